Source: an optimization exercise on an open RTL-to-GDS flow (aim: small area, a short achievable clock period and few clock cycles per item). Production flows keep margins and buffers that such runs may drop. RTL that was checked went through simulation tests only; none was proved equivalent to the original. Order is by start time. A run may have started before the one above it ended, and the first run may already hold edits. Not every run is shown, and edits may drop behaviour that the tests do not exercise. Only the layout flow was run in runs 11, 13, 22 and 24; the RTL was not checked for function there.

==> flow/design.v <==
module calc_core (
	input             clk,
	input             rst,
	input             start,
	input      [9:0]  op,
	input      [19:0] a,
	input      [19:0] b,
	output            busy,
	output reg        done,
	output reg [19:0] result,
	output reg        neg,
	output reg [47:0] hex
	);
	localparam OP_ADD  = 10'b0000000001;
	localparam OP_SUB  = 10'b0000000010;
	localparam OP_MUL  = 10'b0000000100;
	localparam OP_DIV  = 10'b0000001000;
	localparam OP_LOG  = 10'b1000000001;
	localparam OP_POW  = 10'b1000000010;
	localparam OP_FACT = 10'b1000000100;
	localparam OP_D2R  = 10'b1000001000;
	localparam S_IDLE = 2'd0;
	localparam S_CALC = 2'd1;
	localparam S_DISP = 2'd2;
	localparam blank = 8'b11111111;
	localparam zero  = 8'b11000000;
	localparam one   = 8'b11111001;
	localparam two   = 8'b10100100;
	localparam three = 8'b10110000;
	localparam four  = 8'b10011001;
	localparam five  = 8'b10010010;
	localparam six   = 8'b10000010;
	localparam seven = 8'b11111000;
	localparam eight = 8'b10000000;
	localparam nine  = 8'b10010000;
	localparam ifn   = 24'b111110111000111010101011;
	reg [1:0]  state;
	reg [9:0]  bttn_track;
	reg [19:0] operand_one;
	reg [19:0] operand_two;
	reg [19:0] operand_one_hold;
	reg        zero_check;
	reg [31:0] i;
	assign busy = (state != S_IDLE);
	function [7:0] seg;
		input [3:0] d;
		begin
			if (d == 4'd0) seg = zero;
			else if (d == 4'd1) seg = one;
			else if (d == 4'd2) seg = two;
			else if (d == 4'd3) seg = three;
			else if (d == 4'd4) seg = four;
			else if (d == 4'd5) seg = five;
			else if (d == 4'd6) seg = six;
			else if (d == 4'd7) seg = seven;
			else if (d == 4'd8) seg = eight;
			else if (d == 4'd9) seg = nine;
			else seg = blank;
		end
	endfunction
	wire [19:0] hex_hold = result[19] ? ((~result) + 20'd1) : result;
	wire [3:0] hex_decode0 = ((((hex_hold % 100000) % 10000) % 1000) % 100) % 10;
	wire [3:0] hex_decode1 = ((((hex_hold % 100000) % 10000) % 1000) % 100) / 10;
	wire [3:0] hex_decode2 = (((hex_hold % 100000) % 10000) % 1000) / 100;
	wire [3:0] hex_decode3 = ((hex_hold % 100000) % 10000) / 1000;
	wire [3:0] hex_decode4 = (hex_hold % 100000) / 10000;
	wire [3:0] hex_decode5 = (hex_hold / 100000);
	always @(posedge clk)
	begin
		done <= 1'b0;
		if (rst)
		begin
			state <= S_IDLE;
			i <= 32'd0;
		end
		else
		begin
			case (state)
			S_IDLE: begin
				if (start)
				begin
					operand_one <= a;
					operand_two <= b;
					bttn_track  <= op;
					zero_check  <= (b == 20'd0) && (op == OP_DIV);
					i <= 32'd0;
					state <= S_CALC;
				end
			end
			S_CALC: begin
				case (bttn_track)
				OP_ADD: begin
					result <= operand_one + operand_two;
					state <= S_DISP;
				end
				OP_SUB: begin
					result <= operand_one - operand_two;
					state <= S_DISP;
				end
				OP_MUL: begin
					result <= operand_one * operand_two;
					state <= S_DISP;
				end
				OP_DIV: begin
					if (zero_check == 1'b1) result <= 20'b0;
					else result <= operand_one / operand_two;
					state <= S_DISP;
				end
				OP_LOG: begin
					if (i == 0) begin operand_one_hold <= operand_one; i <= i + 1; end
					else if (operand_one_hold >= 2)
					begin
						operand_one_hold <= operand_one_hold / 2;
						i <= i + 1;
					end
					else
					begin
						result <= i - 1;
						state <= S_DISP;
					end
				end
				OP_POW: begin
					if (i == 0) begin operand_one_hold <= operand_one; i <= i + 1; end
					else if (i < operand_two)
					begin
						operand_one_hold <= operand_one_hold * operand_one;
						i <= i + 1;
					end
					else
					begin
						result <= operand_one_hold;
						state <= S_DISP;
					end
				end
				OP_FACT: begin
					if (i == 0) begin operand_one_hold <= 20'd1; i <= 32'd1; end
					else if ((i <= operand_one) && (operand_one_hold != 0))
					begin
						operand_one_hold <= operand_one_hold * i;
						i <= i + 1;
					end
					else
					begin
						result <= operand_one_hold;
						state <= S_DISP;
					end
				end
				OP_D2R: begin
					result <= (3 * operand_one) / 180;
					state <= S_DISP;
				end
				default: begin
					result <= 20'd63;  
					state <= S_DISP;
				end
				endcase
			end
			S_DISP: begin
				neg <= result[19];
				if (zero_check == 1'b1)
					hex <= {ifn[23:16], ifn[15:8], ifn[7:0], blank, blank, blank};
				else
					hex <= {seg(hex_decode5), seg(hex_decode4), seg(hex_decode3),
					        seg(hex_decode2), seg(hex_decode1), seg(hex_decode0)};
				done <= 1'b1;
				state <= S_IDLE;
			end
			default: state <= S_IDLE;
			endcase
		end
	end
endmodule
==> flow/run.sh <==
#!/bin/bash
# synth_recipe.tcl (not shown) runs the flow's synth.tcl, then flattens the netlist and writes it again
# the make line also repeats each setting of config.mk as NAME=value (left out here)
make -C /OpenROAD-flow-scripts/flow DESIGN_CONFIG=/design/flow/config.mk WORK_HOME=/design/flow/orfs CLKGATE_MAP_FILE= SYNTH_SCRIPT=/design/flow/synth_recipe.tcl finish
==> flow/config.mk <==
export PLATFORM = sky130hd
export DESIGN_NAME = calc_core
export DESIGN_NICKNAME = calc_core
export VERILOG_FILES = /design/flow/design.v
export SDC_FILE = /design/flow/constraint.sdc
export NUM_CORES = 4
export LEC_CHECK = 0
export CAP_MARGIN = 20
export CORE_MARGIN = 2
export CORE_UTILIZATION = 40
export SLEW_MARGIN = 20
==> flow/constraint.sdc <==
create_clock -name core_clock -period 55.0 [get_ports {clk}]
set_input_delay 11.0000 -clock core_clock [delete_from_list [all_inputs] [get_ports {clk}]]
set_output_delay 11.0000 -clock core_clock [all_outputs]
set_load 0.01 [all_outputs]
==> results of run 1 <==
[metrics by stage]
step           setup WS (ns)  cell area, sq um
2_1_floorplan           4.46             48100
6_report                4.18             52000
3_3_place_gp            2.67             51000
4_1_cts                 1.41             51600
3_5_place_dp            1.62             51000
5_1_grt               -0.106             52000
[metal layers]
| metal | track usage, % | share of wire (%) | vias up |
|---|---|---|---|
| met5 | 0 | 0.026 | - |
| met4 | 8.51 | 3.6 | 6 |
| met3 | 3.73 | 7.1 | 288 |
| met2 | 41.7 | 45 | 1597 |
| met1 | 35.3 | 45 | 22100 |
| li1 | - | - | 21300 |
[sequential cells by signal, summed over array words and instances (netlist names)]
register and flops:
i 32, neg 1, operand_two 20, done 1, bttn_track 10, operand_one_hold 20, state 2, zero_check 1
result 20, operand_one 20, hex 42
[area by class of cell]
type / count / area, sq um / share of cell area [%]
Inverter: 629 / 2360 / 4.54
Clock buffer: 17 / 425 / 0.818
Clock inverter: 15 / 158 / 0.303
Timing Repair Buffer: 251 / 2230 / 4.30
Tap cell: 1612 / 2020 / 3.88
Sequential cell: 169 / 4720 / 9.08
Multi-Input combinational cell: 5012 / 40100 / 77.1
[synthesized netlist by cell type, types with 41 or more instances]
master,n
or3_1,44
inv_1,624
nor3_1,225
o21bai_1,44
o21a_1,173
clkbuf_1,254
nand2b_1,70
a31oi_1,41
xor2_1,99
fa_1,413
o31ai_1,138
a21o_1,114
nand2_1,760
o21ai_0,229
edfxtp_1,134
a21oi_1,295
nor2_1,405
nor4_1,47
mux2i_1,46
ha_1,524
and2_1,205
nand3_1,113
xnor2_1,266
a211oi_1,42
[path summary, 6_finish.rpt]
| path | cells past startpoint | end | start | slack [ns] |
|---|---|---|---|---|
| hold reg to reg | 2 | i[24] | i[24] | 0.52 |
| setup reg to reg | 278 | result[0] | operand_two[8] | 4.18 |
| hold / removal | 2 | i[24] | i[24] | 0.52 |
| setup / recovery | 278 | result[0] | operand_two[8] | 4.18 |
[repair_timing]
action,CTS,global route
setup endpoints to repair,0,1
resized for setup,0,40
buffers inserted,0,22
[logic make-up after synthesis]
group           synth area share [%]
simple gates                    20.9
other cells                  0.00779
compound gates                  22.3
fa+ha+maj                       31.0
flops                           9.82
mux                             1.96
xor+xnor                        6.78
buf+inv                         7.34
[worst reg2reg max path, delay by kind of cell (launching register included)]
kind	cells	cell delay (ns)
buffers and inverters	11	2.33
flip-flops	1	0.38
multiplexers	3	0.93
AO/OA/AOI/OAI	199	36.00
AND/OR/NAND/NOR	46	5.35
adder cells (fa/ha/maj)	19	5.69
==> out/qor.csv, run 1 <==
stage,metric,value,unit
logic_synthesis,avgSynthCellArea,7.89,sq um
sta,max_freq,0.0197,GHz
job,cap_violations,0,
worst_setup_path,crit_path_frequent_cell,o21a_1,
layout,fin_nets,7070,
global_routing,first_global_vias,43200,
routing,vias,45200,
layout,syn_to_final_growth,8.09,%
worst_setup_path,critPathSlowestCell,nor4_4,
logic_synthesis,synth_ff_type,edfxtp_1,
logic_synthesis,yosysSeqAreaShare,9.82,%
sta,period_share,92.4,%
clock_tree,clk_latency,0.55,ns
logic_synthesis,syn_inst,6096,
clock_tree,clock_sinks,169,
worst_hold_path,hp-class,reg2reg,
logic_synthesis,yosys_warnings,1,
logic_synthesis,synthArstFlopShare,0,%
global_routing,grt_max_degree,53,
sta,fin_skew,0.0344,ns
logic_synthesis,synth_edf_count,134,
clock_tree,htree_levels,4,
routing,drc,0,
clock_tree,cts_root_buf,clkbuf_16,
sta,whs,0.521,ns
layout,stdcell_count,7705,
layout,mostFrequentLayoutCells,"759 x nand2_1, 624 x inv_1, 524 x ha_1",
logic_synthesis,synth_top_area_cell,fa_1,
logic_synthesis,synth.cell_area,48100,sq um
placed_design,dp_hpwl,121000,microns
layout,final_core_utilization,43.5,%
floorplan,core,120000,sq um
worst_setup_path,cp_max_fo,37,
layout,antennaDiodeCount,0,
floorplan,start_util,40.2,%
floorplan,dieWidth,351,microns
placed_design,dp_cells,7647,
logic_synthesis,synthTopCellsByArea,"fa_1 17%, ha_1 14%, edfxtp_1 8.4%",
worst_setup_path,cpLargestDelayFamily,compound AO/OA/AOI/OAI gates,
worst_setup_path,worstSetupStartpointType,flip-flop,
global_routing,antenna_found_initial,4,
sta,min_period,50.82,ns
routing,viasPerCell,5.87,
run_status,outcome,finished clean,
floorplan,die_y,351,microns
sta,finalHoldViolations,0,
clock_tree,cts_tree,yes,
layout,drive_gt1_share,6.19,%
routing,drt_first_pass_iters,6,
worst_setup_path,worst-path-buf-inv,11,
clock_tree,cts_hold_buf,0,
placed_design,place_congestion,0.974,
global_routing,grt_pass1_wl,249000,microns
sta,slew_violations,0,
sta,worstMarginPinSlew,1.27,ns
worst_setup_path,cp.required,55.30,ns
placed_design,portBuffers,117,
clock_tree,clk_pin_slew,0.10,ns
floorplan,row_count,127,
floorplan,ioPinCount,124,
sta,max-slew-margin-rel,15.6,%
routing,drt_iter0_markers,3829,
worst_setup_path,crit_path_end_kind,flip-flop,
layout,final_common_cell,nand2_1,
routing,detail-route-antenna-nets,0,
sta,finalSetupTns,0,ns
logic_synthesis,yosys.area.top_type_share,17.2,%
routing,wl,161000,microns
worst_setup_path,critPathKind,reg2reg,
routing,wl_per_cell,20.8,microns
clock_tree,cts_buffers,17,
floorplan,dieArea,123000,sq um
sta,setup_viol,0,
worst_setup_path,cp_data_arrival_time,51.13,ns
global_routing,gr-total-overflow,0,
worst_setup_path,slowest_delay,0.43,ns
clock_tree,cts.path.max_buffers,2,
global_routing,gr-usage-all-layers,25.8,%
logic_synthesis,synth.distinct_cells,136,
logic_synthesis,ys_seq_elements,169,
layout,fill_cells,12000,
Testbench counts, summed over its fixed seeds: cycles 15,405, items 1,920.
Power of run 1 is left out: the tool's default activity adds up to more than one toggle a clock period on the data nets, which glitch-free logic cannot reach.
==> run 2, diff against run 1 <==
==> flow/design.v (replaced) <==
module calc_core (
	input             clk,
	input             rst,
	input             start,
	input      [9:0]  op,
	input      [19:0] a,
	input      [19:0] b,
	output            busy,
	output reg        done,
	output reg [19:0] result,
	output            neg,
	output     [47:0] hex
	);
	localparam OP_ADD  = 10'b0000000001;
	localparam OP_SUB  = 10'b0000000010;
	localparam OP_MUL  = 10'b0000000100;
	localparam OP_DIV  = 10'b0000001000;
	localparam OP_LOG  = 10'b1000000001;
	localparam OP_POW  = 10'b1000000010;
	localparam OP_FACT = 10'b1000000100;
	localparam OP_D2R  = 10'b1000001000;
	localparam N = 5;  
	reg        busy_r;
	reg        mode_pow;    
	reg        divz;        
	reg        acc1;        
	reg [19:0] ra;          
	reg [19:0] rb;          
	reg [1:0]  cnt;         
	assign busy = busy_r;
	assign neg  = result[19];
	wire accept = start & ~busy_r;
	wire        op_pow = (op == OP_POW);
	wire        pmul   = rb[0] & ~acc1;            
	wire [19:0] mx = busy_r ? (pmul ? result : ra) : a;
	wire [19:0] my = busy_r ? ra : (op_pow ? a : b);
	wire [19:0] prod = mx * my;
	function [19:0] fact_lut;
		input [4:0] x;
		begin
			case (x)
			5'd0: fact_lut = 20'd1;
			5'd1: fact_lut = 20'd1;
			5'd2: fact_lut = 20'd2;
			5'd3: fact_lut = 20'd6;
			5'd4: fact_lut = 20'd24;
			5'd5: fact_lut = 20'd120;
			5'd6: fact_lut = 20'd720;
			5'd7: fact_lut = 20'd5040;
			5'd8: fact_lut = 20'd40320;
			5'd9: fact_lut = 20'd362880;
			5'd10: fact_lut = 20'd483072;
			5'd11: fact_lut = 20'd70912;
			5'd12: fact_lut = 20'd850944;
			5'd13: fact_lut = 20'd576512;
			5'd14: fact_lut = 20'd731136;
			5'd15: fact_lut = 20'd481280;
			5'd16: fact_lut = 20'd360448;
			5'd17: fact_lut = 20'd884736;
			5'd18: fact_lut = 20'd196608;
			5'd19: fact_lut = 20'd589824;
			5'd20: fact_lut = 20'd262144;
			5'd21: fact_lut = 20'd262144;
			5'd22: fact_lut = 20'd524288;
			5'd23: fact_lut = 20'd524288;
			default: fact_lut = 20'd0;
			endcase
		end
	endfunction
	reg [19:0] log_r;
	integer k;
	always @* begin
		log_r = 20'd0;
		for (k = 1; k < 20; k = k + 1)
			if (a[k]) log_r = k;
	end
	wire [19:0] fact_r = (a < 20'd24) ? fact_lut(a[4:0]) : 20'd0;
	wire [19:0] d2r_r  = a / 20'd60;
	reg [19:0] dq, dr;
	reg [20:0] dt;
	reg [21:0] dd;
	integer s;
	always @* begin
		dr = ra;
		dq = result;
		for (s = 0; s < N; s = s + 1) begin
			dt = {dr, dq[19]};
			dq = {dq[18:0], 1'b0};
			dd = {1'b0, dt} - {2'b0, rb};
			if (!dd[21]) begin
				dr = dd[19:0];
				dq[0] = 1'b1;
			end else
				dr = dt[19:0];
		end
	end
	wire ge3 = ({15'd0, a[19:15]} >= b);
	wire ge2 = ({10'd0, a[19:10]} >= b);
	wire ge1 = ({5'd0,  a[19:5]}  >= b);
	wire ge0 = (a >= b);
	always @(posedge clk) begin
		done <= 1'b0;
		if (rst) begin
			busy_r <= 1'b0;
		end else if (!busy_r) begin
			if (start) begin
				divz <= 1'b0;
				case (op)
				OP_ADD:  begin result <= a + b; done <= 1'b1; end
				OP_SUB:  begin result <= a - b; done <= 1'b1; end
				OP_MUL:  begin result <= prod;  done <= 1'b1; end
				OP_LOG:  begin result <= log_r; done <= 1'b1; end
				OP_FACT: begin result <= fact_r; done <= 1'b1; end
				OP_D2R:  begin result <= d2r_r; done <= 1'b1; end
				OP_DIV: begin
					rb <= b;
					mode_pow <= 1'b0;
					if (b == 20'd0) begin
						result <= 20'd0; divz <= 1'b1; done <= 1'b1;
					end else if (ge3) begin
						ra <= 20'd0; result <= a; cnt <= 2'd3; busy_r <= 1'b1;
					end else if (ge2) begin
						ra <= {15'd0, a[19:15]}; result <= {a[14:0], 5'd0}; cnt <= 2'd2; busy_r <= 1'b1;
					end else if (ge1) begin
						ra <= {10'd0, a[19:10]}; result <= {a[9:0], 10'd0}; cnt <= 2'd1; busy_r <= 1'b1;
					end else if (ge0) begin
						ra <= {5'd0, a[19:5]}; result <= {a[4:0], 15'd0}; cnt <= 2'd0; busy_r <= 1'b1;
					end else begin
						result <= 20'd0; done <= 1'b1;
					end
				end
				OP_POW: begin
					mode_pow <= 1'b1;
					if (b == 20'd0) begin
						result <= a; done <= 1'b1;
					end else begin
						result <= b[0] ? a : 20'd1;
						acc1 <= ~b[0];
						ra <= prod;
						rb <= {1'b0, b[19:1]};
						if (b[19:1] == 19'd0) done <= 1'b1;
						else busy_r <= 1'b1;
					end
				end
				default: begin result <= 20'd63; done <= 1'b1; end
				endcase
			end
		end else if (!mode_pow) begin
			ra <= dr;
			result <= dq;
			cnt <= cnt - 2'd1;
			if (cnt == 2'd0) begin
				busy_r <= 1'b0; done <= 1'b1;
			end
		end else begin
			if (rb[0]) begin
				if (acc1) begin
					result <= ra;
					acc1 <= 1'b0;
					ra <= prod;
					rb <= {1'b0, rb[19:1]};
				end else begin
					result <= prod;
					rb[0] <= 1'b0;
				end
				if (rb[19:1] == 19'd0) begin
					busy_r <= 1'b0; done <= 1'b1;
				end
			end else begin
				ra <= prod;
				rb <= {1'b0, rb[19:1]};
			end
		end
	end
	function [7:0] seg;
		input [3:0] d;
		begin
			case (d)
			4'd0: seg = 8'b11000000;
			4'd1: seg = 8'b11111001;
			4'd2: seg = 8'b10100100;
			4'd3: seg = 8'b10110000;
			4'd4: seg = 8'b10011001;
			4'd5: seg = 8'b10010010;
			4'd6: seg = 8'b10000010;
			4'd7: seg = 8'b11111000;
			4'd8: seg = 8'b10000000;
			4'd9: seg = 8'b10010000;
			default: seg = 8'b11111111;
			endcase
		end
	endfunction
	wire [19:0] mag = result[19] ? (~result + 20'd1) : result;
	reg [23:0] bcd;
	integer i;
	always @* begin
		bcd = 24'd0;
		for (i = 19; i >= 0; i = i - 1) begin
			if (bcd[3:0]   >= 4'd5) bcd[3:0]   = bcd[3:0]   + 4'd3;
			if (bcd[7:4]   >= 4'd5) bcd[7:4]   = bcd[7:4]   + 4'd3;
			if (bcd[11:8]  >= 4'd5) bcd[11:8]  = bcd[11:8]  + 4'd3;
			if (bcd[15:12] >= 4'd5) bcd[15:12] = bcd[15:12] + 4'd3;
			if (bcd[19:16] >= 4'd5) bcd[19:16] = bcd[19:16] + 4'd3;
			if (bcd[23:20] >= 4'd5) bcd[23:20] = bcd[23:20] + 4'd3;
			bcd = {bcd[22:0], mag[i]};
		end
	end
	assign hex = divz ? 48'hFB8EAB_FFFFFF :
		{seg(bcd[23:20]), seg(bcd[19:16]), seg(bcd[15:12]),
		 seg(bcd[11:8]), seg(bcd[7:4]), seg(bcd[3:0])};
endmodule
==> run 2 against run 1 <==
Net effect:
- register-to-register slack improved by 26 ns
- die area fell by 37%
- clock-buffer cell count fell by 7
- highest routed layer unchanged
- critical endpoint is now hex[35]
- design area fell by 37%
- critical path type is now reg2out
- global-route usage fell by 1.0 points
- clock skew fell by 0.024 ns
- setup slack improved by 13 ns
==> out/qor.csv, run 2 <==
stage,metric,value,unit,change
logic_synthesis,synth_ff_type,edfxtp_1,,
sta,max-slew-margin-rel,18.0,%,+2.3 points
routing,viasPerCell,5.81,,-1.0%
routing,wl_per_cell,19.1,microns,-8.2%
global_routing,gr-usage-all-layers,24.8,%,-1.0 points
clock_tree,cts_root_buf,clkbuf_16,,
worst_setup_path,cp.required,44.00,ns,-11.30 ns
layout,syn_to_final_growth,8.54,%,
logic_synthesis,synth_top_area_cell,ha_1,,
placed_design,place_congestion,0.977,,+0.29%
routing,vias,29900,,-34%
worst_setup_path,crit_path_frequent_cell,ha_1,,
logic_synthesis,yosysSeqAreaShare,6.57,%,-3.2 points
global_routing,antenna_found_initial,3,,-1
sta,grt_setup_unrepaired,false,,
worst_hold_path,hp-class,reg2reg,,
worst_setup_path,cp_data_arrival_time,26.97,ns,-24.16 ns
routing,detail-route-antenna-nets,0,,unchanged
logic_synthesis,synth.distinct_cells,113,,-17%
logic_synthesis,synth_edf_count,65,,-51%
job,cap_violations,0,,unchanged
clock_tree,clk_latency,0.34,ns,-0.21 ns
logic_synthesis,synthAdderAreaFrac,26.3,%,-4.7 points
clock_tree,post_cts_buffers,0,,unchanged
placed_design,dp_hpwl,79300,microns,-34%
layout,fin_nets,4774,,-32%
clock_tree,clock_sinks,67,,-60%
logic_synthesis,yosys.area.top_type_share,16.6,%,-0.58 points
routing,wl,98600,microns,-39%
clock_tree,cts.path.max_buffers,2,,unchanged
global_routing,grt_pass1_wl,155000,microns,-38%
layout,mostFrequentLayoutCells,"478 x inv_1, 402 x ha_1, 387 x nor2_1, 387 x nand2_1, 332 x a21oi_1",,
routing,drc,0,,unchanged
floorplan,dieWidth,279,microns,-20%
floorplan,start_util,40.6,%,+0.35 points
clock_tree,cts_tree,yes,,
global_routing,grt_max_degree,69,,+30%
sta,slew_violations,0,,unchanged
logic_synthesis,yosys_warnings,1,,unchanged
logic_synthesis,synthSimpleGateAreaFrac,19.5,%,-1.4 points
floorplan,dieArea,78000,sq um,-37%
logic_synthesis,synth_top_family_by_area,compound AO/OA/AOI/OAI gates,,
sta,setup_viol,0,,unchanged
placed_design,portBuffers,117,,unchanged
sta,max_freq,0.0263,GHz,+34%
logic_synthesis,synth_compound_area_share,26.3,%,+4.0 points
worst_setup_path,slowest_delay,0.63,ns,+0.20 ns
sta,fin_skew,0.0105,ns,-0.0240 ns
run_status,outcome,finished clean,,
logic_synthesis,synth_commonest_cells,"478 x inv_1, 402 x ha_1, 388 x nor2_1, 387 x nand2_1, 335 x a21oi_1",,
worst_setup_path,critPathSlowestCell,a211oi_1,,
logic_synthesis,synth.cell_area,30300,sq um,-37%
global_routing,gr-total-overflow,0,,unchanged
layout,final_common_cell,inv_1,,
floorplan,die_y,279,microns,-20%
clock_tree,cts_buffers,9,,-8
floorplan,ioPinCount,124,,unchanged
worst_setup_path,worstSetupStartpointType,flip-flop,,
layout,drive_gt1_share,6.46,%,+0.27 points
clock_tree,cts-resized-gates,0,,unchanged
worst_setup_path,crit_path_end_kind,output port,,
clock_tree,cts_hold_buf,0,,unchanged
sta,period_share,69.0,%,-23 points
floorplan,row_count,100,,-21%
sta,finalSetupTns,0,ns,unchanged
routing,drt_first_pass_iters,6,,unchanged
logic_synthesis,synth_xor_area_share,5.50,%,-1.3 points
logic_synthesis,avgSynthCellArea,7.32,sq um,-7.2%
logic_synthesis,synthArstFlopShare,0,%,unchanged
logic_synthesis,synthTopCellsByArea,"ha_1 17%, fa_1 9.5%, edfxtp_1 6.4%",,
global_routing,first_global_vias,28200,,-35%
routing,drt_iter0_markers,2730,,-29%
layout,reg_top3,"ra: 20 flops, rb: 20 flops, result: 20 flops",,
worst_setup_path,cp_max_fo,10,,-73%
sta,min_period,37.97,ns,-12.86 ns
clock_tree,clk_pin_slew,0.06,ns,-0.04 ns
worst_setup_path,critPathKind,reg2out,,
sta,finalHoldViolations,0,,unchanged
sta,worstMarginPinSlew,1.20,ns,-0.0658 ns
logic_synthesis,ys_seq_elements,67,,-60%
floorplan,core,74700,sq um,-38%
clock_tree,htree_levels,3,,-1
logic_synthesis,yosysMostFrequentCell,inv_1,,
logic_synthesis,syn_inst,4138,,-32%
logic_synthesis,synthMuxAreaShare,7.54,%,+5.6 points
run 2: changes by cell type in the layout (fill, tap and decap cells not counted), sizes merged, moves of 122 or more:
cell and change:
nand2 -372, fa -269, nor3 -179, inv -145
o21a -145, and2 -144, ha -122
run 2: cell families (layout without fill, tap and decap cells):
family                     after synthesis  after routing
muxes                                  210            210
and+or+nand+nor                       1256           1256
DFF                                     67             67
buffers and inverters                  655            692
other                                    1              7
AOI/OAI and AO/OA                     1211           1211
adders and majority gates              551            551
xor gates and xnor gates               187            187
run 2: worst max-delay path, delay by kind of cell (launching register included):
| family | cells | cell delay [ns] |
|---|---|---|
| fa+ha+maj | 20 | 4.74 |
| mux | 4 | 0.98 |
| compound gates | 26 | 7.36 |
| buf+inv | 16 | 2.46 |
| simple gates | 35 | 8.01 |
| flops | 1 | 0.55 |
| xor+xnor | 9 | 2.44 |
run 2: final timing paths:
kind / from / to / slack (ns) / cells past startpoint
max: result[0] / hex[35] / 17.03 / 110
min: cnt[0] / cnt[0] / 0.59 / 1
max reg2reg: rb[1] / result[0] / 29.96 / 126
min reg2reg: cnt[0] / cnt[0] / 0.59 / 1
run 2: area by class of cell:
type / count / area (sq um)
tap: 969 / 1210
multi-input combinational: 3421 / 25900
inverter: 493 / 1850
sequential: 67 / 2000
clock inverter: 6 / 56.3
clock buffer: 10 / 229
fill: 7592 / 41800
antenna: 1 / 2.50
timing repair buffer: 183 / 1670
run 2: layer usage:
metal | share of wire [%] | vias to the layer above | routed length (microns) | GRT usage [%]
li1 | - | 14600 | - | -
met1 | 45 | 14000 | 44300 | 34.3
met2 | 43 | 1096 | 42700 | 39.4
met3 | 7.8 | 191 | 7650 | 2.97
met4 | 4.0 | 4 | 3960 | 8.86
met5 | 0.029 | - | 29 | 0
run 2: through the flow:
stage / worst slack [ns] / util [%] / hold slack, ns / std cells / instance area (sq um)
floorplan: 21.74 / - / 0.550 / 4143 / 30300
global placement: 18.27 / 43.6 / 0.567 / 5133 / 32600
detailed placement: 17.68 / 43.6 / 0.576 / 5133 / 32600
CTS: 17.19 / 44.0 / 0.584 / 5149 / 32900
global route: 14.60 / 44.0 / 0.612 / 5149 / 32900
finish: 17.03 / 44.0 / 0.589 / 5150 / 32900
Testbench counts for the RTL of run 2, summed over its fixed seeds: cycles 3,024, items 1,920.
Power of run 2 is left out for the same reason.
==> run 3, diff against run 2 <==
--- a/flow/config.mk
+++ b/flow/config.mk
@@ -7,2 +7,3 @@
 export LEC_CHECK = 0
+export ABC_AREA = 1
 export CAP_MARGIN = 20
==> run 3 against run 2 <==
Net effect:
- still clean on timing, DRC and antenna
- utilization decreased by 0.087 points
- hold slack got worse by 0.011 ns
- critical path depth increased by 42
- setup slack improved by 8.0 ns
- final cell count increased by 13%
- synthesized cell count increased by 15%
- first-iteration DRC count decreased by 9.6%
- clock-buffer cell count decreased by 1
- wire length increased by 5.2%
- die area decreased by 0.55%
- via count increased by 4.9%
- critical path type unchanged
- largest cell class unchanged
- highest routed layer unchanged
==> out/qor.csv, run 3 <==
stage,metric,value,unit,change
run_status,outcome,finished clean,,
layout,syn_to_final_growth,8.57,%,about the same
placed_design,place_congestion,1.04,,+6.9%
job,cap_violations,0,,unchanged
clock_tree,cts-resized-gates,0,,unchanged
worst_setup_path,crit_path_end_kind,output port,,
logic_synthesis,yosys_warnings,1,,unchanged
logic_synthesis,yosysMostFrequentCell,nand2_1,,
floorplan,start_util,40.5,%,-0.092 points
placed_design,place_ws,25.39,ns,+7.71 ns
global_routing,grt_pass1_wl,163000,microns,+4.6%
logic_synthesis,yosys.area.top_type_share,16.7,%,+0.094 points
sta,max_freq,0.0334,GHz,+27%
routing,drt_first_pass_iters,6,,unchanged
clock_tree,post_cts_buffers,0,,unchanged
clock_tree,cts_buffers,9,,unchanged
routing,vias,31400,,+4.9%
sta,max-slew-margin-rel,11.6,%,-6.4 points
floorplan,die_y,278,microns,-0.28%
sta,period_share,54.5,%,-15 points
worst_setup_path,critPathSlowestCell,clkdlybuf4s50_1,,
logic_synthesis,synth_commonest_cells,"1,085 x nand2_1, 814 x inv_1, 402 x ha_1, 361 x nand3_1, 356 x nor2_1",,
sta,fin_skew,0.0174,ns,+0.00689 ns
sta,slew_violations,0,,unchanged
routing,viasPerCell,5.40,,-7.0%
global_routing,gr-total-overflow,0,,unchanged
worst_setup_path,slowest_delay,0.55,ns,-0.08 ns
routing,wl,104000,microns,+5.2%
floorplan,ioPinCount,124,,unchanged
global_routing,grt_max_degree,54,,-22%
logic_synthesis,synth.distinct_cells,70,,-38%
sta,min_period,29.98,ns,-7.99 ns
clock_tree,cts_hold_buf,0,,unchanged
layout,final_core_utilization,43.9,%,-0.087 points
worst_setup_path,cp_max_fo,8,,-2
worst_setup_path,cpLargestDelayFamily,simple AND/OR/NAND/NOR gates,,
sta,worstMarginPinSlew,1.32,ns,+0.123 ns
global_routing,antenna_found_initial,4,,+1
worst_setup_path,critPathKind,reg2out,,
clock_tree,cts_root_buf,clkbuf_16,,
logic_synthesis,ys_seq_elements,67,,unchanged
layout,mostFrequentLayoutCells,"1,085 x nand2_1, 814 x inv_1, 402 x ha_1",,
logic_synthesis,synth_edf_count,65,,unchanged
worst_setup_path,cp.required,44.00,ns,about the same
sta,finalWorstSetupSlack,25.02,ns,+7.99 ns
layout,reg_top3,"ra: 20 flops, rb: 20 flops, result: 20 flops",,
floorplan,row_count,100,,unchanged
logic_synthesis,syn_inst,4749,,+15%
sta,finalSetupTns,0,ns,unchanged
floorplan,dieArea,77500,sq um,-0.55%
placed_design,portBuffers,117,,unchanged
routing,drt_iter0_markers,2469,,-9.6%
logic_synthesis,yosysSeqAreaShare,6.61,%,+0.037 points
placed_design,dp_hpwl,85500,microns,+7.8%
routing,wl_per_cell,17.9,microns,-6.7%
worst_setup_path,worst-path-buf-inv,41,,+25
worst_setup_path,cp_data_arrival_time,18.98,ns,-7.99 ns
logic_synthesis,synthArstFlopShare,0,%,unchanged
routing,detail-route-antenna-nets,0,,unchanged
logic_synthesis,synthTopCellsByArea,"ha_1 17%, nand2_1 14%, inv_1 10%",,
worst_setup_path,crit_path_frequent_cell,inv_1,,
logic_synthesis,synth_ff_type,edfxtp_1,,
layout,final_common_cell,nand2_1,,
worst_setup_path,worstSetupStartpointType,flip-flop,,
clock_tree,htree_levels,3,,unchanged
layout,drive_gt1_share,9.32,%,+2.9 points
layout,fin_nets,5432,,+14%
clock_tree,cts_tree,yes,,
clock_tree,clk_pin_slew,0.07,ns,about the same
global_routing,gr-usage-all-layers,26.5,%,+1.7 points
layout,stdcell_count,5808,,+13%
placed_design,dp_cells,5791,,+13%
logic_synthesis,synth.cell_area,30100,sq um,-0.56%
logic_synthesis,synth_top_area_cell,ha_1,,
clock_tree,clock_sinks,67,,unchanged
sta,finalHoldViolations,0,,unchanged
floorplan,dieWidth,278,microns,-0.28%
worst_hold_path,hp-class,reg2reg,,
sta,setup_viol,0,,unchanged
clock_tree,cts.path.max_buffers,2,,unchanged
global_routing,first_global_vias,29700,,+5.3%
clock_tree,clk_latency,0.38,ns,+0.04 ns
logic_synthesis,avgSynthCellArea,6.34,sq um,-13%
routing,drc,0,,unchanged
sta,grt_setup_unrepaired,false,,
floorplan,core,74400,sq um,-0.33%
-- run 3: final cells by class --
cell class / count / area, sq um
well taps: 969 / 1210
clock buffers: 9 / 225
repair buffers: 171 / 1580
fillers: 7998 / 41700
multi-input cells: 3705 / 24300
inverters: 879 / 3300
diodes: 1 / 2.50
clock inverters: 7 / 67.6
flip-flops and latches: 67 / 1990
-- run 3: cell families (layout without fill, tap and decap cells) --
group,count (synthesis),count (layout),synth area share [%]
multiplexers,4,4,0.137
adder cells (fa/ha/maj),546,546,26.3
buffers and inverters,982,1066,12.7
AO/OA/AOI/OAI,803,803,16.3
flip-flops,67,67,6.61
XOR/XNOR,153,153,4.50
AND/OR/NAND/NOR,2193,2193,33.4
other,1,7,0.0124
-- run 3: per-layer routing --
layer | global-route usage, % | vias up | part of all wire, %
met5 | 0.625 | - | 0.094
met4 | 12.7 | 6 | 5.8
met3 | 3.83 | 301 | 7.4
met2 | 43.7 | 1180 | 44
met1 | 33.8 | 14300 | 43
li1 | - | 15600 | -
-- run 3: stage by stage --
stage	instance area [sq um]	hold slack (ns)
floorplan	30100	0.533
global placement	32400	0.547
detailed placement	32400	0.550
CTS	32700	0.580
global route	32700	0.604
finish	32700	0.578
-- run 3: tightest hold or removal path: stages (launching register included) --
cell	delay, ns
edfxtp_1	0.35
nand2_1	0.06
o221ai_1	0.06
-- run 3: worst paths after layout --
path | slack [ns] | endpoint | cells after the start | from
hold reg to reg | 0.58 | rb[3] | 2 | rb[4]
setup / recovery | 25.02 | hex[38] | 152 | result[0]
hold / removal | 0.58 | rb[3] | 2 | rb[4]
setup reg to reg | 33.97 | ra[1] | 116 | result[19]
Power of run 3 is left out for the same reason.
==> run 4, diff against run 3 <==
--- a/flow/design.v
+++ b/flow/design.v
@@ -21,3 +21,3 @@
 	localparam OP_D2R  = 10'b1000001000;
-	localparam N = 5;  
+	localparam N = 4;  
 	reg        busy_r;
@@ -28,3 +28,3 @@
 	reg [19:0] rb;          
-	reg [1:0]  cnt;         
+	reg [2:0]  cnt;         
 	assign busy = busy_r;
@@ -96,6 +96,27 @@
 	end
-	wire ge3 = ({15'd0, a[19:15]} >= b);
-	wire ge2 = ({10'd0, a[19:10]} >= b);
-	wire ge1 = ({5'd0,  a[19:5]}  >= b);
-	wire ge0 = (a >= b);
+	reg [4:0] la, lb;
+	integer m;
+	always @* begin
+		la = 5'd0;
+		lb = 5'd0;
+		for (m = 0; m < 20; m = m + 1) begin
+			if (a[m]) la = m + 1;
+			if (b[m]) lb = m + 1;
+		end
+	end
+	wire [4:0] ldiff = la - lb;
+	wire       qzero = (la < lb);
+	reg [2:0]  j0;
+	always @* begin
+		if (ldiff >= 5'd16) j0 = 3'd4;
+		else j0 = {1'b0, ldiff[3:2]};
+	end
+	wire pzero = (a == 20'd0) ||
+		(a[0]   == 1'b0  && b >= 20'd20) ||
+		(a[1:0] == 2'd0  && b >= 20'd10) ||
+		(a[2:0] == 3'd0  && b >= 20'd7)  ||
+		(a[3:0] == 4'd0  && b >= 20'd5)  ||
+		(a[4:0] == 5'd0  && b >= 20'd4)  ||
+		(a[6:0] == 7'd0  && b >= 20'd3)  ||
+		(a[9:0] == 10'd0 && b >= 20'd2);
 	always @(posedge clk) begin
@@ -119,12 +140,14 @@
 						result <= 20'd0; divz <= 1'b1; done <= 1'b1;
-					end else if (ge3) begin
-						ra <= 20'd0; result <= a; cnt <= 2'd3; busy_r <= 1'b1;
-					end else if (ge2) begin
-						ra <= {15'd0, a[19:15]}; result <= {a[14:0], 5'd0}; cnt <= 2'd2; busy_r <= 1'b1;
-					end else if (ge1) begin
-						ra <= {10'd0, a[19:10]}; result <= {a[9:0], 10'd0}; cnt <= 2'd1; busy_r <= 1'b1;
-					end else if (ge0) begin
-						ra <= {5'd0, a[19:5]}; result <= {a[4:0], 15'd0}; cnt <= 2'd0; busy_r <= 1'b1;
+					end else if (qzero) begin
+						result <= 20'd0; done <= 1'b1;
 					end else begin
-						result <= 20'd0; done <= 1'b1;
+						busy_r <= 1'b1;
+						cnt <= j0;
+						case (j0)
+						3'd0: begin ra <= {4'd0,  a[19:4]};  result <= {a[3:0],  16'd0}; end
+						3'd1: begin ra <= {8'd0,  a[19:8]};  result <= {a[7:0],  12'd0}; end
+						3'd2: begin ra <= {12'd0, a[19:12]}; result <= {a[11:0], 8'd0};  end
+						3'd3: begin ra <= {16'd0, a[19:16]}; result <= {a[15:0], 4'd0};  end
+						default: begin ra <= 20'd0; result <= a; end
+						endcase
 					end
@@ -135,2 +158,4 @@
 						result <= a; done <= 1'b1;
+					end else if (pzero) begin
+						result <= 20'd0; done <= 1'b1;
 					end else begin
@@ -150,4 +175,4 @@
 			result <= dq;
-			cnt <= cnt - 2'd1;
-			if (cnt == 2'd0) begin
+			cnt <= cnt - 3'd1;
+			if (cnt == 3'd0) begin
 				busy_r <= 1'b0; done <= 1'b1;
@@ -193,2 +218,11 @@
 	wire [19:0] mag = result[19] ? (~result + 20'd1) : result;
+	function [3:0] add3;
+		input [3:0] d;
+		begin
+			add3[3] = d[3] | (d[2] & d[0]) | (d[2] & d[1]);
+			add3[2] = (d[3] & d[0]) | (d[2] & ~d[1] & ~d[0]);
+			add3[1] = (d[3] & ~d[0]) | (~d[2] & d[1]) | (d[1] & d[0]);
+			add3[0] = (d[3] & ~d[0]) | (~d[3] & ~d[2] & d[0]) | (d[2] & d[1] & ~d[0]);
+		end
+	endfunction
 	reg [23:0] bcd;
@@ -198,8 +232,8 @@
 		for (i = 19; i >= 0; i = i - 1) begin
-			if (bcd[3:0]   >= 4'd5) bcd[3:0]   = bcd[3:0]   + 4'd3;
-			if (bcd[7:4]   >= 4'd5) bcd[7:4]   = bcd[7:4]   + 4'd3;
-			if (bcd[11:8]  >= 4'd5) bcd[11:8]  = bcd[11:8]  + 4'd3;
-			if (bcd[15:12] >= 4'd5) bcd[15:12] = bcd[15:12] + 4'd3;
-			if (bcd[19:16] >= 4'd5) bcd[19:16] = bcd[19:16] + 4'd3;
-			if (bcd[23:20] >= 4'd5) bcd[23:20] = bcd[23:20] + 4'd3;
+			bcd[3:0]   = add3(bcd[3:0]);
+			bcd[7:4]   = add3(bcd[7:4]);
+			bcd[11:8]  = add3(bcd[11:8]);
+			bcd[15:12] = add3(bcd[15:12]);
+			bcd[19:16] = add3(bcd[19:16]);
+			bcd[23:20] = add3(bcd[23:20]);
 			bcd = {bcd[22:0], mag[i]};
==> run 4 against run 3 <==
Net effect:
- clock skew fell by 0.0063 ns
- utilization rose by 0.60 points
- clock-buffer cell count rose by 1
- wire length fell by 7.5%
- setup slack improved by 9.2 ns
- first-iteration DRC count rose by 15%
- design area fell by 18%
- critical path depth fell by 107
- sequential share of layout area rose by 1.4 points
- global-route usage rose by 3.6 points
- maximum frequency rose by 44%
==> out/qor.csv, run 4 <==
stage,metric,value,unit,change
routing,wl_met1,40900,microns,-7.2%
worst_hold_path,min-delay-start,rb[4],,
clock_tree,cts_root_buf,clkbuf_16,,
job,cap_violations,0,,unchanged
floorplan,dieArea,63400,sq um,-18%
sta,setup_viol,0,,unchanged
layout,drive_gt1_share,7.70,%,-1.6 points
clock_tree,cts_tree,yes,,
routing,detail-route-antenna-nets,0,,unchanged
logic_synthesis,yosysSeqAreaShare,8.23,%,+1.6 points
logic_synthesis,synthTopCellsByArea,"nand2_1 15%, fa_1 12%, ha_1 11%",,
routing,wl_per_cell,19.8,microns,+11%
logic_synthesis,synth_edf_count,66,,+1.5%
worst_hold_path,hold_end,rb[3],,
logic_synthesis,synth_ff_type,edfxtp_1,,
worst_setup_path,regToRegSetupSlack,39.02,ns,+5.05 ns
routing,vias,26900,,-14%
clock_tree,htree_levels,3,,unchanged
worst_setup_path,worstSetupStartpointType,input port,,
global_routing,first_global_vias,25300,,-15%
worst_setup_path,crit_path_end_kind,flip-flop,,
clock_tree,cts-resized-gates,0,,unchanged
sta,worstMarginPinSlew,1.17,ns,-0.151 ns
worst_setup_path,cp_data_arrival_time,20.84,ns,+1.86 ns
layout,syn_to_final_growth,9.86,%,
sta,min_period,20.75,ns,-9.23 ns
logic_synthesis,yosys_warnings,1,,unchanged
logic_synthesis,synth.cell_area,24600,sq um,-18%
placed_design,dp_cells,4829,,-17%
floorplan,die_y,252,microns,-9.6%
logic_synthesis,synth_top_area_cell,nand2_1,,
worst_setup_path,r2r_start,result[19],,
sta,slew_violations,0,,unchanged
clock_tree,clk_pin_slew,0.06,ns,about the same
clock_tree,cts_hold_buf,0,,unchanged
worst_hold_path,hold_path_depth,2,,unchanged
routing,drt_first_pass_iters,6,,unchanged
routing,wl,95900,microns,-7.5%
worst_setup_path,cp.required,55.08,ns,+11.08 ns
clock_tree,clock_sinks,68,,+1.5%
layout,fin_nets,4471,,-18%
layout,final_cell_area,27000,sq um,-18%
sta,finalHoldViolations,0,,unchanged
clock_tree,cts.path.max_buffers,2,,unchanged
worst_setup_path,cp_max_fo,50,,+42
sta,period_share,37.7,%,-17 points
floorplan,dieWidth,252,microns,-9.6%
logic_synthesis,yosysMostFrequentCell,nand2_1,,
layout,final_common_cell,nand2_1,,
logic_synthesis,synth_commonest_cells,"1,004 x nand2_1, 626 x inv_1, 330 x nor2_1, 256 x nand3_1, 233 x a21oi_1",,
worst_setup_path,crit_path_frequent_cell,inv_1,,
floorplan,row_count,90,,-10%
routing,drt_iter0_markers,2851,,+15%
placed_design,dp_hpwl,77800,microns,-9.0%
logic_synthesis,avgSynthCellArea,6.18,sq um,-2.7%
sta,finalSetupTns,0,ns,unchanged
floorplan,core,60600,sq um,-19%
worst_setup_path,reg2regPathDepth,93,,-20%
routing,wl_met2,40900,microns,-11%
sta,fin_skew,0.0111,ns,-0.00632 ns
routing,dr_wl_met3,9710,microns,+27%
logic_synthesis,synth.distinct_cells,66,,-5.7%
worst_hold_path,hp-class,reg2reg,,
layout,mostFrequentLayoutCells,"1,004 x nand2_1, 625 x inv_1, 330 x nor2_1",,
logic_synthesis,synthArstFlopShare,0,%,unchanged
sta,grt_setup_unrepaired,false,,
routing,viasPerCell,5.55,,+2.7%
placed_design,place_congestion,1.03,,-1.6%
sta,max_freq,0.0482,GHz,+44%
floorplan,ioPinCount,124,,unchanged
worst_setup_path,slowest_delay,0.83,ns,+0.28 ns
clock_tree,clk_latency,0.34,ns,-0.04 ns
floorplan,start_util,40.5,%,+0.068 points
logic_synthesis,syn_inst,3977,,-16%
clock_tree,cts_buffers,9,,unchanged
logic_synthesis,ys_seq_elements,68,,+1.5%
run_status,outcome,finished clean,,
global_routing,grt_pass1_wl,148000,microns,-8.9%
global_routing,gr-total-overflow,0,,unchanged
layout,reg_top3,"ra: 20 flops, rb: 20 flops, result: 20 flops",,
layout,stdcell_count,4846,,-17%
routing,drc,0,,unchanged
global_routing,gr-usage-all-layers,30.1,%,+3.6 points
routing,top_layer,met4,,
sta,max-slew-margin-rel,21.3,%,+9.7 points
worst_setup_path,r2r-end,ra[19],,
logic_synthesis,yosys.area.top_type_share,15.3,%,-1.3 points
global_routing,antenna_found_initial,2,,-2
global_routing,grt_max_degree,61,,+13%
sta,whs,0.586,ns,+0.00839 ns
worst_setup_path,critPathSlowestCell,nor2_1,,
placed_design,portBuffers,117,,unchanged
clock_tree,post_cts_buffers,0,,unchanged
placed_design,placed_cell_area,26700,sq um,-18%
worst_setup_path,critPathKind,in2reg,,
-- run 4: cell types whose count changed after synthesis, moves of 13 or more --
cell and delta:
inv_1 -188, ha_1 -184, nand3_1 -105, nand2_1 -81, nand2_2 -64, nand3_2 -30
a21oi_1 -27, nor2_1 -26, or2_2 -22, clkbuf_1 +18, a31oi_1 +13, nand2_4 -13
-- run 4: area by class of cell --
type	count	area, sq um
Antenna cell	1	2.50
Clock buffer	10	229
Clock inverter	6	31.3
Fill cell	6567	33600
Inverter	694	2610
Multi-Input combinational cell	3108	19500
Sequential cell	68	2020
Tap cell	782	978
Timing Repair Buffer	177	1620
-- run 4: metal layers --
layer  GRT usage, %  vias up
li1               -    13100
met3           6.15      256
met1           40.4    12400
met4           11.3        0
met5              0        -
met2           47.6     1217
-- run 4: critical path, delay by kind of cell --
kind,cells,cell delay [ns]
xor gates and xnor gates,1,0.33
and+or+nand+nor,9,2.07
adders and majority gates,8,3.05
buffers and inverters,13,1.89
AOI/OAI and AO/OA,14,2.50
-- run 4: worst max path at each step --
stage / startpoint / to
after floorplan: op[5] / result[19]
final: op[5] / result[16]
after global routing: op[5] / result[18]
after CTS: op[5] / result[18]
after global placement: op[5] / result[19]
after detailed placement: op[5] / result[18]
-- run 4: cell families (layout without fill, tap and decap cells) --
| family | count (synthesis) | count (layout) | synth area share (%) |
|---|---|---|---|
| and+or+nand+nor | 1836 | 1836 | 32.5 |
| buffers and inverters | 806 | 887 | 12.5 |
| AOI/OAI and AO/OA | 746 | 746 | 18.3 |
| adders and majority gates | 360 | 360 | 22.7 |
| xor gates and xnor gates | 158 | 158 | 5.67 |
| DFF | 68 | 68 | 8.23 |
| muxes | 2 | 2 | 0.0866 |
| other | 1 | 7 | 0.0153 |
-- run 4: through the flow --
stage | worst slack (ns) | util, %
4_1_cts | 34.47 | 44.5
3_3_place_gp | 34.39 | 44.1
5_1_grt | 33.46 | 44.5
6_report | 34.25 | 44.5
2_1_floorplan | 36.05 | -
3_5_place_dp | 34.16 | 44.1
Testbench counts for the RTL of run 4, summed over its fixed seeds: cycles 2,897, items 1,920.
Power of run 4 is left out for the same reason.
==> run 5, diff against run 4 <==
--- a/flow/design.v
+++ b/flow/design.v
@@ -32,6 +32,5 @@
 	wire accept = start & ~busy_r;
-	wire        op_pow = (op == OP_POW);
 	wire        pmul   = rb[0] & ~acc1;            
 	wire [19:0] mx = busy_r ? (pmul ? result : ra) : a;
-	wire [19:0] my = busy_r ? ra : (op_pow ? a : b);
+	wire [19:0] my = busy_r ? ra : (op[1] ? a : b);
 	wire [19:0] prod = mx * my;
@@ -76,2 +75,3 @@
 	end
+	wire [19:0] addsub = a + (b ^ {20{op[1]}}) + {19'd0, op[1]};
 	wire [19:0] fact_r = (a < 20'd24) ? fact_lut(a[4:0]) : 20'd0;
@@ -129,4 +129,4 @@
 				case (op)
-				OP_ADD:  begin result <= a + b; done <= 1'b1; end
-				OP_SUB:  begin result <= a - b; done <= 1'b1; end
+				OP_ADD:  begin result <= addsub; done <= 1'b1; end
+				OP_SUB:  begin result <= addsub; done <= 1'b1; end
 				OP_MUL:  begin result <= prod;  done <= 1'b1; end
==> run 5 against run 4 <==
Net effect:
- still clean on timing, DRC and antenna
- first-iteration DRC count shrank 4.0%
- design area decreased by 2.0%
- utilization hardly changed
- maximum frequency grew 4.0%
- register-to-register slack lost 0.74 ns
- synthesized cell count down 1.2%
- sequential share of layout area grew 0.15 points
- non-clock buffer count decreased by 12
- critical path type unchanged
- critical endpoint is now result[18]
==> out/qor.csv, run 5 <==
stage,metric,value,unit,change
placed_design,dp_hpwl,74800,microns,-3.8%
floorplan,ioPinCount,124,,unchanged
routing,wl_per_cell,19.3,microns,-2.7%
routing,wl,92000,microns,-4.1%
clock_tree,cts_tree,yes,,
layout,final_common_cell,nand2_1,,
worst_setup_path,critPathSlowestCell,clkdlybuf4s50_1,,
floorplan,row_count,89,,-1.1%
worst_setup_path,cp_max_fo,18,,-64%
worst_hold_path,hp-class,reg2reg,,
sta,setup_viol,0,,unchanged
sta,max-slew-margin-rel,30.7,%,+9.4 points
global_routing,gr-total-overflow,0,,unchanged
global_routing,grt_pass1_wl,142000,microns,-3.8%
worst_setup_path,cp.required,55.07,ns,about the same
sta,worstMarginPinSlew,1.02,ns,-0.149 ns
worst_setup_path,slowest_delay,0.93,ns,+0.10 ns
sta,finalSetupTns,0,ns,unchanged
worst_setup_path,worstSetupStartpointType,input port,,
global_routing,grt_use_met1,39.2,%,-1.2 points
logic_synthesis,yosys_warnings,1,,unchanged
floorplan,dieArea,62200,sq um,-1.8%
worst_setup_path,critPathKind,in2reg,,
logic_synthesis,synth_commonest_cells,"1,069 x nand2_1, 603 x inv_1, 334 x nor2_1, 236 x o21ai_0, 234 x nand3_1",,
routing,vias,26500,,-1.6%
global_routing,grt_most_used_layer,met2,,
logic_synthesis,syn_inst,3929,,-1.2%
layout,antennaDiodeCount,0,,-1
placed_design,place_ws,34.96,ns,+0.805 ns
clock_tree,cts_hold_buf,0,,unchanged
run_status,outcome,finished clean,,
clock_tree,cts-resized-gates,0,,unchanged
job,cap_violations,0,,unchanged
clock_tree,clock_sinks,68,,unchanged
layout,drive_gt1_share,6.63,%,-1.1 points
logic_synthesis,yosysMostFrequentCell,nand2_1,,
logic_synthesis,avgSynthCellArea,6.14,sq um,-0.65%
placed_design,portBuffers,117,,unchanged
layout,syn_to_final_growth,9.69,%,
logic_synthesis,ys_seq_elements,68,,unchanged
sta,period_share,36.3,%,-1.5 points
global_routing,grt_max_degree,51,,-16%
logic_synthesis,synth.cell_area,24100,sq um,-1.8%
worst_setup_path,crit_path_end_kind,flip-flop,,
logic_synthesis,synthTopCellsByArea,"nand2_1 17%, fa_1 12%, ha_1 11%",,
logic_synthesis,synth_top_area_cell,nand2_1,,
routing,detail-route-antenna-nets,0,,unchanged
clock_tree,clk_latency,0.35,ns,about the same
global_routing,antenna_found_initial,3,,+1
layout,fin_nets,4404,,-1.5%
routing,drc,0,,unchanged
layout,stdcell_count,4773,,-1.5%
routing,drt_first_pass_iters,9,,+3
sta,min_period,19.95,ns,-0.807 ns
clock_tree,htree_levels,3,,unchanged
floorplan,start_util,40.6,%,+0.077 points
global_routing,first_global_vias,24700,,-2.6%
global_routing,use_met3,5.34,%,-0.81 points
sta,finalWorstSetupSlack,35.05,ns,+0.807 ns
floorplan,die_y,249,microns,-0.91%
logic_synthesis,synthArstFlopShare,0,%,unchanged
clock_tree,cts_buffers,9,,unchanged
global_routing,grtUsageMet2,45.3,%,-2.3 points
sta,finalHoldViolations,0,,unchanged
clock_tree,post_cts_buffers,0,,unchanged
worst_setup_path,crit_path_frequent_cell,inv_1,,
sta,grt_setup_unrepaired,false,,
logic_synthesis,yosys.area.top_type_share,16.6,%,+1.3 points
floorplan,dieWidth,249,microns,-0.91%
worst_setup_path,cp_data_arrival_time,20.01,ns,-0.83 ns
placed_design,place_congestion,1.05,,+2.4%
placed_design,dp_cells,4758,,-1.5%
layout,mostFrequentLayoutCells,"1,069 x nand2_1, 603 x inv_1, 334 x nor2_1",,
logic_synthesis,synth.distinct_cells,64,,-3.0%
layout,reg_top3,"ra: 20 flops, rb: 20 flops, result: 20 flops",,
sta,fin_skew,0.00830,ns,-0.00275 ns
logic_synthesis,synth_ff_type,edfxtp_1,,
clock_tree,cts_root_buf,clkbuf_16,,
sta,max_freq,0.0501,GHz,+4.0%
clock_tree,cts.path.max_buffers,2,,unchanged
floorplan,core,59400,sq um,-2.0%
logic_synthesis,synth_edf_count,66,,unchanged
routing,drt_iter0_markers,2738,,-4.0%
routing,viasPerCell,5.54,,about the same
sta,slew_violations,0,,unchanged
logic_synthesis,yosysSeqAreaShare,8.39,%,+0.15 points
global_routing,gr-usage-all-layers,29.1,%,-0.95 points
clock_tree,clk_pin_slew,0.06,ns,about the same
[run 5: changes by cell type after synthesis, sizes merged, moves of 8 or more]
cell,change
a31oi,-10
or2,-8
nand3,-33
a221oi,+9
nand2,+54
inv,-29
[run 5: kinds of logic (layout without fill, tap and decap cells)]
| group | Yosys count | after routing | share of synthesized area (%) |
|---|---|---|---|
| AO/OA/AOI/OAI | 725 | 725 | 18.1 |
| adder cells (fa/ha/maj) | 355 | 355 | 22.8 |
| multiplexers | 1 | 1 | 0.0415 |
| other | 1 | 6 | 0.0156 |
| flip-flops | 68 | 68 | 8.39 |
| AND/OR/NAND/NOR | 1843 | 1843 | 32.5 |
| buffers and inverters | 776 | 842 | 12.3 |
| XOR/XNOR | 160 | 160 | 5.88 |
[run 5: per-stage QoR]
step	hold slack [ns]	area [sq um]	util, %
2_1_floorplan	0.552	24100	-
3_3_place_gp	0.650	26100	44.1
3_5_place_dp	0.667	26100	44.1
4_1_cts	0.676	26400	44.5
5_1_grt	0.721	26400	44.5
6_report	0.680	26400	44.5
[run 5: metal layers]
| metal | wire length (microns) | up-vias | part of all wire (%) |
|---|---|---|---|
| li1 | - | 12800 | - |
| met4 | 5110 | 6 | 5.6 |
| met2 | 38900 | 1237 | 42 |
| met3 | 8720 | 265 | 9.5 |
| met5 | 41 | - | 0.045 |
| met1 | 39200 | 12100 | 43 |
[run 5: path summary, 6_finish.rpt]
| kind | from | to | slack, ns | depth (start not counted) |
|---|---|---|---|---|
| worst max-delay path | a[2] | result[18] | 35.05 | 42 |
| worst max register to register | result[19] | ra[17] | 38.28 | 96 |
| worst min register to register | cnt[0] | cnt[0] | 0.68 | 3 |
| worst min-delay path | cnt[0] | cnt[0] | 0.68 | 3 |
[run 5: layout make-up]
class                   instances  area [sq um]
repair buffers                165          1530
multi-input cells            3090         19100
flip-flops and latches         68          2020
clock buffers                   9           225
inverters                     662          2480
clock inverters                 6          66.3
fillers                      6422         32900
well taps                     773           967
[run 5: worst max-delay path: cells and delay by family]
family | cells | cell delay (ns)
compound gates | 18 | 2.72
fa+ha+maj | 8 | 3.00
simple gates | 4 | 0.68
xor+xnor | 1 | 0.33
buf+inv | 11 | 2.26
Testbench counts for the RTL of run 5, summed over its fixed seeds: cycles 2,897, items 1,920.
Power of run 5 is left out for the same reason.
==> run 6, diff against run 5 <==
--- a/flow/config.mk
+++ b/flow/config.mk
@@ -8,5 +8,5 @@
 export ABC_AREA = 1
-export CAP_MARGIN = 20
+export CAP_MARGIN = 50
 export CORE_MARGIN = 2
 export CORE_UTILIZATION = 40
-export SLEW_MARGIN = 20
+export SLEW_MARGIN = 70
==> run 6 against run 5 <==
Net effect:
- die area unchanged
- clock skew increased by 0.0025 ns
- setup slack improved by 0.48 ns
- via count increased by 0.34%
- wire length increased by 0.40%
- hold slack got worse by 0.0068 ns
- flip-flop and latch count unchanged
- critical path depth increased by 9
==> out/qor.csv, run 6 <==
stage,metric,value,unit,change
routing,drt_iter0_markers,2915,,+6.5%
sta,finalHoldViolations,0,,unchanged
logic_synthesis,synth_edf_count,66,,unchanged
sta,period_share,35.4,%,-0.87 points
routing,drc,0,,unchanged
routing,wl_per_cell,19.3,microns,+0.14%
floorplan,ioPinCount,124,,unchanged
clock_tree,cts_hold_buf,0,,unchanged
layout,syn_to_final_growth,11.0,%,
layout,fin_nets,4414,,+0.23%
logic_synthesis,yosysMostFrequentCell,nand2_1,,
logic_synthesis,syn_inst,3929,,unchanged
routing,drt_first_pass_iters,6,,-3
logic_synthesis,synth.cell_area,24100,sq um,unchanged
layout,drive_gt1_share,9.53,%,+2.9 points
worst_setup_path,worstSetupStartpointType,flip-flop,,
clock_tree,cts_buffers,9,,unchanged
clock_tree,cts-resized-gates,0,,unchanged
sta,max_freq,0.0514,GHz,+2.5%
global_routing,antenna_found_initial,1,,-2
logic_synthesis,synth_commonest_cells,"1,069 x nand2_1, 603 x inv_1, 334 x nor2_1, 236 x o21ai_0, 234 x nand3_1",,
sta,finalSetupTns,0,ns,unchanged
sta,slew_violations,0,,unchanged
logic_synthesis,synth_top_area_cell,nand2_1,,
placed_design,dp_hpwl,75000,microns,+0.27%
clock_tree,cts_root_buf,clkbuf_16,,
worst_setup_path,cpLargestDelayFamily,simple AND/OR/NAND/NOR gates,,
layout,mostFrequentLayoutCells,"1,064 x nand2_1, 578 x inv_1, 327 x nor2_1",,
worst_setup_path,cp.required,44.00,ns,-11.07 ns
clock_tree,post_cts_buffers,0,,unchanged
worst_setup_path,cp_data_arrival_time,8.47,ns,-11.54 ns
global_routing,grt_max_degree,51,,unchanged
logic_synthesis,synthArstFlopShare,0,%,unchanged
worst_setup_path,cp_max_fo,8,,-10
worst_setup_path,worst-path-buf-inv,5,,-6
worst_setup_path,crit_path_frequent_cell,nand2_1,,
floorplan,dieArea,62200,sq um,unchanged
global_routing,gr-total-overflow,0,,unchanged
logic_synthesis,synthTopCellsByArea,"nand2_1 17%, fa_1 12%, ha_1 11%",,
clock_tree,clk_latency,0.35,ns,about the same
layout,reg_top3,"ra: 20 flops, rb: 20 flops, result: 20 flops",,
logic_synthesis,synth.distinct_cells,64,,unchanged
worst_setup_path,crit_path_end_kind,output port,,
worst_setup_path,reg2regPathDepth,98,,+2.1%
routing,wl,92300,microns,+0.40%
job,cap_violations,0,,unchanged
placed_design,placed_cell_area,26400,sq um,+0.93%
worst_setup_path,r2r_start,result[19],,
sta,worstMarginPinSlew,0.518,ns,-0.506 ns
clock_tree,clk_pin_slew,0.06,ns,about the same
layout,final_cell_area,26800,sq um,+1.2%
logic_synthesis,yosysSeqAreaShare,8.39,%,unchanged
floorplan,dieWidth,249,microns,unchanged
logic_synthesis,synth_ff_type,edfxtp_1,,
worst_hold_path,hp-class,reg2reg,,
logic_synthesis,ys_seq_elements,68,,unchanged
placed_design,portBuffers,117,,unchanged
sta,min_period,19.47,ns,-0.479 ns
logic_synthesis,yosys_warnings,1,,unchanged
routing,vias,26500,,+0.34%
global_routing,first_global_vias,24700,,-0.093%
layout,final_common_cell,nand2_1,,
floorplan,start_util,40.6,%,unchanged
worst_setup_path,crit_start,result[0],,
worst_setup_path,slowest_delay,0.54,ns,-0.39 ns
floorplan,die_y,249,microns,unchanged
sta,grt_setup_unrepaired,false,,
placed_design,dp_cells,4766,,+0.17%
routing,detail-route-antenna-nets,0,,unchanged
routing,viasPerCell,5.55,,about the same
floorplan,core,59400,sq um,unchanged
run_status,outcome,finished clean,,
clock_tree,cts_tree,yes,,
worst_setup_path,path_depth,51,,+21%
worst_setup_path,critPathKind,reg2out,,
clock_tree,cts.path.max_buffers,2,,unchanged
clock_tree,clock_sinks,68,,unchanged
sta,fin_skew,0.0108,ns,+0.00246 ns
logic_synthesis,avgSynthCellArea,6.14,sq um,unchanged
worst_hold_path,hold_path_depth,3,,unchanged
sta,setup_viol,0,,unchanged
floorplan,row_count,89,,unchanged
worst_hold_path,min-delay-start,cnt[0],,
placed_design,place_congestion,1.05,,unchanged
global_routing,gr-usage-all-layers,29.1,%,-0.053 points
global_routing,grt_pass1_wl,142000,microns,about the same
sta,max-slew-margin-rel,65.5,%,+35 points
layout,stdcell_count,4785,,+0.25%
sta,whs,0.673,ns,-0.00683 ns
clock_tree,htree_levels,3,,unchanged
worst_setup_path,critPathSlowestCell,clkdlybuf4s50_1,,
logic_synthesis,yosys.area.top_type_share,16.6,%,unchanged
run 6: worst paths after layout:
kind	to	slack, ns
hold / removal	cnt[0]	0.67
hold reg to reg	cnt[0]	0.67
setup / recovery	hex[35]	35.53
setup reg to reg	ra[4]	39.77
run 6: layer usage:
| metal | wire [microns] | GRT usage [%] | vias to the layer above |
|---|---|---|---|
| met3 | 8780 | 5.18 | 262 |
| met4 | 5060 | 13.4 | 0 |
| met1 | 39500 | 39.2 | 12100 |
| met2 | 39000 | 45.3 | 1285 |
| met5 | 0 | 0 | - |
| li1 | - | - | 12900 |
run 6: through the flow:
step / util [%] / setup slack, ns
final: 45.1 / 35.53
after global routing: 45.1 / 34.40
after CTS: 44.9 / 35.48
after detailed placement: 44.5 / 35.61
after global placement: 44.1 / 35.15
after floorplan: - / 36.50
run 6: layout make-up:
type | count | area [sq um]
Antenna cell | 2 | 5.00
Clock buffer | 9 | 225
Clock inverter | 6 | 42.5
Fill cell | 6369 | 32600
Inverter | 662 | 2500
Multi-Input combinational cell | 3090 | 19500
Sequential cell | 68 | 2020
Tap cell | 773 | 967
Timing Repair Buffer | 175 | 1480
run 6: kinds of logic after synthesis:
logic type	after synthesis	synth area share, %
adder cells (fa/ha/maj)	355	22.8
XOR/XNOR	160	5.88
buffers and inverters	776	12.3
multiplexers	1	0.0415
flip-flops	68	8.39
AO/OA/AOI/OAI	725	18.1
AND/OR/NAND/NOR	1843	32.5
other	1	0.0156
run 6: worst min-delay path, delay by kind of cell (launching register included):
family | cells | cell delay (ns)
DFF | 1 | 0.32
and+or+nand+nor | 1 | 0.05
buffers and inverters | 1 | 0.07
AOI/OAI and AO/OA | 1 | 0.06
Power of run 6 is left out for the same reason.
==> run 7, diff against run 6 <==
--- a/flow/config.mk
+++ b/flow/config.mk
@@ -8,5 +8,5 @@
 export ABC_AREA = 1
-export CAP_MARGIN = 50
+export CAP_MARGIN = 20
 export CORE_MARGIN = 2
-export CORE_UTILIZATION = 40
-export SLEW_MARGIN = 70
+export CORE_UTILIZATION = 70
+export SLEW_MARGIN = 20
==> run 7 against run 6 <==
Net effect:
- critical endpoint is now result[18]
- still clean
- utilization up 32 points
- clock-buffer cell count rose by 3
- area after synthesis unchanged
- flip-flop and latch count is the same
- via count is 6.9% higher
- maximum frequency shrank 2.4%
- highest routed layer unchanged
==> out/qor.csv, run 7 <==
stage,metric,value,unit,change
clock_tree,htree_levels,3,,unchanged
routing,viasPerCell,6.40,,+15%
floorplan,ioPinCount,124,,unchanged
logic_synthesis,avgSynthCellArea,6.14,sq um,unchanged
logic_synthesis,synth_ff_type,edfxtp_1,,
logic_synthesis,synthArstFlopShare,0,%,unchanged
global_routing,antenna_found_initial,4,,+3
logic_synthesis,yosysMostFrequentCell,nand2_1,,
floorplan,dieWidth,190,microns,-24%
logic_synthesis,synth_edf_count,66,,unchanged
global_routing,first_global_vias,26400,,+7.0%
clock_tree,cts_hold_buf,0,,unchanged
clock_tree,clock_sinks,68,,unchanged
clock_tree,cts_root_buf,clkbuf_16,,
sta,finalHoldViolations,0,,unchanged
layout,mostFrequentLayoutCells,"1,068 x nand2_1, 603 x inv_1, 334 x nor2_1",,
logic_synthesis,synth_commonest_cells,"1,069 x nand2_1, 603 x inv_1, 334 x nor2_1, 236 x o21ai_0, 234 x nand3_1",,
floorplan,die_y,190,microns,-24%
clock_tree,clk_latency,0.34,ns,about the same
clock_tree,cts-resized-gates,0,,unchanged
layout,syn_to_final_growth,7.50,%,
placed_design,dp_hpwl,71400,microns,-4.9%
sta,max_freq,0.0501,GHz,-2.4%
worst_setup_path,crit_path_end_kind,flip-flop,,
clock_tree,cts_tree,yes,,
layout,fin_nets,4388,,-0.59%
routing,wl,89300,microns,-3.2%
logic_synthesis,syn_inst,3929,,unchanged
sta,finalSetupTns,0,ns,unchanged
sta,setup_viol,0,,unchanged
routing,vias,28400,,+6.9%
layout,final_common_cell,nand2_1,,
floorplan,start_util,71.5,%,+31 points
floorplan,row_count,67,,-25%
clock_tree,post_cts_buffers,0,,unchanged
routing,wl_per_cell,20.1,microns,+4.3%
worst_setup_path,critPathKind,in2reg,,
routing,drt_iter0_markers,4301,,+48%
layout,drive_gt1_share,6.22,%,-3.3 points
global_routing,grt_pass1_wl,138000,microns,-3.1%
job,cap_violations,0,,unchanged
run_status,outcome,finished clean,,
floorplan,core,33700,sq um,-43%
sta,period_share,36.3,%,+0.86 points
sta,min_period,19.94,ns,+0.472 ns
worst_setup_path,r2r-end,ra[16],,
layout,fill_cells,2662,,-58%
routing,drc,0,,unchanged
placed_design,portBuffers,117,,unchanged
worst_setup_path,slowest_delay,0.85,ns,+0.31 ns
logic_synthesis,yosys.area.top_type_share,16.6,%,unchanged
logic_synthesis,synth_top_area_cell,nand2_1,,
worst_setup_path,reg2regPathDepth,95,,-3.1%
routing,detail-route-antenna-nets,0,,unchanged
logic_synthesis,synthTopCellsByArea,"nand2_1 17%, fa_1 12%, ha_1 11%",,
logic_synthesis,yosys_warnings,1,,unchanged
sta,fin_skew,0.00479,ns,-0.00597 ns
worst_setup_path,critPathSlowestCell,clkdlybuf4s50_1,,
layout,reg_top3,"ra: 20 flops, rb: 20 flops, result: 20 flops",,
worst_setup_path,worstSetupStartpointType,input port,,
sta,max-slew-margin-rel,14.7,%,-51 points
worst_setup_path,crit_path_frequent_cell,inv_1,,
worst_setup_path,cp.required,55.06,ns,+11.06 ns
logic_synthesis,yosysSeqAreaShare,8.39,%,unchanged
sta,worstMarginPinSlew,1.27,ns,+0.753 ns
worst_setup_path,regToRegSetupSlack,36.14,ns,-3.63 ns
clock_tree,clk_pin_slew,0.06,ns,about the same
logic_synthesis,synth.cell_area,24100,sq um,unchanged
routing,drt_first_pass_iters,13,,+7
placed_design,place_congestion,1.15,,+9.5%
global_routing,gr-usage-all-layers,48.6,%,+20 points
worst_hold_path,hp-class,reg2reg,,
floorplan,dieArea,35900,sq um,-42%
worst_setup_path,r2r_start,result[19],,
global_routing,grt_max_degree,58,,+14%
clock_tree,cts.path.max_buffers,2,,unchanged
clock_tree,cts_buffers,9,,unchanged
sta,slew_violations,0,,unchanged
sta,grt_setup_unrepaired,false,,
worst_setup_path,cp_data_arrival_time,20.00,ns,+11.53 ns
logic_synthesis,synth.distinct_cells,64,,unchanged
worst_setup_path,cp_max_fo,16,,+8
worst_setup_path,cp-endpoint,result[18],,
global_routing,gr-total-overflow,0,,unchanged
worst_setup_path,crit_start,a[3],,
logic_synthesis,ys_seq_elements,68,,unchanged
run 7: final cells by class:
type / instances / area [sq um] / area share, %
multi-input combinational: 3090 / 19200 / 74.0
inverter: 662 / 2480 / 9.59
sequential: 68 / 2020 / 7.80
timing repair buffer: 149 / 1410 / 5.45
tap: 448 / 561 / 2.16
clock buffer: 12 / 236 / 0.913
clock inverter: 4 / 18.8 / 0.0724
antenna: 4 / 10.0 / 0.0386
run 7: cells by family (layout without fill, tap and decap cells):
logic type	count (synthesis)	in the layout	share of synthesized area (%)
buffers and inverters	776	827	12.3
adder cells (fa/ha/maj)	355	355	22.8
other	1	10	0.0156
AO/OA/AOI/OAI	725	725	18.1
flip-flops	68	68	8.39
multiplexers	1	1	0.0415
XOR/XNOR	160	160	5.88
AND/OR/NAND/NOR	1843	1843	32.5
run 7: layer usage:
layer,up-vias,part of all wire [%],global-route usage [%]
met4,0,8.3,30.0
met1,12800,35,57.2
met5,-,0,0.687
met2,2217,42,75.4
li1,12800,-,-
met3,565,15,18.2
run 7: worst min path at each step:
stage | cells after the start | endpoint | start
after floorplan | 3 | done | rb[7]
after global placement | 3 | done | rb[7]
after detailed placement | 3 | cnt[0] | cnt[0]
after CTS | 3 | cnt[0] | cnt[0]
after global routing | 3 | done | rb[7]
final | 3 | cnt[0] | cnt[0]
run 7: through the flow:
stage                     util (%)  hold slack (ns)  instances  cell area [sq um]  worst slack [ns]
after floorplan                  -            0.552       3934              24100             36.50
after global placement        76.0            0.651       4414              25600             34.96
after detailed placement      76.0            0.658       4415              25600             35.04
after CTS                     76.8            0.665       4431              25900             35.33
after global routing          76.9            0.730       4433              25900             34.52
final                         76.9            0.674       4437              25900             35.06
run 7: critical path: cells and delay by family:
family / cells / cell delay [ns]
simple gates: 4 / 0.61
compound gates: 18 / 2.72
fa+ha+maj: 8 / 3.06
xor+xnor: 1 / 0.32
buf+inv: 11 / 2.27
Power of run 7 is left out for the same reason.
==> run 8, diff against run 7 <==
--- a/flow/config.mk
+++ b/flow/config.mk
@@ -8,5 +8,5 @@
 export ABC_AREA = 1
-export CAP_MARGIN = 20
+export CAP_MARGIN = 80
 export CORE_MARGIN = 2
 export CORE_UTILIZATION = 70
-export SLEW_MARGIN = 20
+export SLEW_MARGIN = 90
==> run 8 against run 7 <==
Net effect:
- the flow now stops in detailed placement
- area after synthesis unchanged
- synthesized cell count unchanged
==> out/qor.csv, run 8 <==
stage,metric,value,unit,change
floorplan,row_count,67,,unchanged
floorplan,ioPinCount,124,,unchanged
logic_synthesis,synthMuxAreaShare,0.0415,%,unchanged
logic_synthesis,synth_edf_count,66,,unchanged
logic_synthesis,synth.cell_area,24100,sq um,unchanged
run_status,firstError,"[ERROR DPL-0038] Utilization greater than 100%, impossible to legalize",,
placed_design,place_congestion,1.15,,unchanged
logic_synthesis,synth_commonest_cells,"1,069 x nand2_1, 603 x inv_1, 334 x nor2_1, 236 x o21ai_0, 234 x nand3_1",,
logic_synthesis,synth_top_family_by_area,simple AND/OR/NAND/NOR gates,,
logic_synthesis,synthArstFlopShare,0,%,unchanged
logic_synthesis,ys_seq_elements,68,,unchanged
logic_synthesis,yosysMostFrequentCell,nand2_1,,
floorplan,start_util,71.5,%,unchanged
floorplan,dieWidth,190,microns,unchanged
logic_synthesis,synthTopCellsByArea,"nand2_1 17%, fa_1 12%, ha_1 11%",,
logic_synthesis,synth.distinct_cells,64,,unchanged
placed_design,portBuffers,117,,unchanged
run_status,outcome,aborted with a tool error,,
logic_synthesis,syn_inst,3929,,unchanged
logic_synthesis,synth_ff_type,edfxtp_1,,
logic_synthesis,yosysSeqAreaShare,8.39,%,unchanged
logic_synthesis,yosys_warnings,1,,unchanged
floorplan,die_y,190,microns,unchanged
logic_synthesis,synth_top_area_cell,nand2_1,,
logic_synthesis,synth_xor_area_share,5.88,%,unchanged
logic_synthesis,synthSimpleGateAreaFrac,32.5,%,unchanged
logic_synthesis,yosys.area.top_type_share,16.6,%,unchanged
run_status,haltStage,detailed placement,,
logic_synthesis,synth_compound_area_share,18.1,%,unchanged
logic_synthesis,avgSynthCellArea,6.14,sq um,unchanged
logic_synthesis,synthAdderAreaFrac,22.8,%,unchanged
==> run 8: cell families after synthesis <==
kind of cell,after synthesis
buffers and inverters,776
multiplexers,1
XOR/XNOR,160
other,1
AND/OR/NAND/NOR,1843
flip-flops,68
AO/OA/AOI/OAI,725
adder cells (fa/ha/maj),355
==> run 8: how the worst min path moves through the flow <==
stage / end / depth (start not counted) / startpoint / slack (ns)
after floorplan: done / 3 / rb[7] / 0.55
after global placement: done / 3 / rb[7] / 0.65
==> run 8: stage by stage <==
step | std cells | setup slack, ns | hold slack (ns) | area, sq um
2_1_floorplan | 3934 | 36.50 | 0.552 | 24100
3_3_place_gp | 4414 | 34.96 | 0.651 | 25600
==> run 9, diff against run 8 <==
--- a/flow/config.mk
+++ b/flow/config.mk
@@ -10,3 +10,3 @@
 export CORE_MARGIN = 2
-export CORE_UTILIZATION = 70
+export CORE_UTILIZATION = 40
 export SLEW_MARGIN = 90
==> run 9 against run 8 <==
Net effect:
- the run fails in global routing
- synthesized cell count is the same
- area after synthesis is the same
==> out/qor.csv, run 9 <==
stage,metric,value,unit,change
logic_synthesis,synth.cell_area,24100,sq um,unchanged
logic_synthesis,synth.distinct_cells,64,,unchanged
logic_synthesis,synth_top_area_cell,nand2_1,,
floorplan,row_count,89,,+33%
clock_tree,htree_levels,3,,
clock_tree,post_cts_buffers,0,,
floorplan,start_util,40.6,%,-31 points
clock_tree,cts.path.max_buffers,2,,
run_status,haltStage,global routing,,
clock_tree,cts_hold_buf,0,,
logic_synthesis,ys_seq_elements,68,,unchanged
global_routing,grt_max_degree,19,,
floorplan,ioPinCount,124,,unchanged
floorplan,die_y,249,microns,+32%
run_status,firstError,[ERROR GRT-0116] Global routing finished with congestion. Check the congestion regions in the DRC Viewer.,,
global_routing,gr-total-overflow,3227,,
clock_tree,cts_buffers,9,,
logic_synthesis,yosys.area.top_type_share,16.6,%,unchanged
logic_synthesis,yosys_warnings,1,,unchanged
clock_tree,clock_sinks,68,,
logic_synthesis,synth_ff_type,edfxtp_1,,
logic_synthesis,synth_commonest_cells,"1,069 x nand2_1, 603 x inv_1, 334 x nor2_1, 236 x o21ai_0, 234 x nand3_1",,
logic_synthesis,synthTopCellsByArea,"nand2_1 17%, fa_1 12%, ha_1 11%",,
logic_synthesis,yosysSeqAreaShare,8.39,%,unchanged
global_routing,grt_pass1_wl,436000,microns,
logic_synthesis,synth_edf_count,66,,unchanged
logic_synthesis,syn_inst,3929,,unchanged
global_routing,first_global_vias,54600,,
placed_design,place_congestion,1.05,,-8.7%
global_routing,gr-usage-all-layers,95.2,%,
clock_tree,cts_root_buf,clkbuf_16,,
placed_design,portBuffers,117,,unchanged
logic_synthesis,synthArstFlopShare,0,%,unchanged
logic_synthesis,avgSynthCellArea,6.14,sq um,unchanged
placed_design,dp_hpwl,170000,microns,
clock_tree,cts-resized-gates,0,,
run_status,outcome,aborted with a tool error,,
logic_synthesis,yosysMostFrequentCell,nand2_1,,
placed_design,placed_cell_area,49800,sq um,
floorplan,dieWidth,249,microns,+32%
[run 9: cell counts after synthesis]
Identical to the previous run, type by type.
[run 9: per-stage QoR]
| step | utilization [%] | setup WS [ns] | hold WS (ns) | instances |
|---|---|---|---|---|
| 4_1_cts | 84.4 | 21.54 | 0.633 | 6316 |
| 3_5_place_dp | 83.8 | 21.82 | 0.614 | 6300 |
| 2_1_floorplan | - | 36.50 | 0.552 | 3934 |
| 3_3_place_gp | 44.1 | 35.15 | 0.650 | 4758 |
[run 9: per-layer routing]
layer / global-route usage (%) / GRT overflow
met2: 112 / 2100
met5: 69.1 / 13
met1: 88.7 / 229
met4: 98.8 / 730
met3: 85.1 / 155
[run 9: how the worst max path moves through the flow]
stage | startpoint | end | slack [ns] | cells after the start
2_1_floorplan | op[1] | result[18] | 36.50 | 43
3_3_place_gp | a[2] | result[18] | 35.15 | 42
3_5_place_dp | b[3] | result[6] | 21.82 | 90
4_1_cts | op[7] | result[6] | 21.54 | 80
[run 9: logic make-up after synthesis]
group	synth area share [%]
xor gates and xnor gates	5.88
DFF	8.39
and+or+nand+nor	32.5
buffers and inverters	12.3
adders and majority gates	22.8
AOI/OAI and AO/OA	18.1
other	0.0156
muxes	0.0415
==> run 10, diff against run 9 <==
--- a/flow/design.v
+++ b/flow/design.v
@@ -68,9 +68,2 @@
 	endfunction
-	reg [19:0] log_r;
-	integer k;
-	always @* begin
-		log_r = 20'd0;
-		for (k = 1; k < 20; k = k + 1)
-			if (a[k]) log_r = k;
-	end
 	wire [19:0] addsub = a + (b ^ {20{op[1]}}) + {19'd0, op[1]};
@@ -108,2 +101,3 @@
 	wire       qzero = (la < lb);
+	wire [19:0] log_r = {15'd0, (la[4:1] == 4'd0) ? 5'd0 : la - 5'd1};
 	reg [2:0]  j0;
@@ -160,2 +154,4 @@
 						result <= 20'd0; done <= 1'b1;
+					end else if (b == 20'd2) begin
+						result <= prod; done <= 1'b1;
 					end else begin
@@ -196,2 +192,6 @@
 				rb <= {1'b0, rb[19:1]};
+				if (acc1 && rb[19:1] == 19'd1) begin
+					result <= prod;
+					busy_r <= 1'b0; done <= 1'b1;
+				end
 			end
--- a/flow/config.mk
+++ b/flow/config.mk
@@ -8,5 +8,5 @@
 export ABC_AREA = 1
-export CAP_MARGIN = 80
+export CAP_MARGIN = 50
 export CORE_MARGIN = 2
 export CORE_UTILIZATION = 40
-export SLEW_MARGIN = 90
+export SLEW_MARGIN = 70
==> run 10 against run 9 <==
Net effect:
- synthesized cell count up 2.5%
- the run now finishes clean
- area after synthesis increased by 2.5%
==> out/qor.csv, run 10 <==
stage,metric,value,unit,change
run_status,outcome,finished clean,,
worst_setup_path,r2r_start,result[19],,
worst_setup_path,worstSetupStartpointType,input port,,
placed_design,placed_cell_area,27100,sq um,-46%
clock_tree,cts_tree,yes,,
worst_setup_path,cp.required,55.08,ns,
routing,drc,0,,
floorplan,die_y,252,microns,+1.2%
global_routing,grt_pass1_wl,147000,microns,
layout,fill_cells,6526,,
logic_synthesis,synthTopCellsByArea,"nand2_1 16%, fa_1 12%, ha_1 11%",,
global_routing,gr-total-overflow,0,,
clock_tree,cts_root_buf,clkbuf_16,,
clock_tree,clock_sinks,68,,unchanged
worst_hold_path,min-delay-start,cnt[0],,
floorplan,dieArea,63800,sq um,
worst_setup_path,cp_data_arrival_time,19.60,ns,
logic_synthesis,synth_edf_count,66,,unchanged
sta,worstMarginPinSlew,0.523,ns,
worst_setup_path,crit_path_end_kind,flip-flop,,
logic_synthesis,synth_commonest_cells,"1,054 x nand2_1, 605 x inv_1, 357 x nor2_1, 241 x nand3_1, 230 x a21oi_1",,
floorplan,ioPinCount,124,,unchanged
logic_synthesis,synth_top_area_cell,nand2_1,,
worst_hold_path,hold_path_depth,1,,
logic_synthesis,ys_seq_elements,68,,unchanged
logic_synthesis,yosysMostFrequentCell,nand2_1,,
layout,syn_to_final_growth,11.3,%,
sta,min_period,19.52,ns,
logic_synthesis,yosysSeqAreaShare,8.19,%,-0.20 points
clock_tree,post_cts_buffers,0,,unchanged
worst_hold_path,hp-class,reg2reg,,
layout,final_common_cell,nand2_1,,
routing,viasPerCell,5.62,,
layout,multi_input_area,20100,sq um,
logic_synthesis,synthArstFlopShare,0,%,unchanged
placed_design,portBuffers,117,,unchanged
routing,drt_iter0_markers,2893,,
sta,max_freq,0.0512,GHz,
worst_setup_path,r2r-end,ra[14],,
clock_tree,cts_buffers,9,,unchanged
clock_tree,clk_pin_slew,0.06,ns,
routing,detail-route-antenna-nets,0,,
worst_setup_path,regToRegSetupSlack,39.84,ns,
layout,drive_gt1_share,10.1,%,
worst_setup_path,cp_max_fo,12,,
job,cap_violations,0,,
worst_setup_path,critPathKind,in2reg,,
clock_tree,cts_hold_buf,0,,unchanged
layout,ff_latch_area,2020,sq um,
logic_synthesis,avgSynthCellArea,6.13,sq um,about the same
sta,grt_setup_unrepaired,false,,
sta,finalSetupTns,0,ns,
worst_setup_path,slowest_delay,0.65,ns,
routing,wl_per_cell,19.5,microns,
global_routing,gr-usage-all-layers,29.7,%,
worst_setup_path,reg2regPathDepth,93,,
clock_tree,htree_levels,3,,unchanged
logic_synthesis,syn_inst,4029,,+2.5%
placed_design,place_congestion,1.03,,-1.8%
logic_synthesis,synth.distinct_cells,69,,+7.8%
layout,final_cell_area,27500,sq um,
clock_tree,cts-resized-gates,0,,unchanged
logic_synthesis,synth_ff_type,edfxtp_1,,
placed_design,dp_hpwl,76700,microns,-55%
sta,slew_violations,0,,
logic_synthesis,yosys_warnings,1,,unchanged
worst_hold_path,hold_end,cnt[0],,
sta,period_share,35.5,%,
layout,antennaDiodeCount,0,,
clock_tree,clk_latency,0.35,ns,
layout,fin_nets,4513,,
routing,vias,27500,,
global_routing,antenna_found_initial,0,,
sta,setup_viol,0,,
global_routing,grt_max_degree,58,,
floorplan,core,61400,sq um,
routing,drt_first_pass_iters,8,,
floorplan,dieWidth,252,microns,+1.2%
layout,mostFrequentLayoutCells,"1,050 x nand2_1, 584 x inv_1, 342 x nor2_1",,
clock_tree,cts.path.max_buffers,2,,unchanged
sta,finalHoldViolations,0,,
sta,fin_skew,0.00917,ns,
layout,reg_top3,"ra: 20 flops, rb: 20 flops, result: 20 flops",,
floorplan,start_util,40.2,%,-0.37 points
floorplan,row_count,91,,+2.2%
routing,wl,95300,microns,
global_routing,first_global_vias,25500,,
logic_synthesis,yosys.area.top_type_share,16.0,%,-0.63 points
worst_setup_path,critPathSlowestCell,clkdlybuf4s50_1,,
logic_synthesis,synth.cell_area,24700,sq um,+2.5%
sta,max-slew-margin-rel,65.2,%,
## run 10: logic make-up (layout without fill, tap and decap cells)
kind of cell    after synthesis  after routing  share of synthesized area (%)
compound gates              772            772                           18.8
other cells                   1              6                         0.0152
simple gates               1877           1877                           32.6
mux                           1              1                         0.0456
fa+ha+maj                   356            356                           22.3
flops                        68             68                           8.19
xor+xnor                    155            155                           5.56
buf+inv                     799            873                           12.4
## run 10: worst max-delay path by stage
stage                     startpoint    endpoint  depth (start not counted)
after floorplan                op[1]  result[18]                         37
after global placement          a[5]  result[18]                         39
after detailed placement        a[4]  result[18]                         38
after CTS                       a[4]  result[18]                         38
after global routing       result[0]     hex[27]                         54
final                           a[5]  result[18]                         37
## run 10: cell type report
class	count	area share, %
multi-input cells	3167	72.9
inverters	678	9.33
flip-flops and latches	68	7.35
repair buffers	180	5.65
well taps	790	3.60
clock buffers	10	0.833
clock inverters	5	0.282
## run 10: stage by stage
| stage | hold slack, ns | setup slack, ns | util [%] | std cells |
|---|---|---|---|---|
| after CTS | 0.585 | 35.35 | 44.7 | 4896 |
| after global placement | 0.571 | 35.24 | 43.6 | 4870 |
| after global routing | 0.593 | 34.63 | 44.8 | 4898 |
| after floorplan | 0.549 | 36.70 | - | 4034 |
| after detailed placement | 0.574 | 35.00 | 44.2 | 4881 |
| final | 0.588 | 35.48 | 44.8 | 4898 |
## run 10: critical path, delay by kind of cell
family	cells	cell delay [ns]
AO/OA/AOI/OAI	15	2.28
XOR/XNOR	1	0.33
adder cells (fa/ha/maj)	8	3.49
buffers and inverters	8	1.75
AND/OR/NAND/NOR	5	0.73
## run 10: layer usage
metal	track usage, %	vias to the layer above	part of all wire [%]
li1	-	13300	-
met1	40.4	12700	43
met2	45.7	1316	42
met3	5.28	250	9.9
met4	13.3	0	5.2
met5	0	-	0
Testbench counts for the RTL of run 10, summed over its fixed seeds: cycles 2,871, items 1,920.
Power of run 10 is left out for the same reason.
==> run 11, diff against run 10 <==
--- a/flow/design.v
+++ b/flow/design.v
@@ -217,3 +217,3 @@
 	endfunction
-	wire [19:0] mag = result[19] ? (~result + 20'd1) : result;
+	wire [19:0] mag = result ^ {20{result[19]}};
 	function [3:0] add3;
@@ -241,5 +241,16 @@
 	end
+	reg [23:0] dig;
+	reg        cy;
+	integer    g;
+	always @* begin
+		cy = result[19];
+		for (g = 0; g < 6; g = g + 1) begin
+			dig[4*g +: 4] = !cy ? bcd[4*g +: 4] :
+				(bcd[4*g +: 4] == 4'd9) ? 4'd0 : bcd[4*g +: 4] + 4'd1;
+			cy = cy & (bcd[4*g +: 4] == 4'd9);
+		end
+	end
 	assign hex = divz ? 48'hFB8EAB_FFFFFF :
-		{seg(bcd[23:20]), seg(bcd[19:16]), seg(bcd[15:12]),
-		 seg(bcd[11:8]), seg(bcd[7:4]), seg(bcd[3:0])};
+		{seg(dig[23:20]), seg(dig[19:16]), seg(dig[15:12]),
+		 seg(dig[11:8]), seg(dig[7:4]), seg(dig[3:0])};
 endmodule
==> run 11 against run 10 <==
Net effect:
- utilization down 0.28 points
- clock skew decreased by 0.0023 ns
- final cell count down 1.4%
- design area is 0.62% lower
- hold slack worse by 0.0025 ns
- highest routed layer is now met5
- critical path depth up 18
- flip-flop and latch count stayed put
==> out/qor.csv, run 11 <==
stage,metric,value,unit,change
run_status,outcome,finished clean,,
clock_tree,cts.path.max_buffers,2,,unchanged
placed_design,portBuffers,117,,unchanged
worst_setup_path,cp.required,44.00,ns,-11.08 ns
clock_tree,clk_pin_slew,0.06,ns,about the same
worst_setup_path,crit_start,result[16],,
worst_setup_path,crit_path_end_kind,output port,,
sta,max_freq,0.0520,GHz,+1.6%
sta,max-slew-margin-rel,65.9,%,+0.78 points
placed_design,dp_cells,4811,,-1.4%
global_routing,grt_max_degree,58,,unchanged
worst_hold_path,hp-class,reg2reg,,
floorplan,ioPinCount,124,,unchanged
logic_synthesis,yosysMostFrequentCell,nand2_1,,
clock_tree,cts-resized-gates,0,,unchanged
worst_setup_path,cp-endpoint,hex[35],,
logic_synthesis,yosysSeqAreaShare,8.18,%,about the same
layout,syn_to_final_growth,10.6,%,
logic_synthesis,avgSynthCellArea,6.23,sq um,+1.7%
worst_setup_path,r2r-end,ra[16],,
sta,slew_violations,0,,unchanged
logic_synthesis,synth_ff_type,edfxtp_1,,
layout,mostFrequentLayoutCells,"998 x nand2_1, 570 x inv_1, 322 x nor2_1",,
floorplan,die_y,253,microns,about the same
worst_setup_path,slowest_delay,0.48,ns,-0.17 ns
routing,vias,26900,,-2.3%
layout,ff_latch_area,2020,sq um,about the same
sta,worstMarginPinSlew,0.511,ns,-0.0121 ns
worst_setup_path,critPathSlowestCell,edfxtp_1,,
layout,fin_nets,4450,,-1.4%
floorplan,start_util,40.3,%,about the same
logic_synthesis,syn_inst,3964,,-1.6%
global_routing,gr-usage-all-layers,29.1,%,-0.54 points
worst_setup_path,r2r_start,result[19],,
worst_setup_path,cp_max_fo,9,,-3
sta,grt_setup_unrepaired,false,,
floorplan,dieWidth,253,microns,about the same
layout,multi_input_area,20000,sq um,-0.45%
global_routing,gr-total-overflow,0,,unchanged
routing,detail-route-antenna-nets,0,,unchanged
routing,viasPerCell,5.57,,-0.91%
layout,stdcell_count,4829,,-1.4%
worst_setup_path,cp_data_arrival_time,8.21,ns,-11.39 ns
logic_synthesis,synth.distinct_cells,73,,+5.8%
logic_synthesis,yosys.area.top_type_share,15.2,%,-0.78 points
floorplan,row_count,91,,unchanged
logic_synthesis,synthTopCellsByArea,"nand2_1 15%, fa_1 12%, ha_1 11%",,
global_routing,antenna_found_initial,3,,+3
layout,antennaDiodeCount,0,,unchanged
placed_design,dp_hpwl,75300,microns,-1.8%
clock_tree,cts_buffers,9,,unchanged
logic_synthesis,synth_top_area_cell,nand2_1,,
floorplan,core,61400,sq um,unchanged
layout,reg_top3,"ra: 20 flops, rb: 20 flops, result: 20 flops",,
clock_tree,clk_latency,0.35,ns,about the same
clock_tree,htree_levels,3,,unchanged
routing,drt_first_pass_iters,9,,+1
logic_synthesis,synth_edf_count,66,,unchanged
worst_setup_path,reg2regPathDepth,96,,+3.2%
clock_tree,cts_hold_buf,0,,unchanged
floorplan,dieArea,63800,sq um,about the same
logic_synthesis,yosys_warnings,1,,unchanged
logic_synthesis,ys_seq_elements,68,,unchanged
clock_tree,cts_tree,yes,,
sta,finalSetupTns,0,ns,unchanged
routing,wl,94200,microns,-1.2%
worst_setup_path,worstSetupStartpointType,flip-flop,,
clock_tree,clock_sinks,68,,unchanged
logic_synthesis,synth.cell_area,24700,sq um,about the same
layout,fill_cells,6517,,-0.14%
sta,finalHoldViolations,0,,unchanged
sta,setup_viol,0,,unchanged
sta,min_period,19.21,ns,-0.310 ns
routing,drc,0,,unchanged
routing,wl_per_cell,19.5,microns,+0.25%
sta,fin_skew,0.00685,ns,-0.00232 ns
worst_setup_path,critPathKind,reg2out,,
global_routing,first_global_vias,25200,,-1.3%
worst_setup_path,regToRegSetupSlack,39.53,ns,-0.31 ns
layout,drive_gt1_share,10.3,%,+0.17 points
routing,drt_iter0_markers,2523,,-13%
worst_setup_path,crit_path_frequent_cell,nand2_1,,
clock_tree,cts_root_buf,clkbuf_16,,
placed_design,place_congestion,1.08,,+4.1%
worst_hold_path,hold_path_depth,1,,unchanged
logic_synthesis,synth_commonest_cells,"1,003 x nand2_1, 592 x inv_1, 333 x nor2_1, 245 x nand3_1, 237 x a21oi_1",,
sta,period_share,34.9,%,-0.56 points
global_routing,grt_pass1_wl,145000,microns,-1.8%
layout,final_common_cell,nand2_1,,
logic_synthesis,synthArstFlopShare,0,%,unchanged
job,cap_violations,0,,unchanged
clock_tree,post_cts_buffers,0,,unchanged
-- run 11: cell types whose count changed after synthesis, moves of 13 or more --
cell      before   now
clkbuf_8       0    17
nand2_1     1054  1003
inv_2         54    71
nor2_2        30    14
inv_1        605   592
nand2_2       67    48
nor2_1       357   333
-- run 11: logic make-up (layout without fill, tap and decap cells) --
family,count (synthesis),count (layout),synth area share (%)
buf+inv,805,875,13.2
compound gates,785,785,19.2
other cells,1,6,0.0152
xor+xnor,169,169,6.16
simple gates,1772,1772,30.5
mux,1,1,0.0456
flops,68,68,8.18
fa+ha+maj,363,363,22.7
-- run 11: worst max-delay path: cells and delay by family, from the launching register on --
kind	cells	cell delay, ns
XOR/XNOR	2	0.42
buffers and inverters	9	1.30
AO/OA/AOI/OAI	10	1.70
flip-flops	1	0.48
adder cells (fa/ha/maj)	2	0.47
AND/OR/NAND/NOR	32	3.49
-- run 11: through the flow --
stage / instance area [sq um] / utilization (%) / worst slack [ns] / hold WS [ns]
after global routing: 27300 / 44.5 / 34.63 / 0.622
final: 27300 / 44.5 / 35.79 / 0.585
after global placement: 26500 / 43.2 / 35.12 / 0.574
after detailed placement: 26900 / 43.9 / 35.30 / 0.577
after floorplan: 24700 / - / 36.10 / 0.549
after CTS: 27200 / 44.3 / 35.62 / 0.584
-- run 11: final cells by class --
class	instances	share of cell area (%)
clock buffers	10	0.838
clock inverters	6	0.151
inverters	678	9.38
multi-input cells	3096	73.1
flip-flops and latches	68	7.41
well taps	790	3.62
repair buffers	181	5.54
-- run 11: how the worst min path moves through the flow --
stage            from  endpoint  slack [ns]
4_1_cts        cnt[0]    cnt[0]        0.58
3_5_place_dp   cnt[0]    cnt[0]        0.58
3_3_place_gp   cnt[0]    cnt[0]        0.57
2_1_floorplan  cnt[0]    cnt[0]        0.55
5_1_grt        cnt[0]    cnt[0]        0.62
6_report       cnt[0]    cnt[0]        0.59
-- run 11: routing by layer --
layer	share of wire [%]	track usage [%]	routed length, microns
met5	0.034	0	32
met4	6.3	15.4	5950
met3	9.4	5.52	8810
met2	43	45.3	40200
met1	42	38.2	39200
Power of run 11 is left out for the same reason.
==> run 12, diff against run 11 <==
--- a/flow/design.v
+++ b/flow/design.v
@@ -115,2 +115,5 @@
 		(a[9:0] == 10'd0 && b >= 20'd2);
+	wire take_prod = busy_r ?
+		(mode_pow & ((rb[0] & ~acc1) | (~rb[0] & acc1 & (rb[19:1] == 19'd1)))) :
+		(start & ((op == OP_MUL) | ((op == OP_POW) & (b == 20'd2) & ~pzero)));
 	always @(posedge clk) begin
@@ -125,3 +128,3 @@
 				OP_SUB:  begin result <= addsub; done <= 1'b1; end
-				OP_MUL:  begin result <= prod;  done <= 1'b1; end
+				OP_MUL:  done <= 1'b1;
 				OP_LOG:  begin result <= log_r; done <= 1'b1; end
@@ -155,3 +158,3 @@
 					end else if (b == 20'd2) begin
-						result <= prod; done <= 1'b1;
+						done <= 1'b1;
 					end else begin
@@ -183,3 +186,2 @@
 				end else begin
-					result <= prod;
 					rb[0] <= 1'b0;
@@ -193,3 +195,2 @@
 				if (acc1 && rb[19:1] == 19'd1) begin
-					result <= prod;
 					busy_r <= 1'b0; done <= 1'b1;
@@ -198,2 +199,3 @@
 		end
+		if (!rst && take_prod) result <= prod;
 	end
==> run 12 against run 11 <==
Net effect:
- still clean on timing, DRC and antenna
- final cell count down 3.5%
- critical path depth decreased by 2
- utilization up 0.54 points
- design area fell by 2.8%
- sequential share of layout area up 0.21 points
- wire length is 12% lower
- critical endpoint is now hex[25]
==> out/qor.csv, run 12 <==
stage,metric,value,unit,change
logic_synthesis,synthTopCellsByArea,"nand2_1 15%, fa_1 12%, ha_1 12%",,
logic_synthesis,synthMuxAreaShare,0.137,%,+0.091 points
logic_synthesis,yosysMostFrequentCell,nand2_1,,
logic_synthesis,synthSimpleGateAreaFrac,30.5,%,-0.070 points
logic_synthesis,synth_commonest_cells,"947 x nand2_1, 616 x inv_1, 341 x nor2_1, 233 x nand3_1, 230 x a21oi_1",,
global_routing,gr-total-overflow,0,,unchanged
layout,mostFrequentLayoutCells,"942 x nand2_1, 600 x inv_1, 333 x nor2_1",,
logic_synthesis,synth_compound_area_share,18.6,%,-0.58 points
routing,drc,0,,unchanged
logic_synthesis,ys_seq_elements,68,,unchanged
routing,drt_iter0_markers,2372,,-6.0%
layout,reg_top3,"ra: 20 flops, rb: 20 flops, result: 20 flops",,
worst_setup_path,slowest_delay,0.58,ns,+0.10 ns
global_routing,antenna_found_initial,0,,-3
clock_tree,htree_levels,3,,unchanged
logic_synthesis,synthArstFlopShare,0,%,unchanged
logic_synthesis,synth.distinct_cells,76,,+4.1%
routing,wl_per_cell,17.7,microns,-9.1%
routing,viasPerCell,5.48,,-1.6%
clock_tree,clk_pin_slew,0.06,ns,about the same
worst_hold_path,hp-class,reg2reg,,
placed_design,dp_cells,4637,,-3.6%
sta,finalSetupTns,0,ns,unchanged
global_routing,grt_pass1_wl,129000,microns,-10%
clock_tree,cts_hold_buf,0,,unchanged
global_routing,grt_max_degree,58,,unchanged
global_routing,first_global_vias,23800,,-5.5%
worst_setup_path,worstSetupStartpointType,flip-flop,,
sta,fin_skew,0.00566,ns,-0.00119 ns
sta,period_share,35.0,%,+0.039 points
routing,drt_first_pass_iters,6,,-3
routing,vias,25500,,-5.1%
placed_design,portBuffers,117,,unchanged
sta,setup_viol,0,,unchanged
layout,antennaDiodeCount,0,,unchanged
logic_synthesis,syn_inst,3807,,-4.0%
sta,worstMarginPinSlew,0.498,ns,-0.0128 ns
global_routing,gr-usage-all-layers,26.7,%,-2.4 points
layout,fill_cells,6208,,-4.7%
floorplan,row_count,89,,-2.2%
layout,drive_gt1_share,8.60,%,-1.7 points
worst_setup_path,cp_data_arrival_time,8.23,ns,+0.02 ns
sta,max_freq,0.0520,GHz,-0.11%
job,cap_violations,0,,unchanged
sta,max-slew-margin-rel,66.7,%,+0.73 points
worst_setup_path,cp.required,44.00,ns,about the same
worst_setup_path,cp_max_fo,10,,+1
layout,stdcell_count,4658,,-3.5%
layout,final_common_cell,nand2_1,,
worst_setup_path,crit_path_end_kind,output port,,
logic_synthesis,synthAdderAreaFrac,23.6,%,+0.87 points
worst_setup_path,critPathSlowestCell,edfxtp_1,,
logic_synthesis,synth_top_area_cell,nand2_1,,
routing,wl,82600,microns,-12%
logic_synthesis,synth_ff_type,edfxtp_1,,
floorplan,core,58900,sq um,-4.0%
logic_synthesis,synth_top_family_by_area,simple AND/OR/NAND/NOR gates,,
clock_tree,cts-resized-gates,0,,unchanged
clock_tree,cts_buffers,9,,unchanged
sta,grt_setup_unrepaired,false,,
floorplan,start_util,40.4,%,+0.14 points
clock_tree,cts.path.max_buffers,2,,unchanged
clock_tree,cts_root_buf,clkbuf_16,,
layout,fin_nets,4296,,-3.5%
clock_tree,clk_latency,0.34,ns,about the same
floorplan,ioPinCount,124,,unchanged
logic_synthesis,avgSynthCellArea,6.25,sq um,+0.30%
clock_tree,clock_sinks,68,,unchanged
logic_synthesis,synth_edf_count,66,,unchanged
logic_synthesis,yosys.area.top_type_share,14.9,%,-0.30 points
worst_setup_path,crit_path_frequent_cell,nand2_1,,
worst_setup_path,critPathKind,reg2out,,
clock_tree,post_cts_buffers,0,,unchanged
sta,finalHoldViolations,0,,unchanged
floorplan,dieWidth,248,microns,-1.8%
clock_tree,cts_tree,yes,,
floorplan,die_y,248,microns,-1.8%
placed_design,place_congestion,1.00,,-7.0%
logic_synthesis,yosysSeqAreaShare,8.49,%,+0.31 points
sta,slew_violations,0,,unchanged
logic_synthesis,synth_xor_area_share,6.31,%,+0.16 points
layout,syn_to_final_growth,11.5,%,
logic_synthesis,synth.cell_area,23800,sq um,-3.7%
layout,final_core_utilization,45.1,%,+0.54 points
logic_synthesis,yosys_warnings,1,,unchanged
run_status,outcome,finished clean,,
sta,min_period,19.23,ns,+0.0213 ns
placed_design,dp_hpwl,67300,microns,-11%
floorplan,dieArea,61500,sq um,-3.6%
routing,detail-route-antenna-nets,0,,unchanged
run 12: changes by cell type in the layout (fill, tap and decap cells not counted), sizes merged, moves of 25 or more:
| cell | change |
|---|---|
| o211ai | -32 |
| o21ai | -36 |
| inv | -25 |
| nand2 | -66 |
run 12: cell families after synthesis:
| group | count (synthesis) |
|---|---|
| AOI/OAI and AO/OA | 726 |
| xor gates and xnor gates | 169 |
| adders and majority gates | 363 |
| other | 1 |
| buffers and inverters | 766 |
| muxes | 3 |
| and+or+nand+nor | 1711 |
| DFF | 68 |
run 12: final timing paths:
check / from / endpoint / slack (ns) / depth (start not counted)
hold / removal: cnt[0] / cnt[0] / 0.70 / 3
setup / recovery: result[16] / hex[25] / 35.77 / 53
setup reg to reg: result[19] / ra[11] / 39.48 / 109
hold reg to reg: cnt[0] / cnt[0] / 0.70 / 3
run 12: layout make-up:
| cell class | instances | area [sq um] | area share (%) |
|---|---|---|---|
| sequential | 68 | 2020 | 7.62 |
| clock buffer | 9 | 225 | 0.848 |
| clock inverter | 7 | 115 | 0.434 |
| tap | 773 | 967 | 3.64 |
| timing repair buffer | 169 | 1490 | 5.61 |
| inverter | 654 | 2470 | 9.30 |
| multi-input combinational | 2978 | 19300 | 72.5 |
run 12: stage by stage:
step / instance area [sq um] / hold WS, ns / setup slack (ns)
finish: 26500 / 0.697 / 35.77
CTS: 26400 / 0.692 / 35.63
floorplan: 23800 / 0.626 / 36.62
global route: 26500 / 0.721 / 34.69
detailed placement: 26000 / 0.683 / 35.76
global placement: 25800 / 0.652 / 35.38
run 12: critical path: cells and delay by family, from the launching register on:
family          cells  cell delay, ns
compound gates     12            2.07
simple gates       29            3.02
flops               1            0.58
xor+xnor            1            0.35
buf+inv             9            1.31
fa+ha+maj           2            0.54
run 12: layer usage:
metal	up-vias	GRT usage [%]	share of wire [%]
met5	-	0	0
met4	0	10.8	4.4
met3	198	4.17	8.5
met2	1046	43.4	44
met1	11700	35.3	43
li1	12500	-	-
Testbench counts for the RTL of run 12, summed over its fixed seeds: cycles 2,871, items 1,920.
Power of run 12 is left out for the same reason.
==> run 13, diff against run 12 <==
--- a/flow/design.v
+++ b/flow/design.v
@@ -35,3 +35,358 @@
 	wire [19:0] my = busy_r ? ra : (op[1] ? a : b);
-	wire [19:0] prod = mx * my;
+	wire [19:0] pp [0:19];
+	genvar gi;
+	generate
+		for (gi = 0; gi < 20; gi = gi + 1) begin : g_pp
+			assign pp[gi] = {20{mx[gi]}} & my;
+		end
+	endgenerate
+	wire ms1 = pp[0][19] ^ pp[1][18];
+	wire mc1 = pp[0][19] & pp[1][18];
+	wire ms2 = pp[0][13] ^ pp[1][12];
+	wire mc2 = pp[0][13] & pp[1][12];
+	wire ms3 = pp[0][14] ^ pp[1][13] ^ pp[2][12];
+	wire mc3 = (pp[0][14] & pp[1][13]) | (pp[2][12] & (pp[0][14] ^ pp[1][13]));
+	wire ms4 = pp[3][11] ^ pp[4][10];
+	wire mc4 = pp[3][11] & pp[4][10];
+	wire ms5 = pp[0][15] ^ pp[1][14] ^ pp[2][13];
+	wire mc5 = (pp[0][15] & pp[1][14]) | (pp[2][13] & (pp[0][15] ^ pp[1][14]));
+	wire ms6 = pp[3][12] ^ pp[4][11] ^ pp[5][10];
+	wire mc6 = (pp[3][12] & pp[4][11]) | (pp[5][10] & (pp[3][12] ^ pp[4][11]));
+	wire ms7 = pp[6][9] ^ pp[7][8];
+	wire mc7 = pp[6][9] & pp[7][8];
+	wire ms8 = pp[0][16] ^ pp[1][15] ^ pp[2][14];
+	wire mc8 = (pp[0][16] & pp[1][15]) | (pp[2][14] & (pp[0][16] ^ pp[1][15]));
+	wire ms9 = pp[3][13] ^ pp[4][12] ^ pp[5][11];
+	wire mc9 = (pp[3][13] & pp[4][12]) | (pp[5][11] & (pp[3][13] ^ pp[4][12]));
+	wire ms10 = pp[6][10] ^ pp[7][9] ^ pp[8][8];
+	wire mc10 = (pp[6][10] & pp[7][9]) | (pp[8][8] & (pp[6][10] ^ pp[7][9]));
+	wire ms11 = pp[9][7] ^ pp[10][6];
+	wire mc11 = pp[9][7] & pp[10][6];
+	wire ms12 = pp[0][17] ^ pp[1][16] ^ pp[2][15];
+	wire mc12 = (pp[0][17] & pp[1][16]) | (pp[2][15] & (pp[0][17] ^ pp[1][16]));
+	wire ms13 = pp[3][14] ^ pp[4][13] ^ pp[5][12];
+	wire mc13 = (pp[3][14] & pp[4][13]) | (pp[5][12] & (pp[3][14] ^ pp[4][13]));
+	wire ms14 = pp[6][11] ^ pp[7][10] ^ pp[8][9];
+	wire mc14 = (pp[6][11] & pp[7][10]) | (pp[8][9] & (pp[6][11] ^ pp[7][10]));
+	wire ms15 = pp[9][8] ^ pp[10][7] ^ pp[11][6];
+	wire mc15 = (pp[9][8] & pp[10][7]) | (pp[11][6] & (pp[9][8] ^ pp[10][7]));
+	wire ms16 = pp[12][5] ^ pp[13][4];
+	wire mc16 = pp[12][5] & pp[13][4];
+	wire ms17 = pp[0][18] ^ pp[1][17] ^ pp[2][16];
+	wire mc17 = (pp[0][18] & pp[1][17]) | (pp[2][16] & (pp[0][18] ^ pp[1][17]));
+	wire ms18 = pp[3][15] ^ pp[4][14] ^ pp[5][13];
+	wire mc18 = (pp[3][15] & pp[4][14]) | (pp[5][13] & (pp[3][15] ^ pp[4][14]));
+	wire ms19 = pp[6][12] ^ pp[7][11] ^ pp[8][10];
+	wire mc19 = (pp[6][12] & pp[7][11]) | (pp[8][10] & (pp[6][12] ^ pp[7][11]));
+	wire ms20 = pp[9][9] ^ pp[10][8] ^ pp[11][7];
+	wire mc20 = (pp[9][9] & pp[10][8]) | (pp[11][7] & (pp[9][9] ^ pp[10][8]));
+	wire ms21 = pp[12][6] ^ pp[13][5] ^ pp[14][4];
+	wire mc21 = (pp[12][6] & pp[13][5]) | (pp[14][4] & (pp[12][6] ^ pp[13][5]));
+	wire ms22 = pp[15][3] ^ pp[16][2];
+	wire mc22 = pp[15][3] & pp[16][2];
+	wire ms23 = ms1 ^ pp[2][17] ^ pp[3][16];
+	wire mc23 = (ms1 & pp[2][17]) | (pp[3][16] & (ms1 ^ pp[2][17]));
+	wire ms24 = pp[4][15] ^ pp[5][14] ^ pp[6][13];
+	wire mc24 = (pp[4][15] & pp[5][14]) | (pp[6][13] & (pp[4][15] ^ pp[5][14]));
+	wire ms25 = pp[7][12] ^ pp[8][11] ^ pp[9][10];
+	wire mc25 = (pp[7][12] & pp[8][11]) | (pp[9][10] & (pp[7][12] ^ pp[8][11]));
+	wire ms26 = pp[10][9] ^ pp[11][8] ^ pp[12][7];
+	wire mc26 = (pp[10][9] & pp[11][8]) | (pp[12][7] & (pp[10][9] ^ pp[11][8]));
+	wire ms27 = pp[13][6] ^ pp[14][5] ^ pp[15][4];
+	wire mc27 = (pp[13][6] & pp[14][5]) | (pp[15][4] & (pp[13][6] ^ pp[14][5]));
+	wire ms28 = pp[16][3] ^ pp[17][2] ^ pp[18][1];
+	wire mc28 = (pp[16][3] & pp[17][2]) | (pp[18][1] & (pp[16][3] ^ pp[17][2]));
+	wire ms29 = pp[0][9] ^ pp[1][8];
+	wire mc29 = pp[0][9] & pp[1][8];
+	wire ms30 = pp[0][10] ^ pp[1][9] ^ pp[2][8];
+	wire mc30 = (pp[0][10] & pp[1][9]) | (pp[2][8] & (pp[0][10] ^ pp[1][9]));
+	wire ms31 = pp[3][7] ^ pp[4][6];
+	wire mc31 = pp[3][7] & pp[4][6];
+	wire ms32 = pp[0][11] ^ pp[1][10] ^ pp[2][9];
+	wire mc32 = (pp[0][11] & pp[1][10]) | (pp[2][9] & (pp[0][11] ^ pp[1][10]));
+	wire ms33 = pp[3][8] ^ pp[4][7] ^ pp[5][6];
+	wire mc33 = (pp[3][8] & pp[4][7]) | (pp[5][6] & (pp[3][8] ^ pp[4][7]));
+	wire ms34 = pp[6][5] ^ pp[7][4];
+	wire mc34 = pp[6][5] & pp[7][4];
+	wire ms35 = pp[0][12] ^ pp[1][11] ^ pp[2][10];
+	wire mc35 = (pp[0][12] & pp[1][11]) | (pp[2][10] & (pp[0][12] ^ pp[1][11]));
+	wire ms36 = pp[3][9] ^ pp[4][8] ^ pp[5][7];
+	wire mc36 = (pp[3][9] & pp[4][8]) | (pp[5][7] & (pp[3][9] ^ pp[4][8]));
+	wire ms37 = pp[6][6] ^ pp[7][5] ^ pp[8][4];
+	wire mc37 = (pp[6][6] & pp[7][5]) | (pp[8][4] & (pp[6][6] ^ pp[7][5]));
+	wire ms38 = pp[9][3] ^ pp[10][2];
+	wire mc38 = pp[9][3] & pp[10][2];
+	wire ms39 = ms2 ^ pp[2][11] ^ pp[3][10];
+	wire mc39 = (ms2 & pp[2][11]) | (pp[3][10] & (ms2 ^ pp[2][11]));
+	wire ms40 = pp[4][9] ^ pp[5][8] ^ pp[6][7];
+	wire mc40 = (pp[4][9] & pp[5][8]) | (pp[6][7] & (pp[4][9] ^ pp[5][8]));
+	wire ms41 = pp[7][6] ^ pp[8][5] ^ pp[9][4];
+	wire mc41 = (pp[7][6] & pp[8][5]) | (pp[9][4] & (pp[7][6] ^ pp[8][5]));
+	wire ms42 = pp[10][3] ^ pp[11][2] ^ pp[12][1];
+	wire mc42 = (pp[10][3] & pp[11][2]) | (pp[12][1] & (pp[10][3] ^ pp[11][2]));
+	wire ms43 = ms3 ^ ms4 ^ pp[5][9];
+	wire mc43 = (ms3 & ms4) | (pp[5][9] & (ms3 ^ ms4));
+	wire ms44 = pp[6][8] ^ pp[7][7] ^ pp[8][6];
+	wire mc44 = (pp[6][8] & pp[7][7]) | (pp[8][6] & (pp[6][8] ^ pp[7][7]));
+	wire ms45 = pp[9][5] ^ pp[10][4] ^ pp[11][3];
+	wire mc45 = (pp[9][5] & pp[10][4]) | (pp[11][3] & (pp[9][5] ^ pp[10][4]));
+	wire ms46 = pp[12][2] ^ pp[13][1] ^ pp[14][0];
+	wire mc46 = (pp[12][2] & pp[13][1]) | (pp[14][0] & (pp[12][2] ^ pp[13][1]));
+	wire ms47 = ms5 ^ ms6 ^ ms7;
+	wire mc47 = (ms5 & ms6) | (ms7 & (ms5 ^ ms6));
+	wire ms48 = pp[8][7] ^ pp[9][6] ^ pp[10][5];
+	wire mc48 = (pp[8][7] & pp[9][6]) | (pp[10][5] & (pp[8][7] ^ pp[9][6]));
+	wire ms49 = pp[11][4] ^ pp[12][3] ^ pp[13][2];
+	wire mc49 = (pp[11][4] & pp[12][3]) | (pp[13][2] & (pp[11][4] ^ pp[12][3]));
+	wire ms50 = pp[14][1] ^ pp[15][0] ^ mc3;
+	wire mc50 = (pp[14][1] & pp[15][0]) | (mc3 & (pp[14][1] ^ pp[15][0]));
+	wire ms51 = ms8 ^ ms9 ^ ms10;
+	wire mc51 = (ms8 & ms9) | (ms10 & (ms8 ^ ms9));
+	wire ms52 = ms11 ^ pp[11][5] ^ pp[12][4];
+	wire mc52 = (ms11 & pp[11][5]) | (pp[12][4] & (ms11 ^ pp[11][5]));
+	wire ms53 = pp[13][3] ^ pp[14][2] ^ pp[15][1];
+	wire mc53 = (pp[13][3] & pp[14][2]) | (pp[15][1] & (pp[13][3] ^ pp[14][2]));
+	wire ms54 = pp[16][0] ^ mc5 ^ mc6;
+	wire mc54 = (pp[16][0] & mc5) | (mc6 & (pp[16][0] ^ mc5));
+	wire ms55 = ms12 ^ ms13 ^ ms14;
+	wire mc55 = (ms12 & ms13) | (ms14 & (ms12 ^ ms13));
+	wire ms56 = ms15 ^ ms16 ^ pp[14][3];
+	wire mc56 = (ms15 & ms16) | (pp[14][3] & (ms15 ^ ms16));
+	wire ms57 = pp[15][2] ^ pp[16][1] ^ pp[17][0];
+	wire mc57 = (pp[15][2] & pp[16][1]) | (pp[17][0] & (pp[15][2] ^ pp[16][1]));
+	wire ms58 = mc8 ^ mc9 ^ mc10;
+	wire mc58 = (mc8 & mc9) | (mc10 & (mc8 ^ mc9));
+	wire ms59 = ms17 ^ ms18 ^ ms19;
+	wire mc59 = (ms17 & ms18) | (ms19 & (ms17 ^ ms18));
+	wire ms60 = ms20 ^ ms21 ^ ms22;
+	wire mc60 = (ms20 & ms21) | (ms22 & (ms20 ^ ms21));
+	wire ms61 = pp[17][1] ^ pp[18][0] ^ mc12;
+	wire mc61 = (pp[17][1] & pp[18][0]) | (mc12 & (pp[17][1] ^ pp[18][0]));
+	wire ms62 = mc13 ^ mc14 ^ mc15;
+	wire mc62 = (mc13 & mc14) | (mc15 & (mc13 ^ mc14));
+	wire ms63 = ms23 ^ ms24 ^ ms25;
+	wire mc63 = (ms23 & ms24) | (ms25 & (ms23 ^ ms24));
+	wire ms64 = ms26 ^ ms27 ^ ms28;
+	wire mc64 = (ms26 & ms27) | (ms28 & (ms26 ^ ms27));
+	wire ms65 = pp[19][0] ^ mc17 ^ mc18;
+	wire mc65 = (pp[19][0] & mc17) | (mc18 & (pp[19][0] ^ mc17));
+	wire ms66 = mc19 ^ mc20 ^ mc21;
+	wire mc66 = (mc19 & mc20) | (mc21 & (mc19 ^ mc20));
+	wire ms67 = pp[0][6] ^ pp[1][5];
+	wire mc67 = pp[0][6] & pp[1][5];
+	wire ms68 = pp[0][7] ^ pp[1][6] ^ pp[2][5];
+	wire mc68 = (pp[0][7] & pp[1][6]) | (pp[2][5] & (pp[0][7] ^ pp[1][6]));
+	wire ms69 = pp[3][4] ^ pp[4][3];
+	wire mc69 = pp[3][4] & pp[4][3];
+	wire ms70 = pp[0][8] ^ pp[1][7] ^ pp[2][6];
+	wire mc70 = (pp[0][8] & pp[1][7]) | (pp[2][6] & (pp[0][8] ^ pp[1][7]));
+	wire ms71 = pp[3][5] ^ pp[4][4] ^ pp[5][3];
+	wire mc71 = (pp[3][5] & pp[4][4]) | (pp[5][3] & (pp[3][5] ^ pp[4][4]));
+	wire ms72 = pp[6][2] ^ pp[7][1];
+	wire mc72 = pp[6][2] & pp[7][1];
+	wire ms73 = ms29 ^ pp[2][7] ^ pp[3][6];
+	wire mc73 = (ms29 & pp[2][7]) | (pp[3][6] & (ms29 ^ pp[2][7]));
+	wire ms74 = pp[4][5] ^ pp[5][4] ^ pp[6][3];
+	wire mc74 = (pp[4][5] & pp[5][4]) | (pp[6][3] & (pp[4][5] ^ pp[5][4]));
+	wire ms75 = pp[7][2] ^ pp[8][1] ^ pp[9][0];
+	wire mc75 = (pp[7][2] & pp[8][1]) | (pp[9][0] & (pp[7][2] ^ pp[8][1]));
+	wire ms76 = ms30 ^ ms31 ^ pp[5][5];
+	wire mc76 = (ms30 & ms31) | (pp[5][5] & (ms30 ^ ms31));
+	wire ms77 = pp[6][4] ^ pp[7][3] ^ pp[8][2];
+	wire mc77 = (pp[6][4] & pp[7][3]) | (pp[8][2] & (pp[6][4] ^ pp[7][3]));
+	wire ms78 = pp[9][1] ^ pp[10][0] ^ mc29;
+	wire mc78 = (pp[9][1] & pp[10][0]) | (mc29 & (pp[9][1] ^ pp[10][0]));
+	wire ms79 = ms32 ^ ms33 ^ ms34;
+	wire mc79 = (ms32 & ms33) | (ms34 & (ms32 ^ ms33));
+	wire ms80 = pp[8][3] ^ pp[9][2] ^ pp[10][1];
+	wire mc80 = (pp[8][3] & pp[9][2]) | (pp[10][1] & (pp[8][3] ^ pp[9][2]));
+	wire ms81 = pp[11][0] ^ mc30 ^ mc31;
+	wire mc81 = (pp[11][0] & mc30) | (mc31 & (pp[11][0] ^ mc30));
+	wire ms82 = ms35 ^ ms36 ^ ms37;
+	wire mc82 = (ms35 & ms36) | (ms37 & (ms35 ^ ms36));
+	wire ms83 = ms38 ^ pp[11][1] ^ pp[12][0];
+	wire mc83 = (ms38 & pp[11][1]) | (pp[12][0] & (ms38 ^ pp[11][1]));
+	wire ms84 = mc32 ^ mc33 ^ mc34;
+	wire mc84 = (mc32 & mc33) | (mc34 & (mc32 ^ mc33));
+	wire ms85 = ms39 ^ ms40 ^ ms41;
+	wire mc85 = (ms39 & ms40) | (ms41 & (ms39 ^ ms40));
+	wire ms86 = ms42 ^ pp[13][0] ^ mc35;
+	wire mc86 = (ms42 & pp[13][0]) | (mc35 & (ms42 ^ pp[13][0]));
+	wire ms87 = mc36 ^ mc37 ^ mc38;
+	wire mc87 = (mc36 & mc37) | (mc38 & (mc36 ^ mc37));
+	wire ms88 = ms43 ^ ms44 ^ ms45;
+	wire mc88 = (ms43 & ms44) | (ms45 & (ms43 ^ ms44));
+	wire ms89 = ms46 ^ mc2 ^ mc39;
+	wire mc89 = (ms46 & mc2) | (mc39 & (ms46 ^ mc2));
+	wire ms90 = mc40 ^ mc41 ^ mc42;
+	wire mc90 = (mc40 & mc41) | (mc42 & (mc40 ^ mc41));
+	wire ms91 = ms47 ^ ms48 ^ ms49;
+	wire mc91 = (ms47 & ms48) | (ms49 & (ms47 ^ ms48));
+	wire ms92 = ms50 ^ mc4 ^ mc43;
+	wire mc92 = (ms50 & mc4) | (mc43 & (ms50 ^ mc4));
+	wire ms93 = mc44 ^ mc45 ^ mc46;
+	wire mc93 = (mc44 & mc45) | (mc46 & (mc44 ^ mc45));
+	wire ms94 = ms51 ^ ms52 ^ ms53;
+	wire mc94 = (ms51 & ms52) | (ms53 & (ms51 ^ ms52));
+	wire ms95 = ms54 ^ mc7 ^ mc47;
+	wire mc95 = (ms54 & mc7) | (mc47 & (ms54 ^ mc7));
+	wire ms96 = mc48 ^ mc49 ^ mc50;
+	wire mc96 = (mc48 & mc49) | (mc50 & (mc48 ^ mc49));
+	wire ms97 = ms55 ^ ms56 ^ ms57;
+	wire mc97 = (ms55 & ms56) | (ms57 & (ms55 ^ ms56));
+	wire ms98 = ms58 ^ mc11 ^ mc51;
+	wire mc98 = (ms58 & mc11) | (mc51 & (ms58 ^ mc11));
+	wire ms99 = mc52 ^ mc53 ^ mc54;
+	wire mc99 = (mc52 & mc53) | (mc54 & (mc52 ^ mc53));
+	wire ms100 = ms59 ^ ms60 ^ ms61;
+	wire mc100 = (ms59 & ms60) | (ms61 & (ms59 ^ ms60));
+	wire ms101 = ms62 ^ mc16 ^ mc55;
+	wire mc101 = (ms62 & mc16) | (mc55 & (ms62 ^ mc16));
+	wire ms102 = mc56 ^ mc57 ^ mc58;
+	wire mc102 = (mc56 & mc57) | (mc58 & (mc56 ^ mc57));
+	wire ms103 = ms63 ^ ms64 ^ ms65;
+	wire mc103 = (ms63 & ms64) | (ms65 & (ms63 ^ ms64));
+	wire ms104 = ms66 ^ mc22 ^ mc59;
+	wire mc104 = (ms66 & mc22) | (mc59 & (ms66 ^ mc22));
+	wire ms105 = mc60 ^ mc61 ^ mc62;
+	wire mc105 = (mc60 & mc61) | (mc62 & (mc60 ^ mc61));
+	wire ms106 = pp[0][4] ^ pp[1][3];
+	wire mc106 = pp[0][4] & pp[1][3];
+	wire ms107 = pp[0][5] ^ pp[1][4] ^ pp[2][3];
+	wire mc107 = (pp[0][5] & pp[1][4]) | (pp[2][3] & (pp[0][5] ^ pp[1][4]));
+	wire ms108 = pp[3][2] ^ pp[4][1];
+	wire mc108 = pp[3][2] & pp[4][1];
+	wire ms109 = ms67 ^ pp[2][4] ^ pp[3][3];
+	wire mc109 = (ms67 & pp[2][4]) | (pp[3][3] & (ms67 ^ pp[2][4]));
+	wire ms110 = pp[4][2] ^ pp[5][1] ^ pp[6][0];
+	wire mc110 = (pp[4][2] & pp[5][1]) | (pp[6][0] & (pp[4][2] ^ pp[5][1]));
+	wire ms111 = ms68 ^ ms69 ^ pp[5][2];
+	wire mc111 = (ms68 & ms69) | (pp[5][2] & (ms68 ^ ms69));
+	wire ms112 = pp[6][1] ^ pp[7][0] ^ mc67;
+	wire mc112 = (pp[6][1] & pp[7][0]) | (mc67 & (pp[6][1] ^ pp[7][0]));
+	wire ms113 = ms70 ^ ms71 ^ ms72;
+	wire mc113 = (ms70 & ms71) | (ms72 & (ms70 ^ ms71));
+	wire ms114 = pp[8][0] ^ mc68 ^ mc69;
+	wire mc114 = (pp[8][0] & mc68) | (mc69 & (pp[8][0] ^ mc68));
+	wire ms115 = ms73 ^ ms74 ^ ms75;
+	wire mc115 = (ms73 & ms74) | (ms75 & (ms73 ^ ms74));
+	wire ms116 = mc70 ^ mc71 ^ mc72;
+	wire mc116 = (mc70 & mc71) | (mc72 & (mc70 ^ mc71));
+	wire ms117 = ms76 ^ ms77 ^ ms78;
+	wire mc117 = (ms76 & ms77) | (ms78 & (ms76 ^ ms77));
+	wire ms118 = mc73 ^ mc74 ^ mc75;
+	wire mc118 = (mc73 & mc74) | (mc75 & (mc73 ^ mc74));
+	wire ms119 = ms79 ^ ms80 ^ ms81;
+	wire mc119 = (ms79 & ms80) | (ms81 & (ms79 ^ ms80));
+	wire ms120 = mc76 ^ mc77 ^ mc78;
+	wire mc120 = (mc76 & mc77) | (mc78 & (mc76 ^ mc77));
+	wire ms121 = ms82 ^ ms83 ^ ms84;
+	wire mc121 = (ms82 & ms83) | (ms84 & (ms82 ^ ms83));
+	wire ms122 = mc79 ^ mc80 ^ mc81;
+	wire mc122 = (mc79 & mc80) | (mc81 & (mc79 ^ mc80));
+	wire ms123 = ms85 ^ ms86 ^ ms87;
+	wire mc123 = (ms85 & ms86) | (ms87 & (ms85 ^ ms86));
+	wire ms124 = mc82 ^ mc83 ^ mc84;
+	wire mc124 = (mc82 & mc83) | (mc84 & (mc82 ^ mc83));
+	wire ms125 = ms88 ^ ms89 ^ ms90;
+	wire mc125 = (ms88 & ms89) | (ms90 & (ms88 ^ ms89));
+	wire ms126 = mc85 ^ mc86 ^ mc87;
+	wire mc126 = (mc85 & mc86) | (mc87 & (mc85 ^ mc86));
+	wire ms127 = ms91 ^ ms92 ^ ms93;
+	wire mc127 = (ms91 & ms92) | (ms93 & (ms91 ^ ms92));
+	wire ms128 = mc88 ^ mc89 ^ mc90;
+	wire mc128 = (mc88 & mc89) | (mc90 & (mc88 ^ mc89));
+	wire ms129 = ms94 ^ ms95 ^ ms96;
+	wire mc129 = (ms94 & ms95) | (ms96 & (ms94 ^ ms95));
+	wire ms130 = mc91 ^ mc92 ^ mc93;
+	wire mc130 = (mc91 & mc92) | (mc93 & (mc91 ^ mc92));
+	wire ms131 = ms97 ^ ms98 ^ ms99;
+	wire mc131 = (ms97 & ms98) | (ms99 & (ms97 ^ ms98));
+	wire ms132 = mc94 ^ mc95 ^ mc96;
+	wire mc132 = (mc94 & mc95) | (mc96 & (mc94 ^ mc95));
+	wire ms133 = ms100 ^ ms101 ^ ms102;
+	wire mc133 = (ms100 & ms101) | (ms102 & (ms100 ^ ms101));
+	wire ms134 = mc97 ^ mc98 ^ mc99;
+	wire mc134 = (mc97 & mc98) | (mc99 & (mc97 ^ mc98));
+	wire ms135 = ms103 ^ ms104 ^ ms105;
+	wire mc135 = (ms103 & ms104) | (ms105 & (ms103 ^ ms104));
+	wire ms136 = mc100 ^ mc101 ^ mc102;
+	wire mc136 = (mc100 & mc101) | (mc102 & (mc100 ^ mc101));
+	wire ms137 = pp[0][3] ^ pp[1][2];
+	wire mc137 = pp[0][3] & pp[1][2];
+	wire ms138 = ms106 ^ pp[2][2] ^ pp[3][1];
+	wire mc138 = (ms106 & pp[2][2]) | (pp[3][1] & (ms106 ^ pp[2][2]));
+	wire ms139 = ms107 ^ ms108 ^ pp[5][0];
+	wire mc139 = (ms107 & ms108) | (pp[5][0] & (ms107 ^ ms108));
+	wire ms140 = ms109 ^ ms110 ^ mc107;
+	wire mc140 = (ms109 & ms110) | (mc107 & (ms109 ^ ms110));
+	wire ms141 = ms111 ^ ms112 ^ mc109;
+	wire mc141 = (ms111 & ms112) | (mc109 & (ms111 ^ ms112));
+	wire ms142 = ms113 ^ ms114 ^ mc111;
+	wire mc142 = (ms113 & ms114) | (mc111 & (ms113 ^ ms114));
+	wire ms143 = ms115 ^ ms116 ^ mc113;
+	wire mc143 = (ms115 & ms116) | (mc113 & (ms115 ^ ms116));
+	wire ms144 = ms117 ^ ms118 ^ mc115;
+	wire mc144 = (ms117 & ms118) | (mc115 & (ms117 ^ ms118));
+	wire ms145 = ms119 ^ ms120 ^ mc117;
+	wire mc145 = (ms119 & ms120) | (mc117 & (ms119 ^ ms120));
+	wire ms146 = ms121 ^ ms122 ^ mc119;
+	wire mc146 = (ms121 & ms122) | (mc119 & (ms121 ^ ms122));
+	wire ms147 = ms123 ^ ms124 ^ mc121;
+	wire mc147 = (ms123 & ms124) | (mc121 & (ms123 ^ ms124));
+	wire ms148 = ms125 ^ ms126 ^ mc123;
+	wire mc148 = (ms125 & ms126) | (mc123 & (ms125 ^ ms126));
+	wire ms149 = ms127 ^ ms128 ^ mc125;
+	wire mc149 = (ms127 & ms128) | (mc125 & (ms127 ^ ms128));
+	wire ms150 = ms129 ^ ms130 ^ mc127;
+	wire mc150 = (ms129 & ms130) | (mc127 & (ms129 ^ ms130));
+	wire ms151 = ms131 ^ ms132 ^ mc129;
+	wire mc151 = (ms131 & ms132) | (mc129 & (ms131 ^ ms132));
+	wire ms152 = ms133 ^ ms134 ^ mc131;
+	wire mc152 = (ms133 & ms134) | (mc131 & (ms133 ^ ms134));
+	wire ms153 = ms135 ^ ms136 ^ mc133;
+	wire mc153 = (ms135 & ms136) | (mc133 & (ms135 ^ ms136));
+	wire ms154 = pp[0][2] ^ pp[1][1];
+	wire mc154 = pp[0][2] & pp[1][1];
+	wire ms155 = ms137 ^ pp[2][1] ^ pp[3][0];
+	wire mc155 = (ms137 & pp[2][1]) | (pp[3][0] & (ms137 ^ pp[2][1]));
+	wire ms156 = ms138 ^ pp[4][0] ^ mc137;
+	wire mc156 = (ms138 & pp[4][0]) | (mc137 & (ms138 ^ pp[4][0]));
+	wire ms157 = ms139 ^ mc106 ^ mc138;
+	wire mc157 = (ms139 & mc106) | (mc138 & (ms139 ^ mc106));
+	wire ms158 = ms140 ^ mc108 ^ mc139;
+	wire mc158 = (ms140 & mc108) | (mc139 & (ms140 ^ mc108));
+	wire ms159 = ms141 ^ mc110 ^ mc140;
+	wire mc159 = (ms141 & mc110) | (mc140 & (ms141 ^ mc110));
+	wire ms160 = ms142 ^ mc112 ^ mc141;
+	wire mc160 = (ms142 & mc112) | (mc141 & (ms142 ^ mc112));
+	wire ms161 = ms143 ^ mc114 ^ mc142;
+	wire mc161 = (ms143 & mc114) | (mc142 & (ms143 ^ mc114));
+	wire ms162 = ms144 ^ mc116 ^ mc143;
+	wire mc162 = (ms144 & mc116) | (mc143 & (ms144 ^ mc116));
+	wire ms163 = ms145 ^ mc118 ^ mc144;
+	wire mc163 = (ms145 & mc118) | (mc144 & (ms145 ^ mc118));
+	wire ms164 = ms146 ^ mc120 ^ mc145;
+	wire mc164 = (ms146 & mc120) | (mc145 & (ms146 ^ mc120));
+	wire ms165 = ms147 ^ mc122 ^ mc146;
+	wire mc165 = (ms147 & mc122) | (mc146 & (ms147 ^ mc122));
+	wire ms166 = ms148 ^ mc124 ^ mc147;
+	wire mc166 = (ms148 & mc124) | (mc147 & (ms148 ^ mc124));
+	wire ms167 = ms149 ^ mc126 ^ mc148;
+	wire mc167 = (ms149 & mc126) | (mc148 & (ms149 ^ mc126));
+	wire ms168 = ms150 ^ mc128 ^ mc149;
+	wire mc168 = (ms150 & mc128) | (mc149 & (ms150 ^ mc128));
+	wire ms169 = ms151 ^ mc130 ^ mc150;
+	wire mc169 = (ms151 & mc130) | (mc150 & (ms151 ^ mc130));
+	wire ms170 = ms152 ^ mc132 ^ mc151;
+	wire mc170 = (ms152 & mc132) | (mc151 & (ms152 ^ mc132));
+	wire ms171 = ms153 ^ mc134 ^ mc152;
+	wire mc171 = (ms153 & mc134) | (mc152 & (ms153 ^ mc134));
+	wire [19:0] mt0 = {ms171, ms170, ms169, ms168, ms167, ms166, ms165, ms164, ms163, ms162, ms161, ms160, ms159, ms158, ms157, ms156, ms155, ms154, pp[0][1], pp[0][0]};
+	wire [19:0] mt1 = {mc170, mc169, mc168, mc167, mc166, mc165, mc164, mc163, mc162, mc161, mc160, mc159, mc158, mc157, mc156, mc155, mc154, pp[2][0], pp[1][0], 1'b0};
+	wire        use_tree = busy_r | op[2] | op[9];
+	wire [19:0] sum_x = use_tree ? mt0 : a;
+	wire [19:0] sum_y = use_tree ? mt1 : (b ^ {20{op[1]}});
+	wire [19:0] prod  = sum_x + sum_y + {19'd0, op[1] & ~use_tree};
+	wire [19:0] addsub = prod;
 	function [19:0] fact_lut;
@@ -68,3 +423,2 @@
 	endfunction
-	wire [19:0] addsub = a + (b ^ {20{op[1]}}) + {19'd0, op[1]};
 	wire [19:0] fact_r = (a < 20'd24) ? fact_lut(a[4:0]) : 20'd0;
==> run 13 against run 12 <==
Net effect:
- register-to-register slack lost 0.13 ns
- flip-flop and latch count unchanged
- area after synthesis is 2.1% lower
- clock-buffer cell count stayed put
==> out/qor.csv, run 13 <==
stage,metric,value,unit,change
placed_design,portBuffers,117,,unchanged
logic_synthesis,yosysMostFrequentCell,nand2_1,,
worst_setup_path,critPathSlowestCell,clkdlybuf4s50_1,,
logic_synthesis,yosysSeqAreaShare,8.68,%,+0.18 points
sta,whs,0.676,ns,-0.0209 ns
placed_design,dp_hpwl,70200,microns,+4.4%
logic_synthesis,avgSynthCellArea,6.09,sq um,-2.6%
clock_tree,post_cts_buffers,0,,unchanged
worst_setup_path,r2r_start,result[19],,
floorplan,dieWidth,245,microns,-1.0%
worst_setup_path,crit_path_end_kind,output port,,
logic_synthesis,yosys.area.top_type_share,17.5,%,+2.6 points
floorplan,dieArea,60200,sq um,-2.1%
logic_synthesis,synth_top_area_cell,nand2_1,,
routing,drc,0,,unchanged
floorplan,die_y,245,microns,-1.0%
routing,detail-route-antenna-nets,0,,unchanged
logic_synthesis,synthTopCellsByArea,"nand2_1 18%, fa_1 12%, inv_1 9.8%",,
floorplan,row_count,88,,-1.1%
clock_tree,cts_buffers,9,,unchanged
sta,finalSetupTns,0,ns,unchanged
routing,wl_per_cell,18.7,microns,+5.5%
logic_synthesis,yosys_warnings,1,,unchanged
global_routing,gr-total-overflow,0,,unchanged
sta,fin_skew,0.0166,ns,+0.0110 ns
floorplan,ioPinCount,124,,unchanged
layout,fin_nets,4263,,-0.77%
sta,slew_violations,0,,unchanged
worst_setup_path,worstSetupStartpointType,flip-flop,,
clock_tree,cts_root_buf,clkbuf_16,,
worst_setup_path,worst-path-buf-inv,15,,+6
placed_design,place_ws,35.99,ns,+0.230 ns
run_status,outcome,finished clean,,
layout,antennaDiodeCount,0,,unchanged
placed_design,place_congestion,1.06,,+6.1%
logic_synthesis,synth_edf_count,66,,unchanged
sta,period_share,35.3,%,+0.32 points
sta,grt_setup_unrepaired,false,,
logic_synthesis,syn_inst,3827,,+0.53%
clock_tree,clk_pin_slew,0.07,ns,about the same
sta,min_period,19.41,ns,+0.178 ns
routing,drt_first_pass_iters,6,,unchanged
layout,drive_gt1_share,7.74,%,-0.86 points
clock_tree,cts_hold_buf,0,,unchanged
job,cap_violations,0,,unchanged
global_routing,grt_max_degree,54,,-6.9%
sta,finalHoldViolations,0,,unchanged
logic_synthesis,synth.distinct_cells,70,,-7.9%
layout,syn_to_final_growth,11.6,%,about the same
worst_setup_path,cp_data_arrival_time,8.41,ns,+0.18 ns
sta,max-slew-margin-rel,65.3,%,-1.3 points
worst_hold_path,hp-class,reg2reg,,
global_routing,grt_pass1_wl,137000,microns,+5.5%
layout,final_common_cell,nand2_1,,
clock_tree,cts-resized-gates,0,,unchanged
clock_tree,cts.path.max_buffers,2,,unchanged
worst_setup_path,cpLargestDelayFamily,simple AND/OR/NAND/NOR gates,,
worst_setup_path,critPathKind,reg2out,,
worst_setup_path,crit_start,result[19],,
routing,viasPerCell,5.57,,+1.6%
logic_synthesis,synth_ff_type,edfxtp_1,,
sta,worstMarginPinSlew,0.517,ns,+0.0191 ns
global_routing,antenna_found_initial,1,,+1
routing,drt_iter0_markers,2619,,+10%
global_routing,first_global_vias,24400,,+2.3%
routing,wl,87300,microns,+5.8%
clock_tree,clock_sinks,68,,unchanged
clock_tree,cts_tree,yes,,
global_routing,gr-usage-all-layers,28.8,%,+2.1 points
worst_setup_path,cp_max_fo,28,,+18
sta,finalWorstSetupSlack,35.59,ns,-0.178 ns
clock_tree,htree_levels,3,,unchanged
worst_setup_path,cp.required,44.00,ns,about the same
routing,vias,26000,,+1.9%
worst_setup_path,crit_path_frequent_cell,nand2_1,,
layout,mostFrequentLayoutCells,"1,083 x nand2_1, 593 x inv_1, 298 x nor2_1",,
floorplan,start_util,40.4,%,about the same
floorplan,core,57700,sq um,-2.1%
sta,setup_viol,0,,unchanged
logic_synthesis,ys_seq_elements,68,,unchanged
clock_tree,clk_latency,0.35,ns,about the same
sta,max_freq,0.0515,GHz,-0.92%
logic_synthesis,synthArstFlopShare,0,%,unchanged
layout,reg_top3,"ra: 20 flops, rb: 20 flops, result: 20 flops",,
logic_synthesis,synth_commonest_cells,"1,089 x nand2_1, 606 x inv_1, 306 x nor2_1, 271 x nand3_1, 215 x o21ai_0",,
worst_hold_path,min-delay-start,cnt[0],,
worst_setup_path,slowest_delay,0.53,ns,-0.05 ns
logic_synthesis,synth.cell_area,23300,sq um,-2.1%
## run 13: cell types whose count changed after synthesis, sizes merged, moves of 14 or more
cell	previous run	this run
a221oi	20	38
nand2	990	1116
nand3	244	283
a21oi	241	198
nand4	39	25
xor2	110	91
ha	221	169
nor2	360	328
or2	27	12
## run 13: final timing paths
path                                 to  slack (ns)  cells past startpoint
worst max-delay path            hex[35]       35.59                     62
worst max register to register    ra[5]       39.35                     87
worst min-delay path             cnt[0]        0.68                      3
worst min register to register   cnt[0]        0.68                      3
## run 13: final cells by class
class	instances	area [sq um]
inverter	653	2480
clock inverter	7	81.3
sequential	68	2020
clock buffer	9	225
multi-input combinational	2991	18700
fill	6246	31700
timing repair buffer	176	1510
tap	765	957
## run 13: through the flow
| step | util, % | cells | cell area (sq um) |
|---|---|---|---|
| after CTS | 44.9 | 4667 | 25900 |
| after global routing | 45.1 | 4669 | 26000 |
| after floorplan | - | 3832 | 23300 |
| after global placement | 43.8 | 4634 | 25200 |
| after detailed placement | 44.4 | 4651 | 25600 |
| final | 45.1 | 4669 | 26000 |
## run 13: worst reg2reg max path: cells and delay by family, from the launching register on
kind | cells | cell delay [ns]
muxes | 1 | 0.43
AOI/OAI and AO/OA | 40 | 7.61
adders and majority gates | 4 | 1.26
buffers and inverters | 8 | 2.20
DFF | 1 | 0.34
and+or+nand+nor | 34 | 3.53
## run 13: layer usage
metal / global-route usage [%] / wire (microns) / vias up
li1: - / - / 12600
met1: 37.0 / 35500 / 11800
met2: 45.5 / 37000 / 1292
met3: 6.05 / 8740 / 324
met4: 15.1 / 5970 / 2
met5: 0 / 56 / -
## run 13: cell families after synthesis
logic type | synth area share [%]
XOR/XNOR | 5.88
multiplexers | 0.0483
flip-flops | 8.68
other | 0.0161
AO/OA/AOI/OAI | 18.8
adder cells (fa/ha/maj) | 21.3
buffers and inverters | 12.8
AND/OR/NAND/NOR | 32.6
Power of run 13 is left out for the same reason.
==> run 14, diff against run 13 <==
--- a/flow/design.v
+++ b/flow/design.v
@@ -573,3 +573,10 @@
 	endfunction
-	wire [19:0] mag = result ^ {20{result[19]}};
+	reg [19:0] low_or;
+	integer q;
+	always @* begin
+		low_or[0] = 1'b0;
+		for (q = 1; q < 20; q = q + 1)
+			low_or[q] = low_or[q-1] | result[q-1];
+	end
+	wire [19:0] mag = result ^ ({20{result[19]}} & low_or);
 	function [3:0] add3;
@@ -597,16 +604,5 @@
 	end
-	reg [23:0] dig;
-	reg        cy;
-	integer    g;
-	always @* begin
-		cy = result[19];
-		for (g = 0; g < 6; g = g + 1) begin
-			dig[4*g +: 4] = !cy ? bcd[4*g +: 4] :
-				(bcd[4*g +: 4] == 4'd9) ? 4'd0 : bcd[4*g +: 4] + 4'd1;
-			cy = cy & (bcd[4*g +: 4] == 4'd9);
-		end
-	end
 	assign hex = divz ? 48'hFB8EAB_FFFFFF :
-		{seg(dig[23:20]), seg(dig[19:16]), seg(dig[15:12]),
-		 seg(dig[11:8]), seg(dig[7:4]), seg(dig[3:0])};
+		{seg(bcd[23:20]), seg(bcd[19:16]), seg(bcd[15:12]),
+		 seg(bcd[11:8]), seg(bcd[7:4]), seg(bcd[3:0])};
 endmodule
==> run 14 against run 13 <==
Net effect:
- still clean
- area after synthesis rose by 1.1%
- flip-flop and latch count stayed put
- wire length hardly changed
- synthesized cell count barely moved
- maximum frequency grew 1.1%
- non-clock buffer count increased by 11
- clock-buffer cell count stayed put
- hold slack better by 0.0053 ns
- first-iteration DRC count up 4.0%
- largest cell class unchanged
==> out/qor.csv, run 14 <==
stage,metric,value,unit,change
clock_tree,cts.path.max_buffers,2,,unchanged
placed_design,dp_cells,4656,,+0.11%
placed_design,portBuffers,117,,unchanged
floorplan,start_util,40.7,%,+0.29 points
clock_tree,clock_sinks,68,,unchanged
logic_synthesis,yosys.area.top_type_share,17.6,%,+0.064 points
routing,vias,25900,,-0.30%
worst_setup_path,critPathKind,reg2out,,
floorplan,row_count,88,,unchanged
routing,drc,0,,unchanged
clock_tree,cts_tree,yes,,
logic_synthesis,syn_inst,3825,,-0.052%
sta,grt_setup_unrepaired,false,,
sta,period_share,34.9,%,-0.38 points
logic_synthesis,yosysMostFrequentCell,nand2_1,,
global_routing,antenna_found_initial,1,,unchanged
routing,drt_iter0_markers,2725,,+4.0%
sta,setup_viol,0,,unchanged
logic_synthesis,yosys_warnings,1,,unchanged
layout,syn_to_final_growth,11.3,%,
clock_tree,cts_root_buf,clkbuf_16,,
job,cap_violations,0,,unchanged
floorplan,die_y,247,microns,+0.54%
logic_synthesis,synthTopCellsByArea,"nand2_1 18%, fa_1 12%, inv_1 8.7%",,
clock_tree,clk_latency,0.34,ns,about the same
sta,whs,0.682,ns,+0.00533 ns
logic_synthesis,synth.distinct_cells,72,,+2.9%
layout,reg_top3,"ra: 20 flops, rb: 20 flops, result: 20 flops",,
logic_synthesis,synth_ff_type,edfxtp_1,,
clock_tree,clk_pin_slew,0.06,ns,about the same
sta,max_freq,0.0521,GHz,+1.1%
worst_setup_path,slowest_delay,0.54,ns,about the same
logic_synthesis,synth_edf_count,66,,unchanged
worst_hold_path,hp-class,reg2reg,,
worst_setup_path,worstSetupStartpointType,flip-flop,,
worst_setup_path,cp_max_fo,7,,-75%
layout,final_core_utilization,45.3,%,+0.20 points
logic_synthesis,synth_top_area_cell,nand2_1,,
worst_setup_path,critPathSlowestCell,clkdlybuf4s50_1,,
sta,finalHoldViolations,0,,unchanged
floorplan,ioPinCount,124,,unchanged
routing,wl,87300,microns,about the same
layout,stdcell_count,4676,,+0.15%
placed_design,place_congestion,1.04,,-2.1%
routing,drt_first_pass_iters,6,,unchanged
layout,fin_nets,4262,,-0.023%
clock_tree,cts_buffers,9,,unchanged
clock_tree,cts_hold_buf,0,,unchanged
sta,max-slew-margin-rel,64.4,%,-0.98 points
logic_synthesis,avgSynthCellArea,6.16,sq um,+1.2%
floorplan,dieWidth,247,microns,+0.54%
sta,min_period,19.20,ns,-0.212 ns
clock_tree,cts-resized-gates,0,,unchanged
logic_synthesis,synth_commonest_cells,"1,105 x nand2_1, 547 x inv_1, 287 x nor2_1, 230 x nand3_1, 217 x o21ai_0",,
clock_tree,htree_levels,3,,unchanged
routing,wl_per_cell,18.7,microns,-0.20%
layout,final_common_cell,nand2_1,,
worst_setup_path,cpLargestDelayFamily,simple AND/OR/NAND/NOR gates,,
global_routing,gr-total-overflow,0,,unchanged
layout,fill_cells,6204,,-0.67%
global_routing,grt_pass1_wl,136000,microns,-0.46%
clock_tree,post_cts_buffers,0,,unchanged
layout,antennaDiodeCount,0,,unchanged
routing,detail-route-antenna-nets,0,,unchanged
sta,finalSetupTns,0,ns,unchanged
logic_synthesis,synthArstFlopShare,0,%,unchanged
worst_setup_path,crit_path_frequent_cell,nand2_1,,
worst_setup_path,crit_path_end_kind,output port,,
worst_setup_path,cp.required,44.00,ns,about the same
logic_synthesis,ys_seq_elements,68,,unchanged
layout,mostFrequentLayoutCells,"1,100 x nand2_1, 532 x inv_1, 279 x nor2_1",,
global_routing,first_global_vias,24500,,+0.43%
worst_setup_path,worst-path-buf-inv,9,,-6
sta,fin_skew,0.0108,ns,-0.00580 ns
logic_synthesis,synth.cell_area,23600,sq um,+1.1%
sta,worstMarginPinSlew,0.535,ns,+0.0178 ns
global_routing,grt_max_degree,64,,+19%
worst_setup_path,cp_data_arrival_time,8.20,ns,-0.21 ns
logic_synthesis,yosysSeqAreaShare,8.58,%,-0.094 points
placed_design,dp_hpwl,70200,microns,about the same
layout,drive_gt1_share,10.9,%,+3.2 points
floorplan,core,57900,sq um,+0.38%
routing,viasPerCell,5.54,,-0.45%
sta,slew_violations,0,,unchanged
run_status,outcome,finished clean,,
floorplan,dieArea,60900,sq um,+1.1%
global_routing,gr-usage-all-layers,28.6,%,-0.28 points
[run 14: cell count changes after synthesis, moves of 15 or more]
cell | previous run | this run
nand2_2 | 24 | 87
nor2_1 | 306 | 287
nand3_1 | 271 | 230
nand2_1 | 1089 | 1105
xnor2_1 | 61 | 46
nand3_2 | 11 | 34
inv_2 | 28 | 63
inv_1 | 606 | 547
[run 14: worst reg2reg max path: cells and delay by family (launching register included)]
| family | cells | cell delay [ns] |
|---|---|---|
| AO/OA/AOI/OAI | 47 | 8.41 |
| adder cells (fa/ha/maj) | 4 | 1.43 |
| buffers and inverters | 9 | 1.88 |
| flip-flops | 1 | 0.53 |
| AND/OR/NAND/NOR | 33 | 2.93 |
[run 14: layout make-up]
cell class	instances	area, sq um	share of cell area [%]
flip-flops and latches	68	2020	7.71
well taps	765	957	3.65
multi-input cells	3016	18900	72.2
clock buffers	9	225	0.859
clock inverters	7	98.8	0.377
inverters	624	2360	8.99
repair buffers	187	1630	6.20
[run 14: cells by family after synthesis]
kind of cell               count (synthesis)  synth area share [%]
and+or+nand+nor                         1872                  34.7
buffers and inverters                    746                  12.9
AOI/OAI and AO/OA                        696                  18.1
adders and majority gates                303                  20.6
xor gates and xnor gates                 138                  5.16
DFF                                       68                  8.58
other                                      1                0.0159
muxes                                      1                0.0425
[run 14: worst paths after layout]
kind                   from      end  slack [ns]  cells after the start
setup / recovery  result[0]  hex[35]       35.80                     61
hold / removal       cnt[0]   cnt[0]        0.68                      3
setup reg to reg      ra[1]    ra[6]       39.53                     93
hold reg to reg      cnt[0]   cnt[0]        0.68                      3
[run 14: routing by layer]
| layer | routed length (microns) | global-route usage (%) |
|---|---|---|
| met5 | 0 | 0 |
| met4 | 5840 | 14.8 |
| met3 | 7920 | 4.37 |
| met2 | 37300 | 45.4 |
| met1 | 36200 | 37.4 |
[run 14: through the flow]
step	instance area, sq um	setup WS, ns
6_report	26200	35.80
4_1_cts	26100	35.77
5_1_grt	26200	34.70
3_5_place_dp	25800	36.15
3_3_place_gp	25500	36.20
2_1_floorplan	23600	37.78
Testbench counts for the RTL of run 14, summed over its fixed seeds: cycles 2,871, items 1,920.
Power of run 14 is left out for the same reason.
==> run 15, diff against run 14 <==
--- a/flow/config.mk
+++ b/flow/config.mk
@@ -10,3 +10,3 @@
 export CORE_MARGIN = 2
-export CORE_UTILIZATION = 40
+export CORE_UTILIZATION = 55
 export SLEW_MARGIN = 70
==> run 15 against run 14 <==
Net effect:
- still clean on timing, DRC and antenna
- first-iteration DRC count is 14% higher
- flip-flop and latch count stayed put
- maximum frequency shrank 0.47%
- sequential share of layout area up 0.080 points
- global-route usage up 11 points
- largest cell class unchanged
==> out/qor.csv, run 15 <==
stage,metric,value,unit,change
sta,max_freq,0.0518,GHz,-0.47%
layout,stdcell_count,4457,,-4.7%
sta,min_period,19.29,ns,+0.0908 ns
logic_synthesis,synth.cell_area,23600,sq um,unchanged
logic_synthesis,synth_commonest_cells,"1,105 x nand2_1, 547 x inv_1, 287 x nor2_1, 230 x nand3_1, 217 x o21ai_0",,
sta,finalSetupTns,0,ns,unchanged
worst_setup_path,critPathSlowestCell,edfxtp_1,,
logic_synthesis,yosys_warnings,1,,unchanged
layout,drive_gt1_share,10.9,%,-0.014 points
worst_setup_path,r2r-end,ra[6],,
routing,wl_per_cell,20.0,microns,+7.3%
clock_tree,cts_tree,yes,,
floorplan,core,42100,sq um,-27%
placed_design,dp_hpwl,71400,microns,+1.7%
worst_setup_path,slowest_delay,0.56,ns,+0.02 ns
floorplan,row_count,75,,-15%
floorplan,dieWidth,211,microns,-14%
layout,multi_input_area,18900,sq um,about the same
logic_synthesis,syn_inst,3825,,unchanged
sta,finalHoldViolations,0,,unchanged
routing,drt_first_pass_iters,9,,+3
clock_tree,cts_hold_buf,0,,unchanged
worst_setup_path,cp_max_fo,8,,+1
logic_synthesis,yosysMostFrequentCell,nand2_1,,
worst_hold_path,min-delay-start,cnt[0],,
routing,drt_iter0_markers,3118,,+14%
routing,vias,26900,,+4.0%
logic_synthesis,synthTopCellsByArea,"nand2_1 18%, fa_1 12%, inv_1 8.7%",,
layout,final_core_utilization,61.6,%,+16 points
sta,setup_viol,0,,unchanged
logic_synthesis,yosysSeqAreaShare,8.58,%,unchanged
layout,fin_nets,4267,,+0.12%
routing,wl_met2,38100,microns,+2.2%
worst_setup_path,reg2regPathDepth,94,,+1.1%
sta,worstMarginPinSlew,0.518,ns,-0.0164 ns
sta,slew_violations,0,,unchanged
clock_tree,htree_levels,3,,unchanged
layout,ff_latch_area,2020,sq um,unchanged
clock_tree,cts_root_buf,clkbuf_16,,
global_routing,grt_max_degree,52,,-19%
worst_hold_path,hold_end,cnt[0],,
logic_synthesis,yosys.area.top_type_share,17.6,%,unchanged
floorplan,die_y,211,microns,-14%
placed_design,dp_cells,4435,,-4.7%
logic_synthesis,ys_seq_elements,68,,unchanged
worst_setup_path,regToRegSetupSlack,39.01,ns,-0.52 ns
logic_synthesis,synth_edf_count,66,,unchanged
layout,final_common_cell,nand2_1,,
worst_setup_path,r2r_start,ra[1],,
layout,mostFrequentLayoutCells,"1,102 x nand2_1, 531 x inv_1, 278 x nor2_1",,
global_routing,antenna_found_initial,2,,+1
logic_synthesis,avgSynthCellArea,6.16,sq um,unchanged
routing,viasPerCell,6.04,,+9.1%
routing,top_layer,met4,,
routing,dr_wl_met3,9810,microns,+24%
worst_hold_path,hold_path_depth,3,,unchanged
routing,detail-route-antenna-nets,0,,unchanged
routing,wl,89200,microns,+2.3%
global_routing,gr-total-overflow,0,,unchanged
global_routing,first_global_vias,25300,,+3.3%
layout,final_cell_area,25900,sq um,-1.0%
routing,drc,0,,unchanged
logic_synthesis,synthArstFlopShare,0,%,unchanged
clock_tree,clk_pin_slew,0.07,ns,about the same
clock_tree,cts-resized-gates,0,,unchanged
worst_setup_path,critPathKind,reg2out,,
worst_hold_path,hp-class,reg2reg,,
logic_synthesis,synth.distinct_cells,72,,unchanged
sta,max-slew-margin-rel,65.4,%,+1.1 points
clock_tree,cts_buffers,9,,unchanged
global_routing,gr-usage-all-layers,39.6,%,+11 points
worst_setup_path,cp_data_arrival_time,8.29,ns,+0.09 ns
placed_design,placed_cell_area,25600,sq um,-0.91%
sta,fin_skew,0.0138,ns,+0.00293 ns
worst_setup_path,worstSetupStartpointType,flip-flop,,
layout,syn_to_final_growth,10.1,%,
worst_setup_path,crit_path_frequent_cell,nand2_1,,
layout,reg_top3,"ra: 20 flops, rb: 20 flops, result: 20 flops",,
layout,fill_cells,4063,,-35%
floorplan,start_util,55.9,%,+15 points
sta,period_share,35.1,%,+0.17 points
logic_synthesis,synth_ff_type,edfxtp_1,,
run_status,outcome,finished clean,,
floorplan,ioPinCount,124,,unchanged
clock_tree,cts.path.max_buffers,2,,unchanged
sta,grt_setup_unrepaired,false,,
job,cap_violations,0,,unchanged
clock_tree,clock_sinks,68,,unchanged
floorplan,dieArea,44500,sq um,-27%
worst_setup_path,crit_path_end_kind,output port,,
worst_setup_path,cp.required,44.00,ns,about the same
placed_design,place_congestion,1.11,,+6.6%
clock_tree,clk_latency,0.35,ns,about the same
logic_synthesis,synth_top_area_cell,nand2_1,,
global_routing,grt_pass1_wl,138000,microns,+1.3%
placed_design,portBuffers,117,,unchanged
clock_tree,post_cts_buffers,0,,unchanged
routing,wl_met1,34700,microns,-4.2%
==> run 15: metrics by stage <==
step,setup WS (ns),hold WS [ns]
2_1_floorplan,37.78,0.630
3_3_place_gp,36.25,0.658
3_5_place_dp,36.15,0.667
4_1_cts,35.75,0.676
5_1_grt,34.69,0.715
6_report,35.71,0.679
==> run 15: area by class of cell <==
type / instances / area share, %
clock inverter: 7 / 0.222
antenna: 2 / 0.0193
multi-input combinational: 3016 / 72.9
sequential: 68 / 7.79
inverter: 624 / 9.09
tap: 539 / 2.60
timing repair buffer: 192 / 6.48
clock buffer: 9 / 0.868
==> run 15: layer usage <==
metal  GRT usage (%)  vias to the layer above
met5               0                        -
met4            24.1                        0
met3            8.64                      412
met2            62.0                     1496
met1            49.9                    12400
li1                -                    12600
==> run 15: critical path: cells and delay by family (launching register included) <==
family	cells	cell delay [ns]
compound gates	1	0.20
buf+inv	10	1.29
flops	1	0.56
fa+ha+maj	1	0.29
simple gates	50	5.60
==> run 15: worst max path at each step <==
stage | slack (ns) | from | cells past startpoint | to
6_report | 35.71 | result[0] | 62 | hex[35]
3_5_place_dp | 36.15 | result[0] | 64 | hex[27]
2_1_floorplan | 37.78 | result[0] | 62 | hex[35]
4_1_cts | 35.75 | result[0] | 64 | hex[27]
3_3_place_gp | 36.25 | a[1] | 27 | ra[19]
5_1_grt | 34.69 | result[0] | 66 | hex[27]
==> run 15: cell families (layout without fill, tap and decap cells) <==
family          after synthesis  in the layout  share of synthesized area, %
xor+xnor                    138            138                          5.16
mux                           1              1                        0.0425
compound gates              696            696                          18.1
fa+ha+maj                   303            303                          20.6
flops                        68             68                          8.58
simple gates               1872           1872                          34.7
buf+inv                     746            832                          12.9
other cells                   1              8                        0.0159
Power of run 15 is left out for the same reason.
==> run 16, diff against run 15 <==
==> flow/flow/run.sh (new file) <==
#!/bin/bash
# The standard layout, with a stronger buffer on every input and output port
# than buffer_ports picks by default.
set -euo pipefail
bash standard.sh "BUFFER_PORTS_ARGS=-buffer_cell sky130_fd_sc_hd__buf_4" finish > standard_make.log 2>&1
==> flow/standard.sh (new file) <==
#!/bin/bash
# synth_recipe.tcl (not shown) runs the flow's synth.tcl, then flattens the netlist and writes it again
# the make line also repeats each setting of config.mk as NAME=value (left out here)
make -C /OpenROAD-flow-scripts/flow DESIGN_CONFIG=/design/flow/config.mk WORK_HOME=/design/flow/orfs CLKGATE_MAP_FILE= SYNTH_SCRIPT=/design/flow/synth_recipe.tcl "${@:-finish}"
--- a/flow/config.mk
+++ b/flow/config.mk
@@ -10,3 +10,3 @@
 export CORE_MARGIN = 2
-export CORE_UTILIZATION = 55
+export CORE_UTILIZATION = 40
 export SLEW_MARGIN = 70
removed: flow/run.sh
==> run 16 against run 15 <==
Net effect:
- hold slack lost 0.0070 ns
- critical path depth shrank 2
- utilization shrank 17 points
- area after synthesis is the same
- die area grew 37%
==> out/qor.csv, run 16 <==
stage,metric,value,unit,change
routing,drt_iter0_markers,2357,,-24%
logic_synthesis,avgSynthCellArea,6.16,sq um,unchanged
sta,min_period,18.80,ns,-0.496 ns
clock_tree,cts_hold_buf,0,,unchanged
layout,mostFrequentLayoutCells,"1,101 x nand2_1, 533 x inv_1, 278 x nor2_1",,
logic_synthesis,synthSimpleGateAreaFrac,34.7,%,unchanged
placed_design,dp_hpwl,71500,microns,+0.13%
clock_tree,clock_sinks,68,,unchanged
logic_synthesis,synthTopCellsByArea,"nand2_1 18%, fa_1 12%, inv_1 8.7%",,
routing,wl_met1,36500,microns,+5.4%
layout,stdcell_count,4665,,+4.7%
worst_setup_path,cp-endpoint,hex[35],,
sta,slew_violations,0,,unchanged
floorplan,die_y,247,microns,+17%
sta,period_share,34.2,%,-0.90 points
global_routing,gr-total-overflow,0,,unchanged
worst_setup_path,crit_start,result[1],,
worst_setup_path,r2r_start,ra[1],,
clock_tree,clk_pin_slew,0.06,ns,about the same
logic_synthesis,synth_ff_type,edfxtp_1,,
worst_setup_path,worstSetupStartpointType,flip-flop,,
logic_synthesis,synthMuxAreaShare,0.0425,%,unchanged
worst_setup_path,cp_data_arrival_time,7.80,ns,-0.49 ns
layout,syn_to_final_growth,9.84,%,
worst_setup_path,regToRegSetupSlack,39.25,ns,+0.24 ns
logic_synthesis,synth_top_area_cell,nand2_1,,
clock_tree,htree_levels,3,,unchanged
logic_synthesis,yosys_warnings,1,,unchanged
clock_tree,post_cts_buffers,0,,unchanged
worst_setup_path,r2r-end,ra[6],,
routing,wl,88900,microns,-0.42%
sta,worstMarginPinSlew,0.504,ns,-0.0139 ns
routing,vias,26000,,-3.5%
sta,max-slew-margin-rel,66.3,%,+0.81 points
logic_synthesis,synth_xor_area_share,5.16,%,unchanged
worst_setup_path,cp_max_fo,7,,-1
floorplan,ioPinCount,124,,unchanged
clock_tree,cts.path.max_buffers,2,,unchanged
sta,setup_viol,0,,unchanged
global_routing,gr-usage-all-layers,28.9,%,-11 points
routing,detail-route-antenna-nets,0,,unchanged
floorplan,dieWidth,247,microns,+17%
placed_design,placed_cell_area,25500,sq um,-0.27%
clock_tree,cts_root_buf,clkbuf_16,,
logic_synthesis,ys_seq_elements,68,,unchanged
global_routing,first_global_vias,24100,,-4.4%
sta,grt_setup_unrepaired,false,,
worst_setup_path,crit_path_frequent_cell,nand2_1,,
logic_synthesis,synth_commonest_cells,"1,105 x nand2_1, 547 x inv_1, 287 x nor2_1, 230 x nand3_1, 217 x o21ai_0",,
layout,antennaDiodeCount,0,,-2
logic_synthesis,yosys.area.top_type_share,17.6,%,unchanged
logic_synthesis,syn_inst,3825,,unchanged
sta,fin_skew,0.0104,ns,-0.00335 ns
sta,whs,0.672,ns,-0.00696 ns
routing,top_layer,met4,,
sta,max_freq,0.0532,GHz,+2.6%
clock_tree,clk_latency,0.35,ns,about the same
logic_synthesis,synth.cell_area,23600,sq um,unchanged
worst_setup_path,slowest_delay,0.53,ns,-0.03 ns
clock_tree,cts_buffers,9,,unchanged
logic_synthesis,synth_edf_count,66,,unchanged
worst_hold_path,min-delay-start,cnt[0],,
sta,finalHoldViolations,0,,unchanged
routing,dr_wl_met3,8290,microns,-15%
logic_synthesis,yosysSeqAreaShare,8.58,%,unchanged
clock_tree,cts-resized-gates,0,,unchanged
floorplan,core,57900,sq um,+37%
routing,viasPerCell,5.58,,-7.8%
global_routing,grt_max_degree,53,,+1.9%
logic_synthesis,synth_compound_area_share,18.1,%,unchanged
layout,final_common_cell,nand2_1,,
routing,drt_first_pass_iters,6,,-3
logic_synthesis,synth.distinct_cells,72,,unchanged
routing,wl_per_cell,19.0,microns,-4.9%
global_routing,antenna_found_initial,0,,-2
layout,reg_top3,"ra: 20 flops, rb: 20 flops, result: 20 flops",,
worst_hold_path,hp-class,reg2reg,,
routing,drc,0,,unchanged
floorplan,dieArea,60900,sq um,+37%
sta,finalSetupTns,0,ns,unchanged
worst_setup_path,crit_path_end_kind,output port,,
logic_synthesis,synthArstFlopShare,0,%,unchanged
layout,fill_cells,6313,,+55%
worst_setup_path,critPathSlowestCell,edfxtp_1,,
routing,wl_met2,38400,microns,+0.64%
logic_synthesis,synth_top_family_by_area,simple AND/OR/NAND/NOR gates,,
worst_setup_path,reg2regPathDepth,93,,-1.1%
placed_design,dp_cells,4648,,+4.8%
floorplan,row_count,88,,+17%
worst_setup_path,cp.required,44.00,ns,about the same
logic_synthesis,synthAdderAreaFrac,20.6,%,unchanged
layout,drive_gt1_share,13.2,%,+2.2 points
worst_setup_path,critPathKind,reg2out,,
placed_design,place_congestion,1.04,,-5.8%
run_status,outcome,finished clean,,
layout,fin_nets,4251,,-0.37%
layout,final_cell_area,25900,sq um,-0.25%
logic_synthesis,yosysMostFrequentCell,nand2_1,,
global_routing,grt_pass1_wl,137000,microns,-0.80%
floorplan,start_util,40.7,%,-15 points
job,cap_violations,0,,unchanged
placed_design,portBuffers,117,,unchanged
clock_tree,cts_tree,yes,,
-- run 16: layout make-up --
| type | count | area (sq um) | area share, % |
|---|---|---|---|
| multi-input combinational | 3016 | 18900 | 73.1 |
| inverter | 624 | 2360 | 9.12 |
| sequential | 68 | 2020 | 7.81 |
| timing repair buffer | 176 | 1310 | 5.07 |
| tap | 765 | 957 | 3.70 |
| clock buffer | 9 | 225 | 0.870 |
| clock inverter | 7 | 80.1 | 0.309 |
-- run 16: cells by family after synthesis --
kind of cell               after synthesis
and+or+nand+nor                       1872
buffers and inverters                  746
AOI/OAI and AO/OA                      696
adders and majority gates              303
xor gates and xnor gates               138
DFF                                     68
other                                    1
muxes                                    1
-- run 16: worst min path at each step --
stage / endpoint / slack (ns) / cells past startpoint
global route: cnt[0] / 0.75 / 3
global placement: cnt[0] / 0.66 / 3
detailed placement: cnt[0] / 0.67 / 3
floorplan: cnt[0] / 0.63 / 3
finish: cnt[0] / 0.67 / 3
CTS: cnt[0] / 0.68 / 3
-- run 16: per-stage QoR --
| step | setup slack (ns) | utilization [%] |
|---|---|---|
| 2_1_floorplan | 37.78 | - |
| 3_3_place_gp | 36.65 | 43.4 |
| 3_5_place_dp | 36.61 | 44.0 |
| 4_1_cts | 36.22 | 44.5 |
| 5_1_grt | 35.18 | 44.7 |
| 6_report | 36.20 | 44.7 |
-- run 16: metal layers --
layer  GRT usage, %  vias up
li1               -    12600
met5              0        -
met4           15.2        0
met1           37.6    11900
met2           46.0     1278
met3           4.67      291
-- run 16: critical path, delay by kind of cell (launching register included) --
| kind | cells | cell delay (ns) |
|---|---|---|
| buffers and inverters | 8 | 0.78 |
| adder cells (fa/ha/maj) | 1 | 0.20 |
| flip-flops | 1 | 0.53 |
| AO/OA/AOI/OAI | 3 | 0.47 |
| AND/OR/NAND/NOR | 48 | 5.43 |
Power of run 16 is left out for the same reason.
==> run 17, diff against run 16 <==
--- a/flow/design.v
+++ b/flow/design.v
@@ -578,3 +578,3 @@
 		for (q = 1; q < 20; q = q + 1)
-			low_or[q] = low_or[q-1] | result[q-1];
+			low_or[q] = |(result & ((20'd1 << q) - 20'd1));
 	end
==> run 17 against run 16 <==
Net effect:
- still clean on timing, DRC and antenna
- synthesized cell count is 0.42% lower
- via count is 1.1% lower
- maximum frequency is 0.32% lower
- critical path depth is 3 higher
- global-route usage is 0.47 points lower
- first-iteration DRC count is 19% higher
- critical path type unchanged
- critical endpoint unchanged
- highest routed layer is now met5
==> out/qor.csv, run 17 <==
stage,metric,value,unit,change
layout,final_common_cell,nand2_1,,
layout,syn_to_final_growth,11.3,%,
logic_synthesis,synth_top_area_cell,nand2_1,,
floorplan,ioPinCount,124,,unchanged
logic_synthesis,syn_inst,3809,,-0.42%
floorplan,core,57500,sq um,-0.76%
logic_synthesis,yosys.area.top_type_share,17.7,%,+0.067 points
sta,finalWorstSetupSlack,36.14,ns,-0.0611 ns
worst_setup_path,cp.required,44.00,ns,about the same
layout,drive_gt1_share,11.9,%,-1.2 points
sta,worstMarginPinSlew,0.506,ns,+0.00136 ns
clock_tree,cts.path.max_buffers,2,,unchanged
routing,drc,0,,unchanged
global_routing,grt_pass1_wl,134000,microns,-2.2%
logic_synthesis,yosys_warnings,1,,unchanged
logic_synthesis,synth_edf_count,66,,unchanged
sta,setup_viol,0,,unchanged
global_routing,first_global_vias,23800,,-1.4%
clock_tree,cts_buffers,9,,unchanged
logic_synthesis,synth_ff_type,edfxtp_1,,
placed_design,portBuffers,117,,unchanged
clock_tree,cts_hold_buf,0,,unchanged
clock_tree,clk_latency,0.35,ns,about the same
routing,drt_first_pass_iters,6,,unchanged
layout,mostFrequentLayoutCells,"1,087 x nand2_1, 562 x inv_1, 297 x nor2_1",,
floorplan,dieArea,59800,sq um,-1.7%
worst_setup_path,crit_path_frequent_cell,nand2_1,,
placed_design,dp_hpwl,69600,microns,-2.7%
sta,period_share,34.3,%,+0.11 points
logic_synthesis,yosysSeqAreaShare,8.73,%,+0.15 points
layout,final_cell_area,25800,sq um,-0.46%
global_routing,gr-total-overflow,0,,unchanged
layout,antennaDiodeCount,0,,unchanged
sta,finalHoldViolations,0,,unchanged
routing,detail-route-antenna-nets,0,,unchanged
routing,drt_iter0_markers,2794,,+19%
global_routing,grt_max_degree,52,,-1.9%
placed_design,place_congestion,1.05,,+0.47%
worst_setup_path,cp_data_arrival_time,7.86,ns,+0.06 ns
worst_hold_path,hp-class,reg2reg,,
sta,min_period,18.86,ns,+0.0611 ns
worst_setup_path,slowest_delay,0.51,ns,-0.02 ns
clock_tree,clock_sinks,68,,unchanged
logic_synthesis,synthArstFlopShare,0,%,unchanged
sta,fin_skew,0.00995,ns,-0.000476 ns
layout,fin_nets,4239,,-0.28%
layout,final_core_utilization,44.8,%,+0.13 points
logic_synthesis,avgSynthCellArea,6.08,sq um,-1.3%
sta,grt_setup_unrepaired,false,,
sta,max_freq,0.0530,GHz,-0.32%
logic_synthesis,synth_commonest_cells,"1,090 x nand2_1, 580 x inv_1, 309 x nor2_1, 227 x nand3_1, 209 x o21ai_0",,
run_status,outcome,finished clean,,
floorplan,row_count,88,,unchanged
logic_synthesis,ys_seq_elements,68,,unchanged
worst_setup_path,critPathSlowestCell,edfxtp_1,,
sta,slew_violations,0,,unchanged
job,cap_violations,0,,unchanged
worst_setup_path,crit_path_end_kind,output port,,
clock_tree,htree_levels,3,,unchanged
sta,max-slew-margin-rel,66.3,%,about the same
logic_synthesis,synthTopCellsByArea,"nand2_1 18%, fa_1 12%, inv_1 9.4%",,
routing,wl_per_cell,18.5,microns,-2.9%
clock_tree,cts_tree,yes,,
clock_tree,clk_pin_slew,0.06,ns,about the same
worst_setup_path,worstSetupStartpointType,flip-flop,,
worst_setup_path,cp_max_fo,6,,-1
clock_tree,cts-resized-gates,0,,unchanged
clock_tree,post_cts_buffers,0,,unchanged
logic_synthesis,synth.distinct_cells,64,,-11%
global_routing,antenna_found_initial,5,,+5
routing,vias,25700,,-1.1%
logic_synthesis,yosysMostFrequentCell,nand2_1,,
layout,fill_cells,6195,,-1.9%
routing,wl,86100,microns,-3.1%
logic_synthesis,synth.cell_area,23200,sq um,-1.7%
floorplan,die_y,245,microns,-0.86%
floorplan,start_util,40.3,%,-0.40 points
global_routing,gr-usage-all-layers,28.4,%,-0.47 points
sta,finalSetupTns,0,ns,unchanged
placed_design,placed_cell_area,25300,sq um,-0.69%
clock_tree,cts_root_buf,clkbuf_16,,
layout,reg_top3,"ra: 20 flops, rb: 20 flops, result: 20 flops",,
routing,viasPerCell,5.53,,-0.82%
floorplan,dieWidth,245,microns,-0.86%
worst_setup_path,critPathKind,reg2out,,
placed_design,place_ws,36.47,ns,-0.137 ns
run 17: logic make-up after synthesis:
group,count (synthesis),share of synthesized area (%)
AO/OA/AOI/OAI,702,18.7
XOR/XNOR,137,5.18
adder cells (fa/ha/maj),303,21.0
buffers and inverters,745,12.3
flip-flops,68,8.73
multiplexers,1,0.0432
other,1,0.0162
AND/OR/NAND/NOR,1852,34.1
run 17: area by class of cell:
cell class,instances,area (sq um),area share [%]
multi-input cells,3001,18800,72.9
inverters,627,2370,9.19
flip-flops and latches,68,2020,7.85
repair buffers,176,1340,5.18
well taps,765,957,3.72
clock buffers,9,225,0.874
clock inverters,7,82.6,0.321
run 17: critical path, delay by kind of cell, from the launching register on:
family / cells / cell delay (ns)
AO/OA/AOI/OAI: 2 / 0.38
adder cells (fa/ha/maj): 1 / 0.28
buffers and inverters: 8 / 0.76
flip-flops: 1 / 0.51
AND/OR/NAND/NOR: 52 / 5.56
run 17: metal layers:
metal | track usage, % | wire, microns
met4 | 13.3 | 4940
met3 | 6.08 | 8740
met2 | 44.5 | 36700
met5 | 0 | 85
met1 | 37.3 | 35600
run 17: metrics by stage:
stage          cells  hold slack, ns
3_3_place_gp    4617           0.668
2_1_floorplan   3814           0.618
6_report        4653           0.691
3_5_place_dp    4633           0.675
5_1_grt         4653           0.760
4_1_cts         4649           0.684
run 17: worst paths after layout:
kind,startpoint,to,slack [ns],cells after the start
worst max-delay path,result[1],hex[35],36.14,63
worst max register to register,rb[1],ra[11],39.44,100
worst min-delay path,cnt[0],cnt[0],0.69,3
worst min register to register,cnt[0],cnt[0],0.69,3
Testbench counts for the RTL of run 17, summed over its fixed seeds: cycles 2,871, items 1,920.
Power of run 17 is left out for the same reason.
==> run 18, diff against run 17 <==
==> flow/flow/run.sh (replaced) <==
#!/bin/bash
# The standard layout, with a stronger buffer on every input and output port
# than buffer_ports picks by default.
set -euo pipefail
bash standard.sh "BUFFER_PORTS_ARGS=-buffer_cell sky130_fd_sc_hd__buf_2" finish > standard_make.log 2>&1
==> run 18 against run 17 <==
Net effect:
- critical path depth shrank 5
- synthesized cell count unchanged
- design area is 1.2% lower
- via count grew 0.38%
- register-to-register slack got worse by 0.16 ns
- still clean on timing, DRC and antenna
- global-route usage up 0.28 points
- setup slack gained 0.025 ns
- wire length up 1.3%
- highest routed layer is now met4
==> out/qor.csv, run 18 <==
stage,metric,value,unit,change
run_status,outcome,finished clean,,
job,cap_violations,0,,unchanged
placed_design,placed_cell_area,25000,sq um,-1.3%
layout,final_cell_area,25500,sq um,-1.2%
clock_tree,cts_buffers,9,,unchanged
logic_synthesis,synth_ff_type,edfxtp_1,,
logic_synthesis,synth_top_area_cell,nand2_1,,
layout,syn_to_final_growth,9.98,%,
global_routing,grt_max_degree,52,,unchanged
routing,drc,0,,unchanged
logic_synthesis,syn_inst,3809,,unchanged
worst_setup_path,reg2regPathDepth,101,,+1.0%
layout,final_common_cell,nand2_1,,
clock_tree,clk_pin_slew,0.06,ns,about the same
logic_synthesis,synthArstFlopShare,0,%,unchanged
worst_setup_path,r2r_start,rb[1],,
logic_synthesis,synth.cell_area,23200,sq um,unchanged
routing,drt_iter0_markers,2662,,-4.7%
placed_design,place_ws,36.40,ns,-0.0723 ns
layout,fin_nets,4238,,-0.024%
layout,antennaDiodeCount,0,,unchanged
worst_setup_path,regToRegSetupSlack,39.28,ns,-0.16 ns
clock_tree,clk_latency,0.35,ns,about the same
worst_setup_path,critPathSlowestCell,edfxtp_1,,
worst_setup_path,crit_path_frequent_cell,nand2_1,,
layout,mostFrequentLayoutCells,"1,086 x nand2_1, 561 x inv_1, 294 x nor2_1",,
global_routing,first_global_vias,24000,,+0.64%
clock_tree,htree_levels,3,,unchanged
worst_setup_path,worst-path-buf-inv,6,,-2
placed_design,dp_hpwl,69900,microns,+0.42%
logic_synthesis,yosys_warnings,1,,unchanged
layout,drive_gt1_share,12.1,%,+0.13 points
floorplan,ioPinCount,124,,unchanged
floorplan,core,57500,sq um,unchanged
logic_synthesis,synth_edf_count,66,,unchanged
sta,finalHoldViolations,0,,unchanged
layout,final_core_utilization,44.3,%,-0.52 points
sta,finalSetupTns,0,ns,unchanged
logic_synthesis,synthTopCellsByArea,"nand2_1 18%, fa_1 12%, inv_1 9.4%",,
clock_tree,cts.path.max_buffers,2,,unchanged
worst_hold_path,hold_path_depth,2,,-1
floorplan,start_util,40.3,%,unchanged
worst_setup_path,cp_data_arrival_time,7.83,ns,-0.03 ns
floorplan,dieWidth,245,microns,unchanged
routing,vias,25800,,+0.38%
worst_setup_path,cpLargestDelayFamily,simple AND/OR/NAND/NOR gates,,
sta,finalWorstSetupSlack,36.17,ns,+0.0251 ns
floorplan,dieArea,59800,sq um,unchanged
logic_synthesis,yosysMostFrequentCell,nand2_1,,
logic_synthesis,yosys.area.top_type_share,17.7,%,unchanged
placed_design,portBuffers,117,,unchanged
sta,fin_skew,0.0123,ns,+0.00240 ns
logic_synthesis,yosysSeqAreaShare,8.73,%,unchanged
global_routing,antenna_found_initial,0,,-5
sta,max_freq,0.0531,GHz,+0.13%
clock_tree,clock_sinks,68,,unchanged
sta,min_period,18.83,ns,-0.0251 ns
routing,detail-route-antenna-nets,0,,unchanged
worst_setup_path,slowest_delay,0.51,ns,about the same
global_routing,grt_pass1_wl,134000,microns,+0.67%
global_routing,gr-total-overflow,0,,unchanged
clock_tree,post_cts_buffers,0,,unchanged
worst_hold_path,hp-class,reg2reg,,
logic_synthesis,synth.distinct_cells,64,,unchanged
global_routing,gr-usage-all-layers,28.7,%,+0.28 points
worst_setup_path,r2r-end,ra[11],,
clock_tree,cts-resized-gates,0,,unchanged
clock_tree,cts_hold_buf,0,,unchanged
clock_tree,cts_tree,yes,,
floorplan,row_count,88,,unchanged
logic_synthesis,ys_seq_elements,68,,unchanged
logic_synthesis,synth_commonest_cells,"1,090 x nand2_1, 580 x inv_1, 309 x nor2_1, 227 x nand3_1, 209 x o21ai_0",,
worst_setup_path,cp.required,44.00,ns,about the same
worst_setup_path,worstSetupStartpointType,flip-flop,,
worst_setup_path,crit_path_end_kind,output port,,
layout,reg_top3,"ra: 20 flops, rb: 20 flops, result: 20 flops",,
worst_setup_path,critPathKind,reg2out,,
sta,setup_viol,0,,unchanged
sta,worstMarginPinSlew,0.520,ns,+0.0147 ns
clock_tree,cts_root_buf,clkbuf_16,,
placed_design,place_congestion,1.03,,-1.5%
sta,max-slew-margin-rel,65.3,%,-0.95 points
logic_synthesis,avgSynthCellArea,6.08,sq um,unchanged
sta,period_share,34.2,%,-0.046 points
worst_setup_path,cp_max_fo,7,,+1
sta,grt_setup_unrepaired,false,,
routing,viasPerCell,5.55,,+0.41%
routing,wl_per_cell,18.7,microns,+1.3%
worst_hold_path,min-delay-start,rb[1],,
routing,wl,87200,microns,+1.3%
floorplan,die_y,245,microns,unchanged
worst_hold_path,hold_end,rb[0],,
routing,drt_first_pass_iters,7,,+1
sta,slew_violations,0,,unchanged
run 18: cell counts after synthesis:
No cell type changed its count.
run 18: metrics by stage:
stage | instances | hold WS, ns
global placement | 4616 | 0.677
finish | 4652 | 0.721
floorplan | 3814 | 0.618
CTS | 4646 | 0.716
detailed placement | 4630 | 0.696
global route | 4652 | 0.744
run 18: area by class of cell:
cell class                 instances  area (sq um)
fill                            6190         32000
multi-input combinational       3001         18800
inverter                         627          2370
sequential                        68          2020
timing repair buffer             175          1050
tap                              765           957
clock buffer                       9           225
clock inverter                     7          82.6
run 18: logic make-up (layout without fill, tap and decap cells):
group / after synthesis / in the layout / share of synthesized area, %
AO/OA/AOI/OAI: 702 / 702 / 18.7
multiplexers: 1 / 1 / 0.0432
buffers and inverters: 745 / 818 / 12.3
XOR/XNOR: 137 / 137 / 5.18
AND/OR/NAND/NOR: 1852 / 1852 / 34.1
adder cells (fa/ha/maj): 303 / 303 / 21.0
other: 1 / 6 / 0.0162
flip-flops: 68 / 68 / 8.73
run 18: routing by layer:
metal	routed length, microns	track usage, %	part of all wire, %	up-vias
met5	0	0	0	-
met4	5140	13.6	5.9	0
met3	8740	5.55	10	291
met2	37000	45.0	42	1293
met1	36300	37.9	42	11700
li1	-	-	-	12500
run 18: worst max path at each step:
| stage | start | depth (start not counted) | to | slack (ns) |
|---|---|---|---|---|
| 6_report | result[1] | 58 | hex[37] | 36.17 |
| 5_1_grt | result[1] | 63 | hex[35] | 35.10 |
| 4_1_cts | result[1] | 65 | hex[27] | 36.20 |
| 3_5_place_dp | op[1] | 32 | result[18] | 36.40 |
| 3_3_place_gp | op[1] | 31 | result[18] | 36.01 |
| 2_1_floorplan | op[1] | 32 | result[18] | 37.64 |
run 18: worst min-delay path: stages, from the launching register on:
cell and delay (ns):
edfxtp_1 0.44, nand2_1 0.09, o221ai_1 0.07
Power of run 18 is left out for the same reason.
==> run 19, diff against run 18 <==
--- a/flow/config.mk
+++ b/flow/config.mk
@@ -8,5 +8,5 @@
 export ABC_AREA = 1
-export CAP_MARGIN = 50
+export CAP_MARGIN = 20
 export CORE_MARGIN = 2
 export CORE_UTILIZATION = 40
-export SLEW_MARGIN = 70
+export SLEW_MARGIN = 20
==> run 19 against run 18 <==
Net effect:
- highest routed layer unchanged
- utilization is 1.0 points lower
- die area unchanged
- clock skew decreased by 0.0026 ns
- maximum frequency decreased by 0.70%
- wire length up 0.16%
- first-iteration DRC count shrank 0.11%
- synthesized cell count unchanged
- sequential share of layout area increased by 0.19 points
- hold slack got worse by 0.030 ns
- global-route usage barely moved
- non-clock buffer count fell by 19
==> out/qor.csv, run 19 <==
stage,metric,value,unit,change
sta,slew_violations,0,,unchanged
routing,drt_first_pass_iters,8,,+1
logic_synthesis,synth.cell_area,23200,sq um,unchanged
placed_design,place_congestion,1.03,,unchanged
worst_setup_path,worst-path-buf-inv,6,,unchanged
routing,drc,0,,unchanged
clock_tree,cts.path.max_buffers,2,,unchanged
clock_tree,cts_hold_buf,0,,unchanged
routing,wl_per_cell,18.9,microns,+0.57%
run_status,outcome,finished clean,,
global_routing,first_global_vias,23900,,-0.33%
worst_setup_path,crit_path_end_kind,flip-flop,,
logic_synthesis,ys_seq_elements,68,,unchanged
layout,reg_top3,"ra: 20 flops, rb: 20 flops, result: 20 flops",,
floorplan,start_util,40.3,%,unchanged
routing,top_layer,met4,,
layout,antennaDiodeCount,0,,unchanged
layout,fill_cells,6285,,+1.5%
clock_tree,post_cts_buffers,0,,unchanged
routing,dr_wl_met3,8940,microns,+2.3%
logic_synthesis,avgSynthCellArea,6.08,sq um,unchanged
sta,finalHoldViolations,0,,unchanged
sta,period_share,34.5,%,+0.24 points
floorplan,dieArea,59800,sq um,unchanged
logic_synthesis,synthTopCellsByArea,"nand2_1 18%, fa_1 12%, inv_1 9.4%",,
routing,wl_met2,37100,microns,+0.18%
global_routing,gr-usage-all-layers,28.7,%,+0.032 points
layout,fin_nets,4219,,-0.45%
logic_synthesis,synthArstFlopShare,0,%,unchanged
logic_synthesis,yosysMostFrequentCell,nand2_1,,
layout,final_common_cell,nand2_1,,
global_routing,grt_max_degree,52,,unchanged
placed_design,dp_hpwl,69400,microns,-0.62%
sta,max_freq,0.0527,GHz,-0.70%
routing,wl,87300,microns,+0.16%
clock_tree,clk_latency,0.35,ns,about the same
layout,mostFrequentLayoutCells,"1,090 x nand2_1, 579 x inv_1, 308 x nor2_1",,
worst_setup_path,cp_data_arrival_time,19.04,ns,+11.21 ns
logic_synthesis,synth_top_area_cell,nand2_1,,
worst_setup_path,cp_max_fo,50,,+43
global_routing,grt_pass1_wl,135000,microns,+0.34%
worst_setup_path,r2r-end,ra[11],,
logic_synthesis,synth_commonest_cells,"1,090 x nand2_1, 580 x inv_1, 309 x nor2_1, 227 x nand3_1, 209 x o21ai_0",,
floorplan,core,57500,sq um,unchanged
worst_setup_path,crit_path_frequent_cell,a21oi_1,,
clock_tree,cts_buffers,9,,unchanged
clock_tree,cts_root_buf,clkbuf_16,,
logic_synthesis,yosys_warnings,1,,unchanged
worst_setup_path,regToRegSetupSlack,38.99,ns,-0.29 ns
placed_design,portBuffers,117,,unchanged
floorplan,die_y,245,microns,unchanged
clock_tree,clock_sinks,68,,unchanged
worst_setup_path,cp.required,55.08,ns,+11.08 ns
worst_setup_path,slowest_delay,0.83,ns,+0.32 ns
global_routing,gr-total-overflow,0,,unchanged
routing,wl_met1,36300,microns,about the same
floorplan,dieWidth,245,microns,unchanged
clock_tree,htree_levels,3,,unchanged
worst_setup_path,reg2regPathDepth,101,,unchanged
clock_tree,cts_tree,yes,,
global_routing,antenna_found_initial,0,,unchanged
routing,drt_iter0_markers,2659,,-0.11%
floorplan,row_count,88,,unchanged
worst_setup_path,r2r_start,rb[1],,
routing,vias,25800,,-0.18%
clock_tree,clk_pin_slew,0.07,ns,about the same
logic_synthesis,syn_inst,3809,,unchanged
logic_synthesis,synth.distinct_cells,64,,unchanged
layout,drive_gt1_share,9.49,%,-2.6 points
worst_hold_path,hold_end,cnt[0],,
worst_setup_path,critPathKind,in2reg,,
sta,fin_skew,0.00978,ns,-0.00257 ns
sta,min_period,18.96,ns,+0.133 ns
sta,finalSetupTns,0,ns,unchanged
sta,setup_viol,0,,unchanged
routing,viasPerCell,5.56,,+0.23%
worst_hold_path,min-delay-start,cnt[0],,
floorplan,ioPinCount,124,,unchanged
job,cap_violations,0,,unchanged
worst_setup_path,critPathSlowestCell,clkinv_1,,
worst_hold_path,hp-class,reg2reg,,
logic_synthesis,synth_ff_type,edfxtp_1,,
logic_synthesis,yosys.area.top_type_share,17.7,%,unchanged
worst_hold_path,hold_path_depth,3,,+1
logic_synthesis,yosysSeqAreaShare,8.73,%,unchanged
sta,worstMarginPinSlew,1.19,ns,+0.670 ns
layout,syn_to_final_growth,7.44,%,
clock_tree,cts-resized-gates,0,,unchanged
worst_setup_path,cpLargestDelayFamily,compound AO/OA/AOI/OAI gates,,
sta,max-slew-margin-rel,19.6,%,-46 points
logic_synthesis,synth_edf_count,66,,unchanged
worst_setup_path,worstSetupStartpointType,input port,,
sta,grt_setup_unrepaired,false,,
routing,detail-route-antenna-nets,0,,unchanged
run 19: changes by cell type in the layout (fill, tap and decap cells not counted), moves of 5 or more:
| cell | change |
|---|---|
| o21ai_1 | -20 |
| o21ai_0 | +24 |
| nor3_2 | -5 |
| clkinv_1 | +6 |
| xor2_2 | -18 |
| nor2_2 | -10 |
| nor3_1 | +5 |
| inv_2 | -17 |
| xor2_1 | +18 |
| inv_1 | +18 |
| nor2_1 | +14 |
run 19: kinds of logic after synthesis:
logic type | after synthesis | synth area share (%)
and+or+nand+nor | 1852 | 34.1
buffers and inverters | 745 | 12.3
AOI/OAI and AO/OA | 702 | 18.7
adders and majority gates | 303 | 21.0
xor gates and xnor gates | 137 | 5.18
DFF | 68 | 8.73
other | 1 | 0.0162
muxes | 1 | 0.0432
run 19: layout make-up:
cell class              instances  area, sq um  share of cell area, %
flip-flops and latches         68         2020                   8.13
repair buffers                156          896                   3.60
inverters                     627         2350                   9.46
clock inverters                 7         81.3                  0.327
clock buffers                   9          225                  0.905
multi-input cells            3001        18300                   73.7
well taps                     765          957                   3.85
run 19: routing by layer:
metal  vias to the layer above  global-route usage (%)
li1                      12500                       -
met4                         0                    12.1
met1                     11700                    38.0
met3                       289                    5.67
met5                         -                       0
met2                      1278                    45.5
run 19: worst max-delay path by stage:
stage / endpoint / startpoint / cells after the start
floorplan: result[18] / op[1] / 32
global placement: result[18] / op[1] / 31
detailed placement: result[18] / op[1] / 31
CTS: hex[27] / result[1] / 64
global route: hex[35] / result[1] / 62
finish: result[18] / op[1] / 31
run 19: tightest hold or removal path, cell delays in order, from the launching register on:
cell	delay [ns]
edfxtp_1	0.32
inv_1	0.07
nand2_1	0.05
o21ai_0	0.07
run 19: through the flow:
stage                     std cells  util, %  hold slack (ns)  instance area, sq um  worst slack [ns]
after floorplan                3814        -            0.618                 23200             37.64
after global placement         4616     42.7            0.677                 24500             36.01
after detailed placement       4616     42.7            0.699                 24500             36.00
after CTS                      4632     43.2            0.708                 24900             36.25
after global routing           4633     43.3            0.745                 24900             35.17
final                          4633     43.3            0.691                 24900             36.04
Power of run 19 is left out for the same reason.
==> run 20, diff against run 19 <==
--- a/flow/config.mk
+++ b/flow/config.mk
@@ -8,5 +8,5 @@
 export ABC_AREA = 1
-export CAP_MARGIN = 20
+export CAP_MARGIN = 35
 export CORE_MARGIN = 2
 export CORE_UTILIZATION = 40
-export SLEW_MARGIN = 20
+export SLEW_MARGIN = 45
==> run 20 against run 19 <==
Net effect:
- first-iteration DRC count grew 2.3%
- critical path type unchanged
- clock-buffer cell count is the same
- non-clock buffer count shrank 1
- wire length shrank 0.14%
- utilization is essentially flat
- global-route usage grew 0.063 points
- flip-flop and latch count is the same
- sequential share of layout area is essentially flat
- via count grew 0.25%
- area after synthesis is the same
- clock skew is essentially flat
==> out/qor.csv, run 20 <==
stage,metric,value,unit,change
run_status,outcome,finished clean,,
worst_setup_path,cp_max_fo,50,,unchanged
sta,max_freq,0.0526,GHz,-0.18%
global_routing,grt_pass1_wl,135000,microns,+0.13%
worst_hold_path,hp-class,reg2reg,,
worst_setup_path,crit_path_frequent_cell,a21oi_1,,
floorplan,core,57500,sq um,unchanged
worst_setup_path,cp.required,55.06,ns,-0.02 ns
floorplan,ioPinCount,124,,unchanged
layout,syn_to_final_growth,7.50,%,about the same
worst_setup_path,cp_data_arrival_time,19.06,ns,+0.02 ns
clock_tree,clk_pin_slew,0.07,ns,about the same
global_routing,grt_max_degree,52,,unchanged
worst_setup_path,r2r-end,ra[11],,
global_routing,first_global_vias,23900,,-0.059%
sta,finalWorstSetupSlack,36.00,ns,-0.0341 ns
worst_hold_path,min-delay-start,cnt[0],,
sta,fin_skew,0.00971,ns,-0.0000695 ns
layout,reg_top3,"ra: 20 flops, rb: 20 flops, result: 20 flops",,
sta,period_share,34.5,%,+0.062 points
worst_setup_path,worstSetupStartpointType,input port,,
placed_design,portBuffers,117,,unchanged
sta,max-slew-margin-rel,43.0,%,+23 points
logic_synthesis,yosysMostFrequentCell,nand2_1,,
sta,worstMarginPinSlew,0.844,ns,-0.347 ns
clock_tree,cts-resized-gates,0,,unchanged
logic_synthesis,syn_inst,3809,,unchanged
clock_tree,clock_sinks,68,,unchanged
worst_hold_path,hold_end,cnt[0],,
job,cap_violations,0,,unchanged
layout,final_common_cell,nand2_1,,
sta,slew_violations,0,,unchanged
sta,finalSetupTns,0,ns,unchanged
logic_synthesis,yosysSeqAreaShare,8.73,%,unchanged
logic_synthesis,synth.cell_area,23200,sq um,unchanged
clock_tree,htree_levels,3,,unchanged
routing,detail-route-antenna-nets,0,,unchanged
sta,setup_viol,0,,unchanged
floorplan,dieArea,59800,sq um,unchanged
logic_synthesis,ys_seq_elements,68,,unchanged
routing,vias,25800,,+0.25%
placed_design,dp_hpwl,69300,microns,-0.23%
floorplan,start_util,40.3,%,unchanged
layout,mostFrequentLayoutCells,"1,089 x nand2_1, 578 x inv_1, 307 x nor2_1",,
routing,drt_iter0_markers,2719,,+2.3%
worst_setup_path,regToRegSetupSlack,38.89,ns,-0.10 ns
clock_tree,cts.path.max_buffers,2,,unchanged
floorplan,dieWidth,245,microns,unchanged
layout,drive_gt1_share,9.62,%,+0.13 points
routing,drc,0,,unchanged
clock_tree,cts_root_buf,clkbuf_16,,
placed_design,place_ws,36.00,ns,+0.00400 ns
logic_synthesis,yosys.area.top_type_share,17.7,%,unchanged
worst_setup_path,critPathSlowestCell,clkinv_1,,
routing,viasPerCell,5.58,,+0.27%
sta,min_period,19.00,ns,+0.0341 ns
worst_setup_path,crit_path_end_kind,flip-flop,,
routing,wl_per_cell,18.8,microns,-0.12%
logic_synthesis,synthArstFlopShare,0,%,unchanged
clock_tree,cts_hold_buf,0,,unchanged
worst_setup_path,critPathKind,in2reg,,
placed_design,dp_cells,4616,,unchanged
layout,stdcell_count,4632,,-0.022%
sta,grt_setup_unrepaired,false,,
clock_tree,clk_latency,0.34,ns,about the same
global_routing,gr-total-overflow,0,,unchanged
layout,antennaDiodeCount,0,,unchanged
clock_tree,cts_tree,yes,,
worst_setup_path,slowest_delay,0.85,ns,+0.02 ns
logic_synthesis,synth_ff_type,edfxtp_1,,
logic_synthesis,avgSynthCellArea,6.08,sq um,unchanged
floorplan,die_y,245,microns,unchanged
global_routing,antenna_found_initial,0,,unchanged
logic_synthesis,synthTopCellsByArea,"nand2_1 18%, fa_1 12%, inv_1 9.4%",,
clock_tree,cts_buffers,9,,unchanged
logic_synthesis,yosys_warnings,1,,unchanged
layout,fill_cells,6261,,-0.38%
global_routing,gr-usage-all-layers,28.8,%,+0.063 points
logic_synthesis,synth_edf_count,66,,unchanged
clock_tree,post_cts_buffers,0,,unchanged
layout,fin_nets,4218,,-0.024%
logic_synthesis,synth_top_area_cell,nand2_1,,
worst_setup_path,r2r_start,rb[1],,
worst_setup_path,cpLargestDelayFamily,compound AO/OA/AOI/OAI gates,,
logic_synthesis,synth_commonest_cells,"1,090 x nand2_1, 580 x inv_1, 309 x nor2_1, 227 x nand3_1, 209 x o21ai_0",,
routing,drt_first_pass_iters,7,,-1
logic_synthesis,synth.distinct_cells,64,,unchanged
routing,wl,87200,microns,-0.14%
placed_design,place_congestion,1.03,,unchanged
worst_setup_path,worst-path-buf-inv,6,,unchanged
floorplan,row_count,88,,unchanged
sta,finalHoldViolations,0,,unchanged
worst_hold_path,hold_path_depth,3,,unchanged
worst_setup_path,reg2regPathDepth,101,,unchanged
-- run 20: per-stage QoR --
stage               util [%]  instance area (sq um)  hold WS, ns
floorplan                  -                  23200        0.618
finish                  43.3                  24900        0.722
CTS                     43.3                  24900        0.714
global placement        42.7                  24500        0.677
detailed placement      42.8                  24600        0.700
global route            43.3                  24900        0.742
-- run 20: worst min-delay path, delay by kind of cell, from the launching register on --
kind	cells	cell delay [ns]
buffers and inverters	1	0.07
AO/OA/AOI/OAI	1	0.09
AND/OR/NAND/NOR	1	0.05
flip-flops	1	0.33
-- run 20: kinds of logic (layout without fill, tap and decap cells) --
kind of cell,after synthesis,in the layout,share of synthesized area (%)
AOI/OAI and AO/OA,702,702,18.7
xor gates and xnor gates,137,137,5.18
adders and majority gates,303,303,21.0
buffers and inverters,745,798,12.3
DFF,68,68,8.73
muxes,1,1,0.0432
other,1,6,0.0162
and+or+nand+nor,1852,1852,34.1
-- run 20: final cells by class --
class | count | area (sq um) | share of cell area, %
well taps | 765 | 957 | 3.85
clock buffers | 9 | 225 | 0.905
clock inverters | 7 | 81.3 | 0.327
inverters | 627 | 2360 | 9.47
repair buffers | 155 | 871 | 3.50
multi-input cells | 3001 | 18400 | 73.8
flip-flops and latches | 68 | 2020 | 8.12
-- run 20: how the worst max path moves through the flow --
stage,startpoint,end,cells past startpoint,slack [ns]
2_1_floorplan,op[1],result[18],32,37.64
3_3_place_gp,op[1],result[18],31,36.01
3_5_place_dp,op[1],result[18],31,36.00
4_1_cts,result[1],hex[35],62,36.26
5_1_grt,result[1],hex[35],60,35.14
6_report,op[1],result[18],31,36.00
-- run 20: layer usage --
metal / share of wire [%] / global-route usage (%) / wire, microns / vias to the layer above
li1: - / - / - / 12500
met1: 42 / 38.1 / 36300 / 11800
met2: 42 / 45.0 / 37000 / 1283
met3: 10 / 6.03 / 9100 / 304
met4: 5.6 / 13.0 / 4850 / 0
met5: 0 / 0 / 0 / -
Power of run 20 is left out for the same reason.
==> run 21, diff against run 20 <==
--- a/flow/design.v
+++ b/flow/design.v
@@ -557,16 +557,13 @@
 		input [3:0] d;
+		reg sa, sb, sc, sd, se, sf, sg;
 		begin
-			case (d)
-			4'd0: seg = 8'b11000000;
-			4'd1: seg = 8'b11111001;
-			4'd2: seg = 8'b10100100;
-			4'd3: seg = 8'b10110000;
-			4'd4: seg = 8'b10011001;
-			4'd5: seg = 8'b10010010;
-			4'd6: seg = 8'b10000010;
-			4'd7: seg = 8'b11111000;
-			4'd8: seg = 8'b10000000;
-			4'd9: seg = 8'b10010000;
-			default: seg = 8'b11111111;
-			endcase
+			sa = d[3] | d[1] | (d[2] & d[0]) | (~d[2] & ~d[0]);
+			sb = ~d[2] | (~d[1] & ~d[0]) | (d[1] & d[0]);
+			sc = d[2] | ~d[1] | d[0];
+			sd = d[3] | (~d[2] & ~d[0]) | (~d[2] & d[1]) | (d[1] & ~d[0]) |
+			     (d[2] & ~d[1] & d[0]);
+			se = (~d[2] & ~d[0]) | (d[1] & ~d[0]);
+			sf = d[3] | (~d[1] & ~d[0]) | (d[2] & ~d[1]) | (d[2] & ~d[0]);
+			sg = d[3] | (d[2] & ~d[1]) | (~d[2] & d[1]) | (d[1] & ~d[0]);
+			seg = {1'b1, ~sg, ~sf, ~se, ~sd, ~sc, ~sb, ~sa};
 		end
--- a/flow/config.mk
+++ b/flow/config.mk
@@ -8,5 +8,5 @@
 export ABC_AREA = 1
-export CAP_MARGIN = 35
+export CAP_MARGIN = 20
 export CORE_MARGIN = 2
 export CORE_UTILIZATION = 40
-export SLEW_MARGIN = 45
+export SLEW_MARGIN = 20
==> run 21 against run 20 <==
Net effect:
- still clean
- largest cell class unchanged
- hold slack got worse by 0.048 ns
- synthesized cell count decreased by 1.8%
- highest routed layer unchanged
- first-iteration DRC count decreased by 0.85%
- non-clock buffer count increased by 1
==> out/qor.csv, run 21 <==
stage,metric,value,unit,change
logic_synthesis,synth_ff_type,edfxtp_1,,
logic_synthesis,synthSimpleGateAreaFrac,34.3,%,+0.15 points
clock_tree,cts_root_buf,clkbuf_16,,
run_status,outcome,finished clean,,
worst_setup_path,critPathSlowestCell,clkinv_1,,
floorplan,dieWidth,242,microns,-1.1%
sta,finalSetupTns,0,ns,unchanged
logic_synthesis,synth_xor_area_share,5.49,%,+0.31 points
floorplan,dieArea,58500,sq um,-2.2%
sta,max_freq,0.0537,GHz,+2.0%
routing,drt_first_pass_iters,7,,unchanged
worst_setup_path,critPathKind,in2reg,,
routing,wl_per_cell,19.2,microns,+2.0%
logic_synthesis,synth_edf_count,66,,unchanged
worst_setup_path,slowest_delay,0.81,ns,-0.04 ns
floorplan,core,56200,sq um,-2.3%
worst_setup_path,cpLargestDelayFamily,compound AO/OA/AOI/OAI gates,,
sta,slew_violations,0,,unchanged
placed_design,placed_cell_area,24000,sq um,-2.3%
clock_tree,cts_buffers,9,,unchanged
floorplan,start_util,40.3,%,about the same
logic_synthesis,synth.distinct_cells,64,,unchanged
worst_hold_path,hp-class,reg2reg,,
floorplan,row_count,87,,-1.1%
logic_synthesis,yosys.area.top_type_share,17.7,%,+0.025 points
logic_synthesis,synthMuxAreaShare,0.0442,%,+0.00099 points
layout,drive_gt1_share,9.21,%,-0.41 points
sta,period_share,33.9,%,-0.69 points
logic_synthesis,synth_commonest_cells,"1,067 x nand2_1, 571 x inv_1, 316 x nor2_1, 224 x nand3_1, 212 x o21ai_0",,
layout,final_cell_area,24300,sq um,-2.3%
logic_synthesis,synth_top_family_by_area,simple AND/OR/NAND/NOR gates,,
floorplan,die_y,242,microns,-1.1%
clock_tree,cts.path.max_buffers,2,,unchanged
routing,detail-route-antenna-nets,0,,unchanged
global_routing,gr-usage-all-layers,29.4,%,+0.61 points
routing,drc,0,,unchanged
layout,final_common_cell,nand2_1,,
worst_setup_path,cp_max_fo,48,,-4.0%
clock_tree,htree_levels,3,,unchanged
logic_synthesis,synth_top_area_cell,nand2_1,,
clock_tree,cts-resized-gates,0,,unchanged
logic_synthesis,synthTopCellsByArea,"nand2_1 18%, fa_1 13%, inv_1 9.5%",,
sta,min_period,18.62,ns,-0.377 ns
worst_setup_path,crit_path_end_kind,flip-flop,,
logic_synthesis,syn_inst,3739,,-1.8%
logic_synthesis,synth.cell_area,22600,sq um,-2.2%
job,cap_violations,0,,unchanged
worst_setup_path,cp.required,55.07,ns,about the same
clock_tree,clock_sinks,68,,unchanged
sta,finalHoldViolations,0,,unchanged
layout,syn_to_final_growth,7.50,%,about the same
routing,wl,87600,microns,+0.40%
routing,viasPerCell,5.56,,-0.32%
clock_tree,cts_tree,yes,,
global_routing,grt_pass1_wl,135000,microns,+0.28%
global_routing,grt_max_degree,65,,+25%
worst_setup_path,worstSetupStartpointType,input port,,
logic_synthesis,yosysSeqAreaShare,8.93,%,+0.20 points
sta,worstMarginPinSlew,1.20,ns,+0.354 ns
global_routing,gr-total-overflow,0,,unchanged
global_routing,antenna_found_initial,1,,+1
layout,fin_nets,4120,,-2.3%
placed_design,portBuffers,117,,unchanged
logic_synthesis,synthAdderAreaFrac,19.7,%,-1.3 points
clock_tree,post_cts_buffers,0,,unchanged
layout,fill_cells,6197,,-1.0%
layout,mostFrequentLayoutCells,"1,067 x nand2_1, 570 x inv_1, 316 x nor2_1",,
worst_setup_path,worst-path-buf-inv,8,,+2
routing,vias,25400,,-1.9%
logic_synthesis,synth_compound_area_share,19.1,%,+0.46 points
logic_synthesis,ys_seq_elements,68,,unchanged
sta,setup_viol,0,,unchanged
floorplan,ioPinCount,124,,unchanged
layout,reg_top3,"ra: 20 flops, rb: 20 flops, result: 20 flops",,
clock_tree,cts_hold_buf,0,,unchanged
sta,grt_setup_unrepaired,false,,
sta,max-slew-margin-rel,19.8,%,-23 points
placed_design,dp_hpwl,70300,microns,+1.4%
logic_synthesis,yosys_warnings,1,,unchanged
clock_tree,clk_pin_slew,0.07,ns,about the same
clock_tree,clk_latency,0.35,ns,about the same
placed_design,place_congestion,1.04,,+0.58%
logic_synthesis,synthArstFlopShare,0,%,unchanged
worst_setup_path,cp_data_arrival_time,18.69,ns,-0.37 ns
routing,drt_iter0_markers,2696,,-0.85%
logic_synthesis,yosysMostFrequentCell,nand2_1,,
sta,fin_skew,0.0149,ns,+0.00520 ns
global_routing,first_global_vias,23800,,-0.20%
logic_synthesis,avgSynthCellArea,6.05,sq um,-0.42%
[run 21: cell families after synthesis]
| kind of cell | after synthesis |
|---|---|
| buffers and inverters | 736 |
| xor gates and xnor gates | 141 |
| AOI/OAI and AO/OA | 704 |
| muxes | 1 |
| adders and majority gates | 271 |
| DFF | 68 |
| and+or+nand+nor | 1817 |
| other | 1 |
[run 21: worst min-delay path: stages, from the launching register on]
cell      delay [ns]
edfxtp_1        0.32
inv_1           0.06
nand2_1         0.05
o21ai_0         0.07
[run 21: final cells by class]
| class | instances | area (sq um) | share of cell area, % |
|---|---|---|---|
| antenna | 1 | 2.50 | 0.0103 |
| clock inverter | 7 | 82.6 | 0.339 |
| tap | 756 | 946 | 3.89 |
| clock buffer | 9 | 225 | 0.926 |
| multi-input combinational | 2940 | 17800 | 73.3 |
| timing repair buffer | 156 | 878 | 3.61 |
| inverter | 621 | 2330 | 9.58 |
| sequential | 68 | 2020 | 8.31 |
[run 21: path summary, 6_finish.rpt]
path | start | endpoint | slack, ns | depth (start not counted)
setup / recovery | op[1] | result[18] | 36.38 | 35
hold / removal | cnt[0] | cnt[0] | 0.67 | 3
setup reg to reg | result[19] | ra[19] | 38.24 | 86
hold reg to reg | cnt[0] | cnt[0] | 0.67 | 3
[run 21: layer usage]
layer | wire, microns | global-route usage [%]
met5 | 0 | 0
met4 | 6100 | 16.4
met3 | 9300 | 5.46
met2 | 36000 | 44.9
met1 | 36200 | 39.1
[run 21: per-stage QoR]
| stage | worst slack (ns) | utilization, % | hold slack (ns) | cells |
|---|---|---|---|---|
| floorplan | 37.74 | - | 0.630 | 3744 |
| global placement | 36.38 | 42.8 | 0.662 | 4541 |
| detailed placement | 36.25 | 42.8 | 0.668 | 4541 |
| CTS | 36.57 | 43.3 | 0.677 | 4557 |
| global route | 35.47 | 43.3 | 0.714 | 4557 |
| finish | 36.38 | 43.3 | 0.674 | 4558 |
Testbench counts for the RTL of run 21, summed over its fixed seeds: cycles 2,871, items 1,920.
Power of run 21 is left out for the same reason.
==> run 22, diff against run 21 <==
--- a/flow/design.v
+++ b/flow/design.v
@@ -34,3 +34,3 @@
 	wire [19:0] mx = busy_r ? (pmul ? result : ra) : a;
-	wire [19:0] my = busy_r ? ra : (op[1] ? a : b);
+	wire [19:0] my = busy_r ? ra : (op[9] ? a : b);
 	wire [19:0] pp [0:19];
@@ -443,15 +443,25 @@
 	end
-	reg [4:0] la, lb;
-	integer m;
-	always @* begin
-		la = 5'd0;
-		lb = 5'd0;
-		for (m = 0; m < 20; m = m + 1) begin
-			if (a[m]) la = m + 1;
-			if (b[m]) lb = m + 1;
+	function [4:0] msb;
+		input [19:0] v;
+		reg [15:0] x1;
+		reg [7:0]  x2;
+		reg [3:0]  x3;
+		reg [1:0]  x4;
+		begin
+			msb[4] = |v[19:16];
+			x1 = msb[4] ? {12'd0, v[19:16]} : v[15:0];
+			msb[3] = |x1[15:8];
+			x2 = msb[3] ? x1[15:8] : x1[7:0];
+			msb[2] = |x2[7:4];
+			x3 = msb[2] ? x2[7:4] : x2[3:0];
+			msb[1] = |x3[3:2];
+			x4 = msb[1] ? x3[3:2] : x3[1:0];
+			msb[0] = x4[1];
 		end
-	end
-	wire [4:0] ldiff = la - lb;
-	wire       qzero = (la < lb);
-	wire [19:0] log_r = {15'd0, (la[4:1] == 4'd0) ? 5'd0 : la - 5'd1};
+	endfunction
+	wire [4:0] pa = msb(a);
+	wire [4:0] pb = msb(b);
+	wire [4:0] ldiff = pa - pb;
+	wire       qzero = (a == 20'd0) | (pa < pb);
+	wire [19:0] log_r = {15'd0, pa};
 	reg [2:0]  j0;
==> run 22 against run 21 <==
Net effect:
- die area about the same
- non-clock buffer count grew 6
- clock skew decreased by 0.0042 ns
- setup slack improved by 0.15 ns
- first-iteration DRC count decreased by 5.5%
- critical path depth decreased by 4
- synthesized cell count down 1.5%
- sequential share of layout area about the same
- clock-buffer cell count unchanged
- area after synthesis hardly changed
- flip-flop and latch count unchanged
- final cell count down 1.1%
==> out/qor.csv, run 22 <==
stage,metric,value,unit,change
worst_setup_path,slowest_delay,0.76,ns,-0.05 ns
sta,min_period,18.47,ns,-0.153 ns
sta,setup_viol,0,,unchanged
worst_setup_path,cp.required,55.19,ns,+0.12 ns
run_status,outcome,finished clean,,
clock_tree,clk_pin_slew,0.07,ns,about the same
routing,detail-route-antenna-nets,0,,unchanged
logic_synthesis,yosys.area.top_type_share,17.0,%,-0.65 points
logic_synthesis,yosysMostFrequentCell,nand2_1,,
logic_synthesis,synth_top_area_cell,nand2_1,,
routing,wl,90100,microns,+2.9%
layout,final_common_cell,nand2_1,,
logic_synthesis,synth.cell_area,22600,sq um,about the same
floorplan,ioPinCount,124,,unchanged
sta,period_share,33.6,%,-0.28 points
layout,fill_cells,6201,,+0.065%
routing,viasPerCell,5.65,,+1.6%
layout,drive_gt1_share,9.57,%,+0.36 points
global_routing,antenna_found_initial,5,,+4
sta,finalWorstSetupSlack,36.53,ns,+0.153 ns
logic_synthesis,syn_inst,3682,,-1.5%
logic_synthesis,ys_seq_elements,68,,unchanged
sta,whs,0.584,ns,-0.0896 ns
global_routing,gr-total-overflow,0,,unchanged
placed_design,portBuffers,117,,unchanged
floorplan,die_y,242,microns,about the same
clock_tree,htree_levels,3,,unchanged
worst_setup_path,crit_path_end_kind,flip-flop,,
clock_tree,cts_hold_buf,0,,unchanged
sta,max-slew-margin-rel,28.5,%,+8.6 points
logic_synthesis,synth_ff_type,edfxtp_1,,
routing,drt_first_pass_iters,6,,-1
clock_tree,cts_root_buf,clkbuf_16,,
sta,finalSetupTns,0,ns,unchanged
logic_synthesis,synth.distinct_cells,71,,+11%
logic_synthesis,synthArstFlopShare,0,%,unchanged
sta,grt_setup_unrepaired,false,,
logic_synthesis,synthTopCellsByArea,"nand2_1 17%, fa_1 13%, edfxtp_1 8.8%",,
clock_tree,clk_latency,0.35,ns,about the same
layout,mostFrequentLayoutCells,"1,027 x nand2_1, 523 x inv_1, 318 x nor2_1",,
placed_design,dp_hpwl,72800,microns,+3.5%
routing,top_layer,met5,,
worst_setup_path,regToRegSetupSlack,39.40,ns,+1.16 ns
job,cap_violations,0,,unchanged
clock_tree,cts_buffers,9,,unchanged
logic_synthesis,yosysSeqAreaShare,8.94,%,about the same
global_routing,gr-usage-all-layers,30.3,%,+0.90 points
sta,fin_skew,0.0107,ns,-0.00425 ns
clock_tree,cts-resized-gates,0,,unchanged
layout,fin_nets,4071,,-1.2%
routing,wl_met2,38400,microns,+6.6%
floorplan,dieWidth,242,microns,about the same
floorplan,core,56200,sq um,unchanged
worst_setup_path,crit_path_frequent_cell,nand2_1,,
worst_setup_path,cp_data_arrival_time,18.65,ns,-0.04 ns
logic_synthesis,avgSynthCellArea,6.14,sq um,+1.5%
routing,drt_iter0_markers,2548,,-5.5%
floorplan,dieArea,58500,sq um,about the same
worst_hold_path,hp-class,reg2reg,,
logic_synthesis,yosys_warnings,1,,unchanged
worst_setup_path,cp_max_fo,24,,-50%
clock_tree,cts.path.max_buffers,2,,unchanged
sta,max_freq,0.0541,GHz,+0.83%
global_routing,first_global_vias,24100,,+1.0%
layout,syn_to_final_growth,7.00,%,
layout,ff_latch_area,2020,sq um,about the same
placed_design,place_ws,36.39,ns,+0.140 ns
clock_tree,post_cts_buffers,0,,unchanged
worst_setup_path,worstSetupStartpointType,input port,,
sta,worstMarginPinSlew,1.06,ns,-0.139 ns
worst_setup_path,critPathKind,in2reg,,
routing,wl_per_cell,20.0,microns,+4.0%
logic_synthesis,synth_commonest_cells,"1,027 x nand2_1, 523 x inv_1, 319 x nor2_1, 219 x a21oi_1",,
placed_design,place_congestion,1.05,,+1.0%
routing,wl_met1,36700,microns,+1.5%
layout,multi_input_area,17800,sq um,about the same
routing,vias,25500,,+0.49%
global_routing,grt_pass1_wl,139000,microns,+2.7%
logic_synthesis,synth_edf_count,66,,unchanged
floorplan,start_util,40.3,%,about the same
floorplan,row_count,87,,unchanged
clock_tree,clock_sinks,68,,unchanged
layout,reg_top3,"ra: 20 flops, rb: 20 flops, result: 20 flops",,
sta,slew_violations,0,,unchanged
routing,drc,0,,unchanged
routing,dr_wl_met3,9180,microns,-1.3%
clock_tree,cts_tree,yes,,
sta,finalHoldViolations,0,,unchanged
global_routing,grt_max_degree,72,,+11%
worst_setup_path,critPathSlowestCell,a22oi_1,,
==> run 22: cell count changes in the layout (fill, tap and decap cells not counted), moves of 9 or more <==
cell     previous run  this run
inv_1             570       523
a21oi_1           189       219
inv_2              24        33
nor3_1             22        31
nand2_1          1067      1027
o22ai_1            33        50
xor2_1             92        83
xnor2_1            48        71
nand3_1           224       207
==> run 22: logic make-up (layout without fill, tap and decap cells) <==
group / count (synthesis) / count (layout) / synth area share [%]
AND/OR/NAND/NOR: 1767 / 1767 / 33.4
AO/OA/AOI/OAI: 732 / 732 / 19.6
buffers and inverters: 689 / 755 / 12.4
adder cells (fa/ha/maj): 270 / 270 / 19.6
XOR/XNOR: 154 / 154 / 5.96
flip-flops: 68 / 68 / 8.94
other: 1 / 7 / 0.0166
multiplexers: 1 / 1 / 0.0443
==> run 22: through the flow <==
stage,cells,cell area [sq um],utilization [%]
2_1_floorplan,3687,22600,-
3_3_place_gp,4492,23900,42.5
3_5_place_dp,4492,23900,42.5
4_1_cts,4508,24200,43.1
5_1_grt,4510,24200,43.1
6_report,4510,24200,43.1
==> run 22: final cells by class <==
class                   instances  area share, %
clock buffers                   9          0.931
clock inverters                 7          0.331
multi-input cells            2930           73.7
flip-flops and latches         68           8.36
inverters                     577           8.95
repair buffers                162           3.82
well taps                     756           3.91
diodes                          1         0.0103
==> run 22: final timing paths <==
path | to | from | depth (start not counted)
min reg2reg | cnt[0] | cnt[0] | 1
min | cnt[0] | cnt[0] | 1
max reg2reg | ra[6] | rb[1] | 86
max | result[19] | op[9] | 31
==> run 22: per-layer routing <==
metal,vias to the layer above,global-route usage [%]
li1,12200,-
met1,11700,38.9
met2,1289,47.8
met3,324,6.73
met4,6,15.4
met5,-,0
==> run 22: worst max-delay path: cells and delay by family <==
kind | cells | cell delay [ns]
adders and majority gates | 6 | 3.06
AOI/OAI and AO/OA | 8 | 2.02
and+or+nand+nor | 12 | 1.39
buffers and inverters | 4 | 0.89
xor gates and xnor gates | 1 | 0.29
Power of run 22 is left out for the same reason.
==> run 23, diff against run 22 <==
--- a/flow/design.v
+++ b/flow/design.v
@@ -34,3 +34,3 @@
 	wire [19:0] mx = busy_r ? (pmul ? result : ra) : a;
-	wire [19:0] my = busy_r ? ra : (op[9] ? a : b);
+	wire [19:0] my = busy_r ? ra : (op[1] ? a : b);
 	wire [19:0] pp [0:19];
==> run 23 against run 22 <==
Net effect:
- first-iteration DRC count rose by 6.8%
- area after synthesis shrank 0.19%
- flip-flop and latch count unchanged
- register-to-register slack got worse by 0.81 ns
- utilization increased by 0.39 points
- final cell count grew 0.55%
- wire length shrank 3.0%
- synthesized cell count rose by 0.68%
- setup slack improved by 0.23 ns
- design area is 0.70% higher
- via count is 0.21% lower
- global-route usage fell by 1.2 points
==> out/qor.csv, run 23 <==
stage,metric,value,unit,change
floorplan,row_count,87,,unchanged
sta,min_period,18.23,ns,-0.234 ns
logic_synthesis,yosys_warnings,1,,unchanged
floorplan,core,56100,sq um,-0.19%
clock_tree,cts_tree,yes,,
floorplan,ioPinCount,124,,unchanged
worst_setup_path,cp.required,44.00,ns,-11.19 ns
global_routing,gr-usage-all-layers,29.1,%,-1.2 points
placed_design,portBuffers,117,,unchanged
placed_design,dp_hpwl,70300,microns,-3.4%
worst_setup_path,crit_path_frequent_cell,nand2_1,,
floorplan,dieWidth,242,microns,about the same
clock_tree,htree_levels,3,,unchanged
routing,viasPerCell,5.61,,-0.76%
global_routing,grt_max_degree,53,,-26%
layout,syn_to_final_growth,7.96,%,
logic_synthesis,synth_edf_count,66,,unchanged
worst_setup_path,worst-path-buf-inv,8,,+4
placed_design,place_congestion,1.04,,-1.4%
sta,slew_violations,0,,unchanged
clock_tree,cts.path.max_buffers,2,,unchanged
sta,max-slew-margin-rel,30.2,%,+1.8 points
clock_tree,clk_latency,0.34,ns,about the same
logic_synthesis,synth_ff_type,edfxtp_1,,
logic_synthesis,syn_inst,3707,,+0.68%
logic_synthesis,synth_top_area_cell,nand2_1,,
layout,fill_cells,6048,,-2.5%
clock_tree,cts_hold_buf,0,,unchanged
worst_setup_path,cp_data_arrival_time,7.23,ns,-11.42 ns
floorplan,dieArea,58400,sq um,-0.19%
logic_synthesis,synth.cell_area,22600,sq um,-0.19%
global_routing,first_global_vias,23400,,-2.7%
sta,max_freq,0.0548,GHz,+1.3%
sta,fin_skew,0.0106,ns,-0.0000433 ns
logic_synthesis,synthArstFlopShare,0,%,unchanged
logic_synthesis,yosysSeqAreaShare,8.96,%,+0.017 points
sta,grt_setup_unrepaired,false,,
routing,wl_per_cell,19.3,microns,-3.6%
worst_setup_path,slowest_delay,0.50,ns,-0.26 ns
clock_tree,post_cts_buffers,0,,unchanged
routing,detail-route-antenna-nets,0,,unchanged
logic_synthesis,yosys.area.top_type_share,17.3,%,+0.23 points
sta,finalSetupTns,0,ns,unchanged
layout,reg_top3,"ra: 20 flops, rb: 20 flops, result: 20 flops",,
routing,wl,87400,microns,-3.0%
worst_setup_path,cp_max_fo,7,,-71%
sta,period_share,33.2,%,-0.43 points
floorplan,start_util,40.3,%,about the same
routing,drc,0,,unchanged
clock_tree,cts_root_buf,clkbuf_16,,
sta,finalHoldViolations,0,,unchanged
logic_synthesis,ys_seq_elements,68,,unchanged
global_routing,gr-total-overflow,0,,unchanged
worst_setup_path,cpLargestDelayFamily,simple AND/OR/NAND/NOR gates,,
routing,vias,25400,,-0.21%
worst_setup_path,critPathSlowestCell,edfxtp_1,,
logic_synthesis,synth_commonest_cells,"1,039 x nand2_1, 541 x inv_1, 304 x nor2_1, 222 x nand3_1, 214 x o21ai_0",,
layout,drive_gt1_share,10.6,%,+1.0 points
sta,worstMarginPinSlew,1.04,ns,-0.0154 ns
logic_synthesis,avgSynthCellArea,6.09,sq um,-0.87%
floorplan,die_y,242,microns,about the same
logic_synthesis,synth.distinct_cells,68,,-4.2%
logic_synthesis,synthTopCellsByArea,"nand2_1 17%, fa_1 13%, inv_1 9.0%",,
clock_tree,cts-resized-gates,0,,unchanged
worst_setup_path,worstSetupStartpointType,flip-flop,,
global_routing,antenna_found_initial,0,,-5
worst_setup_path,crit_path_end_kind,output port,,
layout,final_common_cell,nand2_1,,
run_status,outcome,finished clean,,
clock_tree,clk_pin_slew,0.07,ns,about the same
global_routing,grt_pass1_wl,134000,microns,-3.7%
sta,setup_viol,0,,unchanged
layout,fin_nets,4096,,+0.61%
logic_synthesis,yosysMostFrequentCell,nand2_1,,
layout,mostFrequentLayoutCells,"1,039 x nand2_1, 540 x inv_1, 304 x nor2_1",,
worst_setup_path,critPathKind,reg2out,,
clock_tree,cts_buffers,9,,unchanged
routing,drt_first_pass_iters,6,,unchanged
worst_hold_path,hp-class,reg2reg,,
routing,drt_iter0_markers,2720,,+6.8%
job,cap_violations,0,,unchanged
clock_tree,clock_sinks,68,,unchanged
[run 23: changes by cell type after synthesis, moves of 8 or more]
cell,change
nand3_1,+15
nand2_1,+12
o22ai_1,-10
nor2_1,-15
o21ai_1,+8
nand4_1,+8
clkbuf_1,+14
inv_1,+18
inv_2,+25
xnor2_1,-18
clkbuf_8,-9
a21oi_1,-28
[run 23: through the flow]
| step | instances | hold slack, ns | utilization (%) | setup slack (ns) | instance area (sq um) |
|---|---|---|---|---|---|
| CTS | 4530 | 0.587 | 43.4 | 36.83 | 24300 |
| global placement | 4514 | 0.581 | 42.8 | 36.99 | 24000 |
| detailed placement | 4514 | 0.578 | 42.8 | 36.85 | 24000 |
| floorplan | 3712 | 0.549 | - | 37.88 | 22600 |
| finish | 4535 | 0.590 | 43.5 | 36.77 | 24400 |
| global route | 4534 | 0.612 | 43.5 | 35.83 | 24400 |
[run 23: layer usage]
layer / vias up / track usage [%] / routed length [microns]
met2: 1207 / 46.3 / 37500
met1: 11700 / 39.0 / 36900
met4: 0 / 12.5 / 4560
met5: - / 0 / 0
li1: 12200 / - / -
met3: 258 / 4.77 / 8410
[run 23: worst paths after layout]
kind	start	to	slack, ns	cells after the start
setup reg to reg	result[19]	ra[12]	38.59	91
setup / recovery	result[5]	hex[27]	36.77	55
hold / removal	cnt[0]	cnt[0]	0.59	1
hold reg to reg	cnt[0]	cnt[0]	0.59	1
[run 23: cells by family after synthesis]
group	after synthesis	synth area share, %
AND/OR/NAND/NOR	1791	34.3
buffers and inverters	727	12.3
AO/OA/AOI/OAI	709	19.2
adder cells (fa/ha/maj)	270	19.7
XOR/XNOR	140	5.50
flip-flops	68	8.96
other	1	0.0166
multiplexers	1	0.0499
[run 23: layout make-up]
type | instances | area, sq um | area share, %
Clock inverter | 7 | 98.8 | 0.406
Inverter | 615 | 2310 | 9.47
Timing Repair Buffer | 162 | 925 | 3.79
Antenna cell | 1 | 2.50 | 0.0103
Tap cell | 756 | 946 | 3.88
Clock buffer | 9 | 225 | 0.924
Sequential cell | 68 | 2020 | 8.30
Multi-Input combinational cell | 2917 | 17800 | 73.2
[run 23: worst reg2reg max path: cells and delay by family, from the launching register on]
family,cells,cell delay (ns)
compound gates,45,8.85
fa+ha+maj,4,1.22
buf+inv,12,2.59
flops,1,0.32
simple gates,30,3.17
Testbench counts for the RTL of run 23, summed over its fixed seeds: cycles 2,871, items 1,920.
Power of run 23 is left out for the same reason.
==> run 24, diff against run 23 <==
--- a/flow/design.v
+++ b/flow/design.v
@@ -34,3 +34,3 @@
 	wire [19:0] mx = busy_r ? (pmul ? result : ra) : a;
-	wire [19:0] my = busy_r ? ra : (op[1] ? a : b);
+	wire [19:0] my = busy_r ? ra : (op[9] ? a : b);
 	wire [19:0] pp [0:19];
@@ -389,3 +389,7 @@
 	wire [19:0] sum_y = use_tree ? mt1 : (b ^ {20{op[1]}});
-	wire [19:0] prod  = sum_x + sum_y + {19'd0, op[1] & ~use_tree};
+	wire        sum_c = op[1] & ~use_tree;
+	wire [11:0] sum_lo  = {1'b0, sum_x[9:0], 1'b1} + {1'b0, sum_y[9:0], sum_c};
+	wire [10:0] sum_hi0 = {1'b0, sum_x[19:10]} + {1'b0, sum_y[19:10]};
+	wire [10:0] sum_hi1 = {sum_x[19:10], 1'b1} + {sum_y[19:10], 1'b1};
+	wire [19:0] prod  = {sum_lo[11] ? sum_hi1[10:1] : sum_hi0[9:0], sum_lo[10:1]};
 	wire [19:0] addsub = prod;
==> run 24 against run 23 <==
Net effect:
- still clean on timing, DRC and antenna
- critical path depth is 1 higher
- clock skew is 0.00095 ns higher
- hold slack worse by 0.0075 ns
- wire length is 3.4% higher
- first-iteration DRC count is 0.40% lower
- utilization is 0.33 points lower
- die area is 2.5% higher
- via count is 1.2% higher
- critical path type unchanged
- critical endpoint is now hex[35]
- highest routed layer unchanged
==> out/qor.csv, run 24 <==
stage,metric,value,unit,change
layout,antennaDiodeCount,0,,-1
floorplan,core,57500,sq um,+2.5%
layout,multi_input_area,18500,sq um,+3.5%
sta,slew_violations,0,,unchanged
clock_tree,htree_levels,3,,unchanged
placed_design,place_congestion,1.09,,+5.5%
logic_synthesis,ys_seq_elements,68,,unchanged
worst_setup_path,cp.required,44.00,ns,about the same
clock_tree,post_cts_buffers,0,,unchanged
worst_setup_path,worstSetupStartpointType,flip-flop,,
sta,max_freq,0.0547,GHz,-0.23%
layout,reg_top3,"ra: 20 flops, rb: 20 flops, result: 20 flops",,
logic_synthesis,synth_ff_type,edfxtp_1,,
clock_tree,cts_root_buf,clkbuf_16,,
worst_setup_path,regToRegSetupSlack,38.97,ns,+0.38 ns
job,cap_violations,0,,unchanged
worst_hold_path,hold_end,cnt[0],,
logic_synthesis,yosys_warnings,1,,unchanged
logic_synthesis,yosys.area.top_type_share,16.5,%,-0.76 points
sta,finalWorstSetupSlack,36.72,ns,-0.0421 ns
logic_synthesis,yosysMostFrequentCell,nand2_1,,
sta,setup_viol,0,,unchanged
sta,period_share,33.2,%,+0.077 points
worst_setup_path,cp_data_arrival_time,7.28,ns,+0.05 ns
clock_tree,clk_latency,0.35,ns,about the same
floorplan,dieWidth,245,microns,+1.3%
routing,vias,25700,,+1.2%
logic_synthesis,synth.distinct_cells,69,,+1.5%
sta,grt_setup_unrepaired,false,,
worst_setup_path,critPathSlowestCell,edfxtp_1,,
layout,syn_to_final_growth,7.08,%,
global_routing,antenna_found_initial,1,,+1
clock_tree,clk_pin_slew,0.07,ns,about the same
worst_setup_path,reg2regPathDepth,97,,+6.6%
sta,finalHoldViolations,0,,unchanged
placed_design,place_ws,36.56,ns,-0.289 ns
clock_tree,clock_sinks,68,,unchanged
floorplan,start_util,40.3,%,about the same
routing,wl,90300,microns,+3.4%
routing,wl_per_cell,19.7,microns,+2.2%
global_routing,gr-total-overflow,0,,unchanged
worst_setup_path,cp_max_fo,10,,+3
layout,fill_cells,6286,,+3.9%
sta,max-slew-margin-rel,21.0,%,-9.2 points
sta,fin_skew,0.0116,ns,+0.000955 ns
global_routing,grt_pass1_wl,138000,microns,+3.2%
floorplan,die_y,245,microns,+1.3%
worst_setup_path,slowest_delay,0.67,ns,+0.17 ns
sta,worstMarginPinSlew,1.17,ns,+0.126 ns
logic_synthesis,synthTopCellsByArea,"nand2_1 17%, fa_1 12%, edfxtp_1 8.6%",,
routing,drc,0,,unchanged
floorplan,row_count,88,,+1.1%
worst_setup_path,r2r-end,ra[11],,
global_routing,grt_max_degree,67,,+26%
logic_synthesis,yosysSeqAreaShare,8.73,%,-0.22 points
logic_synthesis,avgSynthCellArea,6.16,sq um,+1.2%
clock_tree,cts.path.max_buffers,2,,unchanged
clock_tree,cts_tree,yes,,
logic_synthesis,syn_inst,3758,,+1.4%
routing,viasPerCell,5.61,,about the same
placed_design,dp_hpwl,73500,microns,+4.5%
layout,mostFrequentLayoutCells,"1,019 x nand2_1, 519 x inv_1, 313 x nor2_1",,
routing,drt_first_pass_iters,10,,+4
floorplan,dieArea,59800,sq um,+2.5%
clock_tree,cts_hold_buf,0,,unchanged
layout,final_common_cell,nand2_1,,
logic_synthesis,synth.cell_area,23200,sq um,+2.6%
layout,fin_nets,4143,,+1.1%
logic_synthesis,synth_top_area_cell,nand2_1,,
worst_setup_path,r2r_start,result[19],,
worst_hold_path,hp-class,reg2reg,,
worst_hold_path,hold_path_depth,1,,unchanged
routing,drt_iter0_markers,2709,,-0.40%
worst_setup_path,crit_path_end_kind,output port,,
floorplan,ioPinCount,124,,unchanged
run_status,outcome,finished clean,,
worst_hold_path,min-delay-start,cnt[0],,
sta,finalSetupTns,0,ns,unchanged
worst_setup_path,crit_path_frequent_cell,nand2_1,,
layout,drive_gt1_share,12.3,%,+1.7 points
clock_tree,cts_buffers,9,,unchanged
logic_synthesis,synth_edf_count,66,,unchanged
logic_synthesis,synthArstFlopShare,0,%,unchanged
routing,detail-route-antenna-nets,0,,unchanged
global_routing,gr-usage-all-layers,29.8,%,+0.63 points
global_routing,first_global_vias,23800,,+1.9%
layout,ff_latch_area,2020,sq um,about the same
placed_design,portBuffers,117,,unchanged
worst_setup_path,critPathKind,reg2out,,
logic_synthesis,synth_commonest_cells,"1,019 x nand2_1, 519 x inv_1, 315 x nor2_1, 219 x a21oi_1, 214 x nand3_1",,
sta,min_period,18.28,ns,+0.0421 ns
clock_tree,cts-resized-gates,0,,unchanged
==> run 24: kinds of logic (layout without fill, tap and decap cells) <==
family                   after synthesis  count (layout)  share of synthesized area (%)
AO/OA/AOI/OAI                        704             704                           18.5
XOR/XNOR                             149             149                           5.64
adder cells (fa/ha/maj)              273             273                           19.4
buffers and inverters                696             755                           11.7
flip-flops                            68              68                           8.73
multiplexers                           2               2                         0.0865
other                                  1               6                         0.0162
AND/OR/NAND/NOR                     1865            1865                           36.0
==> run 24: critical path: cells and delay by family, from the launching register on <==
family | cells | cell delay (ns)
AO/OA/AOI/OAI | 1 | 0.20
buffers and inverters | 6 | 0.49
flip-flops | 1 | 0.67
AND/OR/NAND/NOR | 49 | 5.56
==> run 24: final cells by class <==
type / count / share of cell area (%)
inverter: 584 / 8.84
multi-input combinational: 2999 / 74.5
sequential: 68 / 8.16
clock inverter: 7 / 0.202
tap: 765 / 3.86
timing repair buffer: 155 / 3.54
clock buffer: 9 / 0.908
==> run 24: how the worst max path moves through the flow <==
stage / from / endpoint / cells past startpoint
final: result[0] / hex[35] / 56
after global routing: result[0] / hex[35] / 61
after CTS: result[0] / hex[35] / 56
after detailed placement: op[9] / result[11] / 22
after global placement: op[9] / result[11] / 22
after floorplan: op[9] / result[17] / 31
==> run 24: stage by stage <==
step                      hold WS (ns)  std cells  instance area, sq um  util [%]
after floorplan                  0.549       3763                 23200         -
after global placement           0.574       4569                 24500      42.6
after detailed placement         0.579       4570                 24500      42.6
after CTS                        0.587       4586                 24800      43.1
after global routing             0.636       4587                 24800      43.1
final                            0.582       4587                 24800      43.1
==> run 24: metal layers <==
metal / track usage [%] / vias up / share of wire (%)
met2: 46.2 / 1266 / 42
met4: 15.3 / 0 / 6.6
met1: 39.5 / 11800 / 42
met3: 5.18 / 282 / 9.4
li1: - / 12400 / -
met5: 0 / - / 0
Power of run 24 is left out for the same reason.
==> run 25, diff against run 24 <==
--- a/flow/design.v
+++ b/flow/design.v
@@ -34,3 +34,3 @@
 	wire [19:0] mx = busy_r ? (pmul ? result : ra) : a;
-	wire [19:0] my = busy_r ? ra : (op[9] ? a : b);
+	wire [19:0] my = busy_r ? ra : (op[1] ? a : b);
 	wire [19:0] pp [0:19];
@@ -389,7 +389,3 @@
 	wire [19:0] sum_y = use_tree ? mt1 : (b ^ {20{op[1]}});
-	wire        sum_c = op[1] & ~use_tree;
-	wire [11:0] sum_lo  = {1'b0, sum_x[9:0], 1'b1} + {1'b0, sum_y[9:0], sum_c};
-	wire [10:0] sum_hi0 = {1'b0, sum_x[19:10]} + {1'b0, sum_y[19:10]};
-	wire [10:0] sum_hi1 = {sum_x[19:10], 1'b1} + {sum_y[19:10], 1'b1};
-	wire [19:0] prod  = {sum_lo[11] ? sum_hi1[10:1] : sum_hi0[9:0], sum_lo[10:1]};
+	wire [19:0] prod  = sum_x + sum_y + {19'd0, op[1] & ~use_tree};
 	wire [19:0] addsub = prod;
==> flow/flow/run.sh (replaced) <==
#!/bin/bash
# The standard layout with a buf_2 on every port, and repair_timing asked for
# a little extra setup slack on the worst paths only.
set -euo pipefail
bash standard.sh "BUFFER_PORTS_ARGS=-buffer_cell sky130_fd_sc_hd__buf_2" SETUP_SLACK_MARGIN=37 TNS_END_PERCENT=0 finish > standard_make.log 2>&1
==> run 25 against run 24 <==
Net effect:
- hold slack improved by 0.0063 ns
- maximum frequency rose by 1.3%
- non-clock buffer count rose by 17
- wire length fell by 2.7%
- area after synthesis decreased by 2.5%
==> out/qor.csv, run 25 <==
stage,metric,value,unit,change
run_status,outcome,finished clean,,
global_routing,grt_pass1_wl,134000,microns,-3.0%
floorplan,dieArea,58400,sq um,-2.5%
worst_setup_path,crit_path_end_kind,output port,,
logic_synthesis,ys_seq_elements,68,,unchanged
worst_setup_path,critPathSlowestCell,edfxtp_1,,
routing,drt_iter0_markers,2724,,+0.55%
logic_synthesis,synthAdderAreaFrac,19.7,%,+0.30 points
sta,min_period,18.04,ns,-0.235 ns
layout,final_common_cell,nand2_1,,
placed_design,dp_hpwl,70300,microns,-4.3%
placed_design,place_congestion,1.04,,-5.2%
sta,max_freq,0.0554,GHz,+1.3%
logic_synthesis,synth.cell_area,22600,sq um,-2.5%
logic_synthesis,yosysMostFrequentCell,nand2_1,,
routing,drt_first_pass_iters,7,,-3
logic_synthesis,synthMuxAreaShare,0.0499,%,-0.037 points
routing,wl,87900,microns,-2.7%
worst_setup_path,crit_path_frequent_cell,nand2_1,,
logic_synthesis,yosys.area.top_type_share,17.3,%,+0.76 points
sta,max-slew-margin-rel,32.3,%,+11 points
routing,wl_per_cell,19.3,microns,-1.8%
sta,finalWorstSetupSlack,36.96,ns,+0.235 ns
floorplan,row_count,87,,-1.1%
floorplan,dieWidth,242,microns,-1.2%
layout,syn_to_final_growth,10.3,%,
logic_synthesis,synth_ff_type,edfxtp_1,,
logic_synthesis,synth_top_family_by_area,simple AND/OR/NAND/NOR gates,,
floorplan,start_util,40.3,%,about the same
global_routing,gr-usage-all-layers,29.1,%,-0.63 points
clock_tree,cts_buffers,9,,unchanged
clock_tree,clock_sinks,68,,unchanged
floorplan,die_y,242,microns,-1.2%
worst_setup_path,cp.required,44.00,ns,about the same
sta,finalHoldViolations,0,,unchanged
global_routing,grt_max_degree,53,,-21%
worst_setup_path,critPathKind,reg2out,,
clock_tree,cts.path.max_buffers,2,,unchanged
worst_setup_path,worstSetupStartpointType,flip-flop,,
logic_synthesis,synth_commonest_cells,"1,039 x nand2_1, 541 x inv_1, 304 x nor2_1, 222 x nand3_1, 214 x o21ai_0",,
sta,finalSetupTns,0,ns,unchanged
worst_hold_path,hp-class,reg2reg,,
logic_synthesis,synth_edf_count,66,,unchanged
sta,fin_skew,0.0115,ns,-0.0000672 ns
logic_synthesis,synthSimpleGateAreaFrac,34.3,%,-1.7 points
layout,final_core_utilization,44.4,%,+1.3 points
worst_setup_path,cp_max_fo,7,,-3
worst_setup_path,slowest_delay,0.54,ns,-0.13 ns
layout,mostFrequentLayoutCells,"994 x nand2_1, 538 x inv_1, 289 x nor2_1",,
layout,antennaDiodeCount,0,,unchanged
routing,vias,25500,,-1.1%
logic_synthesis,synth.distinct_cells,68,,-1.4%
clock_tree,clk_pin_slew,0.06,ns,about the same
floorplan,ioPinCount,124,,unchanged
job,cap_violations,0,,unchanged
routing,viasPerCell,5.60,,-0.13%
clock_tree,cts_tree,yes,,
sta,grt_setup_unrepaired,true,,
logic_synthesis,synth_top_area_cell,nand2_1,,
sta,setup_viol,0,,unchanged
routing,detail-route-antenna-nets,0,,unchanged
placed_design,portBuffers,117,,unchanged
logic_synthesis,synthArstFlopShare,0,%,unchanged
placed_design,dp_cells,4514,,-1.2%
worst_setup_path,cp_data_arrival_time,7.04,ns,-0.24 ns
logic_synthesis,yosys_warnings,1,,unchanged
clock_tree,htree_levels,3,,unchanged
logic_synthesis,yosysSeqAreaShare,8.96,%,+0.22 points
global_routing,gr-total-overflow,0,,unchanged
clock_tree,cts_root_buf,clkbuf_16,,
layout,reg_top3,"ra: 20 flops, rb: 20 flops, result: 20 flops",,
logic_synthesis,synth_xor_area_share,5.50,%,-0.14 points
sta,worstMarginPinSlew,1.01,ns,-0.161 ns
clock_tree,clk_latency,0.34,ns,about the same
logic_synthesis,synthTopCellsByArea,"nand2_1 17%, fa_1 13%, inv_1 9.0%",,
sta,slew_violations,0,,unchanged
layout,drive_gt1_share,13.3,%,+1.0 points
global_routing,antenna_found_initial,0,,-1
placed_design,place_ws,36.85,ns,+0.289 ns
sta,period_share,32.8,%,-0.43 points
routing,drc,0,,unchanged
global_routing,first_global_vias,23400,,-2.0%
layout,fin_nets,4106,,-0.89%
floorplan,core,56100,sq um,-2.5%
logic_synthesis,synth_compound_area_share,19.2,%,+0.70 points
logic_synthesis,syn_inst,3707,,-1.4%
layout,stdcell_count,4544,,-0.94%
logic_synthesis,avgSynthCellArea,6.09,sq um,-1.2%
## run 25: final timing paths
path | from | to | slack (ns) | cells past startpoint
max | result[0] | hex[27] | 36.96 | 64
min | cnt[0] | cnt[0] | 0.59 | 1
max reg2reg | result[19] | ra[7] | 38.63 | 92
min reg2reg | cnt[0] | cnt[0] | 0.59 | 1
## run 25: per-layer routing
metal | part of all wire [%] | global-route usage (%) | wire length (microns) | up-vias
li1 | - | - | - | 12300
met1 | 42 | 39.0 | 36700 | 11700
met2 | 43 | 46.5 | 38100 | 1254
met3 | 9.8 | 4.81 | 8600 | 257
met4 | 5.0 | 12.1 | 4420 | 0
met5 | 0 | 0 | 0 | -
## run 25: cell type report
class	instances	area [sq um]
Clock inverter	7	98.8
Fill cell	6002	31200
Multi-Input combinational cell	2917	18300
Timing Repair Buffer	172	1000
Inverter	615	2310
Sequential cell	68	2020
Clock buffer	9	225
Tap cell	756	946
## run 25: repair_timing
item	in CTS	in global routing
setup buffers	1	9
hold buffers	0	0
resized for setup	3	120
gates cloned	0	0
pin swaps	0	27
endpoints found under the setup margin	38	70
## run 25: kinds of logic (layout without fill, tap and decap cells)
| group | Yosys count | count (layout) |
|---|---|---|
| and+or+nand+nor | 1791 | 1791 |
| buffers and inverters | 727 | 803 |
| AOI/OAI and AO/OA | 709 | 709 |
| adders and majority gates | 270 | 270 |
| xor gates and xnor gates | 140 | 140 |
| DFF | 68 | 68 |
| other | 1 | 6 |
| muxes | 1 | 1 |
## run 25: through the flow
| stage | area, sq um | hold slack [ns] |
|---|---|---|
| 6_report | 24900 | 0.588 |
| 3_5_place_dp | 24000 | 0.578 |
| 2_1_floorplan | 22600 | 0.549 |
| 3_3_place_gp | 24000 | 0.581 |
| 4_1_cts | 24300 | 0.587 |
| 5_1_grt | 24900 | 0.612 |
## run 25: worst max-delay path: cells and delay by family, from the launching register on
| kind | cells | cell delay [ns] |
|---|---|---|
| AO/OA/AOI/OAI | 2 | 0.35 |
| buffers and inverters | 9 | 0.77 |
| flip-flops | 1 | 0.54 |
| AND/OR/NAND/NOR | 53 | 5.06 |
Testbench counts for the RTL of run 25, summed over its fixed seeds: cycles 2,871, items 1,920.
Power of run 25 is left out for the same reason.
==> run 26, diff against run 25 <==
==> flow/flow/run.sh (replaced) <==
#!/bin/bash
# The standard layout, with a stronger buffer on every input and output port
# than buffer_ports picks by default.
set -euo pipefail
bash standard.sh "BUFFER_PORTS_ARGS=-buffer_cell sky130_fd_sc_hd__buf_2" finish > standard_make.log 2>&1
--- a/flow/config.mk
+++ b/flow/config.mk
@@ -11,2 +11,3 @@
 export CORE_UTILIZATION = 40
+export PLACE_DENSITY = 0.8
 export SLEW_MARGIN = 20
==> run 26 against run 25 <==
Net effect:
- first-iteration DRC count grew 20%
- register-to-register slack got worse by 0.29 ns
- clock-buffer cell count did not move
- design area decreased by 2.7%
- critical path depth shrank 10
- final cell count fell by 0.37%
- setup slack got worse by 0.26 ns
- critical path type unchanged
==> out/qor.csv, run 26 <==
stage,metric,value,unit,change
run_status,outcome,finished clean,,
clock_tree,cts_hold_buf,0,,unchanged
clock_tree,clk_pin_slew,0.06,ns,about the same
worst_setup_path,r2r-end,ra[7],,
floorplan,dieArea,58400,sq um,unchanged
logic_synthesis,yosysSeqAreaShare,8.96,%,unchanged
logic_synthesis,yosys_warnings,1,,unchanged
floorplan,row_count,87,,unchanged
worst_setup_path,reg2regPathDepth,90,,-2.2%
routing,viasPerCell,5.71,,+1.9%
placed_design,portBuffers,117,,unchanged
placed_design,place_congestion,1.11,,+6.9%
floorplan,start_util,40.3,%,unchanged
sta,max-slew-margin-rel,24.8,%,-7.5 points
worst_setup_path,critPathSlowestCell,edfxtp_1,,
routing,drc,0,,unchanged
worst_hold_path,hold_path_depth,1,,unchanged
logic_synthesis,ys_seq_elements,68,,unchanged
logic_synthesis,synth_edf_count,66,,unchanged
global_routing,grt_max_degree,52,,-1.9%
logic_synthesis,synth_ff_type,edfxtp_1,,
sta,slew_violations,0,,unchanged
floorplan,core,56100,sq um,unchanged
worst_setup_path,cp_data_arrival_time,7.30,ns,+0.26 ns
layout,drive_gt1_share,10.4,%,-2.9 points
global_routing,gr-total-overflow,0,,unchanged
clock_tree,cts_root_buf,clkbuf_16,,
sta,finalHoldViolations,0,,unchanged
global_routing,grt_pass1_wl,130000,microns,-3.0%
worst_setup_path,crit_path_end_kind,output port,,
layout,final_common_cell,nand2_1,,
sta,max_freq,0.0546,GHz,-1.4%
clock_tree,cts_buffers,9,,unchanged
global_routing,gr-usage-all-layers,27.8,%,-1.3 points
worst_setup_path,slowest_delay,0.69,ns,+0.15 ns
placed_design,dp_hpwl,66500,microns,-5.3%
routing,vias,25900,,+1.6%
clock_tree,htree_levels,3,,unchanged
global_routing,first_global_vias,24200,,+3.5%
worst_setup_path,r2r_start,result[19],,
layout,fin_nets,4087,,-0.46%
layout,reg_top3,"ra: 20 flops, rb: 20 flops, result: 20 flops",,
routing,drt_iter0_markers,3275,,+20%
sta,setup_viol,0,,unchanged
floorplan,die_y,242,microns,unchanged
logic_synthesis,avgSynthCellArea,6.09,sq um,unchanged
sta,min_period,18.30,ns,+0.259 ns
logic_synthesis,yosys.area.top_type_share,17.3,%,unchanged
routing,drt_first_pass_iters,9,,+2
worst_setup_path,cp.required,44.00,ns,about the same
global_routing,antenna_found_initial,1,,+1
logic_synthesis,syn_inst,3707,,unchanged
layout,syn_to_final_growth,7.37,%,
logic_synthesis,synth.cell_area,22600,sq um,unchanged
sta,fin_skew,0.0156,ns,+0.00408 ns
clock_tree,cts-resized-gates,0,,-3
worst_hold_path,hp-class,reg2reg,,
clock_tree,clock_sinks,68,,unchanged
worst_setup_path,worstSetupStartpointType,flip-flop,,
clock_tree,cts_tree,yes,,
floorplan,dieWidth,242,microns,unchanged
logic_synthesis,yosysMostFrequentCell,nand2_1,,
worst_setup_path,cp_max_fo,7,,unchanged
logic_synthesis,synth_top_area_cell,nand2_1,,
sta,grt_setup_unrepaired,false,,
logic_synthesis,synthArstFlopShare,0,%,unchanged
worst_setup_path,critPathKind,reg2out,,
routing,wl_per_cell,18.4,microns,-4.8%
floorplan,ioPinCount,124,,unchanged
sta,worstMarginPinSlew,1.13,ns,+0.119 ns
layout,mostFrequentLayoutCells,"1,039 x nand2_1, 540 x inv_1, 303 x nor2_1",,
logic_synthesis,synthTopCellsByArea,"nand2_1 17%, fa_1 13%, inv_1 9.0%",,
worst_hold_path,min-delay-start,cnt[0],,
worst_hold_path,hold_end,cnt[0],,
worst_setup_path,regToRegSetupSlack,38.34,ns,-0.29 ns
routing,wl,83300,microns,-5.2%
routing,detail-route-antenna-nets,0,,unchanged
sta,period_share,33.3,%,+0.47 points
logic_synthesis,synth.distinct_cells,68,,unchanged
clock_tree,cts.path.max_buffers,2,,unchanged
sta,finalSetupTns,0,ns,unchanged
clock_tree,clk_latency,0.36,ns,+0.02 ns
clock_tree,post_cts_buffers,0,,-1
job,cap_violations,0,,unchanged
worst_setup_path,crit_path_frequent_cell,nand2_1,,
logic_synthesis,synth_commonest_cells,"1,039 x nand2_1, 541 x inv_1, 304 x nor2_1, 222 x nand3_1, 214 x o21ai_0",,
-- run 26: cell counts after synthesis --
No cell type changed its count.
-- run 26: layout make-up --
cell class / count / area [sq um]
antenna: 2 / 5.00
clock buffer: 9 / 225
clock inverter: 7 / 50.0
fill: 5879 / 31800
inverter: 615 / 2310
multi-input combinational: 2917 / 17800
sequential: 68 / 2020
tap: 756 / 946
timing repair buffer: 153 / 856
-- run 26: how the worst max path moves through the flow --
| stage | from | endpoint | slack [ns] | cells after the start |
|---|---|---|---|---|
| global placement | a[1] | result[19] | 36.86 | 32 |
| global route | result[0] | hex[13] | 35.71 | 53 |
| CTS | result[0] | hex[19] | 36.77 | 55 |
| floorplan | op[1] | result[19] | 37.88 | 34 |
| finish | result[1] | hex[27] | 36.70 | 54 |
| detailed placement | a[1] | result[19] | 36.81 | 32 |
-- run 26: kinds of logic (layout without fill, tap and decap cells) --
| group | after synthesis | in the layout | share of synthesized area, % |
|---|---|---|---|
| adders and majority gates | 270 | 270 | 19.7 |
| buffers and inverters | 727 | 784 | 12.3 |
| AOI/OAI and AO/OA | 709 | 709 | 19.2 |
| muxes | 1 | 1 | 0.0499 |
| and+or+nand+nor | 1791 | 1791 | 34.3 |
| DFF | 68 | 68 | 8.96 |
| other | 1 | 8 | 0.0166 |
| xor gates and xnor gates | 140 | 140 | 5.50 |
-- run 26: metrics by stage --
stage	worst slack, ns	cell area, sq um	hold slack (ns)	utilization [%]	std cells
finish	36.70	24200	0.587	43.2	4527
global route	35.71	24200	0.648	43.2	4525
CTS	36.77	24200	0.594	43.2	4525
detailed placement	36.81	24000	0.584	42.7	4509
global placement	36.86	24000	0.580	42.7	4509
floorplan	37.88	22600	0.549	-	3712
-- run 26: routing by layer --
layer	vias up	wire length [microns]	track usage, %	share of wire [%]
met5	-	10	0	0.012
met4	2	5770	15.3	6.9
li1	12200	-	-	-
met3	400	10600	6.96	13
met1	11700	32400	35.5	39
met2	1546	34600	42.9	42
-- run 26: worst max-delay path, delay by kind of cell, from the launching register on --
family	cells	cell delay [ns]
AO/OA/AOI/OAI	5	1.05
buffers and inverters	6	0.48
AND/OR/NAND/NOR	43	4.74
flip-flops	1	0.69
Power of run 26 is left out for the same reason.
==> run 27, diff against run 26 <==
--- a/flow/config.mk
+++ b/flow/config.mk
@@ -11,3 +11,3 @@
 export CORE_UTILIZATION = 40
-export PLACE_DENSITY = 0.8
+export PLACE_DENSITY = 0.45
 export SLEW_MARGIN = 20
==> run 27 against run 26 <==
Net effect:
- maximum frequency down 1.4%
- largest cell class unchanged
- wire length up 19%
- clock-buffer cell count unchanged
- critical endpoint unchanged
- final cell count about the same
- synthesized cell count unchanged
- hold slack better by 0.0071 ns
- design area up 0.29%
==> out/qor.csv, run 27 <==
stage,metric,value,unit,change
clock_tree,cts_hold_buf,0,,unchanged
placed_design,placed_cell_area,24000,sq um,about the same
routing,drc,0,,unchanged
logic_synthesis,synthArstFlopShare,0,%,unchanged
sta,period_share,33.8,%,+0.48 points
clock_tree,clock_sinks,68,,unchanged
routing,vias,25900,,+0.066%
layout,syn_to_final_growth,7.69,%,
global_routing,gr-total-overflow,0,,unchanged
logic_synthesis,synthTopCellsByArea,"nand2_1 17%, fa_1 13%, inv_1 9.0%",,
logic_synthesis,yosysMostFrequentCell,nand2_1,,
floorplan,row_count,87,,unchanged
sta,slew_violations,0,,unchanged
routing,drt_iter0_markers,2284,,-30%
layout,fill_cells,6089,,+3.6%
clock_tree,cts_tree,yes,,
logic_synthesis,yosys.area.top_type_share,17.3,%,unchanged
sta,grt_setup_unrepaired,false,,
placed_design,dp_hpwl,80800,microns,+21%
floorplan,ioPinCount,124,,unchanged
run_status,outcome,finished clean,,
clock_tree,clk_latency,0.35,ns,about the same
routing,wl,99100,microns,+19%
logic_synthesis,ys_seq_elements,68,,unchanged
sta,max_freq,0.0539,GHz,-1.4%
clock_tree,clk_pin_slew,0.07,ns,about the same
sta,min_period,18.57,ns,+0.266 ns
worst_setup_path,crit_path_frequent_cell,nand2_1,,
worst_setup_path,worstSetupStartpointType,flip-flop,,
clock_tree,cts.path.max_buffers,2,,unchanged
sta,worstMarginPinSlew,1.13,ns,+0.000655 ns
worst_setup_path,crit_start,result[0],,
routing,viasPerCell,5.72,,+0.11%
logic_synthesis,syn_inst,3707,,unchanged
floorplan,dieArea,58400,sq um,unchanged
worst_setup_path,regToRegSetupSlack,36.69,ns,-1.65 ns
logic_synthesis,synth_edf_count,66,,unchanged
clock_tree,cts_buffers,9,,unchanged
worst_setup_path,cp-endpoint,hex[27],,
worst_setup_path,cp_max_fo,10,,+3
clock_tree,htree_levels,3,,unchanged
logic_synthesis,synth.distinct_cells,68,,unchanged
floorplan,dieWidth,242,microns,unchanged
layout,fin_nets,4087,,unchanged
worst_setup_path,r2r-end,ra[15],,
worst_setup_path,slowest_delay,0.67,ns,-0.02 ns
worst_setup_path,crit_path_end_kind,output port,,
layout,mostFrequentLayoutCells,"1,038 x nand2_1, 540 x inv_1, 304 x nor2_1",,
global_routing,grt_max_degree,52,,unchanged
job,cap_violations,0,,unchanged
sta,max-slew-margin-rel,24.8,%,-0.044 points
placed_design,place_congestion,1.02,,-8.2%
routing,wl_per_cell,21.9,microns,+19%
worst_setup_path,critPathKind,reg2out,,
layout,final_cell_area,24300,sq um,+0.29%
floorplan,start_util,40.3,%,unchanged
sta,fin_skew,0.0163,ns,+0.000721 ns
sta,finalSetupTns,0,ns,unchanged
logic_synthesis,avgSynthCellArea,6.09,sq um,unchanged
worst_setup_path,cp.required,44.00,ns,about the same
worst_setup_path,critPathSlowestCell,xor2_1,,
floorplan,die_y,242,microns,unchanged
layout,reg_top3,"ra: 20 flops, rb: 20 flops, result: 20 flops",,
routing,detail-route-antenna-nets,0,,unchanged
logic_synthesis,synth_commonest_cells,"1,039 x nand2_1, 541 x inv_1, 304 x nor2_1, 222 x nand3_1, 214 x o21ai_0",,
clock_tree,cts-resized-gates,0,,unchanged
layout,drive_gt1_share,10.4,%,+0.029 points
global_routing,antenna_found_initial,2,,+1
logic_synthesis,synth_ff_type,edfxtp_1,,
worst_setup_path,reg2regPathDepth,87,,-3.3%
layout,multi_input_area,17800,sq um,about the same
logic_synthesis,synth_top_area_cell,nand2_1,,
layout,final_common_cell,nand2_1,,
sta,setup_viol,0,,unchanged
worst_setup_path,cp_data_arrival_time,7.57,ns,+0.27 ns
logic_synthesis,yosysSeqAreaShare,8.96,%,unchanged
worst_setup_path,r2r_start,rb[1],,
worst_hold_path,min-delay-start,cnt[0],,
clock_tree,cts_root_buf,clkbuf_16,,
global_routing,gr-usage-all-layers,33.0,%,+5.3 points
sta,finalHoldViolations,0,,unchanged
clock_tree,post_cts_buffers,0,,unchanged
global_routing,grt_pass1_wl,149000,microns,+15%
layout,ff_latch_area,2020,sq um,unchanged
logic_synthesis,yosys_warnings,1,,unchanged
routing,drt_first_pass_iters,6,,-3
logic_synthesis,synth.cell_area,22600,sq um,unchanged
placed_design,portBuffers,117,,unchanged
worst_hold_path,hp-class,reg2reg,,
global_routing,first_global_vias,25000,,+3.6%
floorplan,core,56100,sq um,unchanged
[run 27: changes by cell type in the layout (fill, tap and decap cells not counted), sizes merged]
cell,before,now
bufinv,0,3
clkinvlp,3,2
inv,601,599
diode,2,1
clkinv,18,17
[run 27: critical path, delay by kind of cell (launching register included)]
family | cells | cell delay, ns
and+or+nand+nor | 37 | 4.04
AOI/OAI and AO/OA | 5 | 1.26
xor gates and xnor gates | 1 | 0.67
DFF | 1 | 0.61
buffers and inverters | 5 | 0.61
[run 27: per-stage QoR]
step / setup slack [ns] / instances / util, % / hold WS, ns
4_1_cts: 36.48 / 4524 / 43.4 / 0.599
3_5_place_dp: 36.42 / 4509 / 42.7 / 0.590
6_report: 36.43 / 4525 / 43.4 / 0.594
3_3_place_gp: 36.63 / 4509 / 42.7 / 0.587
2_1_floorplan: 37.88 / 3712 / - / 0.549
5_1_grt: 34.99 / 4524 / 43.4 / 0.641
[run 27: how the worst min path moves through the flow]
stage                     cells past startpoint      to  slack, ns
after floorplan                               1  cnt[0]       0.55
after global placement                        1  cnt[0]       0.59
after detailed placement                      1  cnt[0]       0.59
after CTS                                     1  cnt[0]       0.60
after global routing                          1  cnt[0]       0.64
final                                         1  cnt[0]       0.59
[run 27: kinds of logic after synthesis]
logic type                 Yosys count  synth area share, %
and+or+nand+nor                   1791                 34.3
buffers and inverters              727                 12.3
AOI/OAI and AO/OA                  709                 19.2
adders and majority gates          270                 19.7
xor gates and xnor gates           140                 5.50
DFF                                 68                 8.96
other                                1               0.0166
muxes                                1               0.0499
[run 27: layer usage]
layer	vias up	GRT usage, %	wire length (microns)
met1	12400	41.9	41400
met2	1050	55.7	45400
li1	12200	-	-
met3	227	5.58	7790
met5	-	0	13
met4	2	13.3	4510
[run 27: cell type report]
cell class	count	share of cell area [%]
clock inverters	6	0.468
diodes	1	0.0103
inverters	615	9.50
clock buffers	9	0.926
multi-input cells	2917	73.4
flip-flops and latches	68	8.32
repair buffers	153	3.52
well taps	756	3.89
Power of run 27 is left out for the same reason.
==> run 28, diff against run 27 <==
--- a/flow/design.v
+++ b/flow/design.v
@@ -601,3 +601,3 @@
 		bcd = 24'd0;
-		for (i = 19; i >= 0; i = i - 1) begin
+		for (i = 18; i >= 0; i = i - 1) begin
 			bcd[3:0]   = add3(bcd[3:0]);
@@ -612,2 +612,3 @@
 	assign hex = divz ? 48'hFB8EAB_FFFFFF :
+		mag[19] ? 48'h92A499A48080 :
 		{seg(bcd[23:20]), seg(bcd[19:16]), seg(bcd[15:12]),
--- a/flow/config.mk
+++ b/flow/config.mk
@@ -11,3 +11,2 @@
 export CORE_UTILIZATION = 40
-export PLACE_DENSITY = 0.45
 export SLEW_MARGIN = 20
==> run 28 against run 27 <==
Net effect:
- via count down 3.4%
- critical path depth up 7
- maximum frequency up 0.47%
- critical endpoint is now hex[37]
- setup slack better by 0.087 ns
- final cell count down 0.66%
- still clean
- flip-flop and latch count unchanged
- critical path type unchanged
- clock-buffer cell count up 2
- design area down 1.2%
==> out/qor.csv, run 28 <==
stage,metric,value,unit,change
global_routing,grt_use_met1,39.3,%,-2.6 points
clock_tree,cts-resized-gates,0,,unchanged
sta,fin_skew,0.0134,ns,-0.00288 ns
run_status,outcome,finished clean,,
worst_setup_path,critPathKind,reg2out,,
worst_setup_path,cp.required,44.00,ns,about the same
layout,final_cell_area,24000,sq um,-1.2%
global_routing,grt_pass1_wl,134000,microns,-10%
global_routing,first_global_vias,23300,,-6.8%
worst_setup_path,cp_max_fo,7,,-3
clock_tree,clk_latency,0.35,ns,about the same
worst_setup_path,worstSetupStartpointType,flip-flop,,
clock_tree,cts_hold_buf,0,,unchanged
logic_synthesis,ys_seq_elements,68,,unchanged
floorplan,die_y,240,microns,-0.63%
logic_synthesis,synthArstFlopShare,0,%,unchanged
sta,min_period,18.48,ns,-0.0869 ns
floorplan,row_count,86,,-1.1%
worst_setup_path,regToRegSetupSlack,37.95,ns,+1.26 ns
layout,fin_nets,4065,,-0.54%
layout,mostFrequentLayoutCells,"1,064 x nand2_1, 547 x inv_1, 305 x nor2_1",,
worst_hold_path,hp-class,reg2reg,,
clock_tree,cts_tree,yes,,
placed_design,place_congestion,1.07,,+5.1%
logic_synthesis,synthTopCellsByArea,"nand2_1 18%, fa_1 13%, inv_1 9.2%",,
layout,antennaDiodeCount,0,,-1
placed_design,place_ws,36.71,ns,+0.288 ns
routing,drt_first_pass_iters,8,,+2
worst_setup_path,critPathSlowestCell,edfxtp_1,,
worst_setup_path,r2r_start,result[19],,
sta,whs,0.689,ns,+0.0944 ns
clock_tree,cts_root_buf,clkbuf_16,,
sta,setup_viol,0,,unchanged
global_routing,grt_max_degree,73,,+40%
sta,finalSetupTns,0,ns,unchanged
global_routing,grt_most_used_layer,met2,,
floorplan,dieWidth,240,microns,-0.63%
logic_synthesis,synth_top_area_cell,nand2_1,,
clock_tree,post_cts_buffers,0,,unchanged
logic_synthesis,yosys.area.top_type_share,17.9,%,+0.64 points
logic_synthesis,synth_ff_type,edfxtp_1,,
worst_setup_path,reg2regPathDepth,96,,+10%
logic_synthesis,yosys_warnings,1,,unchanged
sta,max-slew-margin-rel,27.6,%,+2.8 points
routing,viasPerCell,5.56,,-2.7%
routing,wl_per_cell,19.6,microns,-10%
worst_setup_path,crit_path_frequent_cell,nand2_1,,
global_routing,gr-usage-all-layers,30.4,%,-2.6 points
sta,finalWorstSetupSlack,36.52,ns,+0.0869 ns
layout,syn_to_final_growth,7.73,%,about the same
clock_tree,cts.path.max_buffers,2,,unchanged
global_routing,antenna_found_initial,0,,-2
job,cap_violations,0,,unchanged
logic_synthesis,yosysMostFrequentCell,nand2_1,,
layout,drive_gt1_share,9.69,%,-0.72 points
floorplan,ioPinCount,124,,unchanged
placed_design,dp_hpwl,71100,microns,-12%
worst_setup_path,cp-endpoint,hex[37],,
logic_synthesis,avgSynthCellArea,6.07,sq um,-0.27%
logic_synthesis,synth_edf_count,66,,unchanged
sta,grt_setup_unrepaired,false,,
routing,drt_iter0_markers,2488,,+8.9%
sta,worstMarginPinSlew,1.08,ns,-0.0454 ns
global_routing,use_met3,6.12,%,+0.54 points
worst_setup_path,cp_data_arrival_time,7.48,ns,-0.09 ns
worst_setup_path,crit_start,result[6],,
logic_synthesis,synth.distinct_cells,57,,-16%
worst_setup_path,crit_path_end_kind,output port,,
layout,final_common_cell,nand2_1,,
routing,vias,25000,,-3.4%
clock_tree,htree_levels,3,,unchanged
floorplan,dieArea,57600,sq um,-1.2%
clock_tree,clock_sinks,68,,unchanged
sta,period_share,33.6,%,-0.16 points
global_routing,gr-total-overflow,0,,unchanged
worst_setup_path,r2r-end,ra[9],,
sta,slew_violations,0,,unchanged
layout,reg_top3,"ra: 20 flops, rb: 20 flops, result: 20 flops",,
logic_synthesis,syn_inst,3670,,-1.0%
routing,drc,0,,unchanged
sta,finalHoldViolations,0,,unchanged
sta,max_freq,0.0541,GHz,+0.47%
logic_synthesis,yosysSeqAreaShare,9.07,%,+0.12 points
routing,detail-route-antenna-nets,0,,unchanged
routing,wl,88300,microns,-11%
clock_tree,clk_pin_slew,0.06,ns,about the same
placed_design,portBuffers,117,,unchanged
clock_tree,cts_buffers,9,,unchanged
global_routing,grtUsageMet2,48.3,%,-7.4 points
placed_design,placed_cell_area,23700,sq um,-0.98%
floorplan,core,55100,sq um,-1.7%
logic_synthesis,synth_commonest_cells,"1,064 x nand2_1, 547 x inv_1, 305 x nor2_1, 223 x o21ai_0, 211 x nand3_1",,
worst_setup_path,slowest_delay,0.55,ns,-0.12 ns
logic_synthesis,synth.cell_area,22300,sq um,-1.3%
floorplan,start_util,40.5,%,+0.19 points
run 28: stage by stage:
step	utilization [%]	instances
floorplan	-	3675
global placement	43.1	4479
detailed placement	43.1	4479
CTS	43.6	4495
global route	43.6	4495
finish	43.6	4495
run 28: worst min path at each step:
stage / start / end / depth (start not counted)
floorplan: cnt[0] / cnt[0] / 3
global placement: cnt[0] / cnt[0] / 3
detailed placement: cnt[0] / cnt[0] / 3
CTS: cnt[0] / cnt[0] / 3
global route: cnt[0] / cnt[0] / 3
finish: cnt[0] / cnt[0] / 3
run 28: critical path, delay by kind of cell (launching register included):
family          cells  cell delay [ns]
compound gates      3             0.52
xor+xnor            1             0.24
buf+inv             4             0.43
flops               1             0.55
simple gates       47             5.39
run 28: area by class of cell:
| cell class | count | area (sq um) |
|---|---|---|
| Clock inverter | 5 | 37.5 |
| Clock buffer | 11 | 243 |
| Sequential cell | 68 | 2020 |
| Inverter | 601 | 2260 |
| Timing Repair Buffer | 160 | 908 |
| Tap cell | 748 | 936 |
| Fill cell | 5986 | 31100 |
| Multi-Input combinational cell | 2902 | 17600 |
run 28: metal layers:
metal	wire [microns]	part of all wire, %
met1	36600	41
met2	37800	43
met3	8570	9.7
met4	5280	6.0
met5	0	0
run 28: logic make-up after synthesis:
family                   share of synthesized area [%]
flip-flops                                        9.07
buffers and inverters                             12.1
multiplexers                                    0.0505
adder cells (fa/ha/maj)                           19.9
AND/OR/NAND/NOR                                   34.1
XOR/XNOR                                          5.57
AO/OA/AOI/OAI                                     19.2
other                                           0.0168
Testbench counts for the RTL of run 28, summed over its fixed seeds: cycles 2,871, items 1,920.
Power of run 28 is left out for the same reason.

separate check: timing with driven ports:
In the flow no input, the clock included, has a driving cell. The finished layouts below were timed again as built, in two steps.
Step 1 assumes that a clkbuf_16 drives the clock port and a buf_2 every other input.
Step 2 adds t to the input delays and takes it off the output delays; t is the mean of the earliest and latest rising clock arrival at the registers after step 1. Input paths then give back, and output paths get back, about the clock's delay inside the block.
Slacks: ideal / step 1 / step 2; pairs: ideal / step 1.
| run | t, ns | slack for setup (ns) | pins driven straight from the clock port |
|---|---|---|---|
| run 1 | 0.603 | 4.176 / 4.176 / 4.176 | 1 |
| run 2 | 0.387 | 17.032 / 16.984 / 17.371 | 1 |
| run 3 | 0.413 | 25.020 / 24.975 / 25.389 | 1 |
| run 4 | 0.386 | 34.246 / 34.272 / 33.887 | 1 |
| run 5 | 0.390 | 35.052 / 35.056 / 34.666 | 1 |
| run 6 | 0.387 | 35.531 / 35.485 / 35.525 | 1 |
| run 7 | 0.374 | 35.059 / 35.076 / 34.702 | 1 |
| run 10 | 0.390 | 35.477 / 35.489 / 35.099 | 1 |
| run 11 | 0.383 | 35.787 / 35.750 / 35.508 | 1 |
| run 12 | 0.387 | 35.766 / 35.721 / 35.625 | 1 |
| run 13 | 0.387 | 35.588 / 35.544 / 35.931 | 1 |
| run 14 | 0.383 | 35.799 / 35.753 / 36.136 | 1 |
| run 15 | 0.388 | 35.709 / 35.665 / 36.053 | 1 |
| run 16 | 0.394 | 36.205 / 36.160 / 36.554 | 1 |
| run 17 | 0.386 | 36.144 / 36.103 / 36.357 | 1 |
| run 18 | 0.388 | 36.169 / 36.126 / 36.336 | 1 |
| run 19 | 0.388 | 36.036 / 36.058 / 35.670 | 1 |
| run 20 | 0.381 | 36.002 / 36.023 / 35.642 | 1 |
| run 21 | 0.393 | 36.379 / 36.392 / 36.000 | 1 |
| run 22 | 0.389 | 36.532 / 36.518 / 36.129 | 1 |
| run 23 | 0.376 | 36.767 / 36.725 / 36.647 | 1 |
| run 24 | 0.384 | 36.724 / 36.681 / 36.506 | 1 |
| run 25 | 0.374 | 36.960 / 36.918 / 36.639 | 1 |
| run 26 | 0.394 | 36.701 / 36.657 / 36.541 | 1 |
| run 27 | 0.389 | 36.435 / 36.388 / 36.260 | 1 |
| run 28 | 0.389 | 36.521 / 36.478 / 36.386 | 1 |
After both steps setup and hold are still met in every run listed. For run 22, which loses most, drivers alone change the setup slack by -0.014 ns; drivers and shift together by -0.403 ns.
